From an optimization exercise on the open Yosys and OpenROAD flow, aimed at small area; shortcuts taken in it are not production practice. Where RTL was checked, it was by simulation tests only, not by an equivalence proof against the original. Runs are listed by start time; runs that overlapped did not see each other's results, and the first one shown may already differ from the original design. Some runs may be left out. An edit can pass the tests and still lose a function that they never use. No functional check of the RTL was part of runs 6 to 9. Power and IR drop assume default switching activity.

==> flow/config.mk <==
export PLATFORM = sky130hd
export DESIGN_NAME = brain_m
export DESIGN_NICKNAME = brain_m
export VERILOG_FILES = /design/flow/design.v
export SDC_FILE = /design/flow/constraint.sdc
export NUM_CORES = 4
export LEC_CHECK = 0
export CAP_MARGIN = 20
export CORE_MARGIN = 2
export CORE_UTILIZATION = 40
export PLACE_DENSITY = 0.6
export SLEW_MARGIN = 20
==> flow/constraint.sdc <==
create_clock -name core_clock -period 10.0 [get_ports {clk}]
set_input_delay 2.0000 -clock core_clock [delete_from_list [all_inputs] [get_ports {clk}]]
set_output_delay 2.0000 -clock core_clock [all_outputs]
set_load 0.01 [all_outputs]
==> flow/design.v <==
`timescale 1ns / 1ps
module sensory_neuron( clk, rst, d, th, start, y);
	input clk, rst, start;
	input [6:0] d, th;
	output reg y;
	reg [1:0] state, nextstate;
	reg [6:0] dReg, dNext;
	reg yHold;
	always@(posedge clk)
		if (rst)
		begin
			state <= 2'b00;
			dReg <= 7'b0;
			yHold <= 1'b0;
		end
		else
		begin
			state <= nextstate;
			dReg <= dNext;
			yHold <= y;
		end
	always@(*)
	begin
		dNext = dReg;
		y = yHold;
		case (state)
			2'b00: 
				begin
				dNext = 7'b0;
				nextstate = (start)? 2'b01: 2'b00;
				y = 1'b0;
				end
			2'b01:
				begin 
				dNext = d;
				nextstate = 2'b10;
				y = 1'b0;
				end
			2'b10:
				if( dReg == th)
					nextstate = 2'b11;
				else
					nextstate = 2'b00;
			2'b11:
				begin
				y = 1'b1;
				nextstate = 2'b00;
				end
		endcase
	end
endmodule 
`timescale 1ns / 1ps
module direction_ganglion(clk, rst, distance, start, dir, colrcode, flat);
	input clk, rst, start, dir;
	input [99:0] distance;
	output reg colrcode;
	output reg [6:0] flat;
	localparam [25:0] WAIT_LIMIT = 26'd7;
	reg [3:0] state, nextstate;
	reg [25:0] cnt, cntNext;
	reg [6:0] ascnt, ascntNext, dscnt, dscntNext; 
	reg [99:0] dReg, dRegNext, prevReg, prevRegNext;
	reg colrHold;
	reg [6:0] flatHold;
	always @(posedge clk)
	if (rst)
	begin
		state <= 4'b0000;
		cnt <= 26'b0;
		ascnt <= 7'b0;
		dscnt <= 7'b0;
		dReg <= 100'b0;
		prevReg <= 100'b0;
		colrHold <= 1'b0;
		flatHold <= 7'b0;
	end
	else
	begin
		colrHold <= colrcode;
		flatHold <= flat;
		state <= nextstate;
		cnt <= cntNext;
		ascnt <= ascntNext;
		dscnt <= dscntNext;
		dReg <= dRegNext;
		prevReg <= prevRegNext;
	end
	always @(*)
	begin
		cntNext = cnt;
		ascntNext = ascnt;
		dscntNext = dscnt;
		dRegNext = dReg;
		prevRegNext = prevReg;
		colrcode = colrHold;
		flat = flatHold;
		case(state)
			4'b0000:
			begin
				cntNext = 26'b0;
				ascntNext = 7'b0;
				dscntNext = 7'b0;
				dRegNext = 100'b0;
				prevRegNext = 100'b0;
				nextstate= (start)? 4'b0001:4'b0000; 
			end
			4'b0001:
			begin
				dRegNext = distance;
				nextstate = 4'b0010;
			end
			4'b0010:
			begin
				cntNext = cnt + 1;
				if(cnt < WAIT_LIMIT)
					nextstate = 4'b0010;
				else
					nextstate = 4'b0011;
			end
			4'b0011:
			begin
				prevRegNext = dReg;
				dRegNext = distance;
				cntNext = 26'b0;
				nextstate = 4'b0100;
			end
			4'b0100:
			begin
				if	(prevReg > dReg)
					nextstate = 4'b0101;
				else if (prevReg < dReg)
					nextstate = 4'b0110;
				else
					nextstate = 4'b0010;
			end
			4'b0101:
			begin
				dscntNext = dscnt + 1;
				nextstate = (start)? 4'b0010:4'b0111;
			end
			4'b0110:
			begin
				ascntNext = ascnt + 1;
				nextstate = (start)? 4'b0010:4'b0111;
			end
			4'b0111:
				nextstate = (dir)? 4'b1000:4'b1001;
			4'b1000:
			begin
				flat = ascnt;
				colrcode = 1'b1;
				nextstate = 4'b0000;
			end
			4'b1001:
			begin
				flat = dscnt;
				colrcode = 1'b0;
				nextstate = 4'b0000;
			end
			default: 
			begin
				nextstate = 4'b0000;
				cntNext = 26'b0;
				ascntNext = 7'b0;
				dscntNext = 7'b0;
				dRegNext = 100'b0;
				prevRegNext = 100'b0;
				flat = 7'b0;
				colrcode = 1'b0;
			end
		endcase
	end
endmodule
`timescale 1ns / 1ps
module inter_neuron(clk, rst, flat, th, mode, shape_code, wAddr, wE);
	input clk, rst, mode;
	input [6:0] th, flat;
	output reg wE;
	output reg [11:0] shape_code;
	output reg [4:0] wAddr;
	reg [4:0] state, nextstate, wAddrNext;
	reg [6:0] fReg, fRegNext;
	reg [11:0] shape_codeNext;
	reg wEHold;
	always @(posedge clk)
	if (rst)
	begin
		state <= 5'b00000;
		fReg <= 7'b0;
		wAddr <= 5'b0;
		shape_code <= 12'b0;
		wEHold <= 1'b0;
	end
	else
	begin
		wEHold <= wE;
		state <= nextstate;
		fReg <= fRegNext;
		wAddr <= wAddrNext;
		shape_code <= shape_codeNext;
	end
	always @(*)
	begin
		fRegNext = fReg;
		wAddrNext = wAddr;
		shape_codeNext = shape_code;
		wE = wEHold;
		case(state)
		5'b00000:
		begin
			fRegNext = 7'b0;
			nextstate = (mode)? 5'b00000:5'b00001;
			wE = 1'b0;
		end
		5'b00001:
		begin
			fRegNext = flat;
			nextstate = 5'b00010;
			wE = 1'b0;
		end
		5'b00010:
			if (fReg == th)
				nextstate = 5'b00011;
			else
				nextstate = 5'b00000;
		5'b00011:
			case(th)
				7'b1100100: nextstate = 5'b00100;
				7'b1011111: nextstate = 5'b00101;
				7'b1011010: nextstate = 5'b00110;
				7'b1010101: nextstate = 5'b00111;
				7'b1010000: nextstate = 5'b01000;
				7'b1001011: nextstate = 5'b01001;
				7'b1000110: nextstate = 5'b01010;
				7'b1000001: nextstate = 5'b01011;
				7'b0111100: nextstate = 5'b01100;
				7'b0110111: nextstate = 5'b01101;
				7'b0110010: nextstate = 5'b01110;
				7'b0101101: nextstate = 5'b01111;
				7'b0101000: nextstate = 5'b10000;
				7'b0100011: nextstate = 5'b10001;
				7'b0011110: nextstate = 5'b10010;
				7'b0011001: nextstate = 5'b10011;
				7'b0010100: nextstate = 5'b10100;
				7'b0001111: nextstate = 5'b10101;
				7'b0001010: nextstate = 5'b10110;
				7'b0000101: nextstate = 5'b10111;
				default: nextstate = 5'b00011;
			endcase
		5'b00100:
		begin
			shape_codeNext = {fReg, 5'b00000};
			wAddrNext = 5'b00000;
			wE = 1'b1;
			nextstate = 5'b00011;
		end
		5'b00101:
		begin
			shape_codeNext = {fReg, 5'b00001};
			wAddrNext = 5'b00001;
			wE = 1'b1;
			nextstate = 5'b00011;
		end
		5'b00110:
		begin
			shape_codeNext = {fReg, 5'b00010};
			wAddrNext = 5'b00010;
			wE = 1'b1;
			nextstate = 5'b00011;
		end
		5'b00111:
		begin
			shape_codeNext = {fReg, 5'b00011};
			wAddrNext = 5'b00011;
			wE = 1'b1;
			nextstate = 5'b00011;
		end
		5'b01000:
		begin
			shape_codeNext = {fReg, 5'b00100};
			wAddrNext = 5'b00100;
			wE = 1'b1;
			nextstate = 5'b00011;
		end
		5'b01001:
		begin
			shape_codeNext = {fReg, 5'b00101};
			wAddrNext = 5'b00101;
			wE = 1'b1;
			nextstate = 5'b00011;
		end
		5'b01010:
		begin
			shape_codeNext = {fReg, 5'b00110};
			wAddrNext = 5'b00110;
			wE = 1'b1;
			nextstate = 5'b00011;
		end
		5'b01011:
		begin
			shape_codeNext = {fReg, 5'b00111};
			wAddrNext = 5'b00111;
			wE = 1'b1;
			nextstate = 5'b00011;
		end
		5'b01100:
		begin
			shape_codeNext = {fReg, 5'b01000};
			wAddrNext = 5'b01000;
			wE = 1'b1;
			nextstate = 5'b00011;
		end
		5'b01101:
		begin
			shape_codeNext = {fReg, 5'b01001};
			wAddrNext = 5'b01001;
			wE = 1'b1;
			nextstate = 5'b00011;
		end
		5'b01110:
		begin
			shape_codeNext = {fReg, 5'b01010};
			wAddrNext = 5'b01010;
			wE = 1'b1;
			nextstate = 5'b00011;
		end
		5'b01111:
		begin
			shape_codeNext = {fReg, 5'b01011};
			wAddrNext = 5'b01011;
			wE = 1'b1;
			nextstate = 5'b00011;
		end
		5'b10000:
		begin
			shape_codeNext = {fReg, 5'b01100};
			wAddrNext = 5'b01100;
			wE = 1'b1;
			nextstate = 5'b00011;
		end
		5'b10001:
		begin
			shape_codeNext = {fReg, 5'b01101};
			wAddrNext = 5'b01101;
			wE = 1'b1;
			nextstate = 5'b00011;
		end
		5'b10010:
		begin
			shape_codeNext = {fReg, 5'b01110};
			wAddrNext = 5'b01110;
			wE = 1'b1;
			nextstate = 5'b00011;
		end
		5'b10011:
		begin
			shape_codeNext = {fReg, 5'b01111};
			wAddrNext = 5'b01111;
			wE = 1'b1;
			nextstate = 5'b00011;
		end
		5'b10100:
		begin
			shape_codeNext = {fReg, 5'b10000};
			wAddrNext = 5'b10000;
			wE = 1'b1;
			nextstate = 5'b00011;
		end
		5'b10101:
		begin
			shape_codeNext = {fReg, 5'b10001};
			wAddrNext = 5'b10001;
			wE = 1'b1;
			nextstate = 5'b00011;
		end
		5'b10110:
		begin
			shape_codeNext = {fReg, 5'b10010};
			wAddrNext = 5'b10010;
			wE = 1'b1;
			nextstate = 5'b00011;
		end
		5'b10111:
		begin
			shape_codeNext = {fReg, 5'b10011};
			wAddrNext = 5'b10011;
			wE = 1'b1;
			nextstate = 5'b00011;
		end
		default: 
		begin
			nextstate = 5'b00000;
			shape_codeNext = shape_code;
			wAddrNext = wAddr;
			wE = 1'b0;
			fRegNext = fReg;
		end
	endcase
	end
endmodule
`timescale 1ns / 1ps
module memory_neuron(clk, rst, WE1, WE2, WE3, WE4, WE5, 
							WE6, WE7, WE8, WE9, WE10, WE11, 
							WE12, WE13, WE14, WE15, WE16, WE17, 
							WE18, WE19, WE20, wAddr1, wAddr2, wAddr3, 
							wAddr4, wAddr5, wAddr6, wAddr7, wAddr8, 
							wAddr9, wAddr10, wAddr11, wAddr12, wAddr13, 
							wAddr14, wAddr15, wAddr16, wAddr17, wAddr18, 
							wAddr19, wAddr20, wData1, wData2, wData3, wData4, 
							wData5, wData6, wData7, wData8, wData9, wData10, 
							wData11, wData12, wData13, wData14, wData15, wData16, 
							wData17, wData18, wData19, wData20, rAddr1, rAddr2, 
							rData1, rData2);
	input clk, rst, WE1, WE2, WE3, WE4, WE5, 
			WE6, WE7, WE8, WE9, WE10, WE11, 
			WE12, WE13, WE14, WE15, WE16, WE17, 
			WE18, WE19, WE20;
	input [4:0] wAddr1, wAddr2, wAddr3, wAddr4, wAddr5, 
					wAddr6, wAddr7, wAddr8, wAddr9, wAddr10, 
					wAddr11, wAddr12, wAddr13, wAddr14, wAddr15, 
					wAddr16, wAddr17, wAddr18, wAddr19, wAddr20, 
					rAddr1, rAddr2;
	input [11:0] wData1, wData2, wData3, wData4, wData5, wData6, 
					 wData7, wData8, wData9, wData10, wData11, wData12, 
					 wData13, wData14, wData15, wData16, wData17, wData18, 
					 wData19, wData20;
	output [11:0] rData1, rData2;
	reg [11:0] mem[31:0];
	integer i;
	always@(posedge clk)
		if(rst)
			for (i = 0; i < 32; i = i + 1)
				mem[i] <= 12'b0;
		else if(WE1)
			mem[wAddr1] <= wData1;
		else if(WE2)
			mem[wAddr2] <= wData2;
		else if(WE3)
			mem[wAddr3] <= wData3;
		else if(WE4)
			mem[wAddr4] <= wData4;
		else if(WE5)
			mem[wAddr5] <= wData5;
		else if(WE6)
			mem[wAddr6] <= wData6;
		else if(WE7)
			mem[wAddr7] <= wData7;
		else if(WE8)
			mem[wAddr8] <= wData8;
		else if(WE9)
			mem[wAddr9] <= wData9;
		else if(WE10)
			mem[wAddr10] <= wData10;
		else if(WE11)
			mem[wAddr11] <= wData11;
		else if(WE12)
			mem[wAddr12] <= wData12;
		else if(WE13)
			mem[wAddr13] <= wData13;
		else if(WE14)
			mem[wAddr14] <= wData14;
		else if(WE15)
			mem[wAddr15] <= wData15;
		else if(WE16)
			mem[wAddr16] <= wData16;
		else if(WE17)
			mem[wAddr17] <= wData17;
		else if(WE18)
			mem[wAddr18] <= wData18;
		else if(WE19)
			mem[wAddr19] <= wData19;
		else if(WE20)
			mem[wAddr20] <= wData20;
		else 
			mem[wAddr20 + 1] <= wData1;
	assign rData1 = mem[rAddr1];
	assign rData2 = mem[rAddr2];
endmodule
`timescale 1ns / 1ps
module intelligent_stimuli_comparison_unit(clk, rst, E, asc, dsc, mode, read1, read2, colr1, colr2, colr, oe, dot_m, r_Addr1, r_Addr2);
	input clk, rst, E, mode, colr1, colr2;
	input [6:0] asc, dsc;
	input [11:0] read1, read2;
	output reg colr, oe;
	output reg [4:0] dot_m, r_Addr1, r_Addr2;
	reg [4:0] state, nextstate,  r_Addr1Next,  r_Addr2Next;
	reg [7:0] ascReg, ascRegNext, dscReg, dscRegNext, 
				 remReg1, remReg1Next, remReg2, remReg2Next;
	reg [27:0] cnt, cntNext;
	reg colrHold, oeHold;
	reg [4:0] dot_mHold;
	localparam [27:0] HOLD_LIMIT = 28'd5;
	always @(posedge clk)
	if (rst)
	begin
		state <= 5'b00000;
		ascReg <= 8'b0;
		dscReg <= 8'b0;
		remReg1 <= 8'b0;
		remReg2 <= 8'b0;
		cnt <= 28'b0;
		r_Addr1 <= 5'b0;
		r_Addr2 <= 5'b0;
		colrHold <= 1'b0;
		oeHold <= 1'b0;
		dot_mHold <= 5'b0;
	end
	else
	begin
		colrHold <= colr;
		oeHold <= oe;
		dot_mHold <= dot_m;
		state <= nextstate;
		ascReg <= ascRegNext;
		dscReg <= dscRegNext;
		remReg1 <= remReg1Next;
		remReg2 <= remReg2Next;
		cnt <= cntNext;
		r_Addr1 <= r_Addr1Next;
		r_Addr2 <= r_Addr2Next;
	end
	always @(*)
	begin
		nextstate = state;
		ascRegNext = ascReg;
		dscRegNext = dscReg;
		remReg1Next = remReg1;
		remReg2Next = remReg2;
		cntNext = cnt;
		r_Addr1Next = r_Addr1;
		r_Addr2Next = r_Addr2;
		colr = colrHold;
		oe = oeHold;
		dot_m = dot_mHold;
		case(state)
			5'b00000:
			begin
				ascRegNext = 8'b0;
				dscRegNext = 8'b0;
				cntNext = 28'b0;
				remReg1Next = 8'b0;
				remReg2Next = 8'b0;
				nextstate = (mode)? 5'b00001: 5'b00000;
			end
			5'b00001:
			begin
				ascRegNext = {1'b0, asc[6:0]};  
				dscRegNext = {1'b0, dsc[6:0]};
				nextstate = (E)? 5'b00010:5'b00011;
			end
			5'b00010:
			begin
				r_Addr1Next = 5'b0;
				r_Addr2Next = 5'b0;
				nextstate = 5'b00100;
			end
			5'b00011:
			begin
				r_Addr1Next = 5'b10100;
				r_Addr2Next = 5'b10100;
				nextstate = 5'b10001;
			end
			5'b00100:
			begin
				remReg1Next = ascReg - {1'b0, read1[11:5]};
				remReg2Next = dscReg - {1'b0, read2[11:5]};
				if ( !(r_Addr1 < 5'b10100) && !(r_Addr2 < 5'b10100))
					nextstate = 5'b00000;
				else if ( !(r_Addr1 < 5'b10100) && (r_Addr2 < 5'b10100))
					nextstate = 5'b01011;
				else if (r_Addr1 < 5'b10100)
					nextstate = 5'b00101;
				else
				 nextstate = 5'b00100;
			end
			5'b00101:
			if (remReg1[7] == 1)
				nextstate = 5'b00110;
			else if (remReg1 == 8'b00000000)
				nextstate = 5'b01000;
			else if (remReg1 > 8'b00000000)
				nextstate = 5'b01001;
			else
				nextstate = 5'b00101;
			5'b00110:
			begin
				r_Addr1Next = r_Addr1 + 1;
				nextstate = 5'b00111;
			end
			5'b00111:
			if (r_Addr1 < 5'b10100)
				nextstate = 5'b00101;
			else if (!(r_Addr1 < 5'b10100))
				nextstate = 5'b01011;
			else
				nextstate = 5'b00111;
			5'b01000:
			begin
				colr = colr1;
				dot_m = read1[4:0];
				cntNext = cnt + 1;
				oe = 1'b1;
				if (cnt < HOLD_LIMIT)
					nextstate = 5'b01000;
				else if (!(cnt < HOLD_LIMIT))
					nextstate = 5'b01010;
			end
			5'b01001:
			begin
				ascRegNext = remReg1;
				nextstate = 5'b00010;
			end
			5'b01010:
			begin
				oe = 1'b0;
				cntNext = 28'b0;
				if (r_Addr1 < 5'b10100)
					nextstate = 5'b00101;
				else if (!(r_Addr1 < 5'b10100))
					nextstate = 5'b01011;
				else 
					nextstate = 5'b01010;
			end
			5'b01011:
			if (remReg2[7] == 1)
				nextstate = 5'b01100;
			else if (remReg2 == 8'b00000000)
				nextstate = 5'b01110;
			else if (remReg2 > 8'b00000000)
				nextstate = 5'b01111;
			else
				nextstate = 5'b01011;
			5'b01100:
			begin
				r_Addr2Next = r_Addr2 + 1;
				nextstate = 5'b01101;
			end
			5'b01101:
			if (r_Addr2 < 5'b10100)
				nextstate = 5'b01011;
			else if (!(r_Addr2 < 5'b10100))
				nextstate = 5'b00000;
			else
				nextstate = 5'b01101;
			5'b01110:
			begin
				colr = colr2;
				dot_m = read2[4:0];
				cntNext = cnt + 1;
				oe = 1'b1;
				if (cnt < HOLD_LIMIT)
					nextstate = 5'b01110;
				else if (!(cnt < HOLD_LIMIT))
					nextstate = 5'b10000;
				else
					nextstate = 5'b01110;
			end
			5'b01111:
			begin
				dscRegNext = remReg2;
				r_Addr2Next = 5'b00000;
				nextstate = 5'b00100;
			end
			5'b10000:
			begin
				oe = 1'b0;
				cntNext = 28'b0;
				if (r_Addr2 < 5'b10100)
					nextstate = 5'b01011;
				else if (!(r_Addr2 < 5'b10100))
					nextstate = 5'b00000;
				else
					nextstate = 5'b10000;
			end
			5'b10001:
			begin
				remReg1Next = ascReg - {1'b0, read1[11:5]};
				remReg2Next = dscReg - {1'b0, read2[11:5]};
				cntNext = 28'b0;
				oe = 1'b0;
				if ((r_Addr1 == 5'b00000) && (r_Addr2 == 5'b00000))
					nextstate = 5'b00000;
				else if ((r_Addr1 == 5'b00000) && !(r_Addr2 == 5'b00000))
					nextstate = 5'b10110;
				else if ( !(r_Addr1 == 5'b00000))
					nextstate = 5'b10010;
				else
					nextstate = 5'b10001;
			end
			5'b10010:
			if (remReg1[7] > 8'b00000000)
				nextstate = 5'b10100;
			else if (remReg1 == 8'b00000000)
				nextstate = 5'b10011;
			else
				nextstate = 5'b10010;
			5'b10011:
			begin
				colr = colr1;
				dot_m = read1[4:0];
				oe = 1'b1;
				cntNext = cnt + 1;
				if (cnt < HOLD_LIMIT)
					nextstate = 5'b10011;
				else if (!(cnt < HOLD_LIMIT))
					nextstate = 5'b10110;
				else
					nextstate = 5'b10011;
			end
			5'b10100:
			begin
				colr = colr1;
				dot_m = read1[4:0];
				oe = 1'b1;
				r_Addr1Next = r_Addr1 - 1;
				ascRegNext = remReg1;
				nextstate = 5'b10101;
			end
			5'b10101:
			begin
				cntNext = cnt + 1;
				if (cnt < HOLD_LIMIT)
					nextstate = 5'b10101;
				else if ( !(cnt < HOLD_LIMIT) && r_Addr1 != 8'b00000000)
					nextstate = 5'b10001;
				else if ( cnt < HOLD_LIMIT && r_Addr1 == 8'b00000000)
					nextstate = 5'b10110;
			end
			5'b10110:
			begin
				cntNext = 28'b0;
				oe = 1'b0;
				if (remReg2 == 8'b00000000)
					nextstate = 5'b11000;
				else if (remReg2 > 8'b00000000)
					nextstate = 5'b10111;
				else 
					nextstate = 5'b10110;
			end
			5'b10111:
			begin
				colr = colr2;
				dot_m = read2[4:0];
				oe = 1'b1;
				r_Addr2Next = r_Addr2 - 1;
				dscRegNext = remReg2;
				nextstate = 5'b10101;
			end
			5'b11000:
			begin
				colr = colr2;
				dot_m = read2[4:0];
				oe = 1'b1;
				cntNext = cnt + 1;
				if (cnt < HOLD_LIMIT)
					nextstate = 5'b11000;
				else if (!(cnt < HOLD_LIMIT))
					nextstate = 5'b00000;
				else
					nextstate = 5'b11000;
			end
			5'b11001:
			begin
				cntNext = cnt + 1;
				if (cnt < HOLD_LIMIT)
					nextstate = 5'b11001;
				else if ( !(cnt < HOLD_LIMIT) && r_Addr2 == 8'b00000000)
					nextstate = 5'b00000;
				else if ( !(cnt < HOLD_LIMIT) && r_Addr2 != 8'b00000000)
					nextstate = 5'b10110;
				else
					nextstate = 5'b11001;
			end
			default:
			begin
				ascRegNext = 8'b0;
				dscRegNext = 8'b0;
				cntNext = 28'b0;
				remReg1Next = 8'b0;
				remReg2Next = 8'b0;
				r_Addr1Next = 5'b0;
				r_Addr2Next = 5'b0;
				colr = 1'b0;
				dot_m = 5'b0;
				oe = 1'b0;
			end
		endcase
	end
endmodule
`timescale 1ns / 1ps
module brain_m(clk, rst, distance, mode, start, E, color, OE, shape);
	input clk, rst, mode, start, E;
	input [6:0] distance;
	output color, OE;
	output [4:0] shape;
	wire [99:0] W1;
	wire W2, W3, W8, W13, W14, 
		  W15, W16, W17, W18, W19, 
		  W20, W21, W22, W23, W24, 
		  W25, W26, W27, W28, W29, 
		  W30, W31;
	wire [6:0] W4, W5;
	wire [11:0] W6, W51, W52, W53, 
					W54, W55, W56, W57, 
					W58, W59, W60, W61, 
					W62, W63, W64, W65, 
					W66, W67, W68, W69, 
					W11, W12;
	wire [4:0] W7, W32, W33, W34, W35, 
				  W36, W37, W38, W39, W40, 
				  W41, W42, W43, W44, W45, 
				  W46, W47, W48, W49, W50, 
				  W9, W10;
	sensory_neuron s1(clk, rst, distance, 7'b0000010, start, W1[0]);
	sensory_neuron s2(clk, rst, distance, 7'b0000011, start, W1[1]);
	sensory_neuron s3(clk, rst, distance, 7'b0000100, start, W1[2]);
	sensory_neuron s4(clk, rst, distance, 7'b0000101, start, W1[3]);
	sensory_neuron s5(clk, rst, distance, 7'b0000110, start, W1[4]);
	sensory_neuron s6(clk, rst, distance, 7'b0000111, start, W1[5]);
	sensory_neuron s7(clk, rst, distance, 7'b0001000, start, W1[6]);
	sensory_neuron s8(clk, rst, distance, 7'b0001001, start, W1[7]);
	sensory_neuron s9(clk, rst, distance, 7'b0001010, start, W1[8]);
	sensory_neuron s10(clk, rst, distance, 7'b0001011, start, W1[9]);
	sensory_neuron s11(clk, rst, distance, 7'b0001100, start, W1[10]);
	sensory_neuron s12(clk, rst, distance, 7'b0001101, start, W1[11]);
	sensory_neuron s13(clk, rst, distance, 7'b0001110, start, W1[12]);
	sensory_neuron s14(clk, rst, distance, 7'b0001111, start, W1[13]);
	sensory_neuron s15(clk, rst, distance, 7'b0010000, start, W1[14]);
	sensory_neuron s16(clk, rst, distance, 7'b0010001, start, W1[15]);
	sensory_neuron s17(clk, rst, distance, 7'b0010010, start, W1[16]);
	sensory_neuron s18(clk, rst, distance, 7'b0010011, start, W1[17]);
	sensory_neuron s19(clk, rst, distance, 7'b0010100, start, W1[18]);
	sensory_neuron s20(clk, rst, distance, 7'b0010101, start, W1[19]);
	sensory_neuron s21(clk, rst, distance, 7'b0010110, start, W1[20]);
	sensory_neuron s22(clk, rst, distance, 7'b0010111, start, W1[21]);
	sensory_neuron s23(clk, rst, distance, 7'b0011000, start, W1[22]);
	sensory_neuron s24(clk, rst, distance, 7'b0011001, start, W1[23]);
	sensory_neuron s25(clk, rst, distance, 7'b0011010, start, W1[24]);
	sensory_neuron s26(clk, rst, distance, 7'b0011011, start, W1[25]);
	sensory_neuron s27(clk, rst, distance, 7'b0011100, start, W1[26]);
	sensory_neuron s28(clk, rst, distance, 7'b0011101, start, W1[27]);
	sensory_neuron s29(clk, rst, distance, 7'b0011110, start, W1[28]);
	sensory_neuron s30(clk, rst, distance, 7'b0011111, start, W1[29]);
	sensory_neuron s31(clk, rst, distance, 7'b0100000, start, W1[30]);
	sensory_neuron s32(clk, rst, distance, 7'b0100001, start, W1[31]);
	sensory_neuron s33(clk, rst, distance, 7'b0100010, start, W1[32]);
	sensory_neuron s34(clk, rst, distance, 7'b0100011, start, W1[33]);
	sensory_neuron s35(clk, rst, distance, 7'b0100100, start, W1[34]);
	sensory_neuron s36(clk, rst, distance, 7'b0100101, start, W1[35]);
	sensory_neuron s37(clk, rst, distance, 7'b0100110, start, W1[36]);
	sensory_neuron s38(clk, rst, distance, 7'b0100111, start, W1[37]);
	sensory_neuron s39(clk, rst, distance, 7'b0101000, start, W1[38]);
	sensory_neuron s40(clk, rst, distance, 7'b0101001, start, W1[39]);
	sensory_neuron s41(clk, rst, distance, 7'b0101010, start, W1[40]);
	sensory_neuron s42(clk, rst, distance, 7'b0101011, start, W1[41]);
	sensory_neuron s43(clk, rst, distance, 7'b0101100, start, W1[42]);
	sensory_neuron s44(clk, rst, distance, 7'b0101101, start, W1[43]);
	sensory_neuron s45(clk, rst, distance, 7'b0101110, start, W1[44]);
	sensory_neuron s46(clk, rst, distance, 7'b0101111, start, W1[45]);
	sensory_neuron s47(clk, rst, distance, 7'b0110000, start, W1[46]);
	sensory_neuron s48(clk, rst, distance, 7'b0110001, start, W1[47]);
	sensory_neuron s49(clk, rst, distance, 7'b0110010, start, W1[48]);
	sensory_neuron s50(clk, rst, distance, 7'b0110011, start, W1[49]);
	sensory_neuron s51(clk, rst, distance, 7'b0110100, start, W1[50]);
	sensory_neuron s52(clk, rst, distance, 7'b0110101, start, W1[51]);
	sensory_neuron s53(clk, rst, distance, 7'b0110110, start, W1[52]);
	sensory_neuron s54(clk, rst, distance, 7'b0110111, start, W1[53]);
	sensory_neuron s55(clk, rst, distance, 7'b0111000, start, W1[54]);
	sensory_neuron s56(clk, rst, distance, 7'b0111001, start, W1[55]);
	sensory_neuron s57(clk, rst, distance, 7'b0111010, start, W1[56]);
	sensory_neuron s58(clk, rst, distance, 7'b0111011, start, W1[57]);
	sensory_neuron s59(clk, rst, distance, 7'b0111100, start, W1[58]);
	sensory_neuron s60(clk, rst, distance, 7'b0111101, start, W1[59]);
	sensory_neuron s61(clk, rst, distance, 7'b0111110, start, W1[60]);
	sensory_neuron s62(clk, rst, distance, 7'b0111111, start, W1[61]);
	sensory_neuron s63(clk, rst, distance, 7'b1000000, start, W1[62]);
	sensory_neuron s64(clk, rst, distance, 7'b1000001, start, W1[63]);
	sensory_neuron s65(clk, rst, distance, 7'b1000010, start, W1[64]);
	sensory_neuron s66(clk, rst, distance, 7'b1000011, start, W1[65]);
	sensory_neuron s67(clk, rst, distance, 7'b1000100, start, W1[66]);
	sensory_neuron s68(clk, rst, distance, 7'b1000101, start, W1[67]);
	sensory_neuron s69(clk, rst, distance, 7'b1000110, start, W1[68]);
	sensory_neuron s70(clk, rst, distance, 7'b1000111, start, W1[69]);
	sensory_neuron s71(clk, rst, distance, 7'b1001000, start, W1[70]);
	sensory_neuron s72(clk, rst, distance, 7'b1001001, start, W1[71]);
	sensory_neuron s73(clk, rst, distance, 7'b1001010, start, W1[72]);
	sensory_neuron s74(clk, rst, distance, 7'b1001011, start, W1[73]);
	sensory_neuron s75(clk, rst, distance, 7'b1001100, start, W1[74]);
	sensory_neuron s76(clk, rst, distance, 7'b1001101, start, W1[75]);
	sensory_neuron s77(clk, rst, distance, 7'b1001110, start, W1[76]);
	sensory_neuron s78(clk, rst, distance, 7'b1001111, start, W1[77]);
	sensory_neuron s79(clk, rst, distance, 7'b1010000, start, W1[78]);
	sensory_neuron s80(clk, rst, distance, 7'b1010001, start, W1[79]);
	sensory_neuron s81(clk, rst, distance, 7'b1010010, start, W1[80]);
	sensory_neuron s82(clk, rst, distance, 7'b1010011, start, W1[81]);
	sensory_neuron s83(clk, rst, distance, 7'b1010100, start, W1[82]);
	sensory_neuron s84(clk, rst, distance, 7'b1010101, start, W1[83]);
	sensory_neuron s85(clk, rst, distance, 7'b1010110, start, W1[84]);
	sensory_neuron s86(clk, rst, distance, 7'b1010111, start, W1[85]);
	sensory_neuron s87(clk, rst, distance, 7'b1011000, start, W1[86]);
	sensory_neuron s88(clk, rst, distance, 7'b1011001, start, W1[87]);
	sensory_neuron s89(clk, rst, distance, 7'b1011010, start, W1[88]);
	sensory_neuron s90(clk, rst, distance, 7'b1011011, start, W1[89]);
	sensory_neuron s91(clk, rst, distance, 7'b1011100, start, W1[90]);
	sensory_neuron s92(clk, rst, distance, 7'b1011101, start, W1[91]);
	sensory_neuron s93(clk, rst, distance, 7'b1011110, start, W1[92]);
	sensory_neuron s94(clk, rst, distance, 7'b1011111, start, W1[93]);
	sensory_neuron s95(clk, rst, distance, 7'b1100000, start, W1[94]);
	sensory_neuron s96(clk, rst, distance, 7'b1100001, start, W1[95]);
	sensory_neuron s97(clk, rst, distance, 7'b1100010, start, W1[96]);
	sensory_neuron s98(clk, rst, distance, 7'b1100011, start, W1[97]);
	sensory_neuron s99(clk, rst, distance, 7'b1100100, start, W1[98]);
	sensory_neuron s100(clk, rst, distance, 7'b1100101, start, W1[99]);
	direction_ganglion d1(clk, rst, W1, start, 1'b1, W2, W4);
	direction_ganglion d2(clk, rst, W1, start, 1'b0, W3, W5);
	inter_neuron in1(clk, rst, W5, 7'b1100100, mode, W6, W7, W8);
	inter_neuron in2(clk, rst, W5, 7'b1011111, mode, W51, W32, W13);
	inter_neuron in3(clk, rst, W5, 7'b1011010, mode, W52, W33, W14);
	inter_neuron in4(clk, rst, W5, 7'b1010101, mode, W53, W34, W15);
	inter_neuron in5(clk, rst, W5, 7'b1010000, mode, W54, W35, W16);
	inter_neuron in6(clk, rst, W5, 7'b1001011, mode, W55, W36, W17);
	inter_neuron in7(clk, rst, W5, 7'b1000110, mode, W56, W37, W18);
	inter_neuron in8(clk, rst, W5, 7'b1000001, mode, W57, W38, W19);
	inter_neuron in9(clk, rst, W5, 7'b0111100, mode, W58, W39, W20);
	inter_neuron in10(clk, rst, W5, 7'b0110111, mode, W59, W40, W21);
	inter_neuron in11(clk, rst, W5, 7'b0110010, mode, W60, W41, W22);
	inter_neuron in12(clk, rst, W5, 7'b0101101, mode, W61, W42, W23);
	inter_neuron in13(clk, rst, W5, 7'b0101000, mode, W62, W43, W24);
	inter_neuron in14(clk, rst, W5, 7'b0100011, mode, W63, W44, W25);
	inter_neuron in15(clk, rst, W5, 7'b0011110, mode, W64, W45, W26);
	inter_neuron in16(clk, rst, W5, 7'b0011001, mode, W65, W46, W27);
	inter_neuron in17(clk, rst, W5, 7'b0010100, mode, W66, W47, W28);
	inter_neuron in18(clk, rst, W5, 7'b0001111, mode, W67, W48, W29);
	inter_neuron in19(clk, rst, W5, 7'b0001010, mode, W68, W49, W30);
	inter_neuron in20(clk, rst, W5, 7'b0000101, mode, W69, W50, W31);
	memory_neuron m(clk, rst, W8, W13, W14, W15, W16, W17, W18, W19, 
						W20, W21, W22, W23, W24, W25, W26, W27, W28, 
						W29, W30, W31, W7, W32, W33, W34, W35, W36, 
						W37, W38, W39, W40, W41, W42, W43, W44, W45, 
						W46, W47, W48, W49, W50, W6, W51, W52, W53, 
						W54, W55, W56, W57, W58, W59, W60, W61, W62, 
						W63, W64, W65, W66, W67, W68, W69, W9, W10, 
						W11, W12);
	intelligent_stimuli_comparison_unit iscu(clk, rst, E, W4, W5, mode, W11, W12, W2, W3, color, OE, shape, W9, W10);
endmodule
==> flow/run.sh <==
#!/bin/bash
# synth_recipe.tcl (not shown) runs the flow's synth.tcl, then flattens the netlist and writes it again
# the make line also repeats each setting of config.mk as NAME=value (left out here)
make -C /OpenROAD-flow-scripts/flow DESIGN_CONFIG=/design/flow/config.mk WORK_HOME=/design/flow/orfs CLKGATE_MAP_FILE= SYNTH_SCRIPT=/design/flow/synth_recipe.tcl finish
==> results of run 1 <==
[power by group]
part	switching [mW]	total, mW	internal [mW]
Sequential	0.317	10.4	10.1
Clock	3.89	9.90	6.01
Combinational	1.40	2.15	0.753
Total	5.61	22.5	16.9
[flip-flops by register name (all words and copies together) (netlist names), 10 cells and up, named ones only]
signal / flops
iscu.cnt: 28
in8.shape_code: 10
in17.shape_code: 10
d2.cnt: 26
d1.cnt: 26
d2.prevReg: 100
m.mem: 384
d2.dReg: 100
d1.prevReg: 100
d1.dReg: 100
[area by class of cell]
class                           instances  share of cell area, %
Timing Repair Buffer                  107                  0.824
Sequential cell                      2396                   46.6
Multi-Input combinational cell       6370                   39.2
Antenna cell                            3                0.00674
Clock inverter                         87                  0.889
Clock buffer                          378                   7.11
Inverter                              488                   1.65
Tap cell                             3330                   3.74
[critical path, delay by kind of cell (launching register included)]
kind	cells	cell delay, ns
compound gates	1	0.22
flops	1	0.77
buf+inv	2	1.25
mux	3	1.32
[worst max-delay path by stage]
stage | start | to | slack (ns) | depth (start not counted)
after floorplan | rst | m.mem[18][0] | 4.71 | 10
after global placement | rst | iscu.remReg2[7] | 3.16 | 8
after detailed placement | rst | m.mem[19][1] | 3.04 | 9
after CTS | register | shape[0] | 3.32 | 6
after global routing | register | shape[0] | 3.15 | 6
final | register | shape[0] | 3.45 | 6
[cells by family (layout without fill, tap and decap cells)]
logic type / after synthesis / in the layout / synth area share (%)
buf+inv: 1309 / 1060 / 5.04
simple gates: 3147 / 3147 / 15.2
compound gates: 2286 / 2286 / 16.4
xor+xnor: 96 / 96 / 0.843
flops: 2396 / 2396 / 51.9
other cells: 1 / 159 / 0.00376
fa+ha+maj: 233 / 233 / 2.95
mux: 452 / 452 / 7.55
[cells in the final DEF, fill, tap and decap left out, types with 67 or more instances in the layout]
master and n:
o21ai_0 123, nand2_1 249, mux2i_1 209, nor2_1 1806, dfxtp_1 2006, o211ai_1 115
buf_4 81, clkbuf_16 285, nor2b_1 128, nor4bb_1 72, a21oi_1 452, inv_1 485
nor3_1 157, nand4_1 125, or3_1 140, conb_1 156, o22a_1 206, a22oi_1 853
nand4b_1 67, ha_1 229, mux4_2 240, nand3_1 73, a22o_1 199, a21o_1 84
edfxtp_1 384
[per-stage QoR]
stage                     hold WS (ns)  area, sq um  instances  worst slack, ns  utilization [%]
after detailed placement         0.457       102000      12700             3.04             41.2
after global routing             0.487       111000      13200             3.15             44.8
final                            0.474       111000      13200             3.45             44.8
after CTS                        0.468       111000      13200             3.32             44.8
after floorplan                  0.432       100000      10100             4.71                -
after global placement           0.446       102000      12700             3.16             41.2
[layer usage]
layer	GRT usage [%]	routed length (um)
met5	0	13
met3	3.41	15500
met4	6.01	6850
met1	26.8	115000
met2	32.4	120000
==> impl_metrics.toml, run 1 <==
[status]
status = "finished clean"

[routing]
drt-pass1-iter-count = 8
detail_route.wirelength_um = 258000
iteration_0_drc_markers = 6398
wire_per_inst_um = 19.6
detailroute.via_count = 74000
drtAntennaViolNets = 0
drc = 0
routed_via_density = 5.62

[clock_tree]
worst_setup_hold_path_clk_slew_ns = 0.06
post_cts.repair.setup_buffers = 0
cts.htree.levels = 5
cts_made_buffers = 277
insertion_delay_ns = 0.94
clock_sink_count = 2396
tritoncts = "yes"
cts_hold_buffers = 0
cts_repair_resize_count = 0
cts.path.max_buffers = 4
cts.root.buffer_cell = "clkbuf_16"

[power_and_ir_drop]
power.total_mw = 22.5
power_per_cell_area_nw_per_um2 = 202
p_leak_nw = 41.0
vdd_ir_drop_max_uv = 194

[timing]
final_max_slew_viol_count = 0
max_slew_margin_pct = 25.3
final-setup-viol-count = 0
worstMarginPinSlew_ns = 1.12
final-hold-violation-count = 0
layout_worst_path_cycle_share_pct = 65.5
grt_setup_unrepaired = "no"
min_period_ns = 6.55
setup_tns_ns = 0
clock.fmax_ghz = 0.153
clock-skew-final_ns = 0.0962

[placement]
gpl.final_weighted_congestion = 0.913
io_buffer_count = 18
dp_hpwl_um = 160000

[synthesis]
synth_area_leader_cell = "dfxtp_1"
number_of_instances_in_the_synthesized_netlist = 9920
netlist_area_sq_um = 99800
ys_seq_elements = 2396
synthArstFlopShare_pct = 0
postSynth.topFlopCell = "dfxtp_1"
post_synth_edffs = 384
syn-mean-instance-area_sq_um = 10.1
yosys-top-cells-area = "dfxtp_1 (40%), edfxtp_1 (12%), nor2_1 (6.8%)"
count_of_unique_library_cells_instantiated_by_yosys = 101
synth.yosys.seq_area_share_pct = 51.9
synth_most_common_cell = "dfxtp_1"
yosysWarningCount = 5
netlist_top_cells_count = "dfxtp_1 (2012), nor2_1 (1812), a22oi_1 (853)"
synth_largest_type_area_fraction_pct = 40.4

[global_routing]
grt_pass1_vias = 71400
gr-usage-all-layers_pct = 19.8
grt_max_degree = 211
grt_pass1_wl_um = 404000
global_route.overflow_total = 0
antenna_found_initial = 8

[hold_path]
hold_class = "register to register"
source_of_the_worst_hold_timing_path = "in12.shape_code[3]"
hold_path_end = "in12.shape_code[3]"
hold_path_depth = 2

[final_layout]
synthToLayoutAreaGrowth_pct = 11.6
seq_area_sq_um = 51800
post_route_cells_drive_above_1_share_pct = 8.76
number_of_nets_in_the_layout = 9885
n_fill_cell = 22900
multiInputGateArea_sq_um = 43700

[die]
die_height_um = 503
ios = 19
die_area_sq_um = 253000
floorplan.die.width_um = 503
core-area_sq_um = 248000
fp-row-count = 183
initial_core_utilization_pct = 40.2

[critical_path]
reg2reg_depth = 10
cp_common_cell = "mux4_2"
critPathRequiredTime_ns = 8.00
crit_path_arrival_time_ns = 4.55
delay_contributed_by_the_slowest_stage_of_the_critical_path_ns = 0.77
worst-path-max-fanout = 35
critical_register_to_register_path_endpoint = "m.mem[4][3]"
path_class = "register to output port"
crit_end_category = "output port"
worstPathCellList = "buf_4 > mux4_2 > mux4_2 > mux2i_1 > o221ai_1 > clkdlybuf4s50_1"
critPathSlowestCell = "dfxtp_4"
timing.rr.start = "in12.state[2]"
startpoint_type = "register"
rrSetupSlack_ns = 4.13

[job]
max_cap_viol_count = 0
==> run 2, diff against run 1 <==
==> flow/design.v (replaced) <==
module sensory_neuron(clk, rst, distance, start, wnext);
	input clk, rst, start;
	input [6:0] distance;
	output [6:0] wnext;
	reg [6:0] d1;
	reg [99:0] na, nb;
	wire [99:0] m;
	genvar k;
	generate
		for (k = 0; k < 100; k = k + 1) begin : g_match
			assign m[k] = ~rst & (d1 == k + 2);
		end
	endgenerate
	always @(posedge clk) begin
		d1 <= distance;
		na <= nb & ((~na & {100{~rst}}) | m);
		nb <= ~na & ((nb & {100{~rst}}) | {100{start & ~rst}});
	end
	wire fire = |(na & nb & m);
	assign wnext = fire ? d1 : 7'd0;
endmodule
module direction_ganglion(clk, rst, wnext, start, asc_flat, dsc_flat, colr1);
	input clk, rst, start;
	input [6:0] wnext;
	output reg [6:0] asc_flat, dsc_flat;
	output reg colr1;
	localparam [3:0] G0 = 4'd0, G1 = 4'd1, G3 = 4'd2, G4 = 4'd3,
	                 G5 = 4'd4, G6 = 4'd5, G7 = 4'd6, G8 = 4'd7;
	reg [3:0] st;
	reg [6:0] ascnt, dscnt, dR;
	reg gt, lt;
	always @(posedge clk) begin
		if (rst) begin
			st <= G0;
			asc_flat <= 7'd0;
			dsc_flat <= 7'd0;
			colr1 <= 1'b0;
		end else begin
			if (st[3])
				st <= (st == 4'b1111) ? G3 : st + 4'd1;
			else case (st)
				G0: st <= start ? G1 : G0;
				G1: st <= 4'b1000;
				G3: st <= G4;
				G4: st <= gt ? G5 : lt ? G6 : 4'b1000;
				G5, G6: st <= start ? 4'b1000 : G7;
				G7: st <= G8;
				default: st <= G0;
			endcase
			if (st == G7) begin
				asc_flat <= ascnt;
				dsc_flat <= dscnt;
				colr1 <= 1'b1;
			end
		end
		if ((st == G0 && start) || st == 4'b1111)
			dR <= wnext;
		if (st == 4'b1111) begin
			gt <= dR > wnext;
			lt <= dR < wnext;
		end
		if (st == G0) begin
			ascnt <= 7'd0;
			dscnt <= 7'd0;
		end
		if (st == G5)
			dscnt <= dscnt + 7'd1;
		if (st == G6)
			ascnt <= ascnt + 7'd1;
	end
endmodule
module inter_neuron(clk, rst, mode, flat, v);
	input clk, rst, mode;
	input [6:0] flat;
	output reg [19:0] v;
	reg [1:0] us;
	reg [6:0] fReg;
	reg [1:0] pc;
	reg [4:0] pidx;
	reg hit;
	reg [4:0] hidx;
	integer i;
	always @(*) begin
		hit = 1'b0;
		hidx = 5'd0;
		for (i = 0; i < 20; i = i + 1)
			if (fReg == 7'd100 - 7'd5 * i) begin
				hit = 1'b1;
				hidx = i;
			end
	end
	wire event_ = (us == 2'd2) & hit;
	reg [19:0] lower;
	always @(*) begin
		lower[0] = 1'b0;
		for (i = 1; i < 20; i = i + 1)
			lower[i] = lower[i-1] | v[i-1];
	end
	always @(posedge clk) begin
		if (rst) begin
			us <= 2'd0;
			pc <= 2'd0;
			v <= 20'd0;
		end else begin
			case (us)
				2'd0: us <= mode ? 2'd0 : 2'd1;
				2'd1: us <= 2'd2;
				default: us <= 2'd0;
			endcase
			if (event_)
				pc <= 2'd1;
			else if (pc != 2'd0)
				pc <= pc + 2'd1;
			if (pc == 2'd3)
				for (i = 0; i < 20; i = i + 1)
					if (pidx == i && !lower[i])
						v[i] <= 1'b1;
		end
		if (us == 2'd1)
			fReg <= flat;
		if (event_)
			pidx <= hidx;
	end
endmodule
module memory_neuron(v, rAddr1, rAddr2, th1, dot1, th2, dot2);
	input [19:0] v;
	input [4:0] rAddr1, rAddr2;
	output [6:0] th1, th2;
	output [4:0] dot1, dot2;
	wire h1 = (rAddr1 < 5'd20) && v[rAddr1];
	wire h2 = (rAddr2 < 5'd20) && v[rAddr2];
	assign th1 = h1 ? 7'd100 - 7'd5 * rAddr1 : 7'd0;
	assign th2 = h2 ? 7'd100 - 7'd5 * rAddr2 : 7'd0;
	assign dot1 = h1 ? rAddr1 : 5'd0;
	assign dot2 = h2 ? rAddr2 : 5'd0;
endmodule
module intelligent_stimuli_comparison_unit(clk, rst, E, asc, dsc, mode, th1, dot1, th2, dot2,
	colr1, colr, oe, dot_m, r_Addr1, r_Addr2);
	input clk, rst, E, mode, colr1;
	input [6:0] asc, dsc, th1, th2;
	input [4:0] dot1, dot2;
	output reg colr, oe;
	output reg [4:0] dot_m;
	output reg [4:0] r_Addr1, r_Addr2;
	localparam [4:0] S0 = 5'd0, S1 = 5'd1, S2 = 5'd2, S3 = 5'd3, S4 = 5'd4, S5 = 5'd5,
	                 S6 = 5'd6, S7 = 5'd7, S8 = 5'd8, S9 = 5'd9, S10 = 5'd10, S11 = 5'd11,
	                 S12 = 5'd12, S13 = 5'd13, S14 = 5'd14, S15 = 5'd15, S16 = 5'd16,
	                 S17 = 5'd17, S18 = 5'd18, S19 = 5'd19, S20 = 5'd20, S21 = 5'd21,
	                 S22 = 5'd22, S23 = 5'd23, S24 = 5'd24;
	reg [4:0] state, nextstate;
	reg [7:0] ascReg, dscReg, remReg1, remReg2;
	reg [2:0] cnt;
	reg colrHold, oeHold;
	reg [4:0] dot_mHold;
	wire a1lo = r_Addr1 < 5'd20;
	wire a2lo = r_Addr2 < 5'd20;
	wire cdone = cnt[2] & cnt[0];	 
	wire counting = (state == S8) | (state == S14) | (state == S19) | (state == S21) | (state == S24);
	always @(*) begin
		nextstate = state;
		colr = colrHold;
		oe = oeHold;
		dot_m = dot_mHold;
		case (state)
			S0: nextstate = mode ? S1 : S0;
			S1: nextstate = E ? S2 : S3;
			S2: nextstate = S4;
			S3: nextstate = S17;
			S4: nextstate = a1lo ? S5 : a2lo ? S11 : S0;
			S5: nextstate = remReg1[7] ? S6 : (remReg1 == 8'd0) ? S8 : S9;
			S6: nextstate = S7;
			S7: nextstate = a1lo ? S5 : S11;
			S8: begin
				colr = colr1; dot_m = dot1; oe = 1'b1;
				nextstate = cdone ? S10 : S8;
			end
			S9: nextstate = S2;
			S10: begin
				oe = 1'b0;
				nextstate = a1lo ? S5 : S11;
			end
			S11: nextstate = remReg2[7] ? S12 : (remReg2 == 8'd0) ? S14 : S15;
			S12: nextstate = S13;
			S13: nextstate = a2lo ? S11 : S0;
			S14: begin
				colr = 1'b0; dot_m = dot2; oe = 1'b1;
				nextstate = cdone ? S16 : S14;
			end
			S15: nextstate = S4;
			S16: begin
				oe = 1'b0;
				nextstate = a2lo ? S11 : S0;
			end
			S17: begin
				oe = 1'b0;
				nextstate = (r_Addr1 != 5'd0) ? S18 : (r_Addr2 != 5'd0) ? S22 : S0;
			end
			S18: nextstate = remReg1[7] ? S20 : (remReg1 == 8'd0) ? S19 : S18;
			S19: begin
				colr = colr1; dot_m = dot1; oe = 1'b1;
				nextstate = cdone ? S22 : S19;
			end
			S20: begin
				colr = colr1; dot_m = dot1; oe = 1'b1;
				nextstate = S21;
			end
			S21: nextstate = (cdone && r_Addr1 != 5'd0) ? S17 : S21;
			S22: begin
				oe = 1'b0;
				nextstate = (remReg2 == 8'd0) ? S24 : S23;
			end
			S23: begin
				colr = 1'b0; dot_m = dot2; oe = 1'b1;
				nextstate = S21;
			end
			S24: begin
				colr = 1'b0; dot_m = dot2; oe = 1'b1;
				nextstate = cdone ? S0 : S24;
			end
			default: nextstate = state;
		endcase
	end
	always @(posedge clk) begin
		if (rst) begin
			state <= S0;
			colrHold <= 1'b0;
			oeHold <= 1'b0;
			dot_mHold <= 5'd0;
		end else begin
			state <= nextstate;
			colrHold <= colr;
			oeHold <= oe;
			dot_mHold <= dot_m;
		end
		cnt <= counting ? cnt + 3'd1 : 3'd0;
		if (state == S1) begin
			ascReg <= {1'b0, asc};
			dscReg <= {1'b0, dsc};
		end
		if (state == S9 || state == S20)
			ascReg <= remReg1;
		if (state == S15 || state == S23)
			dscReg <= remReg2;
		if (state == S4 || state == S17) begin
			remReg1 <= ascReg - {1'b0, th1};
			remReg2 <= dscReg - {1'b0, th2};
		end
		if (state == S2)
			{r_Addr1, r_Addr2} <= 10'd0;
		if (state == S3)
			{r_Addr1, r_Addr2} <= {5'd20, 5'd20};
		if (state == S6)
			r_Addr1 <= r_Addr1 + 5'd1;
		if (state == S20)
			r_Addr1 <= r_Addr1 - 5'd1;
		if (state == S12)
			r_Addr2 <= r_Addr2 + 5'd1;
		if (state == S15)
			r_Addr2 <= 5'd0;
		if (state == S23)
			r_Addr2 <= r_Addr2 - 5'd1;
	end
endmodule
module brain_m(clk, rst, distance, mode, start, E, color, OE, shape);
	input clk, rst, mode, start, E;
	input [6:0] distance;
	output color, OE;
	output [4:0] shape;
	wire [6:0] wnext, asc_flat, dsc_flat, th1, th2;
	wire [4:0] dot1, dot2, rAddr1, rAddr2;
	wire colr1;
	wire [19:0] v;
	sensory_neuron s(clk, rst, distance, start, wnext);
	direction_ganglion d(clk, rst, wnext, start, asc_flat, dsc_flat, colr1);
	inter_neuron in(clk, rst, mode, dsc_flat, v);
	memory_neuron m(v, rAddr1, rAddr2, th1, dot1, th2, dot2);
	intelligent_stimuli_comparison_unit iscu(clk, rst, E, asc_flat, dsc_flat, mode, th1, dot1, th2, dot2,
		colr1, color, OE, shape, rAddr1, rAddr2);
endmodule
==> run 2 against run 1 <==
Count of clock-buffer cells in the layout is 324 lower. Via count decreased by 82%. Power fell by 82%. Non-clock buffer count decreased by 79. Sequential power shrank 83%. Setup slack gained 0.76 ns. First-iteration DRC count decreased by 85%. Utilization fell by 0.47 points. Clock skew is 0.076 ns lower. Worst hold slack lost 0.045 ns. Sequential share of layout area decreased by 4.3 points. Die area decreased by 83%.
==> impl_metrics.toml, run 2 <==
[timing]
clock-skew-final_ns = 0.0201
grt_setup_unrepaired = "no"
post-route-worst-setup-slack_ns = 4.21
min_period_ns = 5.79
setup_tns_ns = 0
final-hold-violation-count = 0
layout_worst_path_cycle_share_pct = 57.9
final-setup-viol-count = 0
clock.fmax_ghz = 0.173
max_slew_margin_pct = 32.8
final_max_slew_viol_count = 0
worstMarginPinSlew_ns = 1.01

[critical_path]
critPathRequiredTime_ns = 8.00
delay_contributed_by_the_slowest_stage_of_the_critical_path_ns = 0.71
worst-path-max-fanout = 14
path_class = "register to output port"
rrSetupSlack_ns = 5.42
crit_end_category = "output port"
startpoint_type = "register"
cp_common_cell = "mux4_2"
critPathSlowestCell = "edfxtp_1"
worstPathCellList = "mux4_2 > or2_0 > mux4_2 > a21boi_4 > and2_4 > a222oi_1 > inv_1 > clkdlybuf4s50_1"
crit_path_arrival_time_ns = 3.79

[synthesis]
post_synth_edffs = 77
synth_most_common_cell = "dfxtp_1"
postSynth.topFlopCell = "dfxtp_1"
netlist_area_sq_um = 16400
yosys-top-cells-area = "dfxtp_1 (32%), edfxtp_1 (14%), nor2_1 (5.0%)"
netlist_top_cells_count = "dfxtp_1 (265), nor2_1 (217), nand2_1 (192)"
number_of_instances_in_the_synthesized_netlist = 1853
synth.yosys.seq_area_share_pct = 46.5
ys_seq_elements = 342
count_of_unique_library_cells_instantiated_by_yosys = 82
yosysWarningCount = 4
synthArstFlopShare_pct = 0
synth_largest_type_area_fraction_pct = 32.4
synth_area_leader_cell = "dfxtp_1"
syn-mean-instance-area_sq_um = 8.84

[routing]
detailroute.via_count = 13200
drc = 0
detail_route.wirelength_um = 40400
drt-pass1-iter-count = 6
drtAntennaViolNets = 0
iteration_0_drc_markers = 985
routed_via_density = 5.62
wire_per_inst_um = 17.2

[placement]
dp_hpwl_um = 26700
io_buffer_count = 18
dpl_ws_ns = 4.42
gpl.final_weighted_congestion = 0.873
dpl_cell_area_sq_um = 16800

[global_routing]
grt_pass1_wl_um = 65700
antenna_found_initial = 0
grt_pass1_vias = 12600
global_route.overflow_total = 0
gr-usage-all-layers_pct = 19.2
grt_max_degree = 95

[final_layout]
biggestRegsByFlops = "s.na: 100 flops, s.nb: 100 flops, in.v: 20 flops"
final_common_cell = "dfxtp_1"
synthToLayoutAreaGrowth_pct = 9.99
post_route_cells_drive_above_1_share_pct = 6.03
antenna_cells_inserted = 0
leading_cell_types_in_the_layout_fill_and_taps_excluded = "dfxtp_1 (265), nor2_1 (217), nand2_1 (192), nor3_1 (150), o21ai_0 (112)"
design_area_sq_um = 18000
number_of_nets_in_the_layout = 1860
n_fill_cell = 3910

[hold_path]
hold_class = "register to register"

[clock_tree]
insertion_delay_ns = 0.54
cts_made_buffers = 37
cts.root.buffer_cell = "clkbuf_16"
tritoncts = "yes"
worst_setup_hold_path_clk_slew_ns = 0.06
cts_repair_resize_count = 0
post_cts.repair.setup_buffers = 0
cts.htree.levels = 2
clock_sink_count = 342
cts.path.max_buffers = 3
cts_hold_buffers = 0

[power_and_ir_drop]
vdd_ir_drop_max_uv = 139
power_per_cell_area_nw_per_um2 = 228
p_leak_nw = 6.78

[die]
die_area_sq_um = 42600
core-area_sq_um = 40600
initial_core_utilization_pct = 40.3
die_height_um = 206
ios = 19
floorplan.die.width_um = 206
fp-row-count = 74

[status]
status = "finished clean"

[job]
max_cap_viol_count = 0
## run 2: cell families (layout without fill, tap and decap cells)
family | Yosys count | count (layout) | synth area share [%]
adder cells (fa/ha/maj) | 54 | 54 | 4.21
flip-flops | 342 | 342 | 46.5
XOR/XNOR | 39 | 39 | 2.08
AND/OR/NAND/NOR | 842 | 842 | 26.4
buffers and inverters | 181 | 151 | 4.45
multiplexers | 30 | 30 | 2.88
AO/OA/AOI/OAI | 365 | 365 | 13.5
## run 2: final cells by class
type	instances	area, sq um	area share (%)
inverter	55	206	1.15
clock inverter	14	154	0.854
multi-input combinational	1330	8050	44.6
tap	532	666	3.69
timing repair buffer	28	254	1.41
sequential	342	7620	42.3
clock buffer	54	1080	6.00
## run 2: final timing paths
kind / to / from / depth (start not counted)
max: shape[3] / iscu.r_Addr2[0] / 8
min reg2reg: in.us[0] / in.us[0] / 1
min: in.us[0] / in.us[0] / 1
max reg2reg: d.gt / s.d1[3] / 14
## run 2: stage by stage
step	hold slack (ns)	instances	utilization [%]	power, mW
2_1_floorplan	0.406	1853	-	2.54
3_3_place_gp	0.420	2287	41.3	2.74
3_5_place_dp	0.422	2287	41.3	2.76
4_1_cts	0.433	2355	44.3	4.15
5_1_grt	0.453	2355	44.3	4.38
6_report	0.430	2355	44.3	4.12
## run 2: where the power goes
part / internal (mW) / leakage, nW / switching [mW] / total (mW)
combinational: 0.421 / 3.25 / 0.557 / 0.978
clock: 0.809 / 0.597 / 0.566 / 1.38
sequential: 1.61 / 2.93 / 0.158 / 1.76
## run 2: worst max-delay path: cells and delay by family, from the launching register on
family,cells,cell delay [ns]
muxes,2,1.01
buffers and inverters,2,0.55
DFF,1,0.71
AOI/OAI and AO/OA,2,0.58
and+or+nand+nor,2,0.39
## run 2: per-layer routing
metal | vias up | part of all wire (%) | GRT usage [%]
met5 | - | 0 | 0
met4 | 0 | 3.0 | 7.02
met3 | 67 | 5.1 | 3.39
met2 | 379 | 48 | 32.8
met1 | 6304 | 44 | 24.1
li1 | 6481 | - | -
==> run 3, diff against run 2 <==
--- a/flow/config.mk
+++ b/flow/config.mk
@@ -7,6 +7,9 @@
 export LEC_CHECK = 0
 export CAP_MARGIN = 20
 export CORE_MARGIN = 2
-export CORE_UTILIZATION = 40
-export PLACE_DENSITY = 0.6
+export CORE_UTILIZATION = 60
+export CTS_BUF_LIST = sky130_fd_sc_hd__clkbuf_2 sky130_fd_sc_hd__clkbuf_4 sky130_fd_sc_hd__clkbuf_8
+export CTS_CLUSTER_DIAMETER = 60
+export CTS_CLUSTER_SIZE = 20
+export PLACE_DENSITY = 0.7
 export SLEW_MARGIN = 20
==> run 3 against run 2 <==
Combinational power about the same. Clock skew up 0.0010 ns. Sequential cell count did not move.
==> impl_metrics.toml, run 3 <==
[power_and_ir_drop]
vdd_ir_drop_max_uv = 111
power_per_cell_area_nw_per_um2 = 211
p_leak_nw = 6.52

[final_layout]
biggestRegsByFlops = "s.na: 100 flops, s.nb: 100 flops, in.v: 20 flops"
number_of_nets_in_the_layout = 1852
seq_area_sq_um = 7620
post_route_cells_drive_above_1_share_pct = 5.71
synthToLayoutAreaGrowth_pct = 5.20
leading_cell_types_in_the_layout_fill_and_taps_excluded = "dfxtp_1 (265), nor2_1 (217), nand2_1 (192), nor3_1 (150), o21ai_0 (112)"
final_common_cell = "dfxtp_1"
n_fill_cell = 2296
multiInputGateArea_sq_um = 8050
utilization_pct = 64.1
antenna_cells_inserted = 0

[synthesis]
postSynth.topFlopCell = "dfxtp_1"
yosysWarningCount = 4
synthArstFlopShare_pct = 0
yosys-top-cells-area = "dfxtp_1 (32%), edfxtp_1 (14%), nor2_1 (5.0%)"
synth_largest_type_area_fraction_pct = 32.4
syn-mean-instance-area_sq_um = 8.84
number_of_instances_in_the_synthesized_netlist = 1853
netlist_area_sq_um = 16400
post_synth_edffs = 77
ys_seq_elements = 342
netlist_top_cells_count = "dfxtp_1 (265), nor2_1 (217), nand2_1 (192)"
synth_area_leader_cell = "dfxtp_1"
synth_most_common_cell = "dfxtp_1"
synth.yosys.seq_area_share_pct = 46.5
count_of_unique_library_cells_instantiated_by_yosys = 82

[critical_path]
critPathRequiredTime_ns = 8.00
worstPathCellList = "mux4_2 > or2_0 > mux4_2 > a21boi_4 > and2_4 > a222oi_1 > inv_1 > clkdlybuf4s50_1"
crit_end_category = "output port"
critPathSlowestCell = "edfxtp_1"
rrSetupSlack_ns = 5.28
path_delay_family = "multiplexers"
delay_contributed_by_the_slowest_stage_of_the_critical_path_ns = 0.70
cp_common_cell = "mux4_2"
path_class = "register to output port"
startpoint_type = "register"
crit_path_arrival_time_ns = 3.85
cp.buffers_inverters = 2
worst-path-max-fanout = 14

[die]
fp-row-count = 60
ios = 19
die_height_um = 169
initial_core_utilization_pct = 61.0
core-area_sq_um = 26900
floorplan.die.width_um = 169
die_area_sq_um = 28700

[global_routing]
antenna_found_initial = 0
grt_pass1_vias = 12600
global_route.overflow_total = 0
grt_pass1_wl_um = 63400
gr-usage-all-layers_pct = 27.0
grt_max_degree = 116

[job]
max_cap_viol_count = 0

[clock_tree]
worst_setup_hold_path_clk_slew_ns = 0.12
post_cts.repair.setup_buffers = 0
cts.root.buffer_cell = "clkbuf_8"
cts_hold_buffers = 0
cts.path.max_buffers = 3
insertion_delay_ns = 0.59
cts_made_buffers = 27
tritoncts = "yes"
clock_sink_count = 342
cts_repair_resize_count = 0
cts.htree.levels = 1

[routing]
iteration_0_drc_markers = 1080
routed_via_density = 6.17
drc = 0
drt-pass1-iter-count = 5
drtAntennaViolNets = 0
wire_per_inst_um = 18.0
detail_route.wirelength_um = 38700
detailroute.via_count = 13200

[timing]
final-hold-violation-count = 0
clock.fmax_ghz = 0.171
final-setup-viol-count = 0
hold_ws_ns = 0.443
grt_setup_unrepaired = "no"
setup_tns_ns = 0
max_slew_margin_pct = 38.9
final_max_slew_viol_count = 0
layout_worst_path_cycle_share_pct = 58.5
worstMarginPinSlew_ns = 0.916
clock-skew-final_ns = 0.0211
min_period_ns = 5.85
post-route-worst-setup-slack_ns = 4.15

[placement]
io_buffer_count = 18
gpl.final_weighted_congestion = 0.902
dp_hpwl_um = 26400
dpl_ws_ns = 3.77

[status]
status = "finished clean"

[hold_path]
hold_class = "register to register"
## run 3: changes by cell type in the layout (fill, tap and decap cells not counted), moves of 2 or more
cell,before,now
inv_6,1,4
clkinv_8,0,3
clkinv_4,0,3
clkinv_1,3,1
clkinv_2,5,1
clkbuf_8,7,28
clkbuf_16,38,0
clkbuf_1,9,0
bufinv_16,2,4
## run 3: worst reg2reg max path, cell delays in order (launching register included)
cell and delay (ns):
dfxtp_1 0.86, or4b_1 0.64, o22ai_1 0.19, or4_1 0.63, nor3_1 0.29, a2bb2oi_1 0.28
nand4_1 0.48, nand2_1 0.22, ha_1 0.26, a21oi_1 0.14, nor2b_1 0.05, o21ai_0 0.14
o21ai_0 0.11, nor2_1 0.12, nor2_1 0.06
## run 3: report_power, final
part           internal, mW  switching [mW]  total [mW]  leakage, nW
Clock                 0.395           0.504       0.900        0.331
Combinational         0.421           0.555       0.976         3.26
Sequential             1.60           0.159        1.76         2.93
## run 3: layer usage
layer / track usage, % / wire (um) / up-vias
li1: - / - / 6460
met1: 33.7 / 16200 / 6268
met2: 46.9 / 18800 / 392
met3: 3.66 / 1990 / 113
met4: 12.0 / 1750 / 0
met5: 0 / 0 / -
## run 3: layout make-up
| type | count | share of cell area [%] |
|---|---|---|
| clock buffers | 29 | 2.28 |
| clock inverters | 19 | 1.61 |
| inverters | 55 | 1.20 |
| multi-input cells | 1330 | 46.7 |
| flip-flops and latches | 342 | 44.2 |
| well taps | 341 | 2.47 |
| repair buffers | 30 | 1.58 |
## run 3: worst paths after layout
| check | cells past startpoint | startpoint | end |
|---|---|---|---|
| worst max register to register | 14 | s.d1[0] | d.gt |
| worst max-delay path | 8 | iscu.r_Addr2[0] | shape[3] |
| worst min register to register | 1 | s.na[82] | s.nb[82] |
| worst min-delay path | 1 | s.na[82] | s.nb[82] |
## run 3: cell families (layout without fill, tap and decap cells)
group,Yosys count,count (layout),synth area share [%]
flip-flops,342,342,46.5
XOR/XNOR,39,39,2.08
AND/OR/NAND/NOR,842,842,26.4
buffers and inverters,181,133,4.45
AO/OA/AOI/OAI,365,365,13.5
multiplexers,30,30,2.88
adder cells (fa/ha/maj),54,54,4.21
## run 3: through the flow
stage / cells / power (mW) / area (sq um)
detailed placement: 2098 / 2.76 / 16600
CTS: 2146 / 3.66 / 17200
global placement: 2098 / 2.74 / 16600
floorplan: 1853 / 2.54 / 16400
global route: 2146 / 3.87 / 17200
finish: 2146 / 3.64 / 17200
==> run 4, diff against run 3 <==
==> flow/config.mk (replaced) <==
export PLATFORM = sky130hd
export DESIGN_NAME = brain_m
export DESIGN_NICKNAME = brain_m
export VERILOG_FILES = /design/flow/design.v
export SDC_FILE = /design/flow/constraint.sdc
export NUM_CORES = 4
export LEC_CHECK = 0
export ABC_AREA = 1
export CAP_MARGIN = 20
export CORE_MARGIN = 2
export CORE_UTILIZATION = 60
export CTS_BUF_LIST = sky130_fd_sc_hd__clkbuf_4
export PLACE_DENSITY = 0.7
export SLEW_MARGIN = 20
==> run 4 against run 3 <==
Sequential share of layout area decreased by 1.7 points. Area after synthesis about the same. Count of clock-buffer cells in the layout rose by 103. Worst hold slack worse by 0.038 ns. Routed wire length up 2.0%. Register-to-register slack better by 0.73 ns. Utilization increased by 2.6 points.
==> impl_metrics.toml, run 4 <==
[routing]
wire_per_inst_um = 15.1
drc = 0
routed_via_density = 5.44
detail_route.wirelength_um = 39500
detailroute.via_count = 14300
drt-pass1-iter-count = 5
iteration_0_drc_markers = 1064
drtAntennaViolNets = 0

[timing]
final-hold-violation-count = 0
layout_worst_path_cycle_share_pct = 56.1
final-setup-viol-count = 0
min_period_ns = 5.61
worstMarginPinSlew_ns = 0.877
clock.fmax_ghz = 0.178
post-route-worst-setup-slack_ns = 4.39
grt_setup_unrepaired = "no"
max_slew_margin_pct = 41.4
setup_tns_ns = 0
hold_ws_ns = 0.405
final_max_slew_viol_count = 0
clock-skew-final_ns = 0.0907

[critical_path]
path_class = "register to output port"
crit_path_arrival_time_ns = 3.61
timing.rr.start = "iscu.r_Addr1[0]"
cp_common_cell = "nand3_1"
timing.critical_path.depth = 11
worstPathCellList = "inv_2 > a21oi_1 > o21ai_0 > nand3_1 > o21ai_0 > nand2_1 > nand3_1 > nor2_1 > nand2_1 > nand3_1 > clkdlybuf4s50_1"
critPathSlowestCell = "edfxtp_1"
reg2reg_depth = 21
timing.critical_path.from = "iscu.r_Addr2[0]"
delay_contributed_by_the_slowest_stage_of_the_critical_path_ns = 0.74
worst-path-max-fanout = 19
startpoint_type = "register"
crit_end_category = "output port"
path_delay_family = "simple AND/OR/NAND/NOR gates"
critPathRequiredTime_ns = 8.00
cp.buffers_inverters = 2

[die]
ios = 19
fp-row-count = 60
floorplan.die.width_um = 169
core-area_sq_um = 26900
die_height_um = 169
die_area_sq_um = 28700
initial_core_utilization_pct = 61.0

[placement]
dpl_cell_area_sq_um = 16800
dpl_ws_ns = 4.26
gpl.final_weighted_congestion = 0.876
io_buffer_count = 18
dp_hpwl_um = 28200

[final_layout]
number_of_nets_in_the_layout = 2284
leading_cell_types_in_the_layout_fill_and_taps_excluded = "nand2_1 (340), inv_1 (330), dfxtp_1 (265), nor2_1 (258), a21oi_1 (237)"
n_fill_cell = 2457
design_area_sq_um = 17900
post_route_cells_drive_above_1_share_pct = 10.9
multiInputGateArea_sq_um = 7290
biggestRegsByFlops = "s.na: 100 flops, s.nb: 100 flops, in.v: 20 flops"
final_common_cell = "nand2_1"
synthToLayoutAreaGrowth_pct = 9.27
seq_area_sq_um = 7620

[synthesis]
synth_area_leader_cell = "dfxtp_1"
number_of_instances_in_the_synthesized_netlist = 2161
count_of_unique_library_cells_instantiated_by_yosys = 47
ys_seq_elements = 342
postSynth.topFlopCell = "dfxtp_1"
synth_most_common_cell = "nand2_1"
yosys-top-cells-area = "dfxtp_1 (32%), edfxtp_1 (14%), nand2_1 (7.8%)"
post_synth_edffs = 77
syn-mean-instance-area_sq_um = 7.59
netlist_top_cells_count = "nand2_1 (340), inv_1 (330), dfxtp_1 (265)"
synth_largest_type_area_fraction_pct = 32.3
synthArstFlopShare_pct = 0
synth.yosys.seq_area_share_pct = 46.4
yosysWarningCount = 4
netlist_area_sq_um = 16400

[global_routing]
antenna_found_initial = 1
grt_pass1_vias = 14000
gr-usage-all-layers_pct = 27.9
grt_max_degree = 86
grt_pass1_wl_um = 64900
global_route.overflow_total = 0

[clock_tree]
cts.htree.levels = 3
clock_sink_count = 342
cts.root.buffer_cell = "clkbuf_4"
worst_setup_hold_path_clk_slew_ns = 0.07
insertion_delay_ns = 0.75
cts_repair_resize_count = 0
cts_made_buffers = 88
cts.path.max_buffers = 3
cts_hold_buffers = 0
tritoncts = "yes"
post_cts.repair.setup_buffers = 0

[hold_path]
hold_class = "register to register"
hold_path_depth = 0
source_of_the_worst_hold_timing_path = "d.dsc_flat[0]"

[job]
max_cap_viol_count = 0

[power_and_ir_drop]
p_leak_nw = 7.80
power.total_mw = 3.77
vdd_ir_drop_max_uv = 132
power_per_cell_area_nw_per_um2 = 210

[status]
status = "finished clean"
[run 4: cell type report]
type | instances | area share, %
flip-flops and latches | 342 | 42.5
multi-input cells | 1429 | 40.7
clock inverters | 22 | 0.740
well taps | 341 | 2.38
clock buffers | 132 | 5.53
repair buffers | 21 | 1.12
diodes | 1 | 0.0140
inverters | 336 | 7.04
[run 4: final timing paths]
| check | slack, ns | endpoint |
|---|---|---|
| worst max-delay path | 4.39 | shape[0] |
| worst max register to register | 6.01 | iscu.remReg1[7] |
| worst min register to register | 0.41 | in.fReg[0] |
| worst min-delay path | 0.41 | in.fReg[0] |
[run 4: logic make-up after synthesis]
kind of cell,count (synthesis),share of synthesized area (%)
adders and majority gates,54,4.21
and+or+nand+nor,951,25.8
buffers and inverters,390,9.14
DFF,342,46.4
AOI/OAI and AO/OA,394,12.8
xor gates and xnor gates,30,1.60
[run 4: worst reg2reg max path: stages, from the launching register on]
cell,delay [ns]
edfxtp_1,0.75
inv_1,0.36
a21oi_1,0.23
o21ai_0,0.10
nand2_1,0.12
nand2_1,0.06
nand2_1,0.05
nand2_1,0.08
inv_1,0.09
nand2_1,0.17
or2_2,0.32
ha_1,0.33
a21oi_1,0.13
o21ai_0,0.14
nand2_1,0.09
nand2_1,0.05
a21oi_1,0.20
nor2_1,0.07
nor2_1,0.09
nor2_1,0.05
nor2_1,0.16
xor2_1,0.09
[run 4: stage by stage]
step	utilization [%]	cells
after floorplan	-	2161
after global placement	62.5	2469
after detailed placement	62.5	2469
after CTS	66.7	2623
after global routing	66.7	2624
final	66.7	2624
[run 4: metal layers]
layer / GRT usage, % / vias to the layer above / share of wire (%)
met5: 0 / - / 0
met4: 12.9 / 0 / 3.8
met3: 4.29 / 116 / 4.8
met2: 50.4 / 417 / 49
met1: 32.5 / 6526 / 42
li1: - / 7207 / -
[run 4: power breakdown]
| group | internal [mW] | switching (mW) | total (mW) | leakage, nW |
|---|---|---|---|---|
| logic | 0.317 | 0.533 | 0.851 | 4.21 |
| clock network | 0.630 | 0.571 | 1.20 | 0.665 |
| registers | 1.60 | 0.114 | 1.71 | 2.93 |
| total | 2.55 | 1.22 | 3.77 | 7.80 |
==> run 5, diff against run 4 <==
==> flow/design.v (replaced) <==
module sensory_neuron(clk, rst, distance, start, wnext);
	input clk, rst, start;
	input [6:0] distance;
	output [6:0] wnext;
	reg [6:0] d1;
	reg [99:0] na, nb;
	wire [99:0] m;
	genvar k;
	generate
		for (k = 0; k < 100; k = k + 1) begin : g_match
			assign m[k] = ~rst & (d1 == k + 2);
		end
	endgenerate
	always @(posedge clk) begin
		d1 <= distance;
		na <= nb & ((~na & {100{~rst}}) | m);
		nb <= ~na & ((nb & {100{~rst}}) | {100{start & ~rst}});
	end
	wire fire = |(na & nb & m);
	assign wnext = fire ? d1 : 7'd0;
endmodule
module direction_ganglion(clk, rst, wnext, start, asc_flat, dsc_flat, colr1);
	input clk, rst, start;
	input [6:0] wnext;
	output reg [6:0] asc_flat, dsc_flat;
	output reg colr1;
	localparam [3:0] G0 = 4'd0, G1 = 4'd1, G3 = 4'd2, G4 = 4'd3,
	                 G5 = 4'd4, G6 = 4'd5, G7 = 4'd6, G8 = 4'd7;
	reg [3:0] st;
	reg [6:0] ascnt, dscnt, dR;
	reg gt, lt;
	always @(posedge clk) begin
		if (rst) begin
			st <= G0;
			asc_flat <= 7'd0;
			dsc_flat <= 7'd0;
			colr1 <= 1'b0;
		end else begin
			if (st[3])
				st <= (st == 4'b1111) ? G3 : st + 4'd1;
			else case (st)
				G0: st <= start ? G1 : G0;
				G1: st <= 4'b1000;
				G3: st <= G4;
				G4: st <= gt ? G5 : lt ? G6 : 4'b1000;
				G5, G6: st <= start ? 4'b1000 : G7;
				G7: st <= G8;
				default: st <= G0;
			endcase
			if (st == G7) begin
				asc_flat <= ascnt;
				dsc_flat <= dscnt;
				colr1 <= 1'b1;
			end
		end
		if ((st == G0 && start) || st == 4'b1111)
			dR <= wnext;
		if (st == 4'b1111) begin
			gt <= dR > wnext;
			lt <= dR < wnext;
		end
		if (st == G0) begin
			ascnt <= 7'd0;
			dscnt <= 7'd0;
		end
		if (st == G5)
			dscnt <= dscnt + 7'd1;
		if (st == G6)
			ascnt <= ascnt + 7'd1;
	end
endmodule
module inter_neuron(clk, rst, mode, flat, v);
	input clk, rst, mode;
	input [6:0] flat;
	output reg [19:0] v;
	reg [1:0] us;
	reg [6:0] fReg;
	reg [1:0] pc;
	reg [4:0] pidx;
	reg hit;
	reg [4:0] hidx;
	integer i;
	always @(*) begin
		hit = 1'b0;
		hidx = 5'd0;
		for (i = 0; i < 20; i = i + 1)
			if (fReg == 7'd100 - 7'd5 * i) begin
				hit = 1'b1;
				hidx = i;
			end
	end
	wire event_ = (us == 2'd2) & hit;
	reg [19:0] lower;
	always @(*) begin
		lower[0] = 1'b0;
		for (i = 1; i < 20; i = i + 1)
			lower[i] = lower[i-1] | v[i-1];
	end
	always @(posedge clk) begin
		if (rst) begin
			us <= 2'd0;
			pc <= 2'd0;
			v <= 20'd0;
		end else begin
			case (us)
				2'd0: us <= mode ? 2'd0 : 2'd1;
				2'd1: us <= 2'd2;
				default: us <= 2'd0;
			endcase
			if (event_)
				pc <= 2'd1;
			else if (pc != 2'd0)
				pc <= pc + 2'd1;
			if (pc == 2'd3)
				for (i = 0; i < 20; i = i + 1)
					if (pidx == i && !lower[i])
						v[i] <= 1'b1;
		end
		if (us == 2'd1)
			fReg <= flat;
		if (event_)
			pidx <= hidx;
	end
endmodule
module memory_neuron(v, rAddr, hit, th, dot);
	input [19:0] v;
	input [4:0] rAddr;
	output hit;
	output [6:0] th;
	output [4:0] dot;
	assign hit = (rAddr < 5'd20) && v[rAddr];
	assign th = 7'd100 - 7'd5 * rAddr;
	assign dot = hit ? rAddr : 5'd0;
endmodule
module intelligent_stimuli_comparison_unit(clk, rst, E, asc, dsc, mode, hit, th, dot,
	colr1, colr, oe, dot_m, c);
	input clk, rst, E, mode, colr1, hit;
	input [6:0] asc, dsc, th;
	input [4:0] dot;
	output reg colr, oe;
	output reg [4:0] dot_m;
	output reg [4:0] c;
	localparam [4:0] S0 = 5'd0, S1 = 5'd1, S2 = 5'd2, S3 = 5'd3, S4a = 5'd4, S5 = 5'd5,
	                 S6 = 5'd6, S7 = 5'd7, S8 = 5'd8, S9 = 5'd9, S10 = 5'd10, S11 = 5'd11,
	                 S12 = 5'd12, S13 = 5'd13, S14 = 5'd14, S15 = 5'd15, S16 = 5'd16,
	                 S17 = 5'd17, S18 = 5'd18, S19 = 5'd19, S4b = 5'd20, S21 = 5'd21,
	                 S22 = 5'd22, S23 = 5'd23, S24 = 5'd24;
	reg [4:0] state, nextstate;
	reg [6:0] ascReg;
	reg [7:0] dscReg;
	reg vL;
	reg [2:0] cnt;
	reg colrHold, oeHold;
	reg [4:0] dot_mHold;
	wire cdone = cnt[2] & cnt[0];	 
	wire counting = (state == S8) | (state == S14) | (state == S19) | (state == S21) | (state == S24);
	wire [7:0] rem1 = {1'b0, ascReg} - (vL ? 8'd100 : 8'd0);
	wire [7:0] rem2 = dscReg - (vL ? 8'd100 : 8'd0);
	wire [7:0] remd = dscReg - {1'b0, vL ? th : 7'd0};
	always @(*) begin
		nextstate = state;
		colr = colrHold;
		oe = oeHold;
		dot_m = dot_mHold;
		case (state)
			S0: nextstate = mode ? S1 : S0;
			S1: nextstate = E ? S2 : S3;
			S2: nextstate = S4a;
			S4a: nextstate = S5;
			S5: nextstate = rem1[7] ? S6 : (rem1 == 8'd0) ? S8 : S9;
			S6: nextstate = S7;
			S7: nextstate = (c < 5'd20) ? S5 : S11;
			S8: begin
				colr = colr1; dot_m = 5'd0; oe = 1'b1;
				nextstate = cdone ? S10 : S8;
			end
			S9: nextstate = S2;
			S10: begin
				oe = 1'b0;
				nextstate = S5;
			end
			S11: nextstate = rem2[7] ? S12 : (rem2 == 8'd0) ? S14 : S15;
			S12: nextstate = S13;
			S13: nextstate = (c < 5'd20) ? S11 : S0;
			S14: begin
				colr = 1'b0; dot_m = 5'd0; oe = 1'b1;
				nextstate = cdone ? S16 : S14;
			end
			S15: nextstate = S4b;
			S4b: nextstate = S11;
			S16: begin
				oe = 1'b0;
				nextstate = S11;
			end
			S3: nextstate = S17;
			S17: begin
				oe = 1'b0;
				nextstate = S18;
			end
			S18: nextstate = (ascReg == 7'd0) ? S19 : S18;
			S19: begin
				colr = colr1; dot_m = 5'd0; oe = 1'b1;
				nextstate = cdone ? S22 : S19;
			end
			S21: nextstate = cdone ? S17 : S21;
			S22: begin
				oe = 1'b0;
				nextstate = (remd == 8'd0) ? S24 : S23;
			end
			S23: begin
				colr = 1'b0; dot_m = dot; oe = 1'b1;
				nextstate = S21;
			end
			S24: begin
				colr = 1'b0; dot_m = dot; oe = 1'b1;
				nextstate = cdone ? S0 : S24;
			end
			default: nextstate = state;
		endcase
	end
	always @(posedge clk) begin
		if (rst) begin
			state <= S0;
			colrHold <= 1'b0;
			oeHold <= 1'b0;
			dot_mHold <= 5'd0;
		end else begin
			state <= nextstate;
			colrHold <= colr;
			oeHold <= oe;
			dot_mHold <= dot_m;
		end
		cnt <= counting ? cnt + 3'd1 : 3'd0;
		if (state == S1) begin
			ascReg <= asc;
			dscReg <= {1'b0, dsc};
		end
		if (state == S9)
			ascReg <= rem1[6:0];
		if (state == S15)
			dscReg <= rem2;
		if (state == S23)
			dscReg <= remd;
		if (state == S4a || state == S4b || state == S17)
			vL <= hit;
		if (state == S2 || state == S15 || (state == S7 && !(c < 5'd20)))
			c <= 5'd0;
		if (state == S3)
			c <= 5'd20;
		if (state == S6 || state == S12)
			c <= c + 5'd1;
		if (state == S23)
			c <= c - 5'd1;
	end
endmodule
module brain_m(clk, rst, distance, mode, start, E, color, OE, shape);
	input clk, rst, mode, start, E;
	input [6:0] distance;
	output color, OE;
	output [4:0] shape;
	wire [6:0] wnext, asc_flat, dsc_flat, th;
	wire [4:0] dot, rAddr;
	wire colr1, hit;
	wire [19:0] v;
	sensory_neuron s(clk, rst, distance, start, wnext);
	direction_ganglion d(clk, rst, wnext, start, asc_flat, dsc_flat, colr1);
	inter_neuron in(clk, rst, mode, dsc_flat, v);
	memory_neuron m(v, rAddr, hit, th, dot);
	intelligent_stimuli_comparison_unit iscu(clk, rst, E, asc_flat, dsc_flat, mode, hit, th, dot,
		colr1, color, OE, shape, rAddr);
endmodule
==> flow/config.mk (replaced) <==
export PLATFORM = sky130hd
export DESIGN_NAME = brain_m
export DESIGN_NICKNAME = brain_m
export VERILOG_FILES = /design/flow/design.v
export SDC_FILE = /design/flow/constraint.sdc
export NUM_CORES = 4
export LEC_CHECK = 0
export CAP_MARGIN = 20
export CORE_MARGIN = 2
export CORE_UTILIZATION = 60
export CTS_BUF_LIST = sky130_fd_sc_hd__clkbuf_2 sky130_fd_sc_hd__clkbuf_4 sky130_fd_sc_hd__clkbuf_8
export CTS_CLUSTER_DIAMETER = 60
export CTS_CLUSTER_SIZE = 20
export PLACE_DENSITY = 0.7
export SLEW_MARGIN = 20
==> run 5 against run 4 <==
Still clean. Utilization is 1.6 points lower. Cell area is 11% lower. Maximum frequency is 3.0% lower. Via count is 13% lower. Count of clock-buffer cells in the layout is 100 lower. First-iteration DRC count is 10% higher. Register-to-register slack worse by 0.44 ns. Critical path depth is 4 lower. Power is 8.0% lower. Worst hold slack better by 0.026 ns. Critical path type unchanged. Critical endpoint is now OE.
==> impl_metrics.toml, run 5 <==
[clock_tree]
cts_repair_resize_count = 0
insertion_delay_ns = 0.61
cts.htree.levels = 1
cts.path.max_buffers = 3
post_cts.repair.setup_buffers = 0
clock_sink_count = 321
cts.root.buffer_cell = "clkbuf_8"
tritoncts = "yes"
worst_setup_hold_path_clk_slew_ns = 0.12
cts_made_buffers = 28
cts_hold_buffers = 0

[critical_path]
rrSetupSlack_ns = 5.57
worstPathCellList = "clkinv_1 > nor2_1 > nand2_1 > o21ai_0 > a21oi_1 > a221oi_1 > clkdlybuf4s50_1"
critPathRequiredTime_ns = 8.00
path_class = "register to output port"
crit_end_category = "output port"
delay_contributed_by_the_slowest_stage_of_the_critical_path_ns = 0.85
crit_path_arrival_time_ns = 3.79
startpoint_type = "register"
worst-path-max-fanout = 23
critPathSlowestCell = "dfxtp_1"

[timing]
final-setup-viol-count = 0
final-hold-violation-count = 0
clock-skew-final_ns = 0.0260
layout_worst_path_cycle_share_pct = 57.9
min_period_ns = 5.79
clock.fmax_ghz = 0.173
worstMarginPinSlew_ns = 1.04
final_max_slew_viol_count = 0
grt_setup_unrepaired = "no"
setup_tns_ns = 0
post-route-worst-setup-slack_ns = 4.21
max_slew_margin_pct = 30.5

[die]
floorplan.die.width_um = 162
fp-row-count = 57
initial_core_utilization_pct = 61.4
core-area_sq_um = 24500
die_area_sq_um = 26300
die_height_um = 162
ios = 19

[synthesis]
post_synth_edffs = 56
netlist_top_cells_count = "dfxtp_1 (265), nor2_1 (224), nand2_1 (168)"
postSynth.topFlopCell = "dfxtp_1"
synthArstFlopShare_pct = 0
synth_top_family_by_area = "simple AND/OR/NAND/NOR gates"
ys_seq_elements = 321
count_of_unique_library_cells_instantiated_by_yosys = 77
synth_most_common_cell = "dfxtp_1"
yosysWarningCount = 4
yosys.area_share.simple_pct = 28.0
synth_compound_area_share_pct = 14.7
synth_area_leader_cell = "dfxtp_1"
netlist_area_sq_um = 15000
yosys-top-cells-area = "dfxtp_1 (35%), edfxtp_1 (11%), nor2_1 (5.6%)"
synth_largest_type_area_fraction_pct = 35.3
synth.yosys.seq_area_share_pct = 46.5
number_of_instances_in_the_synthesized_netlist = 1732
mux_contribution_to_synthesized_area_pct = 1.27
synth_xor_xnor_area_share_pct = 1.81
syn-mean-instance-area_sq_um = 8.67
post_synth_fa_ha_maj_area_fraction_pct = 3.63

[routing]
iteration_0_drc_markers = 1171
wire_per_inst_um = 18.1
drt-pass1-iter-count = 5
drtAntennaViolNets = 0
drc = 0
routed_via_density = 6.16
detail_route.wirelength_um = 36800
detailroute.via_count = 12500

[placement]
dp_hpwl_um = 24700
dpl_ws_ns = 3.75
gpl.final_weighted_congestion = 0.979
dpl_cell_area_sq_um = 15200
io_buffer_count = 18

[final_layout]
antenna_cells_inserted = 0
leading_cell_types_in_the_layout_fill_and_taps_excluded = "dfxtp_1 (265), nor2_1 (224), nand2_1 (168), nor3_1 (137), o21ai_0 (105)"
biggestRegsByFlops = "s.na: 100 flops, s.nb: 100 flops, in.v: 20 flops"
number_of_nets_in_the_layout = 1735
final_common_cell = "dfxtp_1"
design_area_sq_um = 15900
utilization_pct = 65.1
post_route_cells_drive_above_1_share_pct = 5.99
synthToLayoutAreaGrowth_pct = 6.17

[power_and_ir_drop]
vdd_ir_drop_max_uv = 209
power.total_mw = 3.47
power_per_cell_area_nw_per_um2 = 217
p_leak_nw = 6.00

[hold_path]
hold_class = "register to register"

[global_routing]
grt_pass1_vias = 11700
global_route.overflow_total = 0
grt_pass1_wl_um = 60600
antenna_found_initial = 0
grt_max_degree = 107
gr-usage-all-layers_pct = 28.0

[status]
status = "finished clean"

[job]
max_cap_viol_count = 0
==> run 5: worst paths after layout <==
path,start,depth (start not counted),to
max,iscu.state[4],7,OE
min,s.na[73],1,s.nb[73]
max reg2reg,s.d1[2],14,d.gt
min reg2reg,s.na[73],1,s.nb[73]
==> run 5: kinds of logic (layout without fill, tap and decap cells) <==
logic type	Yosys count	count (layout)
adders and majority gates	43	43
AOI/OAI and AO/OA	356	356
xor gates and xnor gates	31	31
and+or+nand+nor	815	815
muxes	12	12
DFF	321	321
buffers and inverters	154	124
==> run 5: worst max-delay path: cells and delay by family, from the launching register on <==
family,cells,cell delay [ns]
DFF,1,0.85
AOI/OAI and AO/OA,3,0.56
and+or+nand+nor,2,0.65
buffers and inverters,2,1.13
==> run 5: through the flow <==
step,std cells,hold WS [ns]
finish,2026,0.432
global route,2026,0.443
CTS,2026,0.431
detailed placement,1974,0.425
global placement,1974,0.421
floorplan,1732,0.401
==> run 5: power breakdown <==
group | switching, mW | total, mW | internal, mW
combinational | 0.558 | 0.954 | 0.395
sequential | 0.155 | 1.62 | 1.47
clock | 0.518 | 0.891 | 0.373
==> run 5: cell type report <==
cell class / instances / area, sq um
fill: 2093 / 8530
tap: 324 / 405
timing repair buffer: 30 / 269
inverter: 42 / 158
clock buffer: 32 / 415
clock inverter: 20 / 275
multi-input combinational: 1257 / 7430
sequential: 321 / 6990
==> run 5: metal layers <==
layer / up-vias / global-route usage (%) / part of all wire [%]
met5: - / 0 / 0
met4: 0 / 8.85 / 3.1
met3: 75 / 3.78 / 6.1
met2: 405 / 45.4 / 45
met1: 5906 / 39.2 / 46
li1: 6092 / - / -
==> run 6, diff against run 5 <==
--- a/flow/design.v
+++ b/flow/design.v
@@ -3,20 +3,26 @@
 	input [6:0] distance;
 	output [6:0] wnext;
 	reg [6:0] d1;
-	reg [99:0] na, nb;
+	reg [99:0] Xn, Yn;
+	reg F, E1;
+	wire nr = ~rst;
+	wire st = start & nr;
+	wire g = F & E1;
 	wire [99:0] m;
 	genvar k;
 	generate
-		for (k = 0; k < 100; k = k + 1) begin : g_match
-			assign m[k] = ~rst & (d1 == k + 2);
+		for (k = 0; k < 100; k = k + 1) begin : g_m
+			assign m[k] = nr & ~g & (d1 == k + 2);
 		end
 	endgenerate
+	wire fire = |(~Xn & ~Yn & m);
 	always @(posedge clk) begin
 		d1 <= distance;
-		na <= nb & ((~na & {100{~rst}}) | m);
-		nb <= ~na & ((nb & {100{~rst}}) | {100{start & ~rst}});
-	end
-	wire fire = |(na & nb & m);
+		E1 <= (distance == d1);
+		F <= fire;
+		Xn <= ~((Xn & {100{st}}) | (~Xn & ((Yn & {100{nr}}) | (~Yn & m))));
+		Yn <= Xn;
+	end
 	assign wnext = fire ? d1 : 7'd0;
 endmodule
 module direction_ganglion(clk, rst, wnext, start, asc_flat, dsc_flat, colr1);
@@ -74,23 +80,26 @@
 	input [6:0] flat;
 	output reg [19:0] v;
 	reg [1:0] us;
-	reg [6:0] fReg;
+	reg hhit;
+	reg [4:0] hidx;
 	reg [1:0] pc;
 	reg [4:0] pidx;
-	reg hit;
-	reg [4:0] hidx;
+	reg dhit;
+	reg [4:0] didx;
+	always @(*) begin
+		dhit = 1'b1;
+		case (flat)
+			7'd100: didx = 5'd0;  7'd95: didx = 5'd1;  7'd90: didx = 5'd2;  7'd85: didx = 5'd3;
+			7'd80: didx = 5'd4;   7'd75: didx = 5'd5;  7'd70: didx = 5'd6;  7'd65: didx = 5'd7;
+			7'd60: didx = 5'd8;   7'd55: didx = 5'd9;  7'd50: didx = 5'd10; 7'd45: didx = 5'd11;
+			7'd40: didx = 5'd12;  7'd35: didx = 5'd13; 7'd30: didx = 5'd14; 7'd25: didx = 5'd15;
+			7'd20: didx = 5'd16;  7'd15: didx = 5'd17; 7'd10: didx = 5'd18; 7'd5: didx = 5'd19;
+			default: begin dhit = 1'b0; didx = 5'd0; end
+		endcase
+	end
+	wire event_ = us[1] & hhit;
+	reg [19:0] lower;
 	integer i;
-	always @(*) begin
-		hit = 1'b0;
-		hidx = 5'd0;
-		for (i = 0; i < 20; i = i + 1)
-			if (fReg == 7'd100 - 7'd5 * i) begin
-				hit = 1'b1;
-				hidx = i;
-			end
-	end
-	wire event_ = (us == 2'd2) & hit;
-	reg [19:0] lower;
 	always @(*) begin
 		lower[0] = 1'b0;
 		for (i = 1; i < 20; i = i + 1)
@@ -116,8 +125,8 @@
 					if (pidx == i && !lower[i])
 						v[i] <= 1'b1;
 		end
-		if (us == 2'd1)
-			fReg <= flat;
+		hhit <= dhit;
+		hidx <= didx;
 		if (event_)
 			pidx <= hidx;
 	end
@@ -126,10 +135,19 @@
 	input [19:0] v;
 	input [4:0] rAddr;
 	output hit;
-	output [6:0] th;
+	output reg [6:0] th;
 	output [4:0] dot;
-	assign hit = (rAddr < 5'd20) && v[rAddr];
-	assign th = 7'd100 - 7'd5 * rAddr;
+	wire [31:0] vx = {12'd0, v};
+	assign hit = vx[rAddr];
+	always @(*)
+		case (rAddr)
+			5'd0: th = 7'd100;  5'd1: th = 7'd95;  5'd2: th = 7'd90;  5'd3: th = 7'd85;
+			5'd4: th = 7'd80;   5'd5: th = 7'd75;  5'd6: th = 7'd70;  5'd7: th = 7'd65;
+			5'd8: th = 7'd60;   5'd9: th = 7'd55;  5'd10: th = 7'd50; 5'd11: th = 7'd45;
+			5'd12: th = 7'd40;  5'd13: th = 7'd35; 5'd14: th = 7'd30; 5'd15: th = 7'd25;
+			5'd16: th = 7'd20;  5'd17: th = 7'd15; 5'd18: th = 7'd10; 5'd19: th = 7'd5;
+			default: th = 7'd0;
+		endcase
 	assign dot = hit ? rAddr : 5'd0;
 endmodule
 module intelligent_stimuli_comparison_unit(clk, rst, E, asc, dsc, mode, hit, th, dot,
@@ -152,7 +170,7 @@
 	reg [2:0] cnt;
 	reg colrHold, oeHold;
 	reg [4:0] dot_mHold;
-	wire cdone = cnt[2] & cnt[0];	 
+	wire cdone = cnt[2] & ~cnt[1];	 
 	wire counting = (state == S8) | (state == S14) | (state == S19) | (state == S21) | (state == S24);
 	wire [7:0] rem1 = {1'b0, ascReg} - (vL ? 8'd100 : 8'd0);
 	wire [7:0] rem2 = dscReg - (vL ? 8'd100 : 8'd0);
@@ -230,7 +248,7 @@
 			oeHold <= oe;
 			dot_mHold <= dot_m;
 		end
-		cnt <= counting ? cnt + 3'd1 : 3'd0;
+		cnt <= counting ? {cnt[1:0], ~cnt[2]} : 3'd0;
 		if (state == S1) begin
 			ascReg <= asc;
 			dscReg <= {1'b0, dsc};
--- a/flow/config.mk
+++ b/flow/config.mk
@@ -5,11 +5,11 @@
 export SDC_FILE = /design/flow/constraint.sdc
 export NUM_CORES = 4
 export LEC_CHECK = 0
-export CAP_MARGIN = 20
+export CAP_MARGIN = 0
 export CORE_MARGIN = 2
 export CORE_UTILIZATION = 60
 export CTS_BUF_LIST = sky130_fd_sc_hd__clkbuf_2 sky130_fd_sc_hd__clkbuf_4 sky130_fd_sc_hd__clkbuf_8
 export CTS_CLUSTER_DIAMETER = 60
 export CTS_CLUSTER_SIZE = 20
 export PLACE_DENSITY = 0.7
-export SLEW_MARGIN = 20
+export SLEW_MARGIN = 0
==> run 6 against run 5 <==
Sequential cell count increased by 8. Still clean. Sequential share of layout area increased by 0.91 points. Highest routed layer unchanged. Non-clock buffer count increased by 1. Largest power group unchanged.
==> impl_metrics.toml, run 6 <==
[placement]
dp_hpwl_um = 22400
gpl.final_weighted_congestion = 0.865
io_buffer_count = 18

[timing]
layout_worst_path_cycle_share_pct = 55.7
final-setup-viol-count = 0
max_slew_margin_pct = 37.9
worstMarginPinSlew_ns = 0.931
clock-skew-final_ns = 0.0309
setup_tns_ns = 0
final-hold-violation-count = 0
min_period_ns = 5.57
final_max_slew_viol_count = 0
clock.fmax_ghz = 0.180
grt_setup_unrepaired = "no"

[synthesis]
syn-mean-instance-area_sq_um = 9.92
ys_seq_elements = 329
synthArstFlopShare_pct = 0
number_of_instances_in_the_synthesized_netlist = 1505
netlist_area_sq_um = 14900
synth_area_leader_cell = "dfxtp_1"
postSynth.topFlopCell = "dfxtp_1"
count_of_unique_library_cells_instantiated_by_yosys = 76
yosys-top-cells-area = "dfxtp_1 (38%), edfxtp_1 (9.9%), mux2i_1 (7.6%)"
netlist_top_cells_count = "dfxtp_1 (280), mux2i_1 (113), nor2_1 (109)"
synth.yosys.seq_area_share_pct = 47.4
post_synth_edffs = 49
synth_largest_type_area_fraction_pct = 37.5
synth_most_common_cell = "dfxtp_1"
yosysWarningCount = 5

[critical_path]
startpoint_type = "primary input"
critPathSlowestCell = "buf_4"
reg2reg_depth = 14
delay_contributed_by_the_slowest_stage_of_the_critical_path_ns = 0.78
timing.rr.start = "s.d1[6]"
path_delay_family = "simple AND/OR/NAND/NOR gates"
crit_path_arrival_time_ns = 5.91
crit_end_category = "register"
path_class = "primary input to register"
critical_register_to_register_path_endpoint = "d.gt"
critPathRequiredTime_ns = 10.34
worstPathCellList = "buf_4 > buf_4 > a211oi_1 > nand3_1 > nor4_1 > or4_1 > nor4_1 > nand3b_1 > o21ai_0 > ha_1 > a21o_1 > a21oi_1 > o21ai_0 > nor2_1 > nor2_1"
cp.buffers_inverters = 2
rrSetupSlack_ns = 5.59
worst-path-max-fanout = 85

[final_layout]
biggestRegsByFlops = "s.Xn: 100 flops, s.Yn: 100 flops, in.v: 20 flops"
post_route_cells_drive_above_1_share_pct = 6.83
n_fill_cell = 2074
utilization_pct = 64.8
final_common_cell = "dfxtp_1"
synthToLayoutAreaGrowth_pct = 5.92
leading_cell_types_in_the_layout_fill_and_taps_excluded = "dfxtp_1 (280), mux2i_1 (113), nor2_1 (109), o32a_1 (94), nand2_1 (82)"
number_of_nets_in_the_layout = 1512
antenna_cells_inserted = 0

[job]
max_cap_viol_count = 0

[die]
core-area_sq_um = 24400
die_height_um = 162
floorplan.die.width_um = 162
die_area_sq_um = 26200
initial_core_utilization_pct = 61.2
ios = 19
fp-row-count = 57

[routing]
iteration_0_drc_markers = 915
routed_via_density = 6.39
drt-pass1-iter-count = 6
drc = 0
detail_route.wirelength_um = 33900
wire_per_inst_um = 18.8
drtAntennaViolNets = 0
detailroute.via_count = 11500

[clock_tree]
cts.path.max_buffers = 3
cts.root.buffer_cell = "clkbuf_8"
insertion_delay_ns = 0.59
cts.htree.levels = 1
cts_hold_buffers = 0
post_cts.repair.setup_buffers = 0
clock_sink_count = 329
cts_made_buffers = 27
worst_setup_hold_path_clk_slew_ns = 0.12
tritoncts = "yes"
cts_repair_resize_count = 0

[hold_path]
source_of_the_worst_hold_timing_path = "s.Xn[17]"
hold_path_end = "s.Yn[17]"
hold_path_depth = 0
hold_class = "register to register"

[global_routing]
grt_pass1_vias = 10900
gr-usage-all-layers_pct = 25.7
grt_pass1_wl_um = 55600
antenna_found_initial = 0
grt_max_degree = 86
global_route.overflow_total = 0

[power_and_ir_drop]
vdd_ir_drop_max_uv = 129
power.total_mw = 3.26
power_per_cell_area_nw_per_um2 = 206
p_leak_nw = 5.96

[status]
status = "finished clean"
run 6: cell count changes after synthesis, moves of 38 or more:
cell,delta
o32a_1,+94
nand2_1,-86
o22ai_1,-44
nor2_1,-115
and3b_1,-63
o21ai_0,-63
mux2i_1,+109
nor3_1,-64
and2_1,-38
run 6: cell type report:
type                       count  area (sq um)  share of cell area, %
multi-input combinational   1034          7290                   46.1
clock buffer                  30           407                   2.57
sequential                   329          7080                   44.8
inverter                      37           139                  0.878
clock inverter                18           223                   1.41
timing repair buffer          31           273                   1.72
tap                          324           405                   2.56
run 6: power breakdown:
| group | total, mW | switching [mW] | leakage [nW] | internal, mW |
|---|---|---|---|---|
| sequential | 1.67 | 0.157 | 2.80 | 1.51 |
| clock | 0.831 | 0.499 | 0.318 | 0.332 |
| combinational | 0.757 | 0.436 | 2.84 | 0.321 |
run 6: worst register-to-register path: cells and delay by family (launching register included):
| family | cells | cell delay (ns) |
|---|---|---|
| DFF | 1 | 0.75 |
| AOI/OAI and AO/OA | 5 | 0.78 |
| buffers and inverters | 1 | 0.42 |
| and+or+nand+nor | 7 | 1.95 |
| adders and majority gates | 1 | 0.28 |
run 6: stage by stage:
stage | hold slack [ns] | setup slack [ns] | instances | instance area [sq um]
finish | 0.368 | 4.43 | 1803 | 15800
global route | 0.374 | 4.17 | 1803 | 15800
CTS | 0.372 | 4.50 | 1803 | 15800
detailed placement | 0.369 | 3.85 | 1755 | 15200
global placement | 0.361 | 3.93 | 1755 | 15200
floorplan | 0.359 | 4.92 | 1505 | 14900
run 6: cell families after synthesis:
logic type | count (synthesis) | share of synthesized area [%]
AOI/OAI and AO/OA | 353 | 18.0
xor gates and xnor gates | 36 | 2.11
adders and majority gates | 40 | 3.40
buffers and inverters | 142 | 3.77
DFF | 329 | 47.4
muxes | 119 | 8.26
and+or+nand+nor | 486 | 17.1
run 6: how the worst max path moves through the flow:
| stage | start | endpoint | cells past startpoint | slack (ns) |
|---|---|---|---|---|
| 3_3_place_gp | rst | d.gt | 16 | 3.93 |
| 6_report | rst | d.gt | 15 | 4.43 |
| 2_1_floorplan | rst | d.gt | 16 | 4.92 |
| 4_1_cts | rst | d.gt | 16 | 4.50 |
| 5_1_grt | rst | d.gt | 16 | 4.17 |
| 3_5_place_dp | rst | d.gt | 15 | 3.85 |
run 6: per-layer routing:
metal | part of all wire [%] | up-vias | GRT usage (%) | routed length, um
met1 | 45 | 5549 | 34.0 | 15200
met4 | 3.7 | 0 | 9.69 | 1240
met2 | 47 | 311 | 44.0 | 16000
met5 | 0 | - | 0 | 0
met3 | 4.4 | 79 | 2.68 | 1480
li1 | - | 5580 | - | -
==> run 7, diff against run 6 <==
==> flow/flow/run.sh (new file) <==
#!/bin/bash
# Layout flow: the standard flow (standard.sh) with two changes.
# 1. Synthesis is the standard flow's synthesis script with the ABC step given an
#    area-oriented script (flow/area.abc) and without the adder-cell mapping.
#    Registers, their names and their cell types are those of the standard
#    synthesis; only the combinational mapping differs.
# 2. Clock tree synthesis does not add dummy clock loads.
# Each tool's full output stays in the ORFS logs folder (orfs/logs/...); the
# make output of each step is written to a log file here.
set -euo pipefail
HERE=$(pwd)
MAKECMD=$(grep '^make ' standard.sh)
MAKECMD=$(echo "$MAKECMD" | sed -E "s#SYNTH_SCRIPT=[^ ]+#SYNTH_SCRIPT=$HERE/flow/area_synth.tcl ADDER_MAP_FILE=#; s#\"\\\$\{@:-finish\}\"#synth#")
echo "$MAKECMD" > synth_cmd.log
export MY_ABC_SCRIPT=$HERE/flow/area.abc
eval "$MAKECMD" > synth_make.log 2>&1
export CTS_ARGS="-sink_clustering_enable -repair_clock_nets -sink_clustering_size 20 -sink_clustering_max_diameter 60 -buf_list {sky130_fd_sc_hd__clkbuf_2 sky130_fd_sc_hd__clkbuf_4 sky130_fd_sc_hd__clkbuf_8} -dont_use_dummy_load"
bash standard.sh > standard_make.log 2>&1
==> flow/flow/area.abc (new file) <==
strash
dch -f
amap
strash
dch -f
amap
topo
stime -c
==> flow/flow/area_synth.tcl (new file) <==
proc synth {args} { yosys synth -nofsm -noshare {*}$args }
proc abc {args} {
  set i [lsearch -exact $args -script]
  if {$i >= 0} { lset args [expr {$i + 1}] $::env(MY_ABC_SCRIPT) }
  yosys abc {*}$args
}
source $::env(SCRIPTS_DIR)/synth.tcl
# left out here: clear keep_hierarchy, flatten, clean up, hide names made inside functions, write 1_2_yosys.v
==> flow/standard.sh (new file) <==
#!/bin/bash
# synth_recipe.tcl (not shown) runs the flow's synth.tcl, then flattens the netlist and writes it again
# the make line also repeats each setting of config.mk as NAME=value (left out here)
make -C /OpenROAD-flow-scripts/flow DESIGN_CONFIG=/design/flow/config.mk WORK_HOME=/design/flow/orfs CLKGATE_MAP_FILE= SYNTH_SCRIPT=/design/flow/synth_recipe.tcl "${@:-finish}"
removed: flow/run.sh
==> run 7 against run 6 <==
Combinational power fell by 18%. Cell area fell by 10%. Sequential cell count did not move. Via count rose by 0.61%. Power fell by 8.6%. Largest cell class is now sequential cells. Setup slack got worse by 0.68 ns. Area after synthesis fell by 12%. Sequential power rose by 2%. Sequential share of layout area rose by 5.1 points. Worst hold slack got worse by 0.037 ns. Utilization rose by 0.56 points.
==> impl_metrics.toml, run 7 <==
[critical_path]
crit_end_category = "register"
path_class = "primary input to register"
startpoint_type = "primary input"
timing.rr.start = "s.d1[0]"
worst-path-max-fanout = 60
critPathRequiredTime_ns = 10.26
critical_register_to_register_path_endpoint = "d.gt"
crit_path_arrival_time_ns = 6.51
rrSetupSlack_ns = 5.18
reg2reg_depth = 20

[clock_tree]
worst_setup_hold_path_clk_slew_ns = 0.08
clock_sink_count = 329
tritoncts = "yes"
cts.htree.levels = 1
cts_hold_buffers = 0
insertion_delay_ns = 0.62
cts.path.max_buffers = 3
cts_made_buffers = 27
post_cts.repair.setup_buffers = 0
cts_repair_resize_count = 0
cts.root.buffer_cell = "clkbuf_8"

[power_and_ir_drop]
power_per_cell_area_nw_per_um2 = 210
vdd_ir_drop_max_uv = 153
p_leak_nw = 4.98

[die]
core-area_sq_um = 21700
ios = 19
initial_core_utilization_pct = 60.8
die_area_sq_um = 23200
floorplan.die.width_um = 152
die_height_um = 152
fp-row-count = 54

[placement]
gpl.final_weighted_congestion = 0.916
dpl_ws_ns = 3.31
dpl_cell_area_sq_um = 13800
dp_hpwl_um = 23100
io_buffer_count = 18
placedCellCount = 1870

[hold_path]
source_of_the_worst_hold_timing_path = "s.Xn[90]"
hold_class = "register to register"
hold_path_depth = 0
hold_path_end = "s.Yn[90]"

[global_routing]
grt_pass1_vias = 10800
antenna_found_initial = 0
global_route.overflow_total = 0
gr-usage-all-layers_pct = 27.7
grt_max_degree = 61
grt_pass1_wl_um = 53500

[final_layout]
n_fill_cell = 1832
synthToLayoutAreaGrowth_pct = 7.61
biggestRegsByFlops = "s.Xn: 100 flops, s.Yn: 100 flops, in.v: 20 flops"
leading_cell_types_in_the_layout_fill_and_taps_excluded = "nor2_1 (396), dfxtp_1 (280), a21oi_1 (209), nand2_1 (83), clkinv_1 (82)"
final_common_cell = "nor2_1"
antenna_cells_inserted = 0
number_of_nets_in_the_layout = 1631
design_area_sq_um = 14200
fin_cells = 1897
post_route_cells_drive_above_1_share_pct = 2.66

[job]
max_cap_viol_count = 0

[synthesis]
post_synth_edffs = 49
number_of_instances_in_the_synthesized_netlist = 1559
synth_largest_type_area_fraction_pct = 42.5
netlist_area_sq_um = 13200
yosys-top-cells-area = "dfxtp_1 (43%), nor2_1 (11%), edfxtp_1 (11%)"
count_of_unique_library_cells_instantiated_by_yosys = 45
synth.yosys.seq_area_share_pct = 53.7
syn-mean-instance-area_sq_um = 8.45
netlist_top_cells_count = "nor2_1 (397), dfxtp_1 (280), a21oi_1 (209)"
synth_area_leader_cell = "dfxtp_1"
synth_most_common_cell = "nor2_1"
synthArstFlopShare_pct = 0
yosysWarningCount = 5
ys_seq_elements = 329
postSynth.topFlopCell = "dfxtp_1"

[timing]
min_period_ns = 6.25
final-hold-violation-count = 0
clock.fmax_ghz = 0.160
final_max_slew_viol_count = 0
post-route-worst-setup-slack_ns = 3.75
grt_setup_unrepaired = "no"
layout_worst_path_cycle_share_pct = 62.5
clock-skew-final_ns = 0.0943
max_slew_margin_pct = 23.3
final-setup-viol-count = 0
setup_tns_ns = 0
worstMarginPinSlew_ns = 1.12

[status]
status = "finished clean"

[routing]
detail_route.wirelength_um = 33000
drc = 0
routed_via_density = 6.11
iteration_0_drc_markers = 1022
drt-pass1-iter-count = 5
drtAntennaViolNets = 0
detailroute.via_count = 11600
wire_per_inst_um = 17.4
==> run 7: cell count changes after synthesis, moves of 19 or more <==
cell       change
nor3_1        -19
a2111oi_0     +23
or3_1         +20
clkbuf_1      -90
o32a_1        -93
inv_1         -37
ha_1          -39
xnor2_1       -22
nor4_1        +41
mux2i_1      -113
a21oi_1      +141
clkinv_1      +83
nor2_1       +288
==> run 7: power by group <==
part           total (mW)  switching, mW  internal (mW)
Sequential           1.71          0.152           1.55
Clock               0.652          0.411          0.241
Combinational       0.620          0.404          0.216
Total                2.98          0.968           2.01
==> run 7: logic make-up after synthesis <==
group | synth area share, %
buffers and inverters | 2.36
and+or+nand+nor | 25.5
DFF | 53.7
AOI/OAI and AO/OA | 18.4
==> run 7: worst max-delay path by stage <==
stage,startpoint,endpoint,depth (start not counted)
after floorplan,rst,d.gt,20
after global placement,rst,d.gt,21
after detailed placement,rst,d.gt,21
after CTS,rst,d.gt,21
after global routing,rst,d.gt,20
final,rst,d.gt,20
==> run 7: final cells by class <==
class | instances | area (sq um) | area share (%)
Clock buffer | 27 | 372 | 2.62
Tap cell | 280 | 350 | 2.47
Sequential cell | 329 | 7080 | 49.9
Inverter | 83 | 313 | 2.21
Multi-Input combinational cell | 1147 | 5800 | 40.9
Timing Repair Buffer | 31 | 273 | 1.92
==> run 7: routing by layer <==
layer  up-vias  track usage (%)  wire length (um)
met5         -                0                 0
met4         0             9.57              1100
met3        77             3.21              1620
met2       353             49.5             16300
met1      5397             34.8             13900
li1       5762                -                 -
==> run 7: worst max-delay path, stage by stage <==
cell,delay [ns]
buf_2,0.10
clkinv_2,0.65
nand4_1,0.40
or3_1,0.43
nor4_1,0.11
a2111oi_0,0.98
nand4_1,0.19
nor2_1,0.15
nand3_1,0.12
clkinv_1,0.22
nor2_1,0.09
clkinv_1,0.06
nand2_1,0.06
o21ai_0,0.11
clkinv_1,0.09
o311ai_0,0.12
nor3_1,0.13
o31a_1,0.13
nor3_1,0.24
a31oi_1,0.06
==> run 7: stage by stage <==
stage	total power [mW]	util [%]	hold WS, ns
floorplan	2.15	-	0.355
global placement	2.34	63.7	0.359
detailed placement	2.34	63.7	0.366
CTS	2.98	65.4	0.326
global route	3.14	65.4	0.336
finish	2.98	65.4	0.331
==> run 8, diff against run 7 <==
==> flow/flow/run.sh (replaced) <==
#!/bin/bash
# Layout flow: the standard flow (standard.sh) with two changes.
# 1. Synthesis is the standard flow's synthesis script with the ABC step given an
#    area-oriented script (flow/area.abc) and without the adder-cell mapping.
#    Registers, their names and their cell types are those of the standard
#    synthesis; only the combinational mapping differs.
# 2. Ports are buffered with sky130_fd_sc_hd__buf_1.
# 3. Clock tree synthesis does not add dummy clock loads.
# Each tool's full output stays in the ORFS logs folder (orfs/logs/...); the
# make output of each step is written to a log file here.
set -euo pipefail
HERE=$(pwd)
MAKECMD=$(grep '^make ' standard.sh)
MAKECMD=$(echo "$MAKECMD" | sed -E "s#SYNTH_SCRIPT=[^ ]+#SYNTH_SCRIPT=$HERE/flow/area_synth.tcl ADDER_MAP_FILE=#; s#\"\\\$\{@:-finish\}\"#synth#")
echo "$MAKECMD" > synth_cmd.log
export MY_ABC_SCRIPT=$HERE/flow/area.abc
eval "$MAKECMD" > synth_make.log 2>&1
export BUFFER_PORTS_ARGS="-buffer_cell sky130_fd_sc_hd__buf_1"
export CTS_ARGS="-sink_clustering_enable -repair_clock_nets -sink_clustering_size 18 -sink_clustering_max_diameter 50 -buf_list {sky130_fd_sc_hd__clkbuf_2 sky130_fd_sc_hd__clkbuf_4 sky130_fd_sc_hd__clkbuf_8} -dont_use_dummy_load"
bash standard.sh > standard_make.log 2>&1
==> run 8 against run 7 <==
Power grew 2.1%. Maximum frequency shrank 6.8%. Area after synthesis stayed put. Largest cell class unchanged. Register-to-register slack better by 0.36 ns. Non-clock buffer count is 1 lower. Clock skew decreased by 0.025 ns.
==> impl_metrics.toml, run 8 <==
[timing]
final-hold-violation-count = 0
clock-skew-final_ns = 0.0689
worstMarginPinSlew_ns = 0.812
grt_setup_unrepaired = "no"
max_slew_margin_pct = 44.5
layout_worst_path_cycle_share_pct = 67.0
final-setup-viol-count = 0
min_period_ns = 6.70
hold_ws_ns = 0.354
setup_tns_ns = 0
clock.fmax_ghz = 0.149
final_max_slew_viol_count = 0

[die]
core-area_sq_um = 21700
die_area_sq_um = 23200
initial_core_utilization_pct = 60.8
fp-row-count = 54
die_height_um = 152
ios = 19
floorplan.die.width_um = 152

[critical_path]
crit_path_arrival_time_ns = 6.96
crit_end_category = "register"
worstPathCellList = "clkbuf_2 > buf_4 > clkinv_2 > nand4_1 > or3_1 > nor4_1 > a2111oi_0 > nand4_1 > nor3_1 > nand3_1 > clkinv_1 > nor2_1 > clkinv_1 > nand2_1 > o21ai_0 > clkinv_1 > o311ai_0 > nor3_1 > o31a_1 > nor3_1 > a31oi_1"
cp.buffers_inverters = 6
path_delay_family = "simple AND/OR/NAND/NOR gates"
critPathSlowestCell = "clkinv_2"
path_class = "primary input to register"
delay_contributed_by_the_slowest_stage_of_the_critical_path_ns = 0.71
critPathRequiredTime_ns = 10.26
startpoint_type = "primary input"
worst-path-max-fanout = 56

[synthesis]
synth_largest_type_area_fraction_pct = 42.5
synth_most_common_cell = "nor2_1"
synth.yosys.seq_area_share_pct = 53.7
netlist_top_cells_count = "nor2_1 (397), dfxtp_1 (280), a21oi_1 (209)"
yosysWarningCount = 5
netlist_area_sq_um = 13200
syn-mean-instance-area_sq_um = 8.45
postSynth.topFlopCell = "dfxtp_1"
number_of_instances_in_the_synthesized_netlist = 1559
yosys-top-cells-area = "dfxtp_1 (43%), nor2_1 (11%), edfxtp_1 (11%)"
synthArstFlopShare_pct = 0
count_of_unique_library_cells_instantiated_by_yosys = 45
post_synth_edffs = 49
ys_seq_elements = 329
synth_area_leader_cell = "dfxtp_1"

[clock_tree]
cts.htree.levels = 2
clock_sink_count = 329
tritoncts = "yes"
insertion_delay_ns = 0.55
cts_made_buffers = 34
post_cts.repair.setup_buffers = 0
cts_hold_buffers = 0
cts_repair_resize_count = 0
cts.path.max_buffers = 3
cts.root.buffer_cell = "clkbuf_8"
worst_setup_hold_path_clk_slew_ns = 0.09

[global_routing]
grt_pass1_vias = 10900
global_route.overflow_total = 0
grt_max_degree = 67
grt_pass1_wl_um = 52900
antenna_found_initial = 0
gr-usage-all-layers_pct = 27.5

[routing]
iteration_0_drc_markers = 810
wire_per_inst_um = 16.9
drt-pass1-iter-count = 5
detailroute.via_count = 11500
detail_route.wirelength_um = 32200
drc = 0
routed_via_density = 6.07
drtAntennaViolNets = 0

[final_layout]
multiInputGateArea_sq_um = 5800
number_of_nets_in_the_layout = 1637
seq_area_sq_um = 7080
utilization_pct = 65.3
post_route_cells_drive_above_1_share_pct = 3.02
synthToLayoutAreaGrowth_pct = 7.48
leading_cell_types_in_the_layout_fill_and_taps_excluded = "nor2_1 (396), dfxtp_1 (280), a21oi_1 (209), nand2_1 (83), clkinv_1 (82)"
final_common_cell = "nor2_1"
biggestRegsByFlops = "s.Xn: 100 flops, s.Yn: 100 flops, in.v: 20 flops"
n_fill_cell = 1825
antenna_cells_inserted = 0

[job]
max_cap_viol_count = 0

[status]
status = "finished clean"

[power_and_ir_drop]
vdd_ir_drop_max_uv = 158
p_leak_nw = 4.98
power_per_cell_area_nw_per_um2 = 215

[placement]
gpl.final_weighted_congestion = 0.947
io_buffer_count = 18
dp_hpwl_um = 22300

[hold_path]
hold_class = "register to register"
==> run 8: area by class of cell <==
class                           count  area share [%]
Inverter                           83            2.21
Tap cell                          280            2.47
Multi-Input combinational cell   1147            40.9
Sequential cell                   329            50.0
Timing Repair Buffer               30            1.12
Clock buffer                       34            3.30
==> run 8: through the flow <==
step	power, mW	setup slack (ns)	cell area (sq um)	cells
2_1_floorplan	2.15	3.52	13200	1559
6_report	3.04	3.30	14200	1903
3_3_place_gp	2.33	2.94	13700	1869
3_5_place_dp	2.34	2.83	13700	1869
4_1_cts	3.05	3.40	14200	1903
5_1_grt	3.21	2.92	14200	1903
==> run 8: worst paths after layout <==
kind | from | endpoint | slack, ns | depth (start not counted)
min reg2reg | s.Xn[18] | s.Yn[18] | 0.35 | 0
min | s.Xn[18] | s.Yn[18] | 0.35 | 0
max reg2reg | s.d1[3] | d.gt | 5.54 | 18
max | rst | d.gt | 3.30 | 21
==> run 8: cells by family (layout without fill, tap and decap cells) <==
group	Yosys count	in the layout	synth area share, %
AOI/OAI and AO/OA	405	405	18.4
and+or+nand+nor	742	742	25.5
buffers and inverters	83	147	2.36
DFF	329	329	53.7
==> run 8: routing by layer <==
metal / routed length, um / track usage [%] / share of wire [%]
met5: 0 / 0 / 0
met1: 13900 / 33.9 / 43
met3: 1390 / 4.04 / 4.3
met4: 1240 / 11.9 / 3.8
met2: 15700 / 48.0 / 49
==> run 8: report_power, final <==
group          internal [mW]  switching, mW
logic                  0.208          0.407
registers               1.56          0.151
clock network          0.304          0.416
total                   2.07          0.975
==> run 9, diff against run 8 <==
--- a/flow/design.v
+++ b/flow/design.v
@@ -3,26 +3,35 @@
 	input [6:0] distance;
 	output [6:0] wnext;
 	reg [6:0] d1;
-	reg [99:0] Xn, Yn;
-	reg F, E1;
+	reg [99:0] an, nb;
 	wire nr = ~rst;
 	wire st = start & nr;
-	wire g = F & E1;
-	wire [99:0] m;
+	wire [7:0] plo;
+	wire [15:0] phi;
 	genvar k;
 	generate
-		for (k = 0; k < 100; k = k + 1) begin : g_m
-			assign m[k] = nr & ~g & (d1 == k + 2);
+		for (k = 0; k < 8; k = k + 1) begin : g_lo
+			assign plo[k] = nr & (d1[2:0] == k);
+		end
+		for (k = 0; k < 16; k = k + 1) begin : g_hi
+			assign phi[k] = (d1[6:3] == k);
 		end
 	endgenerate
-	wire fire = |(~Xn & ~Yn & m);
+	wire [99:0] m, an_next, nb_next, fire_next;
+	generate
+		for (k = 0; k < 100; k = k + 1) begin : g_n
+			assign m[k] = plo[(k + 2) % 8] & phi[(k + 2) / 8];
+			assign an_next[k] = ~((nb[k] & m[k]) | (nb[k] & an[k] & nr));
+			assign nb_next[k] = an[k] & nr & (nb[k] | start);
+			assign fire_next[k] = ~an_next[k] & ~nb_next[k];
+		end
+	endgenerate
 	always @(posedge clk) begin
 		d1 <= distance;
-		E1 <= (distance == d1);
-		F <= fire;
-		Xn <= ~((Xn & {100{st}}) | (~Xn & ((Yn & {100{nr}}) | (~Yn & m))));
-		Yn <= Xn;
-	end
+		an <= an_next;
+		nb <= nb_next;
+	end
+	wire fire = |fire_next;
 	assign wnext = fire ? d1 : 7'd0;
 endmodule
 module direction_ganglion(clk, rst, wnext, start, asc_flat, dsc_flat, colr1);
==> run 9 against run 8 <==
Still clean. Sequential share of layout area shrank 0.32 points. Critical path depth up 1. Sequential cell count is 2 lower. Area after synthesis grew 0.66%. Sequential power fell by 9.9%. Critical endpoint unchanged. Largest cell class unchanged.
==> impl_metrics.toml, run 9 <==
[final_layout]
synthToLayoutAreaGrowth_pct = 6.87
antenna_cells_inserted = 0
number_of_nets_in_the_layout = 1760
final_common_cell = "nor2_1"
biggestRegsByFlops = "s.an: 100 flops, s.nb: 100 flops, in.v: 20 flops"
post_route_cells_drive_above_1_share_pct = 2.41
leading_cell_types_in_the_layout_fill_and_taps_excluded = "nor2_1 (503), dfxtp_1 (278), clkinv_1 (194), nand2_1 (162), o21ai_0 (148)"

[synthesis]
count_of_unique_library_cells_instantiated_by_yosys = 45
synth.yosys.seq_area_share_pct = 53.0
synth_area_leader_cell = "dfxtp_1"
netlist_top_cells_count = "nor2_1 (503), dfxtp_1 (278), clkinv_1 (195)"
netlist_area_sq_um = 13300
synth_largest_type_area_fraction_pct = 42.0
postSynth.topFlopCell = "dfxtp_1"
ys_seq_elements = 327
syn-mean-instance-area_sq_um = 7.85
yosys-top-cells-area = "dfxtp_1 (42%), nor2_1 (14%), edfxtp_1 (11%)"
synth_most_common_cell = "nor2_1"
post_synth_edffs = 49
yosysWarningCount = 5
synthArstFlopShare_pct = 0
number_of_instances_in_the_synthesized_netlist = 1689

[power_and_ir_drop]
p_leak_nw = 5.31
power_per_cell_area_nw_per_um2 = 195
vdd_ir_drop_max_uv = 144

[routing]
detail_route.wirelength_um = 30100
routed_via_density = 5.59
drc = 0
wire_per_inst_um = 14.9
drtAntennaViolNets = 0
detailroute.via_count = 11300
iteration_0_drc_markers = 864
drt-pass1-iter-count = 6

[job]
max_cap_viol_count = 0

[critical_path]
worst-path-max-fanout = 60
timing.rr.start = "s.d1[0]"
reg2reg_depth = 21
path_class = "primary input to register"
critical_register_to_register_path_endpoint = "d.gt"
crit_path_arrival_time_ns = 7.17
critPathRequiredTime_ns = 10.34
startpoint_type = "primary input"
rrSetupSlack_ns = 5.23
crit_end_category = "register"

[timing]
min_period_ns = 6.84
post-route-worst-setup-slack_ns = 3.16
grt_setup_unrepaired = "no"
final-hold-violation-count = 0
final_max_slew_viol_count = 0
max_slew_margin_pct = 24.0
setup_tns_ns = 0
clock-skew-final_ns = 0.0742
clock.fmax_ghz = 0.146
final-setup-viol-count = 0
worstMarginPinSlew_ns = 1.13
layout_worst_path_cycle_share_pct = 68.4

[hold_path]
hold_class = "register to register"
hold_path_depth = 1
hold_path_end = "s.an[17]"
source_of_the_worst_hold_timing_path = "s.nb[17]"

[die]
ios = 19
die_area_sq_um = 23300
core-area_sq_um = 21800
floorplan.die.width_um = 153
die_height_um = 153
initial_core_utilization_pct = 61.0
fp-row-count = 54

[clock_tree]
clock_sink_count = 327
cts_hold_buffers = 0
cts_repair_resize_count = 0
tritoncts = "yes"
post_cts.repair.setup_buffers = 0
worst_setup_hold_path_clk_slew_ns = 0.08
insertion_delay_ns = 0.62
cts.path.max_buffers = 3
cts.root.buffer_cell = "clkbuf_8"
cts_made_buffers = 31
cts.htree.levels = 1

[global_routing]
antenna_found_initial = 0
grt_max_degree = 61
grt_pass1_vias = 10500
gr-usage-all-layers_pct = 25.3
global_route.overflow_total = 0
grt_pass1_wl_um = 49600

[placement]
gpl.final_weighted_congestion = 0.922
dp_hpwl_um = 20400
dpl_ws_ns = 2.53
io_buffer_count = 18

[status]
status = "finished clean"
-- run 9: report_power, final --
part,internal [mW],total [mW],switching (mW)
registers,1.47,1.54,0.0725
logic,0.168,0.544,0.376
clock network,0.274,0.681,0.407
-- run 9: logic make-up (layout without fill, tap and decap cells) --
kind of cell / Yosys count / count (layout) / share of synthesized area, %
AOI/OAI and AO/OA: 310 / 310 / 14.2
buffers and inverters: 195 / 252 / 5.52
DFF: 327 / 327 / 53.0
and+or+nand+nor: 857 / 857 / 27.3
-- run 9: layout make-up --
| cell class | count | area (sq um) |
|---|---|---|
| inverters | 195 | 733 |
| fillers | 1911 | 7580 |
| repair buffers | 26 | 133 |
| multi-input cells | 1167 | 5500 |
| clock buffers | 31 | 427 |
| flip-flops and latches | 327 | 7040 |
| well taps | 280 | 350 |
-- run 9: worst max-delay path by stage --
stage	end	slack (ns)	start	cells after the start
6_report	d.gt	3.16	rst	22
5_1_grt	d.gt	2.48	rst	22
4_1_cts	d.gt	3.15	rst	22
3_5_place_dp	d.gt	2.53	rst	22
3_3_place_gp	d.gt	2.64	rst	22
2_1_floorplan	d.gt	3.48	rst	20
-- run 9: worst max-delay path, cell delays in order --
cell and delay [ns]:
clkbuf_2 0.07, buf_4 0.52, clkinv_2 0.75, buf_4 0.58
nand2_1 0.17, clkinv_1 0.09, o21ai_0 0.22, nor2_1 0.06
nor4_1 0.28, o221ai_1 0.21, nor4_1 0.36, nand4b_1 0.15
nor3_1 0.70, nor2_1 0.12, clkinv_1 0.11, a22oi_1 0.11
o221ai_1 0.12, nor3_1 0.08, nand2_1 0.09, a31oi_1 0.05
nor3_1 0.24, a21oi_1 0.06
-- run 9: through the flow --
step                      area (sq um)  utilization, %  instances  hold slack, ns  total power [mW]
after floorplan                  13300               -       1689           0.386              1.95
after global placement           13700            63.2       1995           0.387              2.10
after detailed placement         13700            63.2       1995           0.390              2.10
after CTS                        14200            65.2       2026           0.385              2.77
after global routing             14200            65.2       2026           0.401              2.92
final                            14200            65.2       2026           0.399              2.77
-- run 9: layer usage --
metal	routed length (um)	share of wire (%)	global-route usage (%)
met4	850	2.8	7.98
met2	14300	47	43.6
met5	0	0	0
met3	1420	4.7	3.44
met1	13500	45	33.1
==> run 10, diff against run 9 <==
--- a/flow/design.v
+++ b/flow/design.v
@@ -3,35 +3,34 @@
 	input [6:0] distance;
 	output [6:0] wnext;
 	reg [6:0] d1;
-	reg [99:0] an, nb;
+	reg [99:0] Xn, Yn;
+	reg F, E1;
 	wire nr = ~rst;
 	wire st = start & nr;
+	wire g = F & E1;
+	wire [99:0] m;
 	wire [7:0] plo;
 	wire [15:0] phi;
 	genvar k;
 	generate
 		for (k = 0; k < 8; k = k + 1) begin : g_lo
-			assign plo[k] = nr & (d1[2:0] == k);
+			assign plo[k] = nr & ~g & (d1[2:0] == k);
 		end
 		for (k = 0; k < 16; k = k + 1) begin : g_hi
 			assign phi[k] = (d1[6:3] == k);
 		end
+		for (k = 0; k < 100; k = k + 1) begin : g_m
+			assign m[k] = plo[(k + 2) % 8] & phi[(k + 2) / 8];
+		end
 	endgenerate
-	wire [99:0] m, an_next, nb_next, fire_next;
-	generate
-		for (k = 0; k < 100; k = k + 1) begin : g_n
-			assign m[k] = plo[(k + 2) % 8] & phi[(k + 2) / 8];
-			assign an_next[k] = ~((nb[k] & m[k]) | (nb[k] & an[k] & nr));
-			assign nb_next[k] = an[k] & nr & (nb[k] | start);
-			assign fire_next[k] = ~an_next[k] & ~nb_next[k];
-		end
-	endgenerate
+	wire fire = |(~Xn & ~Yn & m);
 	always @(posedge clk) begin
 		d1 <= distance;
-		an <= an_next;
-		nb <= nb_next;
-	end
-	wire fire = |fire_next;
+		E1 <= (distance == d1);
+		F <= fire;
+		Xn <= ~((Xn & {100{st}}) | (~Xn & ((Yn & {100{nr}}) | (~Yn & m))));
+		Yn <= Xn;
+	end
 	assign wnext = fire ? d1 : 7'd0;
 endmodule
 module direction_ganglion(clk, rst, wnext, start, asc_flat, dsc_flat, colr1);
@@ -144,19 +143,11 @@
 	input [19:0] v;
 	input [4:0] rAddr;
 	output hit;
-	output reg [6:0] th;
+	output [6:0] th;
 	output [4:0] dot;
 	wire [31:0] vx = {12'd0, v};
 	assign hit = vx[rAddr];
-	always @(*)
-		case (rAddr)
-			5'd0: th = 7'd100;  5'd1: th = 7'd95;  5'd2: th = 7'd90;  5'd3: th = 7'd85;
-			5'd4: th = 7'd80;   5'd5: th = 7'd75;  5'd6: th = 7'd70;  5'd7: th = 7'd65;
-			5'd8: th = 7'd60;   5'd9: th = 7'd55;  5'd10: th = 7'd50; 5'd11: th = 7'd45;
-			5'd12: th = 7'd40;  5'd13: th = 7'd35; 5'd14: th = 7'd30; 5'd15: th = 7'd25;
-			5'd16: th = 7'd20;  5'd17: th = 7'd15; 5'd18: th = 7'd10; 5'd19: th = 7'd5;
-			default: th = 7'd0;
-		endcase
+	assign th = 7'd100 - {rAddr, 2'b00} - {2'b00, rAddr};
 	assign dot = hit ? rAddr : 5'd0;
 endmodule
 module intelligent_stimuli_comparison_unit(clk, rst, E, asc, dsc, mode, hit, th, dot,
@@ -171,7 +162,7 @@
 	                 S6 = 5'd6, S7 = 5'd7, S8 = 5'd8, S9 = 5'd9, S10 = 5'd10, S11 = 5'd11,
 	                 S12 = 5'd12, S13 = 5'd13, S14 = 5'd14, S15 = 5'd15, S16 = 5'd16,
 	                 S17 = 5'd17, S18 = 5'd18, S19 = 5'd19, S4b = 5'd20, S21 = 5'd21,
-	                 S22 = 5'd22, S23 = 5'd23, S24 = 5'd24;
+	                 S22 = 5'd22, S23 = 5'd23, S24 = 5'd24, S11n = 5'd25;
 	reg [4:0] state, nextstate;
 	reg [6:0] ascReg;
 	reg [7:0] dscReg;
@@ -182,8 +173,7 @@
 	wire cdone = cnt[2] & ~cnt[1];	 
 	wire counting = (state == S8) | (state == S14) | (state == S19) | (state == S21) | (state == S24);
 	wire [7:0] rem1 = {1'b0, ascReg} - (vL ? 8'd100 : 8'd0);
-	wire [7:0] rem2 = dscReg - (vL ? 8'd100 : 8'd0);
-	wire [7:0] remd = dscReg - {1'b0, vL ? th : 7'd0};
+	wire [7:0] rem2 = dscReg - {1'b0, vL ? th : 7'd0};
 	always @(*) begin
 		nextstate = state;
 		colr = colrHold;
@@ -208,7 +198,8 @@
 			end
 			S11: nextstate = rem2[7] ? S12 : (rem2 == 8'd0) ? S14 : S15;
 			S12: nextstate = S13;
-			S13: nextstate = (c < 5'd20) ? S11 : S0;
+			S13: nextstate = (c < 5'd20) ? S11n : S0;
+			S11n: nextstate = S12;	 
 			S14: begin
 				colr = 1'b0; dot_m = 5'd0; oe = 1'b1;
 				nextstate = cdone ? S16 : S14;
@@ -232,7 +223,7 @@
 			S21: nextstate = cdone ? S17 : S21;
 			S22: begin
 				oe = 1'b0;
-				nextstate = (remd == 8'd0) ? S24 : S23;
+				nextstate = (rem2 == 8'd0) ? S24 : S23;
 			end
 			S23: begin
 				colr = 1'b0; dot_m = dot; oe = 1'b1;
@@ -264,10 +255,8 @@
 		end
 		if (state == S9)
 			ascReg <= rem1[6:0];
-		if (state == S15)
+		if (state == S15 || state == S23)
 			dscReg <= rem2;
-		if (state == S23)
-			dscReg <= remd;
 		if (state == S4a || state == S4b || state == S17)
 			vL <= hit;
 		if (state == S2 || state == S15 || (state == S7 && !(c < 5'd20)))
==> run 10 against run 9 <==
Setup slack worse by 0.42 ns. Utilization hardly changed. Cell area is 4.0% lower. Critical path type unchanged. Synthesized cell count is 15% lower. Largest cell class unchanged. Clock skew is 0.017 ns lower. Register-to-register slack worse by 0.97 ns. First-iteration DRC count is 19% lower. Count of clock-buffer cells in the layout is 1 lower. Still clean. Die area is 3.9% lower. Largest power group unchanged.
==> impl_metrics.toml, run 10 <==
[status]
status = "finished clean"

[synthesis]
mux_contribution_to_synthesized_area_pct = 0
yosys-top-cells-area = "dfxtp_1 (43%), edfxtp_1 (12%), nor2_1 (6.5%)"
ys_seq_elements = 322
netlist_area_sq_um = 12700
post_synth_edffs = 49
yosys.area_share.simple_pct = 24.5
netlist_top_cells_count = "dfxtp_1 (273), nor2_1 (219), clkinv_1 (122)"
count_of_unique_library_cells_instantiated_by_yosys = 46
post_synth_fa_ha_maj_area_fraction_pct = 0
number_of_instances_in_the_synthesized_netlist = 1428
synth_xor_xnor_area_share_pct = 0.0688
yosysWarningCount = 4
synthArstFlopShare_pct = 0
syn-mean-instance-area_sq_um = 8.91
synth_most_common_cell = "dfxtp_1"
synth_largest_type_area_fraction_pct = 42.9
synth_compound_area_share_pct = 17.3
synth.yosys.seq_area_share_pct = 54.5
synth_area_leader_cell = "dfxtp_1"
synth_top_family_by_area = "simple AND/OR/NAND/NOR gates"
postSynth.topFlopCell = "dfxtp_1"

[critical_path]
worstPathCellList = "clkbuf_4 > inv_2 > nand3_1 > or3_1 > nor4_1 > a21o_1 > or4_1 > or4_1 > or4_1 > or4_1 > nor4_2 > nor2_1 > nor2b_1 > nor2_1 > o211ai_1 > nor4b_1 > o21a_1 > nor4_1 > a31oi_1"
critPathRequiredTime_ns = 10.34
timing.critical_path.depth = 19
path_class = "primary input to register"
crit_end_category = "register"
rrSetupSlack_ns = 4.26
delay_contributed_by_the_slowest_stage_of_the_critical_path_ns = 0.84
path_delay_family = "simple AND/OR/NAND/NOR gates"
critPathSlowestCell = "nor4_2"
reg2reg_depth = 18
crit_path_arrival_time_ns = 7.59
worst-path-max-fanout = 37
cp_common_cell = "or4_1"
startpoint_type = "primary input"
cp.buffers_inverters = 2

[final_layout]
final_common_cell = "dfxtp_1"
number_of_nets_in_the_layout = 1495
synthToLayoutAreaGrowth_pct = 6.91
post_route_cells_drive_above_1_share_pct = 2.70
antenna_cells_inserted = 0
utilization_pct = 65.1
biggestRegsByFlops = "s.Xn: 100 flops, s.Yn: 100 flops, in.v: 20 flops"
leading_cell_types_in_the_layout_fill_and_taps_excluded = "dfxtp_1 (273), nor2_1 (218), clkinv_1 (120), o21ai_0 (96), a21oi_1 (89)"

[die]
die_area_sq_um = 22400
core-area_sq_um = 20900
die_height_um = 150
floorplan.die.width_um = 150
fp-row-count = 53
ios = 19
initial_core_utilization_pct = 60.9

[timing]
final-setup-viol-count = 0
grt_setup_unrepaired = "no"
max_slew_margin_pct = 25.1
final_max_slew_viol_count = 0
final-hold-violation-count = 0
setup_tns_ns = 0
min_period_ns = 7.25
clock.fmax_ghz = 0.138
clock-skew-final_ns = 0.0575
worstMarginPinSlew_ns = 1.11
layout_worst_path_cycle_share_pct = 72.5

[clock_tree]
tritoncts = "yes"
worst_setup_hold_path_clk_slew_ns = 0.09
cts_repair_resize_count = 0
cts.htree.levels = 1
cts.path.max_buffers = 3
clock_sink_count = 322
insertion_delay_ns = 0.58
cts_hold_buffers = 0
post_cts.repair.setup_buffers = 0
cts_made_buffers = 30
cts.root.buffer_cell = "clkbuf_8"

[global_routing]
grt_pass1_vias = 9945
gr-usage-met2_pct = 47.1
grt_pass1_wl_um = 48900
grt_max_degree = 61
grt_use_met1_pct = 34.4
global_route.overflow_total = 0
gr-usage-met3_pct = 2.99
gr-usage-all-layers_pct = 26.8
grt.busiest_layer = "met2"
antenna_found_initial = 0

[routing]
drc = 0
drt-pass1-iter-count = 8
wire_per_inst_um = 17.3
drtAntennaViolNets = 0
routed_via_density = 6.14
detail_route.wirelength_um = 30300
iteration_0_drc_markers = 696
detailroute.via_count = 10800

[hold_path]
hold_class = "register to register"
hold_path_depth = 0

[job]
max_cap_viol_count = 0

[placement]
io_buffer_count = 18
dp_hpwl_um = 20700
gpl.final_weighted_congestion = 0.919

[power_and_ir_drop]
power_per_cell_area_nw_per_um2 = 224
p_leak_nw = 4.85
vdd_ir_drop_max_uv = 160
==> run 10: path summary, 6_finish.rpt <==
check	startpoint	to
worst max-delay path	rst	d.gt
worst min-delay path	s.Xn[83]	s.Yn[83]
worst max register to register	s.d1[2]	d.gt
worst min register to register	s.Xn[83]	s.Yn[83]
==> run 10: per-layer routing <==
layer  part of all wire [%]  vias up
li1                       -     5365
met1                     44     5072
met2                     48      286
met3                    4.2       66
met4                    3.2        0
met5                      0        -
==> run 10: metrics by stage <==
step	total power, mW	cells	hold WS [ns]	setup WS, ns	area [sq um]
CTS	3.06	1756	0.347	2.82	13600
finish	3.05	1756	0.352	2.75	13600
floorplan	2.22	1428	0.338	2.56	12700
detailed placement	2.40	1726	0.345	2.21	13200
global route	3.23	1756	0.356	2.32	13600
global placement	2.40	1726	0.341	2.33	13200
==> run 10: worst reg2reg max path: stages (launching register included) <==
cell	delay, ns
dfxtp_1	0.44
clkinv_1	0.17
nand3_1	0.15
or3_1	0.58
nor3_1	0.14
a21o_1	0.20
or4_1	0.48
or4_1	0.41
or4_1	0.45
or4_1	0.50
nor4_2	0.84
nor2_1	0.13
nor2b_1	0.19
nor2_1	0.07
o211ai_1	0.12
nor4b_1	0.11
o21a_1	0.11
nor4_1	0.31
a31oi_1	0.07
==> run 10: kinds of logic after synthesis <==
group,after synthesis
flops,322
buf+inv,122
xor+xnor,1
simple gates,636
compound gates,347
==> run 10: final cells by class <==
cell class	instances	area, sq um
Fill cell	1754	7280
Sequential cell	322	6940
Multi-Input combinational cell	984	5350
Inverter	122	458
Clock buffer	30	413
Tap cell	275	344
Timing Repair Buffer	23	109
==> run 10: power by group <==
group | leakage (nW) | switching, mW | internal [mW]
Clock | 0.216 | 0.399 | 0.265
Sequential | 2.76 | 0.186 | 1.59
Combinational | 1.87 | 0.382 | 0.231
==> run 11, diff against run 10 <==
--- a/flow/design.v
+++ b/flow/design.v
@@ -33,10 +33,11 @@
 	end
 	assign wnext = fire ? d1 : 7'd0;
 endmodule
-module direction_ganglion(clk, rst, wnext, start, asc_flat, dsc_flat, colr1);
+module direction_ganglion(clk, rst, wnext, start, acat_flat, dsc_flat, colr1);
 	input clk, rst, start;
 	input [6:0] wnext;
-	output reg [6:0] asc_flat, dsc_flat;
+	output reg [1:0] acat_flat;
+	output reg [6:0] dsc_flat;
 	output reg colr1;
 	localparam [3:0] G0 = 4'd0, G1 = 4'd1, G3 = 4'd2, G4 = 4'd3,
 	                 G5 = 4'd4, G6 = 4'd5, G7 = 4'd6, G8 = 4'd7;
@@ -46,7 +47,7 @@
 	always @(posedge clk) begin
 		if (rst) begin
 			st <= G0;
-			asc_flat <= 7'd0;
+			acat_flat <= 2'd0;
 			dsc_flat <= 7'd0;
 			colr1 <= 1'b0;
 		end else begin
@@ -62,7 +63,7 @@
 				default: st <= G0;
 			endcase
 			if (st == G7) begin
-				asc_flat <= ascnt;
+				acat_flat <= (ascnt == 7'd0) ? 2'd0 : (ascnt < 7'd100) ? 2'd1 : (ascnt == 7'd100) ? 2'd2 : 2'd3;
 				dsc_flat <= dscnt;
 				colr1 <= 1'b1;
 			end
@@ -150,10 +151,11 @@
 	assign th = 7'd100 - {rAddr, 2'b00} - {2'b00, rAddr};
 	assign dot = hit ? rAddr : 5'd0;
 endmodule
-module intelligent_stimuli_comparison_unit(clk, rst, E, asc, dsc, mode, hit, th, dot,
+module intelligent_stimuli_comparison_unit(clk, rst, E, acat_in, dsc, mode, hit, th, dot,
 	colr1, colr, oe, dot_m, c);
 	input clk, rst, E, mode, colr1, hit;
-	input [6:0] asc, dsc, th;
+	input [1:0] acat_in;
+	input [6:0] dsc, th;
 	input [4:0] dot;
 	output reg colr, oe;
 	output reg [4:0] dot_m;
@@ -164,7 +166,7 @@
 	                 S17 = 5'd17, S18 = 5'd18, S19 = 5'd19, S4b = 5'd20, S21 = 5'd21,
 	                 S22 = 5'd22, S23 = 5'd23, S24 = 5'd24, S11n = 5'd25;
 	reg [4:0] state, nextstate;
-	reg [6:0] ascReg;
+	reg [1:0] acat;
 	reg [7:0] dscReg;
 	reg vL;
 	reg [2:0] cnt;
@@ -172,7 +174,8 @@
 	reg [4:0] dot_mHold;
 	wire cdone = cnt[2] & ~cnt[1];	 
 	wire counting = (state == S8) | (state == S14) | (state == S19) | (state == S21) | (state == S24);
-	wire [7:0] rem1 = {1'b0, ascReg} - (vL ? 8'd100 : 8'd0);
+	wire rem1_neg = vL & ~acat[1];
+	wire rem1_zero = vL ? (acat == 2'd2) : (acat == 2'd0);
 	wire [7:0] rem2 = dscReg - {1'b0, vL ? th : 7'd0};
 	always @(*) begin
 		nextstate = state;
@@ -184,7 +187,7 @@
 			S1: nextstate = E ? S2 : S3;
 			S2: nextstate = S4a;
 			S4a: nextstate = S5;
-			S5: nextstate = rem1[7] ? S6 : (rem1 == 8'd0) ? S8 : S9;
+			S5: nextstate = rem1_neg ? S6 : rem1_zero ? S8 : S9;
 			S6: nextstate = S7;
 			S7: nextstate = (c < 5'd20) ? S5 : S11;
 			S8: begin
@@ -215,7 +218,7 @@
 				oe = 1'b0;
 				nextstate = S18;
 			end
-			S18: nextstate = (ascReg == 7'd0) ? S19 : S18;
+			S18: nextstate = (acat == 2'd0) ? S19 : S18;
 			S19: begin
 				colr = colr1; dot_m = 5'd0; oe = 1'b1;
 				nextstate = cdone ? S22 : S19;
@@ -250,11 +253,11 @@
 		end
 		cnt <= counting ? {cnt[1:0], ~cnt[2]} : 3'd0;
 		if (state == S1) begin
-			ascReg <= asc;
+			acat <= acat_in;
 			dscReg <= {1'b0, dsc};
 		end
-		if (state == S9)
-			ascReg <= rem1[6:0];
+		if (state == S9 && vL)
+			acat <= 2'd1;
 		if (state == S15 || state == S23)
 			dscReg <= rem2;
 		if (state == S4a || state == S4b || state == S17)
@@ -274,14 +277,15 @@
 	input [6:0] distance;
 	output color, OE;
 	output [4:0] shape;
-	wire [6:0] wnext, asc_flat, dsc_flat, th;
+	wire [6:0] wnext, dsc_flat, th;
+	wire [1:0] acat_flat;
 	wire [4:0] dot, rAddr;
 	wire colr1, hit;
 	wire [19:0] v;
 	sensory_neuron s(clk, rst, distance, start, wnext);
-	direction_ganglion d(clk, rst, wnext, start, asc_flat, dsc_flat, colr1);
+	direction_ganglion d(clk, rst, wnext, start, acat_flat, dsc_flat, colr1);
 	inter_neuron in(clk, rst, mode, dsc_flat, v);
 	memory_neuron m(v, rAddr, hit, th, dot);
-	intelligent_stimuli_comparison_unit iscu(clk, rst, E, asc_flat, dsc_flat, mode, hit, th, dot,
+	intelligent_stimuli_comparison_unit iscu(clk, rst, E, acat_flat, dsc_flat, mode, hit, th, dot,
 		colr1, color, OE, shape, rAddr);
 endmodule
==> flow/flow/area.abc (replaced) <==
strash
ifraig
dc2
dc2
dch -f
amap
strash
ifraig
dc2
dc2
dch -f
amap
topo
stime -c
==> run 11 against run 10 <==
Via count is 5.1% lower. Global-route usage is 0.37 points lower. Die area is 5.7% lower. Critical path depth is 2 lower. Clock skew is 0.0048 ns higher. Register-to-register slack better by 1.5 ns. Largest power group unchanged. Highest routed layer unchanged.
==> impl_metrics.toml, run 11 <==
[status]
status = "finished clean"

[die]
ios = 19
initial_core_utilization_pct = 61.4
die_area_sq_um = 21100
floorplan.die.width_um = 145
core-area_sq_um = 19500
fp-row-count = 51
die_height_um = 145

[synthesis]
netlist_top_cells_count = "dfxtp_1 (270), nor2_1 (258), a21oi_1 (206)"
synthArstFlopShare_pct = 0
number_of_instances_in_the_synthesized_netlist = 1380
synth_largest_type_area_fraction_pct = 45.1
ys_seq_elements = 312
post_synth_edffs = 42
yosys-top-cells-area = "dfxtp_1 (45%), edfxtp_1 (11%), a21oi_1 (8.6%)"
postSynth.topFlopCell = "dfxtp_1"
synth_area_leader_cell = "dfxtp_1"
netlist_area_sq_um = 12000
count_of_unique_library_cells_instantiated_by_yosys = 41
synth.yosys.seq_area_share_pct = 55.6
syn-mean-instance-area_sq_um = 8.69
yosysWarningCount = 4
synth_most_common_cell = "dfxtp_1"

[clock_tree]
cts_hold_buffers = 0
tritoncts = "yes"
cts.root.buffer_cell = "clkbuf_8"
worst_setup_hold_path_clk_slew_ns = 0.11
post_cts.repair.setup_buffers = 0
insertion_delay_ns = 0.59
cts.htree.levels = 1
cts_made_buffers = 29
clock_sink_count = 312
cts_repair_resize_count = 0
cts.path.max_buffers = 3

[routing]
drc = 0
detail_route.wirelength_um = 28300
detailroute.via_count = 10200
drtAntennaViolNets = 0
routed_via_density = 6.03
wire_per_inst_um = 16.7
iteration_0_drc_markers = 765
drt-pass1-iter-count = 5

[critical_path]
critPathSlowestCell = "nor4_1"
path_class = "primary input to register"
cp_common_cell = "nor2_1"
crit_end_category = "register"
startpoint_type = "primary input"
critPathRequiredTime_ns = 10.33
worst-path-max-fanout = 48
worstPathCellList = "clkbuf_2 > buf_4 > clkinv_2 > nand3_1 > or3_1 > nor4_1 > nor4_1 > nand4_1 > nor4b_1 > nand2_1 > clkinv_1 > nor2_1 > a22oi_1 > nor2_1 > o21a_1 > nor2_1 > o22ai_1"
crit_path_arrival_time_ns = 6.36
cp.buffers_inverters = 4
path_delay_family = "simple AND/OR/NAND/NOR gates"
delay_contributed_by_the_slowest_stage_of_the_critical_path_ns = 0.56

[final_layout]
final_common_cell = "dfxtp_1"
n_fill_cell = 1730
leading_cell_types_in_the_layout_fill_and_taps_excluded = "dfxtp_1 (270), nor2_1 (258), a21oi_1 (206), nor4_1 (127), clkinv_1 (87)"
synthToLayoutAreaGrowth_pct = 7.00
utilization_pct = 65.7
antenna_cells_inserted = 0
number_of_nets_in_the_layout = 1446
post_route_cells_drive_above_1_share_pct = 2.58
biggestRegsByFlops = "s.Xn: 100 flops, s.Yn: 100 flops, in.v: 20 flops"

[global_routing]
antenna_found_initial = 0
global_route.overflow_total = 0
grt_pass1_wl_um = 46600
gr-usage-all-layers_pct = 26.5
grt_max_degree = 99
grt_pass1_vias = 9575

[timing]
hold_ws_ns = 0.359
clock.fmax_ghz = 0.166
grt_setup_unrepaired = "no"
final_max_slew_viol_count = 0
layout_worst_path_cycle_share_pct = 60.3
final-hold-violation-count = 0
worstMarginPinSlew_ns = 1.13
setup_tns_ns = 0
clock-skew-final_ns = 0.0623
min_period_ns = 6.03
final-setup-viol-count = 0
max_slew_margin_pct = 23.8

[power_and_ir_drop]
vdd_ir_drop_max_uv = 136
power.total_mw = 2.58
power_per_cell_area_nw_per_um2 = 201
p_leak_nw = 4.44

[job]
max_cap_viol_count = 0

[placement]
dp_hpwl_um = 19300
gpl.final_weighted_congestion = 0.919
io_buffer_count = 18

[hold_path]
hold_class = "register to register"
run 11: cell types whose count changed in the layout (fill, tap and decap cells not counted), moves of 9 or more:
cell,delta
nor3_1,-29
o22ai_1,-9
o21ai_0,-45
o32ai_1,-31
nor4_1,+56
a22oi_1,-15
clkinv_1,-33
a21oi_1,+117
nor2b_1,-32
nor2_1,+40
or4_1,-15
run 11: area by class of cell:
type | instances | area, sq um | share of cell area [%]
tap | 265 | 332 | 2.59
inverter | 89 | 337 | 2.62
clock buffer | 29 | 399 | 3.11
timing repair buffer | 23 | 106 | 0.829
sequential | 312 | 6670 | 52.0
multi-input combinational | 979 | 4990 | 38.9
run 11: worst register-to-register path: cells and delay by family (launching register included):
family / cells / cell delay (ns)
flops: 1 / 0.36
simple gates: 12 / 3.79
run 11: cells by family after synthesis:
kind of cell	share of synthesized area, %
and+or+nand+nor	25.8
buffers and inverters	2.79
DFF	55.6
xor gates and xnor gates	0.0731
AOI/OAI and AO/OA	15.7
run 11: per-stage QoR:
stage               setup slack, ns  instances  instance area (sq um)
floorplan                      3.87       1380                  12000
global placement               3.48       1668                  12400
detailed placement             3.44       1668                  12400
CTS                            4.01       1697                  12800
global route                   3.63       1697                  12800
finish                         3.97       1697                  12800
run 11: power breakdown:
group / internal (mW) / total [mW] / leakage, nW / switching (mW)
combinational: 0.146 / 0.448 / 1.58 / 0.302
sequential: 1.40 / 1.49 / 2.66 / 0.0892
clock: 0.257 / 0.639 / 0.209 / 0.382
run 11: routing by layer:
metal  vias to the layer above  GRT usage [%]  routed length, um  part of all wire, %
met5                         -              0                  0                    0
met4                         0           12.3               1290                  4.5
met3                        83           4.11               1440                  5.1
met2                       316           44.3              13300                   47
met1                      4665           33.9              12400                   44
li1                       5177              -                  -                    -
run 11: final timing paths:
path / from / to / slack [ns] / cells after the start
max: rst / d.lt / 3.97 / 17
min: s.Xn[25] / s.Yn[25] / 0.36 / 0
max reg2reg: in.v[1] / in.v[19] / 5.78 / 12
min reg2reg: s.Xn[25] / s.Yn[25] / 0.36 / 0
==> run 12, diff against run 11 <==
--- a/flow/flow/run.sh
+++ b/flow/flow/run.sh
@@ -16,5 +16,5 @@
 export MY_ABC_SCRIPT=$HERE/flow/area.abc
 eval "$MAKECMD" > synth_make.log 2>&1
 export BUFFER_PORTS_ARGS="-buffer_cell sky130_fd_sc_hd__buf_1"
-export CTS_ARGS="-sink_clustering_enable -repair_clock_nets -sink_clustering_size 18 -sink_clustering_max_diameter 50 -buf_list {sky130_fd_sc_hd__clkbuf_2 sky130_fd_sc_hd__clkbuf_4 sky130_fd_sc_hd__clkbuf_8} -dont_use_dummy_load"
+export CTS_ARGS="-sink_clustering_enable -repair_clock_nets -sink_clustering_size 20 -sink_clustering_max_diameter 55 -buf_list {sky130_fd_sc_hd__clkbuf_2 sky130_fd_sc_hd__clkbuf_4 sky130_fd_sc_hd__clkbuf_8} -dont_use_dummy_load"
 bash standard.sh > standard_make.log 2>&1
==> run 12 against run 11 <==
Critical path type unchanged. Clock power is 5.2% lower. Global-route usage is essentially flat. Highest routed layer unchanged. Setup slack better by 0.016 ns. Worst hold slack worse by 0.041 ns. Register-to-register slack is essentially flat. Maximum frequency rose by 0.26%. Critical path depth unchanged. Clock skew shrank 0.012 ns.
==> impl_metrics.toml, run 12 <==
[global_routing]
global_route.overflow_total = 0
grt_pass1_wl_um = 46500
grt_max_degree = 99
grt_pass1_vias = 9525
gr-usage-all-layers_pct = 26.4
antenna_found_initial = 0

[final_layout]
design_area_sq_um = 12800
post_route_cells_drive_above_1_share_pct = 2.38
antenna_cells_inserted = 0
leading_cell_types_in_the_layout_fill_and_taps_excluded = "dfxtp_1 (270), nor2_1 (258), a21oi_1 (206), nor4_1 (127), clkinv_1 (87)"
synthToLayoutAreaGrowth_pct = 6.66
n_fill_cell = 1724
biggestRegsByFlops = "s.Xn: 100 flops, s.Yn: 100 flops, in.v: 20 flops"
final_common_cell = "dfxtp_1"
number_of_nets_in_the_layout = 1443

[die]
floorplan.die.width_um = 145
die_area_sq_um = 21100
core-area_sq_um = 19500
ios = 19
die_height_um = 145
fp-row-count = 51
initial_core_utilization_pct = 61.4

[synthesis]
synthArstFlopShare_pct = 0
syn-mean-instance-area_sq_um = 8.69
mux_contribution_to_synthesized_area_pct = 0
synth_area_leader_cell = "dfxtp_1"
synth_largest_type_area_fraction_pct = 45.1
count_of_unique_library_cells_instantiated_by_yosys = 41
synth.yosys.seq_area_share_pct = 55.6
synth_most_common_cell = "dfxtp_1"
netlist_area_sq_um = 12000
synth_top_family_by_area = "simple AND/OR/NAND/NOR gates"
synth_compound_area_share_pct = 15.7
yosys-top-cells-area = "dfxtp_1 (45%), edfxtp_1 (11%), a21oi_1 (8.6%)"
postSynth.topFlopCell = "dfxtp_1"
number_of_instances_in_the_synthesized_netlist = 1380
yosysWarningCount = 4
ys_seq_elements = 312
post_synth_fa_ha_maj_area_fraction_pct = 0
netlist_top_cells_count = "dfxtp_1 (270), nor2_1 (258), a21oi_1 (206)"
synth_xor_xnor_area_share_pct = 0.0731
yosys.area_share.simple_pct = 25.8
post_synth_edffs = 42

[critical_path]
crit_end_category = "register"
worstPathCellList = "clkbuf_2 > buf_4 > clkinv_2 > nand3_1 > or3_1 > nor4_1 > nor4_1 > nand4_1 > nor4b_1 > nand2_1 > clkinv_1 > nor2_1 > a22oi_1 > nor2_1 > o21a_1 > nor2_1 > o22ai_1"
worst-path-max-fanout = 48
reg2reg_depth = 12
critPathRequiredTime_ns = 10.30
crit_path_arrival_time_ns = 6.32
path_class = "primary input to register"
rrSetupSlack_ns = 5.78
worst_setup_path_end = "d.lt"
timing.rr.start = "in.v[1]"
critical_register_to_register_path_endpoint = "in.v[19]"
startpoint_type = "primary input"
critPathSlowestCell = "or3_1"
timing.critical_path.depth = 17
cp_common_cell = "nor2_1"
cp.buffers_inverters = 4
path_delay_family = "simple AND/OR/NAND/NOR gates"
timing.critical_path.from = "rst"
delay_contributed_by_the_slowest_stage_of_the_critical_path_ns = 0.59

[placement]
dpl_cell_area_sq_um = 12400
dp_hpwl_um = 19300
gpl.final_weighted_congestion = 0.919
io_buffer_count = 18

[clock_tree]
worst_setup_hold_path_clk_slew_ns = 0.11
cts.root.buffer_cell = "clkbuf_8"
cts.htree.levels = 1
clock_sink_count = 312
cts_repair_resize_count = 0
cts.path.max_buffers = 3
post_cts.repair.setup_buffers = 0
cts_made_buffers = 26
cts_hold_buffers = 0
insertion_delay_ns = 0.57
tritoncts = "yes"

[timing]
grt_setup_unrepaired = "no"
clock.fmax_ghz = 0.166
layout_worst_path_cycle_share_pct = 60.2
clock-skew-final_ns = 0.0506
final-setup-viol-count = 0
worstMarginPinSlew_ns = 1.14
min_period_ns = 6.02
hold_ws_ns = 0.318
max_slew_margin_pct = 23.0
final_max_slew_viol_count = 0
setup_tns_ns = 0
final-hold-violation-count = 0

[power_and_ir_drop]
vdd_ir_drop_max_uv = 148
p_leak_nw = 4.42
power_per_cell_area_nw_per_um2 = 199

[status]
status = "finished clean"

[routing]
drtAntennaViolNets = 0
detailroute.via_count = 10200
drt-pass1-iter-count = 5
wire_per_inst_um = 16.7
drc = 0
detail_route.wirelength_um = 28300
routed_via_density = 6.01
iteration_0_drc_markers = 716

[job]
max_cap_viol_count = 0

[hold_path]
hold_class = "register to register"
-- run 12: cell counts after synthesis --
No cell type changed its count.
-- run 12: cells by family after synthesis --
family                    Yosys count
AOI/OAI and AO/OA                 337
and+or+nand+nor                   641
buffers and inverters              89
xor gates and xnor gates            1
DFF                               312
-- run 12: worst reg2reg max path: stages, from the launching register on --
cell and delay [ns]:
dfxtp_1 0.36, or2_0 0.24, or3_1 0.36, or3_1 0.35, or3_1 0.39, or3_1 0.39
or3_1 0.40, or3_1 0.40, or4b_1 0.56, or3_1 0.38, nor3_1 0.19, nor2_1 0.06
nor2_1 0.07
-- run 12: cell type report --
type	count	area, sq um	area share (%)
timing repair buffer	23	106	0.832
tap	265	332	2.59
sequential	312	6670	52.1
inverter	89	337	2.63
clock buffer	26	358	2.80
multi-input combinational	979	4990	39.0
-- run 12: layer usage --
metal | global-route usage [%] | wire length (um) | up-vias
met3 | 4.01 | 1430 | 79
met4 | 11.1 | 1090 | 0
met1 | 34.3 | 12300 | 4653
li1 | - | - | 5163
met2 | 44.5 | 13500 | 285
met5 | 0 | 0 | -
-- run 12: metrics by stage --
stage          instances  total power, mW  setup WS, ns  utilization, %
2_1_floorplan       1380             1.83          3.87               -
3_3_place_gp        1668             1.95          3.48            63.6
3_5_place_dp        1668             1.96          3.44            63.6
4_1_cts             1694             2.56          4.03            65.5
5_1_grt             1694             2.68          3.60            65.5
6_report            1694             2.54          3.98            65.5
-- run 12: report_power, final --
group / leakage (nW) / switching, mW / internal [mW]
registers: 2.66 / 0.0895 / 1.40
logic: 1.58 / 0.303 / 0.146
clock network: 0.187 / 0.374 / 0.232
-- run 12: how the worst min path moves through the flow --
stage	startpoint	endpoint	slack, ns	depth (start not counted)
4_1_cts	s.Xn[74]	s.Yn[74]	0.32	0
2_1_floorplan	s.Xn[22]	s.Yn[22]	0.34	0
3_5_place_dp	s.Xn[23]	s.Yn[23]	0.36	0
3_3_place_gp	s.Xn[56]	s.Yn[56]	0.35	0
5_1_grt	s.Xn[74]	s.Yn[74]	0.33	0
6_report	s.Xn[74]	s.Yn[74]	0.32	0
==> run 13, diff against run 12 <==
--- a/flow/flow/run.sh
+++ b/flow/flow/run.sh
@@ -16,5 +16,5 @@
 export MY_ABC_SCRIPT=$HERE/flow/area.abc
 eval "$MAKECMD" > synth_make.log 2>&1
 export BUFFER_PORTS_ARGS="-buffer_cell sky130_fd_sc_hd__buf_1"
-export CTS_ARGS="-sink_clustering_enable -repair_clock_nets -sink_clustering_size 20 -sink_clustering_max_diameter 55 -buf_list {sky130_fd_sc_hd__clkbuf_2 sky130_fd_sc_hd__clkbuf_4 sky130_fd_sc_hd__clkbuf_8} -dont_use_dummy_load"
+export CTS_ARGS="-sink_clustering_enable -repair_clock_nets -sink_clustering_size 30 -sink_clustering_max_diameter 70 -buf_list {sky130_fd_sc_hd__clkbuf_16} -dont_use_dummy_load"
 bash standard.sh > standard_make.log 2>&1
==> run 13 against run 12 <==
Worst hold slack improved by 0.040 ns. Sequential share of layout area decreased by 0.17 points. Combinational power about the same. Still clean on timing, DRC and antenna. Utilization increased by 0.22 points. Cell count decreased by 0.59%. Critical endpoint unchanged. Clock skew increased by 0.0089 ns. Non-clock buffer count unchanged. Setup slack got worse by 0.11 ns. Synthesized cell count unchanged.
==> impl_metrics.toml, run 13 <==
[placement]
io_buffer_count = 18
gpl.final_weighted_congestion = 0.919
dp_hpwl_um = 19300

[critical_path]
critPathSlowestCell = "or3_1"
worst-path-max-fanout = 48
crit_path_arrival_time_ns = 6.36
cp_common_cell = "nor2_1"
reg2reg_depth = 12
delay_contributed_by_the_slowest_stage_of_the_critical_path_ns = 0.56
path_class = "primary input to register"
crit_end_category = "register"
critPathRequiredTime_ns = 10.24
startpoint_type = "primary input"
worstPathCellList = "clkbuf_2 > buf_4 > clkinv_2 > nand3_1 > or3_1 > nor4_1 > nor4_1 > nand4_1 > nor4b_1 > nand2_1 > clkinv_1 > nor2_1 > a22oi_1 > nor2_1 > o21a_1 > nor2_1 > o22ai_1"

[die]
die_height_um = 145
fp-row-count = 51
core-area_sq_um = 19500
die_area_sq_um = 21100
ios = 19
floorplan.die.width_um = 145
initial_core_utilization_pct = 61.4

[global_routing]
grt_pass1_vias = 9436
grt_max_degree = 99
global_route.overflow_total = 0
antenna_found_initial = 0
gr-usage-all-layers_pct = 26.1
grt_pass1_wl_um = 46000

[power_and_ir_drop]
vdd_ir_drop_max_uv = 141
power.total_mw = 2.59
p_leak_nw = 4.43
power_per_cell_area_nw_per_um2 = 202

[synthesis]
postSynth.topFlopCell = "dfxtp_1"
yosysWarningCount = 4
synth_largest_type_area_fraction_pct = 45.1
synth_area_leader_cell = "dfxtp_1"
synthArstFlopShare_pct = 0
netlist_top_cells_count = "dfxtp_1 (270), nor2_1 (258), a21oi_1 (206)"
yosys-top-cells-area = "dfxtp_1 (45%), edfxtp_1 (11%), a21oi_1 (8.6%)"
netlist_area_sq_um = 12000
synth.yosys.seq_area_share_pct = 55.6
number_of_instances_in_the_synthesized_netlist = 1380
count_of_unique_library_cells_instantiated_by_yosys = 41
syn-mean-instance-area_sq_um = 8.69
post_synth_edffs = 42
ys_seq_elements = 312
synth_most_common_cell = "dfxtp_1"

[timing]
final-hold-violation-count = 0
worstMarginPinSlew_ns = 1.16
min_period_ns = 6.12
clock-skew-final_ns = 0.0596
grt_setup_unrepaired = "no"
setup_tns_ns = 0
final-setup-viol-count = 0
max_slew_margin_pct = 21.8
final_max_slew_viol_count = 0
layout_worst_path_cycle_share_pct = 61.2
clock.fmax_ghz = 0.163

[routing]
detail_route.wirelength_um = 28000
iteration_0_drc_markers = 700
drt-pass1-iter-count = 7
wire_per_inst_um = 16.7
routed_via_density = 6.03
drtAntennaViolNets = 0
detailroute.via_count = 10100
drc = 0

[clock_tree]
worst_setup_hold_path_clk_slew_ns = 0.10
cts.root.buffer_cell = "clkbuf_16"
cts.path.max_buffers = 3
tritoncts = "yes"
cts.htree.levels = 1
post_cts.repair.setup_buffers = 0
cts_made_buffers = 16
cts_repair_resize_count = 0
insertion_delay_ns = 0.50
cts_hold_buffers = 0
clock_sink_count = 312

[hold_path]
hold_path_depth = 0
hold_class = "register to register"

[final_layout]
n_fill_cell = 1714
post_route_cells_drive_above_1_share_pct = 1.69
biggestRegsByFlops = "s.Xn: 100 flops, s.Yn: 100 flops, in.v: 20 flops"
synthToLayoutAreaGrowth_pct = 7.01
number_of_nets_in_the_layout = 1433
antenna_cells_inserted = 0
leading_cell_types_in_the_layout_fill_and_taps_excluded = "dfxtp_1 (270), nor2_1 (258), a21oi_1 (206), nor4_1 (127), clkinv_1 (87)"
final_common_cell = "dfxtp_1"

[job]
max_cap_viol_count = 0

[status]
status = "finished clean"
-- run 13: cell types whose count changed in the layout (fill, tap and decap cells not counted), sizes merged --
cell    delta
clkbuf    -10
-- run 13: metrics by stage --
step                instance area (sq um)  std cells  util [%]  worst slack (ns)  hold slack, ns
floorplan                           12000       1380         -              3.87           0.344
global placement                    12400       1668      63.6              3.48           0.348
detailed placement                  12400       1668      63.6              3.44           0.357
CTS                                 12800       1684      65.7              3.96           0.362
global route                        12800       1684      65.7              3.56           0.372
finish                              12800       1684      65.7              3.88           0.358
-- run 13: path summary, 6_finish.rpt --
check / endpoint / start / slack (ns)
setup / recovery: d.lt / rst / 3.88
hold / removal: s.Yn[61] / s.Xn[61] / 0.36
setup reg to reg: in.v[19] / in.v[1] / 5.75
hold reg to reg: s.Yn[61] / s.Xn[61] / 0.36
-- run 13: where the power goes --
part	switching (mW)	total (mW)	internal (mW)	leakage (nW)
Combinational	0.302	0.449	0.146	1.58
Clock	0.363	0.651	0.288	0.197
Sequential	0.0894	1.49	1.40	2.66
Total	0.755	2.59	1.83	4.43
-- run 13: kinds of logic (layout without fill, tap and decap cells) --
logic type | after synthesis | in the layout | synth area share [%]
buffers and inverters | 89 | 128 | 2.79
xor gates and xnor gates | 1 | 1 | 0.0731
and+or+nand+nor | 641 | 641 | 25.8
DFF | 312 | 312 | 55.6
AOI/OAI and AO/OA | 337 | 337 | 15.7
-- run 13: layout make-up --
class	count	area (sq um)	share of cell area, %
Sequential cell	312	6670	52.0
Inverter	89	337	2.62
Tap cell	265	332	2.58
Multi-Input combinational cell	979	4990	38.9
Clock buffer	16	400	3.12
Timing Repair Buffer	23	106	0.829
-- run 13: metal layers --
layer / share of wire [%] / global-route usage (%) / vias to the layer above
met5: 0 / 0 / -
met4: 4.0 / 11.1 / 0
met3: 4.8 / 3.42 / 68
met2: 48 / 44.2 / 291
met1: 44 / 33.9 / 4637
li1: - / - / 5152
-- run 13: worst max-delay path: cells and delay by family --
| family | cells | cell delay, ns |
|---|---|---|
| simple gates | 10 | 2.57 |
| buf+inv | 4 | 1.23 |
| compound gates | 3 | 0.50 |
==> run 14, diff against run 13 <==
--- a/flow/design.v
+++ b/flow/design.v
@@ -189,7 +189,7 @@
 			S4a: nextstate = S5;
 			S5: nextstate = rem1_neg ? S6 : rem1_zero ? S8 : S9;
 			S6: nextstate = S7;
-			S7: nextstate = (c < 5'd20) ? S5 : S11;
+			S7: nextstate = (c != 5'd12) ? S5 : S11;
 			S8: begin
 				colr = colr1; dot_m = 5'd0; oe = 1'b1;
 				nextstate = cdone ? S10 : S8;
@@ -201,7 +201,7 @@
 			end
 			S11: nextstate = rem2[7] ? S12 : (rem2 == 8'd0) ? S14 : S15;
 			S12: nextstate = S13;
-			S13: nextstate = (c < 5'd20) ? S11n : S0;
+			S13: nextstate = (c != 5'd12) ? S11n : S0;
 			S11n: nextstate = S12;	 
 			S14: begin
 				colr = 1'b0; dot_m = 5'd0; oe = 1'b1;
@@ -262,13 +262,11 @@
 			dscReg <= rem2;
 		if (state == S4a || state == S4b || state == S17)
 			vL <= hit;
-		if (state == S2 || state == S15 || (state == S7 && !(c < 5'd20)))
+		if (state == S2 || state == S15 || (state == S7 && c == 5'd12))
 			c <= 5'd0;
 		if (state == S3)
 			c <= 5'd20;
-		if (state == S6 || state == S12)
-			c <= c + 5'd1;
-		if (state == S23)
+		if (state == S6 || state == S12 || state == S23)
 			c <= c - 5'd1;
 	end
 endmodule
--- a/flow/flow/run.sh
+++ b/flow/flow/run.sh
@@ -16,5 +16,5 @@
 export MY_ABC_SCRIPT=$HERE/flow/area.abc
 eval "$MAKECMD" > synth_make.log 2>&1
 export BUFFER_PORTS_ARGS="-buffer_cell sky130_fd_sc_hd__buf_1"
-export CTS_ARGS="-sink_clustering_enable -repair_clock_nets -sink_clustering_size 30 -sink_clustering_max_diameter 70 -buf_list {sky130_fd_sc_hd__clkbuf_16} -dont_use_dummy_load"
+export CTS_ARGS="-sink_clustering_enable -repair_clock_nets -sink_clustering_size 16 -sink_clustering_max_diameter 45 -buf_list {sky130_fd_sc_hd__clkbuf_4 sky130_fd_sc_hd__clkbuf_8} -dont_use_dummy_load"
 bash standard.sh > standard_make.log 2>&1
==> run 14 against run 13 <==
Global-route usage down 0.11 points. Count of clock-buffer cells in the layout up 20. Still clean on timing, DRC and antenna. Die area down 0.51%. Setup slack worse by 0.35 ns. Cell area up 0.14%. Area after synthesis down 0.52%. First-iteration DRC count down 5.1%. Critical path depth up 1. Sequential share of layout area down 0.071 points. Non-clock buffer count down 2. Sequential cell count unchanged.
==> impl_metrics.toml, run 14 <==
[critical_path]
critPathSlowestCell = "or3_1"
crit_path_arrival_time_ns = 6.73
reg2reg_depth = 16
worst-path-max-fanout = 47
cp_common_cell = "nor4_1"
path_class = "primary input to register"
delay_contributed_by_the_slowest_stage_of_the_critical_path_ns = 0.63
worstPathCellList = "clkbuf_2 > buf_4 > clkinv_2 > nand3_1 > or3_1 > nor4_1 > nor4_1 > nand4_1 > nor4_1 > nand2_1 > clkinv_1 > nor2_1 > clkinv_1 > o221ai_1 > or3_1 > a2111oi_0 > o21a_1 > nor2_1"
timing.rr.start = "s.d1[6]"
startpoint_type = "primary input"
critical_register_to_register_path_endpoint = "d.gt"
critPathRequiredTime_ns = 10.26
rrSetupSlack_ns = 5.43
crit_end_category = "register"

[placement]
dp_hpwl_um = 18800
io_buffer_count = 18
dpl_ws_ns = 3.07
gpl.final_weighted_congestion = 0.948

[synthesis]
yosys.area_share.simple_pct = 25.4
netlist_top_cells_count = "dfxtp_1 (270), nor2_1 (245), a21oi_1 (198)"
synthArstFlopShare_pct = 0
synth_compound_area_share_pct = 16.1
postSynth.topFlopCell = "dfxtp_1"
mux_contribution_to_synthesized_area_pct = 0
synth_most_common_cell = "dfxtp_1"
netlist_area_sq_um = 11900
synth.yosys.seq_area_share_pct = 55.9
yosysWarningCount = 4
syn-mean-instance-area_sq_um = 8.75
post_synth_edffs = 42
number_of_instances_in_the_synthesized_netlist = 1363
synth_xor_xnor_area_share_pct = 0
synth_top_family_by_area = "simple AND/OR/NAND/NOR gates"
synth_area_leader_cell = "dfxtp_1"
count_of_unique_library_cells_instantiated_by_yosys = 44
synth_largest_type_area_fraction_pct = 45.3
yosys-top-cells-area = "dfxtp_1 (45%), edfxtp_1 (11%), a21oi_1 (8.3%)"
ys_seq_elements = 312
post_synth_fa_ha_maj_area_fraction_pct = 0

[routing]
iteration_0_drc_markers = 664
detail_route.wirelength_um = 28000
wire_per_inst_um = 16.6
detailroute.via_count = 10200
drt-pass1-iter-count = 5
routed_via_density = 6.06
drc = 0
drtAntennaViolNets = 0

[clock_tree]
cts_hold_buffers = 0
cts.path.max_buffers = 3
cts_made_buffers = 36
cts.root.buffer_cell = "clkbuf_8"
clock_sink_count = 312
tritoncts = "yes"
post_cts.repair.setup_buffers = 0
worst_setup_hold_path_clk_slew_ns = 0.07
cts_repair_resize_count = 0
insertion_delay_ns = 0.54
cts.htree.levels = 2

[die]
die_height_um = 145
core-area_sq_um = 19500
initial_core_utilization_pct = 61.3
floorplan.die.width_um = 145
die_area_sq_um = 21000
ios = 19
fp-row-count = 51

[final_layout]
number_of_nets_in_the_layout = 1434
n_fill_cell = 1642
multiInputGateArea_sq_um = 4950
synthToLayoutAreaGrowth_pct = 7.72
biggestRegsByFlops = "s.Xn: 100 flops, s.Yn: 100 flops, in.v: 20 flops"
seq_area_sq_um = 6670
post_route_cells_drive_above_1_share_pct = 2.96
final_common_cell = "dfxtp_1"
antenna_cells_inserted = 0
leading_cell_types_in_the_layout_fill_and_taps_excluded = "dfxtp_1 (270), nor2_1 (245), a21oi_1 (198), nor4_1 (124), nand2_1 (97)"

[power_and_ir_drop]
p_comb_share_pct = 16.6
switching_power_mw = 0.786
power_switching_share_pct = 29.6
internal_power_mw = 1.87
power_per_cell_area_nw_per_um2 = 207
seq_power_share_pct = 56.3
p_leak_nw = 4.53
vdd_ir_drop_max_uv = 128
power.share.clock_pct = 27.1

[timing]
min_period_ns = 6.47
max_slew_margin_pct = 28.9
layout_worst_path_cycle_share_pct = 64.7
grt_setup_unrepaired = "no"
final-hold-violation-count = 0
setup_tns_ns = 0
worstMarginPinSlew_ns = 1.07
post-route-worst-setup-slack_ns = 3.53
clock-skew-final_ns = 0.0604
clock.fmax_ghz = 0.155
final_max_slew_viol_count = 0
final-setup-viol-count = 0

[global_routing]
grt_pass1_wl_um = 45600
global_route.overflow_total = 0
grt_pass1_vias = 9388
grt_max_degree = 99
antenna_found_initial = 0
gr-usage-all-layers_pct = 26.0

[hold_path]
hold_class = "register to register"
hold_path_depth = 0
hold_path_end = "s.Yn[67]"
source_of_the_worst_hold_timing_path = "s.Xn[67]"

[job]
max_cap_viol_count = 0

[status]
status = "finished clean"
run 14: cell types whose count changed in the layout (fill, tap and decap cells not counted), moves of 4 or more:
cell,delta
nor2_1,-13
o31ai_1,-5
nor4b_1,-4
clkbuf_16,-16
clkbuf_8,+36
a21oi_1,-8
nand2_1,+17
clkinv_1,-7
nor2b_1,-4
a211oi_1,+5
o21ai_0,-7
run 14: worst max path at each step:
stage                     from   end  slack (ns)  cells past startpoint
after global routing       rst  d.gt        3.17                     18
after floorplan            rst  d.gt        3.44                     16
final                      rst  d.gt        3.53                     18
after detailed placement   rst  d.gt        3.07                     18
after global placement     rst  d.gt        3.20                     18
after CTS                  rst  d.gt        3.61                     18
run 14: critical path, delay by kind of cell:
family,cells,cell delay [ns]
AO/OA/AOI/OAI,3,0.79
buffers and inverters,5,1.28
AND/OR/NAND/NOR,10,2.63
run 14: layout make-up:
cell class | count | area share (%)
well taps | 265 | 2.58
multi-input cells | 969 | 38.5
inverters | 82 | 2.42
repair buffers | 21 | 0.711
clock buffers | 36 | 3.86
flip-flops and latches | 312 | 51.9
run 14: metal layers:
| metal | up-vias | track usage, % | routed length (um) |
|---|---|---|---|
| met5 | - | 0 | 0 |
| met4 | 0 | 10.1 | 893 |
| met3 | 75 | 3.84 | 1460 |
| met2 | 301 | 44.3 | 13400 |
| met1 | 4711 | 33.5 | 12200 |
| li1 | 5123 | - | - |
run 14: cells by family (layout without fill, tap and decap cells):
family                 after synthesis  count (layout)
AND/OR/NAND/NOR                    633             633
buffers and inverters               82             139
flip-flops                         312             312
AO/OA/AOI/OAI                      336             336
run 14: power by group through the flow:
stage	clock network, mW	logic [mW]	registers, mW
finish	0.718	0.441	1.49
global route	0.783	0.499	1.51
CTS	0.736	0.435	1.49
detailed placement	0	0.433	1.52
global placement	0	0.437	1.51
floorplan	0	0.335	1.49
run 14: through the flow:
step	util, %	hold slack [ns]	power [mW]	cell area (sq um)	instances
6_report	66.0	0.335	2.65	12800	1685
5_1_grt	66.0	0.339	2.79	12800	1685
4_1_cts	66.0	0.335	2.66	12800	1685
3_5_place_dp	63.5	0.355	1.95	12300	1649
3_3_place_gp	63.5	0.351	1.95	12300	1649
2_1_floorplan	-	0.344	1.83	11900	1363
==> run 15, diff against run 14 <==
--- a/flow/flow/run.sh
+++ b/flow/flow/run.sh
@@ -16,5 +16,5 @@
 export MY_ABC_SCRIPT=$HERE/flow/area.abc
 eval "$MAKECMD" > synth_make.log 2>&1
 export BUFFER_PORTS_ARGS="-buffer_cell sky130_fd_sc_hd__buf_1"
-export CTS_ARGS="-sink_clustering_enable -repair_clock_nets -sink_clustering_size 16 -sink_clustering_max_diameter 45 -buf_list {sky130_fd_sc_hd__clkbuf_4 sky130_fd_sc_hd__clkbuf_8} -dont_use_dummy_load"
+export CTS_ARGS="-sink_clustering_enable -repair_clock_nets -sink_clustering_size 10 -sink_clustering_max_diameter 35 -buf_list {sky130_fd_sc_hd__clkbuf_4} -dont_use_dummy_load"
 bash standard.sh > standard_make.log 2>&1
==> run 15 against run 14 <==
Area after synthesis unchanged. Non-clock buffer count stayed put. Sequential share of layout area increased by 0.70 points. Sequential power about the same.
==> impl_metrics.toml, run 15 <==
[routing]
detail_route.wirelength_um = 27900
routed_via_density = 6.00
wire_per_inst_um = 16.5
detailroute.via_count = 10200
drt-pass1-iter-count = 5
drtAntennaViolNets = 0
iteration_0_drc_markers = 632
drc = 0

[critical_path]
critPathSlowestCell = "or3_1"
startpoint_type = "primary input"
delay_contributed_by_the_slowest_stage_of_the_critical_path_ns = 0.63
crit_path_arrival_time_ns = 6.76
path_delay_family = "simple AND/OR/NAND/NOR gates"
worstPathCellList = "clkbuf_2 > buf_4 > clkinv_2 > nand3_1 > or3_1 > nor4_1 > nor4_1 > nand4_1 > nor4_1 > nand2_1 > clkinv_1 > nor2_1 > clkinv_1 > o221ai_1 > or3_1 > a2111oi_0 > o21a_1 > nor2_1"
cp_common_cell = "nor4_1"
critPathRequiredTime_ns = 10.37
worst-path-max-fanout = 47
cp.buffers_inverters = 5
path_class = "primary input to register"
crit_end_category = "register"

[synthesis]
postSynth.topFlopCell = "dfxtp_1"
synth.yosys.seq_area_share_pct = 55.9
ys_seq_elements = 312
synth_largest_type_area_fraction_pct = 45.3
yosysWarningCount = 4
count_of_unique_library_cells_instantiated_by_yosys = 44
synth_most_common_cell = "dfxtp_1"
synth_area_leader_cell = "dfxtp_1"
yosys-top-cells-area = "dfxtp_1 (45%), edfxtp_1 (11%), a21oi_1 (8.3%)"
syn-mean-instance-area_sq_um = 8.75
number_of_instances_in_the_synthesized_netlist = 1363
netlist_area_sq_um = 11900
post_synth_edffs = 42
synthArstFlopShare_pct = 0
netlist_top_cells_count = "dfxtp_1 (270), nor2_1 (245), a21oi_1 (198)"

[die]
fp-row-count = 51
die_area_sq_um = 21000
initial_core_utilization_pct = 61.3
ios = 19
die_height_um = 145
core-area_sq_um = 19500
floorplan.die.width_um = 145

[placement]
dp_hpwl_um = 18800
io_buffer_count = 18
gpl.final_weighted_congestion = 0.948
dpl_cell_area_sq_um = 12300

[clock_tree]
cts.root.buffer_cell = "clkbuf_4"
cts.path.max_buffers = 3
clock_sink_count = 312
worst_setup_hold_path_clk_slew_ns = 0.10
cts_made_buffers = 43
cts.htree.levels = 2
tritoncts = "yes"
insertion_delay_ns = 0.68
post_cts.repair.setup_buffers = 0
cts_hold_buffers = 0
cts_repair_resize_count = 0

[final_layout]
final_common_cell = "dfxtp_1"
post_route_cells_drive_above_1_share_pct = 3.43
number_of_nets_in_the_layout = 1441
leading_cell_types_in_the_layout_fill_and_taps_excluded = "dfxtp_1 (270), nor2_1 (245), a21oi_1 (198), nor4_1 (124), nand2_1 (97)"
biggestRegsByFlops = "s.Xn: 100 flops, s.Yn: 100 flops, in.v: 20 flops"
synthToLayoutAreaGrowth_pct = 6.30
design_area_sq_um = 12700

[power_and_ir_drop]
power_switching_share_pct = 30.5
p_comb_share_pct = 17.6
power.total_mw = 2.51
internal_power_mw = 1.74
switching_power_mw = 0.766
seq_power_share_pct = 59.5
vdd_ir_drop_max_uv = 127
p_leak_nw = 4.46
power_per_cell_area_nw_per_um2 = 198
power.share.clock_pct = 22.9

[timing]
setup_tns_ns = 0
min_period_ns = 6.40
max_slew_margin_pct = 29.5
final_max_slew_viol_count = 0
layout_worst_path_cycle_share_pct = 64.0
final-setup-viol-count = 0
final-hold-violation-count = 0
clock-skew-final_ns = 0.0694
grt_setup_unrepaired = "no"
worstMarginPinSlew_ns = 1.06
clock.fmax_ghz = 0.156

[status]
status = "finished clean"

[global_routing]
antenna_found_initial = 1
gr-usage-all-layers_pct = 26.2
grt_max_degree = 99
global_route.overflow_total = 0
grt_pass1_vias = 9435
grt_pass1_wl_um = 45900

[job]
max_cap_viol_count = 0

[hold_path]
hold_class = "register to register"
## run 15: worst register-to-register path: stages, from the launching register on
cell	delay, ns
dfxtp_1	0.41
clkinv_1	0.20
or3_1	0.74
nor4_1	0.47
nor4_1	0.18
nand4_1	0.19
nor3_1	0.08
nand2_1	0.11
clkinv_1	0.19
nor2_1	0.18
clkinv_1	0.12
a22oi_1	0.25
o221ai_1	0.17
or3_1	0.35
a2111oi_0	0.47
o21a_1	0.20
nor2_1	0.04
## run 15: worst paths after layout
| kind | from | end | slack, ns | depth (start not counted) |
|---|---|---|---|---|
| worst max-delay path | rst | d.gt | 3.60 | 18 |
| worst min-delay path | s.Xn[68] | s.Yn[68] | 0.35 | 0 |
| worst max register to register | s.d1[0] | d.gt | 5.38 | 16 |
| worst min register to register | s.Xn[68] | s.Yn[68] | 0.35 | 0 |
## run 15: metrics by stage
step,hold slack [ns],cells,worst slack [ns],util [%]
final,0.351,1693,3.60,65.1
after CTS,0.352,1692,3.74,65.1
after global placement,0.351,1649,3.20,63.5
after detailed placement,0.355,1649,3.07,63.5
after floorplan,0.344,1363,3.44,-
after global routing,0.352,1693,3.26,65.1
## run 15: cell families after synthesis
group                  share of synthesized area (%)
AOI/OAI and AO/OA                               16.1
buffers and inverters                           2.58
DFF                                             55.9
and+or+nand+nor                                 25.4
## run 15: per-layer routing
layer | GRT usage (%) | vias up | part of all wire [%]
met3 | 4.59 | 73 | 5.7
met2 | 44.7 | 303 | 48
li1 | - | 5143 | -
met5 | 0 | - | 0
met4 | 10.0 | 0 | 3.0
met1 | 33.2 | 4646 | 43
## run 15: layout make-up
cell class | instances | area, sq um
antenna | 1 | 2.50
clock buffer | 43 | 323
fill | 1691 | 6790
inverter | 82 | 310
multi-input combinational | 969 | 4950
sequential | 312 | 6670
tap | 265 | 332
timing repair buffer | 21 | 91.3
## run 15: power by group through the flow
stage                     logic [mW]  clock network (mW)  registers [mW]
after floorplan                0.335                   0            1.49
final                          0.442               0.576            1.49
after global placement         0.437                   0            1.51
after detailed placement       0.433                   0            1.52
after CTS                      0.435               0.596            1.49
after global routing           0.499               0.651            1.51
==> run 16, diff against run 15 <==
--- a/flow/config.mk
+++ b/flow/config.mk
@@ -7,9 +7,9 @@
 export LEC_CHECK = 0
 export CAP_MARGIN = 0
 export CORE_MARGIN = 2
-export CORE_UTILIZATION = 60
+export CORE_UTILIZATION = 70
 export CTS_BUF_LIST = sky130_fd_sc_hd__clkbuf_2 sky130_fd_sc_hd__clkbuf_4 sky130_fd_sc_hd__clkbuf_8
 export CTS_CLUSTER_DIAMETER = 60
 export CTS_CLUSTER_SIZE = 20
-export PLACE_DENSITY = 0.7
+export PLACE_DENSITY = 0.8
 export SLEW_MARGIN = 0
==> run 16 against run 15 <==
Still clean. Count of clock-buffer cells in the layout is the same. Largest cell class unchanged. Combinational power up 0.9%. Cell count fell by 2.7%. Critical path type unchanged.
==> impl_metrics.toml, run 16 <==
[critical_path]
critPathSlowestCell = "or3_1"
rrSetupSlack_ns = 5.45
crit_path_arrival_time_ns = 6.64
crit_end_category = "register"
worstPathCellList = "clkbuf_2 > buf_4 > clkinv_2 > nand3_1 > or3_1 > nor3_1 > nor4_1 > nand4_1 > nor4_1 > nand2_1 > clkinv_1 > nor2_1 > clkinv_1 > o221ai_1 > or3_1 > a2111oi_0 > o21a_1 > nor2_1"
critPathRequiredTime_ns = 10.42
path_delay_family = "simple AND/OR/NAND/NOR gates"
startpoint_type = "primary input"
delay_contributed_by_the_slowest_stage_of_the_critical_path_ns = 0.61
cp.buffers_inverters = 5
worst-path-max-fanout = 47
path_class = "primary input to register"

[synthesis]
synth_most_common_cell = "dfxtp_1"
post_synth_edffs = 42
count_of_unique_library_cells_instantiated_by_yosys = 44
synthArstFlopShare_pct = 0
yosys-top-cells-area = "dfxtp_1 (45%), edfxtp_1 (11%), a21oi_1 (8.3%)"
netlist_area_sq_um = 11900
synth_compound_area_share_pct = 16.1
syn-mean-instance-area_sq_um = 8.75
synth.yosys.seq_area_share_pct = 55.9
mux_contribution_to_synthesized_area_pct = 0
postSynth.topFlopCell = "dfxtp_1"
ys_seq_elements = 312
number_of_instances_in_the_synthesized_netlist = 1363
netlist_top_cells_count = "dfxtp_1 (270), nor2_1 (245), a21oi_1 (198)"
synth_xor_xnor_area_share_pct = 0
post_synth_fa_ha_maj_area_fraction_pct = 0
synth_largest_type_area_fraction_pct = 45.3
yosysWarningCount = 4
synth_top_family_by_area = "simple AND/OR/NAND/NOR gates"
synth_area_leader_cell = "dfxtp_1"
yosys.area_share.simple_pct = 25.4

[global_routing]
antenna_found_initial = 1
global_route.overflow_total = 0
gr-usage-all-layers_pct = 31.0
grt_pass1_wl_um = 45400
grt_max_degree = 103
grt_pass1_vias = 9789

[clock_tree]
cts.path.max_buffers = 3
cts.root.buffer_cell = "clkbuf_4"
cts_made_buffers = 43
clock_sink_count = 312
cts_repair_resize_count = 0
cts_hold_buffers = 0
tritoncts = "yes"
worst_setup_hold_path_clk_slew_ns = 0.10
insertion_delay_ns = 0.67
cts.htree.levels = 2
post_cts.repair.setup_buffers = 0

[die]
ios = 19
floorplan.die.width_um = 135
die_area_sq_um = 18100
die_height_um = 135
fp-row-count = 47
initial_core_utilization_pct = 71.6
core-area_sq_um = 16600

[placement]
placedCellCount = 1604
dp_hpwl_um = 19300
gpl.final_weighted_congestion = 0.890
dpl_ws_ns = 3.20
io_buffer_count = 18
dpl_cell_area_sq_um = 12300

[final_layout]
post_route_cells_drive_above_1_share_pct = 3.43
number_of_nets_in_the_layout = 1441
biggestRegsByFlops = "s.Xn: 100 flops, s.Yn: 100 flops, in.v: 20 flops"
synthToLayoutAreaGrowth_pct = 5.81
final_common_cell = "dfxtp_1"
leading_cell_types_in_the_layout_fill_and_taps_excluded = "dfxtp_1 (270), nor2_1 (245), a21oi_1 (198), nor4_1 (124), nand2_1 (97)"
fin_cells = 1648
n_fill_cell = 1233
utilization_pct = 75.8
design_area_sq_um = 12600

[timing]
worstMarginPinSlew_ns = 1.09
final_max_slew_viol_count = 0
grt_setup_unrepaired = "no"
final-hold-violation-count = 0
min_period_ns = 6.22
final-setup-viol-count = 0
clock-skew-final_ns = 0.0666
clock.fmax_ghz = 0.161
hold_ws_ns = 0.345
max_slew_margin_pct = 27.6
post-route-worst-setup-slack_ns = 3.78
setup_tns_ns = 0
layout_worst_path_cycle_share_pct = 62.2

[power_and_ir_drop]
power_per_cell_area_nw_per_um2 = 199
power.total_mw = 2.52
vdd_ir_drop_max_uv = 136
p_leak_nw = 4.47

[status]
status = "finished clean"

[routing]
wire_per_inst_um = 17.1
iteration_0_drc_markers = 799
drtAntennaViolNets = 0
detailroute.via_count = 10500
drc = 0
routed_via_density = 6.38
detail_route.wirelength_um = 28200
drt-pass1-iter-count = 6

[hold_path]
hold_class = "register to register"

[job]
max_cap_viol_count = 0
==> run 16: cell counts after synthesis <==
Identical to the previous run, type by type.
==> run 16: power by group <==
group | total [mW] | switching (mW) | internal, mW
Sequential | 1.49 | 0.0965 | 1.40
Clock | 0.575 | 0.377 | 0.198
Combinational | 0.446 | 0.298 | 0.148
==> run 16: logic make-up after synthesis <==
logic type,after synthesis
DFF,312
buffers and inverters,82
and+or+nand+nor,633
AOI/OAI and AO/OA,336
==> run 16: layout make-up <==
cell class	instances	area, sq um	share of cell area [%]
antenna	1	2.50	0.0198
clock buffer	43	323	2.56
inverter	82	309	2.45
multi-input combinational	969	4950	39.2
sequential	312	6670	52.8
tap	220	275	2.18
timing repair buffer	21	91.3	0.724
==> run 16: worst register-to-register path, cell delays in order (launching register included) <==
cell,delay (ns)
dfxtp_1,0.41
clkinv_1,0.20
or3_1,0.74
nor3_1,0.46
nor4_1,0.15
nand4_1,0.14
nor4_1,0.08
nand2_1,0.15
clkinv_1,0.19
nor2_1,0.16
clkinv_1,0.12
a22oi_1,0.25
o221ai_1,0.19
or3_1,0.36
a2111oi_0,0.47
o21a_1,0.20
nor2_1,0.04
==> run 16: worst paths after layout <==
| path | endpoint | start | depth (start not counted) |
|---|---|---|---|
| setup reg to reg | d.gt | s.d1[0] | 16 |
| hold reg to reg | s.Yn[44] | s.Xn[44] | 0 |
| hold / removal | s.Yn[44] | s.Xn[44] | 0 |
| setup / recovery | d.gt | rst | 18 |
==> run 16: layer usage <==
layer  wire length (um)  track usage, %
met3               1680            5.07
met2              14000            54.8
met1              11200            36.4
met5                  0               0
met4               1270            16.0
==> run 17, diff against run 16 <==
--- a/flow/flow/run.sh
+++ b/flow/flow/run.sh
@@ -16,5 +16,5 @@
 export MY_ABC_SCRIPT=$HERE/flow/area.abc
 eval "$MAKECMD" > synth_make.log 2>&1
 export BUFFER_PORTS_ARGS="-buffer_cell sky130_fd_sc_hd__buf_1"
-export CTS_ARGS="-sink_clustering_enable -repair_clock_nets -sink_clustering_size 10 -sink_clustering_max_diameter 35 -buf_list {sky130_fd_sc_hd__clkbuf_4} -dont_use_dummy_load"
+export CTS_ARGS="-sink_clustering_enable -repair_clock_nets -sink_clustering_size 7 -sink_clustering_max_diameter 30 -buf_list {sky130_fd_sc_hd__clkbuf_2 sky130_fd_sc_hd__clkbuf_4} -dont_use_dummy_load"
 bash standard.sh > standard_make.log 2>&1
--- a/flow/config.mk
+++ b/flow/config.mk
@@ -7,9 +7,9 @@
 export LEC_CHECK = 0
 export CAP_MARGIN = 0
 export CORE_MARGIN = 2
-export CORE_UTILIZATION = 70
+export CORE_UTILIZATION = 60
 export CTS_BUF_LIST = sky130_fd_sc_hd__clkbuf_2 sky130_fd_sc_hd__clkbuf_4 sky130_fd_sc_hd__clkbuf_8
 export CTS_CLUSTER_DIAMETER = 60
 export CTS_CLUSTER_SIZE = 20
-export PLACE_DENSITY = 0.8
+export PLACE_DENSITY = 0.7
 export SLEW_MARGIN = 0
==> run 17 against run 16 <==
Via count is 2.5% lower. Clock skew up 0.021 ns. Cell area is 1.4% higher. Count of clock-buffer cells in the layout up 16. First-iteration DRC count fell by 27%. Sequential cell count unchanged. Global-route usage fell by 4.7 points. Highest routed layer unchanged. Still clean on timing, DRC and antenna. Utilization is 10 points lower. Die area up 16%. Maximum frequency shrank 2.6%. Combinational power shrank 0.9%.
==> impl_metrics.toml, run 17 <==
[critical_path]
critical_register_to_register_path_endpoint = "d.gt"
timing.rr.start = "s.d1[6]"
startpoint_type = "primary input"
worstPathCellList = "clkbuf_2 > buf_4 > clkinv_2 > nand3_1 > or3_1 > nor4_1 > nor4_1 > nand4_1 > nor4_1 > nand2_1 > clkinv_1 > nor2_1 > clkinv_1 > o221ai_1 > or3_1 > a2111oi_0 > o21a_1 > nor2_1"
delay_contributed_by_the_slowest_stage_of_the_critical_path_ns = 0.63
cp_common_cell = "nor4_1"
rrSetupSlack_ns = 5.37
critPathSlowestCell = "or3_1"
crit_end_category = "register"
path_class = "primary input to register"
worst-path-max-fanout = 47
crit_path_arrival_time_ns = 6.76
critPathRequiredTime_ns = 10.38
reg2reg_depth = 16

[synthesis]
synth_most_common_cell = "dfxtp_1"
netlist_area_sq_um = 11900
synth_area_leader_cell = "dfxtp_1"
netlist_top_cells_count = "dfxtp_1 (270), nor2_1 (245), a21oi_1 (198)"
synth.yosys.seq_area_share_pct = 55.9
yosys-top-cells-area = "dfxtp_1 (45%), edfxtp_1 (11%), a21oi_1 (8.3%)"
post_synth_edffs = 42
count_of_unique_library_cells_instantiated_by_yosys = 44
number_of_instances_in_the_synthesized_netlist = 1363
syn-mean-instance-area_sq_um = 8.75
yosysWarningCount = 4
synth_largest_type_area_fraction_pct = 45.3
synthArstFlopShare_pct = 0
ys_seq_elements = 312
postSynth.topFlopCell = "dfxtp_1"

[placement]
gpl.final_weighted_congestion = 0.948
io_buffer_count = 18
dp_hpwl_um = 18800
dpl_ws_ns = 3.07

[status]
status = "finished clean"

[global_routing]
grt_max_degree = 99
global_route.overflow_total = 0
antenna_found_initial = 1
grt_pass1_wl_um = 46100
grt_pass1_vias = 9580
gr-usage-all-layers_pct = 26.2

[clock_tree]
worst_setup_hold_path_clk_slew_ns = 0.07
cts_made_buffers = 59
tritoncts = "yes"
cts.htree.levels = 2
cts.root.buffer_cell = "clkbuf_4"
post_cts.repair.setup_buffers = 0
cts_repair_resize_count = 0
clock_sink_count = 312
insertion_delay_ns = 0.69
cts.path.max_buffers = 3
cts_hold_buffers = 0

[die]
floorplan.die.width_um = 145
ios = 19
die_area_sq_um = 21000
die_height_um = 145
fp-row-count = 51
initial_core_utilization_pct = 61.3
core-area_sq_um = 19500

[final_layout]
n_fill_cell = 1677
number_of_nets_in_the_layout = 1457
utilization_pct = 65.7
final_common_cell = "dfxtp_1"
post_route_cells_drive_above_1_share_pct = 4.50
biggestRegsByFlops = "s.Xn: 100 flops, s.Yn: 100 flops, in.v: 20 flops"
synthToLayoutAreaGrowth_pct = 7.30
leading_cell_types_in_the_layout_fill_and_taps_excluded = "dfxtp_1 (270), nor2_1 (245), a21oi_1 (198), nor4_1 (124), nand2_1 (97)"

[job]
max_cap_viol_count = 0

[timing]
final_max_slew_viol_count = 0
min_period_ns = 6.38
layout_worst_path_cycle_share_pct = 63.8
grt_setup_unrepaired = "no"
final-setup-viol-count = 0
max_slew_margin_pct = 29.4
post-route-worst-setup-slack_ns = 3.62
final-hold-violation-count = 0
clock.fmax_ghz = 0.157
clock-skew-final_ns = 0.0873
worstMarginPinSlew_ns = 1.06
setup_tns_ns = 0

[routing]
met3_wirelength_um = 1580
drtAntennaViolNets = 0
drc = 0
drt-pass1-iter-count = 5
wire_per_inst_um = 16.4
highest_layer = "met4"
met2RoutedLength_um = 13600
routed_via_density = 6.00
detailroute.via_count = 10300
iteration_0_drc_markers = 580
detail_route.wirelength_um = 28100
m1WireLength_um = 12200

[power_and_ir_drop]
internal_power_mw = 1.81
seq_power_share_pct = 57.4
power.share.clock_pct = 25.6
power_per_cell_area_nw_per_um2 = 203
vdd_ir_drop_max_uv = 129
p_leak_nw = 4.54
switching_power_mw = 0.788
p_comb_share_pct = 17.0
power_switching_share_pct = 30.3
power.total_mw = 2.60

[hold_path]
hold_path_end = "s.Yn[79]"
source_of_the_worst_hold_timing_path = "s.Xn[79]"
hold_class = "register to register"
hold_path_depth = 0
==> run 17: cell counts after synthesis <==
No cell type changed its count.
==> run 17: worst max path at each step <==
stage / startpoint / cells after the start / end
final: rst / 18 / d.gt
after detailed placement: rst / 18 / d.gt
after floorplan: rst / 16 / d.gt
after global placement: rst / 18 / d.gt
after global routing: rst / 18 / d.gt
after CTS: rst / 18 / d.gt
==> run 17: layout make-up <==
type / instances / area (sq um) / share of cell area (%)
antenna: 1 / 2.50 / 0.0196
clock buffer: 59 / 443 / 3.46
inverter: 82 / 310 / 2.43
multi-input combinational: 969 / 4950 / 38.7
sequential: 312 / 6670 / 52.1
tap: 265 / 332 / 2.59
timing repair buffer: 21 / 91.3 / 0.714
==> run 17: worst max-delay path, delay by kind of cell <==
kind | cells | cell delay (ns)
compound gates | 3 | 0.79
buf+inv | 5 | 1.28
simple gates | 10 | 2.66
==> run 17: per-layer routing <==
| layer | track usage (%) | up-vias |
|---|---|---|
| met5 | 0 | - |
| met4 | 9.90 | 0 |
| met3 | 5.06 | 59 |
| met2 | 44.9 | 276 |
| met1 | 33.0 | 4737 |
| li1 | - | 5183 |
==> run 17: metrics by stage <==
step / cells / area (sq um) / hold WS, ns
after floorplan: 1363 / 11900 / 0.344
after global placement: 1649 / 12300 / 0.351
after detailed placement: 1649 / 12300 / 0.355
after CTS: 1708 / 12800 / 0.365
after global routing: 1709 / 12800 / 0.359
final: 1709 / 12800 / 0.362
==> run 17: cell families after synthesis <==
kind of cell           Yosys count  synth area share [%]
AOI/OAI and AO/OA              336                  16.1
DFF                            312                  55.9
buffers and inverters           82                  2.58
and+or+nand+nor                633                  25.4
==> run 17: power by group through the flow <==
stage                     registers [mW]  clock network [mW]  logic, mW
after global routing                1.51               0.747      0.499
after CTS                           1.49               0.688      0.435
after detailed placement            1.52                   0      0.433
final                               1.49               0.667      0.442
after floorplan                     1.49                   0      0.335
after global placement              1.51                   0      0.437
==> run 18, diff against run 17 <==
--- a/flow/flow/run.sh
+++ b/flow/flow/run.sh
@@ -1,7 +1,8 @@
 #!/bin/bash
 # Layout flow: the standard flow (standard.sh) with two changes.
 # 1. Synthesis is the standard flow's synthesis script with the ABC step given an
-#    area-oriented script (flow/area.abc) and without the adder-cell mapping.
+#    area-oriented script (flow/area.abc, which includes a 60-second
+#    &deepsyn search) and without the adder-cell mapping.
 #    Registers, their names and their cell types are those of the standard
 #    synthesis; only the combinational mapping differs.
 # 2. Ports are buffered with sky130_fd_sc_hd__buf_1.
@@ -16,5 +17,5 @@
 export MY_ABC_SCRIPT=$HERE/flow/area.abc
 eval "$MAKECMD" > synth_make.log 2>&1
 export BUFFER_PORTS_ARGS="-buffer_cell sky130_fd_sc_hd__buf_1"
-export CTS_ARGS="-sink_clustering_enable -repair_clock_nets -sink_clustering_size 7 -sink_clustering_max_diameter 30 -buf_list {sky130_fd_sc_hd__clkbuf_2 sky130_fd_sc_hd__clkbuf_4} -dont_use_dummy_load"
+export CTS_ARGS="-sink_clustering_enable -repair_clock_nets -sink_clustering_size 10 -sink_clustering_max_diameter 35 -buf_list {sky130_fd_sc_hd__clkbuf_4} -dont_use_dummy_load"
 bash standard.sh > standard_make.log 2>&1
==> flow/flow/area.abc (replaced) <==
strash
ifraig
dc2
dc2
&get -n
&deepsyn -T 60
&put
dch -f
amap
strash
ifraig
dc2
dc2
dch -f
amap
topo
stime -c
==> run 18 against run 17 <==
Power down 2.9%. Sequential power about the same. Critical path type unchanged. Critical path depth up 2. Combinational power about the same. Die area down 1.9%. Sequential share of layout area up 1.4 points. Clock power down about 10%. Still clean. First-iteration DRC count up 6.0%. Utilization down 1.0 points. Setup slack worse by 0.37 ns.
==> impl_metrics.toml, run 18 <==
[synthesis]
yosysWarningCount = 4
netlist_top_cells_count = "dfxtp_1 (270), nor2_1 (199), a21oi_1 (191)"
netlist_area_sq_um = 11700
postSynth.topFlopCell = "dfxtp_1"
synth_xor_xnor_area_share_pct = 0.0749
synth_top_family_by_area = "simple AND/OR/NAND/NOR gates"
synth.yosys.seq_area_share_pct = 57.0
mux_contribution_to_synthesized_area_pct = 0
yosys-top-cells-area = "dfxtp_1 (46%), edfxtp_1 (11%), a21oi_1 (8.2%)"
synth_most_common_cell = "dfxtp_1"
post_synth_edffs = 42
number_of_instances_in_the_synthesized_netlist = 1303
synth_area_leader_cell = "dfxtp_1"
synthArstFlopShare_pct = 0
synth_compound_area_share_pct = 17.6
syn-mean-instance-area_sq_um = 8.97
synth_largest_type_area_fraction_pct = 46.2
count_of_unique_library_cells_instantiated_by_yosys = 39
post_synth_fa_ha_maj_area_fraction_pct = 0
ys_seq_elements = 312
yosys.area_share.simple_pct = 21.9

[die]
die_area_sq_um = 20600
initial_core_utilization_pct = 60.6
core-area_sq_um = 19300
ios = 19
die_height_um = 144
fp-row-count = 51
floorplan.die.width_um = 144

[status]
status = "finished clean"

[critical_path]
cp_common_cell = "or4_1"
path_delay_family = "simple AND/OR/NAND/NOR gates"
crit_path_arrival_time_ns = 7.10
cp.buffers_inverters = 5
startpoint_type = "primary input"
critPathSlowestCell = "clkinv_2"
worst-path-max-fanout = 40
delay_contributed_by_the_slowest_stage_of_the_critical_path_ns = 0.59
critPathRequiredTime_ns = 10.35
worstPathCellList = "clkbuf_2 > buf_4 > clkinv_2 > nand3_1 > or3_1 > nor4_1 > or4_1 > or4_1 > or4_1 > or4_1 > nor4_1 > buf_4 > nor2_1 > clkinv_1 > a22o_1 > a21oi_1 > o21ai_0 > o221ai_1 > nand2_1 > o21ai_0"
crit_end_category = "register"
path_class = "primary input to register"

[routing]
iteration_0_drc_markers = 615
drtAntennaViolNets = 0
drt-pass1-iter-count = 5
detailroute.via_count = 9802
drc = 0
routed_via_density = 5.99
detail_route.wirelength_um = 28000
wire_per_inst_um = 17.1

[timing]
clock-skew-final_ns = 0.0573
grt_setup_unrepaired = "no"
final-setup-viol-count = 0
final_max_slew_viol_count = 0
final-hold-violation-count = 0
layout_worst_path_cycle_share_pct = 67.5
min_period_ns = 6.75
max_slew_margin_pct = 25.5
clock.fmax_ghz = 0.148
worstMarginPinSlew_ns = 1.11
setup_tns_ns = 0

[global_routing]
grt_pass1_vias = 8909
global_route.overflow_total = 0
gr-usage-all-layers_pct = 27.3
antenna_found_initial = 1
grt_max_degree = 101
grt_pass1_wl_um = 44700

[clock_tree]
insertion_delay_ns = 0.67
cts.path.max_buffers = 3
tritoncts = "yes"
cts_repair_resize_count = 0
cts.htree.levels = 2
cts_hold_buffers = 0
post_cts.repair.setup_buffers = 0
cts.root.buffer_cell = "clkbuf_4"
cts_made_buffers = 45
worst_setup_hold_path_clk_slew_ns = 0.11
clock_sink_count = 312

[final_layout]
final_common_cell = "dfxtp_1"
number_of_nets_in_the_layout = 1385
leading_cell_types_in_the_layout_fill_and_taps_excluded = "dfxtp_1 (270), nor2_1 (199), a21oi_1 (191), clkinv_1 (104), nor4_1 (88)"
biggestRegsByFlops = "s.Xn: 100 flops, s.Yn: 100 flops, in.v: 20 flops"
post_route_cells_drive_above_1_share_pct = 3.87
utilization_pct = 64.7
synthToLayoutAreaGrowth_pct = 6.68

[power_and_ir_drop]
vdd_ir_drop_max_uv = 117
power_per_cell_area_nw_per_um2 = 203
p_leak_nw = 4.38

[placement]
dp_hpwl_um = 18700
gpl.final_weighted_congestion = 0.860
io_buffer_count = 18

[hold_path]
hold_class = "register to register"

[job]
max_cap_viol_count = 0
-- run 18: logic make-up after synthesis --
family | after synthesis
AOI/OAI and AO/OA | 357
xor gates and xnor gates | 1
buffers and inverters | 106
DFF | 312
and+or+nand+nor | 527
-- run 18: power by group --
part	total, mW	internal (mW)	switching, mW
Sequential	1.49	1.40	0.0915
Combinational	0.441	0.146	0.294
Clock	0.597	0.207	0.390
-- run 18: through the flow --
stage          power (mW)  hold WS, ns  area [sq um]  setup slack, ns  cells
2_1_floorplan        1.82        0.344         11700             2.13   1303
3_3_place_gp         1.95        0.351         12100             2.73   1591
3_5_place_dp         1.95        0.354         12100             2.70   1591
4_1_cts              2.54        0.343         12500             3.37   1636
5_1_grt              2.66        0.363         12500             2.89   1637
6_report             2.53        0.338         12500             3.25   1637
-- run 18: worst paths after layout --
| kind | startpoint | to | slack (ns) | depth (start not counted) |
|---|---|---|---|---|
| worst max-delay path | rst | d.lt | 3.25 | 20 |
| worst min-delay path | s.Xn[88] | s.Yn[88] | 0.34 | 0 |
| worst max register to register | s.d1[0] | d.lt | 5.21 | 18 |
| worst min register to register | s.Xn[88] | s.Yn[88] | 0.34 | 0 |
-- run 18: final cells by class --
type                       instances  area, sq um
fill                            1687         6800
sequential                       312         6670
multi-input combinational        885         4620
inverter                         106          400
clock buffer                      45          338
tap                              265          332
timing repair buffer              23          106
antenna                            1         2.50
-- run 18: worst reg2reg max path: stages, from the launching register on --
cell and delay [ns]:
dfxtp_1 0.38, clkinv_1 0.21, nand3_1 0.19, or3_1 0.59
nor4_1 0.13, or4_1 0.52, or4_1 0.41, or4_1 0.40
or4_1 0.44, nor4_1 0.24, buf_4 0.22, nor2_1 0.07
clkinv_1 0.07, a22o_1 0.15, a21oi_1 0.04, o21ai_0 0.10
o221ai_1 0.14, nand2_1 0.08, o21ai_0 0.09
-- run 18: metal layers --
| metal | track usage (%) | vias up | part of all wire, % |
|---|---|---|---|
| li1 | - | 4920 | - |
| met1 | 34.1 | 4489 | 43 |
| met2 | 46.5 | 310 | 48 |
| met3 | 5.00 | 83 | 5.3 |
| met4 | 11.7 | 0 | 3.8 |
| met5 | 0 | - | 0 |
==> run 19, diff against run 18 <==
--- a/flow/flow/run.sh
+++ b/flow/flow/run.sh
@@ -1,8 +1,8 @@
 #!/bin/bash
-# Layout flow: the standard flow (standard.sh) with two changes.
+# Layout flow: the standard flow (standard.sh) with three changes.
 # 1. Synthesis is the standard flow's synthesis script with the ABC step given an
-#    area-oriented script (flow/area.abc, which includes a 60-second
-#    &deepsyn search) and without the adder-cell mapping.
+#    area-oriented script (flow/area.abc, which includes two 60-second
+#    &deepsyn searches) and without the adder-cell mapping.
 #    Registers, their names and their cell types are those of the standard
 #    synthesis; only the combinational mapping differs.
 # 2. Ports are buffered with sky130_fd_sc_hd__buf_1.
--- a/flow/flow/area.abc
+++ b/flow/flow/area.abc
@@ -11,6 +11,9 @@
 ifraig
 dc2
 dc2
+&get -n
+&deepsyn -T 60
+&put
 dch -f
 amap
 topo
==> run 19 against run 18 <==
Cell count shrank 0.79%. Critical path depth shrank 1. Global-route usage grew 0.36 points. Sequential power is essentially flat. Sequential cell count is the same. Highest routed layer unchanged. Utilization grew 0.99 points. Worst hold slack gained 0.0083 ns. Synthesized cell count shrank 0.54%. Critical endpoint is now d.gt. Combinational power shrank 0.9%. Via count is essentially flat. Largest power group unchanged. Cell area shrank 0.46%.
==> impl_metrics.toml, run 19 <==
[clock_tree]
cts.root.buffer_cell = "clkbuf_4"
cts_hold_buffers = 0
cts_repair_resize_count = 0
cts_made_buffers = 46
post_cts.repair.setup_buffers = 0
cts.path.max_buffers = 3
tritoncts = "yes"
cts.htree.levels = 2
clock_sink_count = 312
worst_setup_hold_path_clk_slew_ns = 0.11
insertion_delay_ns = 0.67

[global_routing]
grt_pass1_vias = 9188
gr-usage-all-layers_pct = 27.7
global_route.overflow_total = 0
grt_pass1_wl_um = 45400
grt_max_degree = 105
antenna_found_initial = 1

[timing]
max_slew_margin_pct = 24.0
setup_tns_ns = 0
final_max_slew_viol_count = 0
clock-skew-final_ns = 0.0504
layout_worst_path_cycle_share_pct = 54.5
final-setup-viol-count = 0
clock.fmax_ghz = 0.183
grt_setup_unrepaired = "no"
final-hold-violation-count = 0
worstMarginPinSlew_ns = 1.14
min_period_ns = 5.45

[final_layout]
biggestRegsByFlops = "s.Xn: 100 flops, s.Yn: 100 flops, in.v: 20 flops"
synthToLayoutAreaGrowth_pct = 6.56
leading_cell_types_in_the_layout_fill_and_taps_excluded = "dfxtp_1 (270), nor2_1 (199), a21oi_1 (188), nor4_1 (107), clkinv_1 (102)"
final_common_cell = "dfxtp_1"
post_route_cells_drive_above_1_share_pct = 3.74
n_fill_cell = 1644
number_of_nets_in_the_layout = 1377
utilization_pct = 65.7

[die]
core-area_sq_um = 18900
initial_core_utilization_pct = 61.6
ios = 19
fp-row-count = 50
floorplan.die.width_um = 143
die_area_sq_um = 20500
die_height_um = 143

[critical_path]
worst-path-max-fanout = 35
cp_common_cell = "clkinv_1"
startpoint_type = "primary input"
crit_path_arrival_time_ns = 5.84
critPathRequiredTime_ns = 10.39
critical_register_to_register_path_endpoint = "d.gt"
delay_contributed_by_the_slowest_stage_of_the_critical_path_ns = 0.49
timing.rr.start = "s.d1[0]"
path_delay_family = "simple AND/OR/NAND/NOR gates"
path_class = "primary input to register"
worstPathCellList = "buf_1 > buf_4 > clkinv_2 > nand3_1 > nor3_1 > clkinv_1 > nor4_1 > nor4_1 > nand4_1 > nor3_1 > nand2_1 > clkinv_1 > nor2_1 > clkinv_1 > a22o_1 > a211oi_1 > nand2b_1 > o221ai_1 > a31oi_1"
cp.buffers_inverters = 6
reg2reg_depth = 16
critPathSlowestCell = "clkinv_1"
rrSetupSlack_ns = 5.77
timing.critical_path.depth = 19
crit_end_category = "register"

[placement]
gpl.final_weighted_congestion = 0.919
io_buffer_count = 18
dp_hpwl_um = 18500

[hold_path]
hold_class = "register to register"
hold_path_depth = 0
source_of_the_worst_hold_timing_path = "s.Xn[79]"
hold_path_end = "s.Yn[79]"

[synthesis]
synthArstFlopShare_pct = 0
yosys-top-cells-area = "dfxtp_1 (46%), edfxtp_1 (11%), a21oi_1 (8.1%)"
synth_largest_type_area_fraction_pct = 46.4
syn-mean-instance-area_sq_um = 8.99
netlist_top_cells_count = "dfxtp_1 (270), nor2_1 (199), a21oi_1 (188)"
count_of_unique_library_cells_instantiated_by_yosys = 40
yosysWarningCount = 4
netlist_area_sq_um = 11600
post_synth_edffs = 42
postSynth.topFlopCell = "dfxtp_1"
synth_area_leader_cell = "dfxtp_1"
synth_most_common_cell = "dfxtp_1"
synth.yosys.seq_area_share_pct = 57.2
number_of_instances_in_the_synthesized_netlist = 1296
ys_seq_elements = 312

[routing]
drt-pass1-iter-count = 5
detailroute.via_count = 9800
drc = 0
iteration_0_drc_markers = 755
wire_per_inst_um = 17.1
drtAntennaViolNets = 0
detail_route.wirelength_um = 27800
routed_via_density = 6.03

[power_and_ir_drop]
vdd_ir_drop_max_uv = 130
power_per_cell_area_nw_per_um2 = 203
p_leak_nw = 4.28

[job]
max_cap_viol_count = 0

[status]
status = "finished clean"
-- run 19: cell types whose count changed after synthesis, sizes merged, moves of 5 or more --
cell,previous run,this run
o32ai,7,12
o22ai,37,21
o21ai,41,56
nor4,88,107
or4,21,2
a2111oi,2,10
a211oi,17,12
a31oi,28,22
or3,25,19
-- run 19: stage by stage --
| stage | instances | power [mW] | cell area, sq um | hold WS, ns | worst slack [ns] |
|---|---|---|---|---|---|
| floorplan | 1296 | 1.82 | 11600 | 0.338 | 3.70 |
| global placement | 1577 | 1.94 | 12100 | 0.340 | 4.01 |
| detailed placement | 1577 | 1.94 | 12100 | 0.345 | 3.96 |
| CTS | 1623 | 2.54 | 12400 | 0.349 | 4.53 |
| global route | 1624 | 2.67 | 12400 | 0.356 | 4.17 |
| finish | 1624 | 2.53 | 12400 | 0.346 | 4.55 |
-- run 19: how the worst max path moves through the flow --
| stage | start | endpoint | slack (ns) |
|---|---|---|---|
| 3_3_place_gp | rst | d.gt | 4.01 |
| 3_5_place_dp | rst | d.gt | 3.96 |
| 6_report | rst | d.gt | 4.55 |
| 5_1_grt | iscu.state[0] | shape[4] | 4.17 |
| 2_1_floorplan | rst | d.gt | 3.70 |
| 4_1_cts | iscu.state[0] | shape[4] | 4.53 |
-- run 19: power by group --
part / switching (mW) / leakage, nW / total (mW) / internal, mW
sequential: 0.0912 / 2.66 / 1.49 / 1.39
combinational: 0.293 / 1.41 / 0.437 / 0.144
clock: 0.392 / 0.212 / 0.602 / 0.211
total: 0.776 / 4.28 / 2.53 / 1.75
-- run 19: logic make-up (layout without fill, tap and decap cells) --
| logic type | count (synthesis) | in the layout | synth area share, % |
|---|---|---|---|
| buffers and inverters | 104 | 171 | 3.35 |
| AND/OR/NAND/NOR | 519 | 519 | 21.2 |
| other | 0 | 1 | 0 |
| AO/OA/AOI/OAI | 361 | 361 | 18.2 |
| flip-flops | 312 | 312 | 57.2 |
-- run 19: area by class of cell --
type	count	area [sq um]	share of cell area (%)
clock buffer	46	345	2.78
tap	260	325	2.62
inverter	104	392	3.16
timing repair buffer	21	90.1	0.726
antenna	1	2.50	0.0202
multi-input combinational	880	4590	37.0
sequential	312	6670	53.7
-- run 19: routing by layer --
metal,global-route usage (%),routed length (um)
met5,0,0
met4,11.2,919
met3,4.83,1450
met2,46.1,13200
met1,36.0,12200

==> what the ideal ports hide <==
No port has a modelled driver above. Below, the same layouts with a new extraction and two added sets of constraints.
Step 1, drivers: a clkbuf_16 drives clk and a buf_2 each remaining input, both assumed.
Step 2 moves the port delays by t, midway between the first and last clock arrival at a register: inputs arrive t later, outputs are due t later. That takes back most of the time a late clock gives input paths.
a / b / c = no drivers / after step 1 / after step 2; a / b = the first two.
run | t (ns) | setup WS [ns] | worst register clock-pin slew, ns | worst slew at a driven data input, ns
run 1 | 0.982 | 3.455 / 3.367 / 2.928 | 0.07 / 0.07 | 0.05
run 2 | 0.586 | 4.211 / 4.160 / 4.373 | 0.07 / 0.07 | 0.04
run 3 | 0.621 | 4.148 / 4.107 / 3.707 | 0.12 / 0.12 | 0.04
run 4 | 0.748 | 4.388 / 4.341 / 4.204 | 0.07 / 0.07 | 0.04
run 5 | 0.643 | 4.212 / 4.168 / 3.652 | 0.12 / 0.12 | 0.04
run 6 | 0.625 | 4.430 / 4.445 / 3.820 | 0.12 / 0.12 | 0.03
run 7 | 0.610 | 3.750 / 3.773 / 3.163 | 0.12 / 0.12 | 0.04
run 8 | 0.565 | 3.297 / 3.315 / 2.750 | 0.10 / 0.10 | 0.05
run 9 | 0.624 | 3.165 / 3.188 / 2.564 | 0.10 / 0.10 | 0.05
run 10 | 0.610 | 2.747 / 2.768 / 2.158 | 0.10 / 0.10 | 0.04
run 11 | 0.610 | 3.969 / 3.991 / 3.381 | 0.11 / 0.11 | 0.04
run 12 | 0.595 | 3.984 / 4.006 / 3.411 | 0.11 / 0.11 | 0.05
run 13 | 0.526 | 3.878 / 3.906 / 3.380 | 0.11 / 0.11 | 0.05
run 14 | 0.556 | 3.532 / 3.550 / 2.994 | 0.09 / 0.09 | 0.03
run 15 | 0.672 | 3.604 / 3.625 / 2.953 | 0.11 / 0.11 | 0.04
run 16 | 0.667 | 3.779 / 3.796 / 3.129 | 0.10 / 0.10 | 0.04
run 17 | 0.700 | 3.616 / 3.635 / 2.936 | 0.09 / 0.09 | 0.04
run 18 | 0.678 | 3.251 / 3.268 / 2.590 | 0.11 / 0.11 | 0.03
run 19 | 0.681 | 4.550 / 4.508 / 3.889 | 0.11 / 0.11 | 0.04
After both steps every run listed still meets setup and hold. For run 17, which loses most, drivers alone change the setup slack by +0.019 ns; drivers and shift together by -0.680 ns.
